Context: an optimization exercise on an open-source flow, tuned for small area and a short achievable clock period. The choices shown serve that exercise and are no tape-out recipe.
RTL that was checked went through simulation tests only; none was proved equivalent to the original.
Order is by start time. A run may have started before the one above it ended, and the first run may already hold edits.
Some runs may be left out. An edit can pass the tests and still lose a function that they never use.
For runs 4 to 10 and 15, only the layout was checked, not whether the RTL still works.
Power and IR drop assume default switching activity.

<file path="flow/config.mk">
export PLATFORM = sky130hd
export DESIGN_NAME = cpu_core
export DESIGN_NICKNAME = cpu_core
export VERILOG_FILES = /design/flow/design.v
export SDC_FILE = /design/flow/constraint.sdc
export NUM_CORES = 4
export LEC_CHECK = 0
export CAP_MARGIN = 20
export CORE_MARGIN = 2
export CORE_UTILIZATION = 40
export SLEW_MARGIN = 20
</file>
<file path="flow/constraint.sdc">
create_clock -name core_clock -period 45.0 [get_ports {clk}]
set_input_delay 9.0000 -clock core_clock [delete_from_list [all_inputs] [get_ports {clk}]]
set_output_delay 9.0000 -clock core_clock [all_outputs]
set_load 0.01 [all_outputs]
</file>
<file path="flow/design.v">
module if_stage (
    input  wire        clk,
    input  wire        rst_n,
    input  wire        stall,
    input  wire        branch_taken,
    input  wire [18:0] branch_target,
    output reg         ibus_valid,
    output reg  [18:0] ibus_addr,
    input  wire [18:0] ibus_rdata,
    output reg  [18:0] pc,
    output reg  [18:0] instruction
);
    always @(posedge clk or negedge rst_n) begin
        if (!rst_n) begin
            pc          <= 19'd0;
            ibus_valid  <= 1'b0;
        end
        else if (!stall) begin
            pc <= branch_taken ? branch_target : pc + 19'd1;
            ibus_valid <= 1'b1;
            ibus_addr  <= pc;
        end
    end
    always @(posedge clk or negedge rst_n) begin
        if (!rst_n)
            instruction <= 19'd0;
        else if (ibus_valid)
            instruction <= ibus_rdata;
    end
endmodule
module id_stage(
    input [18:0] instruction,
    output [4:0] opcode,
    output [2:0] rd,
    output [2:0] rs1,
    output [2:0] rs2,
    output [14:0] immediate,
    output reg [1:0] prediction
);
    assign opcode = instruction[18:14];
    assign rd = instruction[13:11];
    assign rs1 = instruction[10:8];
    assign rs2 = instruction[7:5];
    assign immediate = instruction[14:0];
    always @(*) begin
        case(opcode)
            5'b01010, 5'b01011, 5'b01100: prediction = 2'b10;  
            default: prediction = 2'b00;  
        endcase
    end
endmodule
module regfile(
    input clk,
    input [2:0] rd_addr,
    input [2:0] rs1_addr,
    input [2:0] rs2_addr,
    input [18:0] wb_data,
    input reg_write,
    output [18:0] rs1_data,
    output [18:0] rs2_data
);
    reg [18:0] registers [0:7];
    always @(posedge clk) begin
        if (reg_write && rd_addr != 0)
            registers[rd_addr] <= wb_data;
    end
    assign rs1_data = (rs1_addr == 3'd0) ? 19'd0 : registers[rs1_addr];
    assign rs2_data = (rs2_addr == 3'd0) ? 19'd0 : registers[rs2_addr];
endmodule
module alu(
    input [4:0] opcode,
    input [18:0] operand_a,
    input [18:0] operand_b,
    output reg [18:0] result,
    output reg zero_flag,
    output reg div_by_zero
);
    always @(*) begin
        result = 19'd0;
        div_by_zero = 1'b0;
        case(opcode)
            5'b00000: result = operand_a + operand_b;
            5'b00001: result = operand_a - operand_b;
            5'b00010: result = operand_a * operand_b;
            5'b00011: begin
                div_by_zero = (operand_b == 0);
                result = (operand_b == 0) ? 19'h7FFFF : operand_a / operand_b;
            end
            5'b00100: result = operand_a & operand_b;
            5'b00101: result = operand_a | operand_b;
            5'b00110: result = operand_a ^ operand_b;
            5'b00111: result = ~operand_a;
            5'b01000: result = operand_a + 1;
            5'b01001: result = operand_a - 1;
        endcase
        zero_flag = (result == 0);
    end
endmodule
module cpu_core (
    input  wire        clk,
    input  wire        rst_n,
    output reg         bus_valid,
    output reg         bus_write,
    output reg  [18:0] bus_addr,
    output reg  [18:0] bus_wdata,
    input  wire [18:0] bus_rdata
);
    wire [18:0] if_pc;
    wire [18:0] if_instr;
    wire [4:0]  opcode;
    wire [2:0]  rd, rs1, rs2;
    wire [14:0] imm;
    wire [18:0] rs1_data, rs2_data;
    wire [18:0] alu_result;
    wire        zero_flag;
    wire        div_by_zero;
    wire [18:0] wb_data;
    wire        reg_write;
    wire is_load  = (opcode == 5'b01000);
    wire is_store = (opcode == 5'b01001);
    wire mem_access = is_load | is_store;
    if_stage ifs (
        .clk(clk),
        .rst_n(rst_n),
        .stall(mem_access),           
        .branch_taken(1'b0),
        .branch_target(19'd0),
        .ibus_valid(),                
        .ibus_addr(),                 
        .ibus_rdata(bus_rdata),
        .pc(if_pc),
        .instruction(if_instr)
    );
    id_stage id (
        .instruction(if_instr),
        .opcode(opcode),
        .rd(rd),
        .rs1(rs1),
        .rs2(rs2),
        .immediate(imm),
        .prediction()
    );
    regfile rf (
        .clk(clk),
        .rd_addr(rd),
        .rs1_addr(rs1),
        .rs2_addr(rs2),
        .wb_data(wb_data),
        .reg_write(reg_write),
        .rs1_data(rs1_data),
        .rs2_data(rs2_data)
    );
    alu alu_u (
        .opcode(opcode),
        .operand_a(rs1_data),
        .operand_b(rs2_data),
        .result(alu_result),
        .zero_flag(zero_flag),
        .div_by_zero(div_by_zero)
    );
always @(*) begin
    bus_valid = mem_access;
    bus_write = is_store;
    bus_addr  = alu_result;
    bus_wdata = rs2_data;
end
    assign wb_data =
        (is_load)  ? bus_rdata :
                     alu_result;
    assign reg_write = ~is_store & ~is_load;
endmodule
</file>
<file path="flow/run.sh">
#!/bin/bash
# synth_recipe.tcl (not shown) runs the flow's synth.tcl, then flattens the netlist and writes it again
# the make line also repeats each setting of config.mk as NAME=value (left out here)
make -C /OpenROAD-flow-scripts/flow DESIGN_CONFIG=/design/flow/config.mk WORK_HOME=/design/flow/orfs CLKGATE_MAP_FILE= SYNTH_SCRIPT=/design/flow/synth_recipe.tcl finish
</file>
==> impl_metrics.ini, run 1 <==
[critical_path]
arrival_ns = 34.62
required_ns = 36.00
r2r_slack_ns = 10.41
crit_top_cell = ha_1
start_kind = register
cp-end-kind = primary output
cp_slowest_cell = or4b_2
worst-path-max-fanout = 17
critical_path_class = reg -> out
cp_slowest_stage_delay_ns = 0.64

[global_routing]
grt_overflow_total = 0
grt_pass1_wl_mm = 160
grtUsageTotal_pct = 31.8
antenna_found_initial = 11
grt_max_degree = 44
grt_pass1_vias = 25337

[die]
coreArea_um2 = 64500
start_util_pct = 40.5
die_h_um = 259
num_rows = 93
io_pins = 61
die-area_um2 = 67300
die_w_um = 259

[synth]
yosys_register_bits = 158
seq_area_frac_synth_pct = 17.9
synth_top_area_share_pct = 16.5
synth_cells = 3023
ys.flop_type = edfxtp_1
synth-edff-count = 143
yosys_warnings = 5
synth_area_um2 = 26100
ys_top_cells_by_area = edfxtp_1 (16%), ha_1 (15%), fa_1 (9.5%)
ys_types = 99
avgSynthCellArea_um2 = 8.63
synth.largest_area_cell = edfxtp_1
synthArstFlopShare_pct = 9.49

[clock_network]
clockBufferDepth = 2
cts-root-buf = clkbuf_16
path_clk_slew_ns = 0.06
cts.sinks = 158
cts-buffers-inserted = 17
tritoncts = done
htree_levels = 4
clk_latency_ns = 0.42

[layout]
design_area_um2 = 30600
area_growth_pct = 17.3
antenna_cells = 0
layout-drive-gt1-share_pct = 18.1
utilization_pct = 47.5
ff_latch_area_um2 = 4680
nets = 3672
multi_input_area_um2 = 20800
fillerInstances = 6186

[outcome]
outcome = timing/DRC/antenna clean

[run]
max_cap_violations = 0

[detailed_routing]
firstDrtPassIters = 8
wl_mm = 109
via_count = 25794
drt_iter0_drc = 3159
drc = 0
vias_per_cell = 6.32
antenna_left = 0
wl_per_cell_um = 26.8

[min_path]
hp-class = reg -> reg

[timing]
finalWorstSetupSlack_ns = 1.38
worst_pin_slew_ns = 1.14
setup_viol = 0
hold_violations = 0
finClkSkew_ns = 0.0102
slew_viol_final = 0
max_slew_margin_pct = 23.1
fmaxAchievable_mhz = 22.9
timing.final.crit_share_pct = 96.9
period_needed_ns = 43.62
whs_ns = 0.667

[placed_design]
finalWeightedCongestion = 1.01
pre_cts_ws_ns = -1.75
port_buffers = 60
post_dp_cell_area_um2 = 28800
dp_hpwl_mm = 83.8

[power_and_ir_drop]
ir_worst_vdd_uv = 96.0
power_density_nw_per_um2 = 67.5
p_leak_uw = 0.0132
## sequential cells by signal (all words and copies together) (netlist names)
register         count
ifs.ibus_valid       1
ifs.instruction     14
rf.registers       143
## layer usage
metal	track usage, %	vias up	routed length [um]
met1	41.8	12634	44100
met5	0	-	34
met3	6.11	316	10700
met2	50.1	1376	48200
met4	15.3	6	6300
li1	-	11462	-
## cells in the final DEF, fill, tap and decap left out, types with 16 or more instances in the layout
master and count:
a21oi_1 156, a221oi_1 19, a22oi_1 21, mux4_2 43, fa_1 124, nor2_1 242
mux2_2 83, nand3_1 39, clkbuf_16 18, o211ai_1 38, o21ai_1 19, mux2i_1 56
o21ai_0 153, nand4_1 19, edfxtp_1 143, clkdlybuf4s50_1 59, and3_1 20, xnor2_1 91
ha_1 308, a211oi_1 17, nor3_1 74, a21oi_2 19, o21a_1 73, nor2b_1 16
or3_1 35, inv_1 254, nand2_1 294, xor2_1 44, a21o_1 56, a31oi_1 26
buf_4 221
## worst max-delay path: cells and delay by family, from the launching register on
kind                       cells  cell delay (ns)
AOI/OAI and AO/OA             73            13.51
adders and majority gates     18             5.45
buffers and inverters         15             2.48
DFF                            1             0.50
muxes                          6             1.96
and+or+nand+nor               47            10.22
## power by group
part           internal [uW]  switching (uW)  leakage [uW]  total, uW
registers                181            6.44       0.00152        188
clock network            105            57.9      0.000322        162
logic                    715             999        0.0114       1710
total                   1000            1060        0.0132       2060
## synthesized netlist by cell type (10+ instances only)
library cell / instances
o21ai_0: 177
xnor2_1: 91
a22oi_1: 23
xor2_1: 44
or2_2: 16
nor2b_1: 17
fa_1: 124
buf_2: 21
o2111ai_1: 11
o211ai_1: 38
a221o_1: 10
nand2_1: 298
o22ai_1: 16
clkbuf_1: 93
inv_1: 254
and3_1: 22
a211o_1: 11
a21oi_1: 176
nand2b_1: 15
buf_1: 12
a31oi_1: 30
a21o_1: 57
nor3_1: 85
o21ai_1: 13
mux4_2: 43
or3_1: 37
edfxtp_1: 143
nand3_1: 41
a211oi_1: 24
a221oi_1: 24
ha_1: 314
nand4_1: 19
mux2_2: 83
dfrtp_1: 15
nor2_1: 251
mux2i_1: 57
o31ai_1: 15
o21a_1: 77
and2_1: 15
nor4_1: 14
a21boi_0: 12
## kinds of logic (layout without fill, tap and decap cells)
| kind of cell | count (synthesis) | in the layout | synth area share, % |
|---|---|---|---|
| xor gates and xnor gates | 140 | 140 | 4.96 |
| and+or+nand+nor | 875 | 876 | 15.5 |
| adders and majority gates | 438 | 438 | 24.6 |
| AOI/OAI and AO/OA | 834 | 835 | 21.6 |
| other | 1 | 10 | 0.0144 |
| muxes | 185 | 185 | 9.58 |
| DFF | 158 | 158 | 17.9 |
| buffers and inverters | 392 | 584 | 5.87 |
## through the flow
stage	setup TNS, ns	instances	total power, uW
after global routing	-0.217	4081	2230
after floorplan	0	3032	1320
after detailed placement	-1.75	4011	1780
after CTS	0	4049	1970
after global placement	-0.720	4011	1750
final	0	4081	2060
## path summary, 6_finish.rpt
kind,start,end,depth (start not counted)
min in group asynchronous,rst_n,ifs.instruction[7],1
max in group asynchronous,rst_n,ifs.instruction[5],1
worst max register to register,ifs.instruction[5],rf.registers[1][0],159
worst max-delay path,ifs.instruction[5],bus_addr[0],159
worst min register to register,ifs.instruction[12],ifs.instruction[12],1
worst min-delay path,ifs.instruction[12],ifs.instruction[12],1
## final cells by class
class	instances	share of cell area, %
clock buffers	19	1.42
clock inverters	13	0.773
inverters	261	3.20
multi-input cells	2484	67.9
flip-flops and latches	158	15.3
well taps	855	3.50
repair buffers	291	7.96
## timing repair
| action | in CTS | in global routing |
|---|---|---|
| cloned | 0 | 3 |
| hold buffers | 0 | 0 |
| gates resized for setup | 46 | 137 |
| endpoints found under the setup margin | 2 | 2 |
| pin swaps | 2 | 40 |
| buffers inserted | 6 | 29 |
| hold endpoints to repair | 0 | 0 |
==> inputs of run 2 (changes only) <==
==> flow/design.v (replaced) <==
module if_stage (
    input  wire        clk,
    input  wire        rst_n,
    input  wire [18:0] ibus_rdata,
    output reg  [13:0] instruction
);
    reg fetch_en;
    always @(posedge clk or negedge rst_n) begin
        if (!rst_n) begin
            fetch_en    <= 1'b0;
            instruction <= 14'd0;
        end else begin
            fetch_en    <= 1'b1;
            instruction <= ibus_rdata[18:5] & {14{fetch_en}};
        end
    end
endmodule
module id_stage (
    input  [13:0] instruction,    
    output [4:0]  opcode,
    output [2:0]  rd,
    output [2:0]  rs1,
    output [2:0]  rs2
);
    assign opcode = instruction[13:9];
    assign rd     = instruction[8:6];
    assign rs1    = instruction[5:3];
    assign rs2    = instruction[2:0];
endmodule
module regfile (
    input         clk,
    input  [2:0]  rd_addr,
    input  [2:0]  rs1_addr,
    input  [2:0]  rs2_addr,
    input  [18:0] wb_data,
    input         reg_write,
    output [18:0] rs1_data,
    output [18:0] rs2_data
);
    reg [18:0] registers [1:7];
    always @(posedge clk) begin
        if (reg_write && rd_addr != 3'd0)
            registers[rd_addr] <= wb_data;
    end
    assign rs1_data = (rs1_addr == 3'd0) ? 19'd0 : registers[rs1_addr];
    assign rs2_data = (rs2_addr == 3'd0) ? 19'd0 : registers[rs2_addr];
endmodule
module alu (
    input  [4:0]  opcode,
    input  [18:0] operand_a,
    input  [18:0] operand_b,
    output reg [18:0] result
);
    wire [18:0] a = operand_a;
    wire [18:0] b = operand_b;
    wire [18:0] addb = opcode[3] ? {19{opcode[0]}} : (b ^ {19{opcode[0]}});
    wire [18:0] sum  = a + addb + {18'd0, opcode[0] ^ opcode[3]};
    wire [18:0] prod = a * b;
    wire [18:0] quot;
    divider div_u (.a(a), .b(b), .q(quot));
    always @(*) begin
        case (opcode)
            5'd0, 5'd1, 5'd8, 5'd9: result = sum;
            5'd2: result = prod;
            5'd3: result = quot;
            5'd4: result = a & b;
            5'd5: result = a | b;
            5'd6: result = a ^ b;
            5'd7: result = ~a;
            default: result = 19'd0;
        endcase
    end
endmodule
module divider(input [18:0] a, input [18:0] b, output [18:0] q);
    wire [20:0] b3 = {2'b0, b} + {1'b0, b, 1'b0};
    wire [18:0] rem [0:19];
    wire top_c = (b[18:1] == 0) & (a[18] >= b[0]);
    assign q[18] = top_c;
    assign rem[18] = top_c ? {a[18] ^ b[0], a[17:0]} : a;
    genvar j;
    generate
        for (j = 8; j >= 0; j = j - 1) begin : st
            localparam integer S = 2*j;
            localparam integer W = 19 - S;
            wire [W-1:0] R = rem[S+2][18:S];
            wire ok1 = (W >= 19) ? 1'b1 : ~|(b >> W);
            wire ok2 = ~|(b >> (W-1));
            wire ok3 = ~|(b3 >> W);
            wire [W:0] d1 = {1'b0, R} - {1'b0, b[W-1:0]};
            wire [W:0] d2 = {1'b0, R} - {1'b0, b[W-2:0], 1'b0};
            wire [W:0] d3 = {1'b0, R} - {1'b0, b3[W-1:0]};
            wire c1 = ok1 & ~d1[W];
            wire c2 = ok2 & ~d2[W];
            wire c3 = ok3 & ~d3[W];
            assign q[S+1] = c2;
            assign q[S]   = c3 | (c1 & ~c2);
            wire [W-1:0] nr = c3 ? d3[W-1:0] : c2 ? d2[W-1:0] : c1 ? d1[W-1:0] : R;
            if (S == 0) begin : l
                assign rem[S] = nr;
            end else begin : m
                assign rem[S] = {nr, rem[S+2][S-1:0]};
            end
        end
    endgenerate
endmodule
module cpu_core (
    input  wire        clk,
    input  wire        rst_n,
    output wire        bus_valid,
    output wire        bus_write,
    output wire [18:0] bus_addr,
    output wire [18:0] bus_wdata,
    input  wire [18:0] bus_rdata
);
    wire [13:0] instr;
    wire [4:0]  opcode;
    wire [2:0]  rd, rs1, rs2;
    wire [18:0] rs1_data, rs2_data;
    wire [18:0] alu_result;
    if_stage ifs (
        .clk(clk),
        .rst_n(rst_n),
        .ibus_rdata(bus_rdata),
        .instruction(instr)
    );
    id_stage id (
        .instruction(instr),
        .opcode(opcode),
        .rd(rd),
        .rs1(rs1),
        .rs2(rs2)
    );
    wire mem_access = (opcode == 5'd8) | (opcode == 5'd9);
    regfile rf (
        .clk(clk),
        .rd_addr(rd),
        .rs1_addr(rs1),
        .rs2_addr(rs2),
        .wb_data(alu_result),
        .reg_write(~mem_access),
        .rs1_data(rs1_data),
        .rs2_data(rs2_data)
    );
    alu alu_u (
        .opcode(opcode),
        .operand_a(rs1_data),
        .operand_b(rs2_data),
        .result(alu_result)
    );
    assign bus_valid = mem_access;
    assign bus_write = (opcode == 5'd9);
    assign bus_addr  = alu_result;
    assign bus_wdata = rs2_data;
endmodule
--- a/flow/config.mk
+++ b/flow/config.mk
@@ -5,6 +5,7 @@
 export SDC_FILE = /design/flow/constraint.sdc
 export NUM_CORES = 4
 export LEC_CHECK = 0
+export ABC_AREA = 1
 export CAP_MARGIN = 20
 export CORE_MARGIN = 2
 export CORE_UTILIZATION = 40
==> impl_metrics.ini, run 2 <==
[run]
max_cap_violations = 0

[critical_path]
crit_end = bus_addr[0]
cp-end-kind = primary output
worst-path-max-fanout = 49
cp_slowest_stage_delay_ns = 0.73
arrival_ns = 28.45
required_ns = 36.00
start_kind = register
cp_slowest_cell = nor2_1
critical_path_class = reg -> out
r2r-end = rf.registers[4][0]
crit_top_cell = nand2_1
r2r_start = ifs.instruction[2]
r2r_slack_ns = 17.21
critPathLaunch = ifs.instruction[2]
r2r_cells = 149

[synth]
synth-edff-count = 133
synth.largest_area_cell = ha_1
avgSynthCellArea_um2 = 7.19
yosys.cell_count.top_type = nand2_1
synth_cells = 3974
ys_types = 62
yosys_warnings = 4
synth_common_cells = nand2_1 (829), inv_1 (591), ha_1 (457), a21oi_1 (365), nor2_1 (310)
yosys_register_bits = 148
seq_area_frac_synth_pct = 15.3
ys.flop_type = edfxtp_1
synth_top_area_share_pct = 20.0
synth_area_um2 = 28600
ys_top_cells_by_area = ha_1 (20%), edfxtp_1 (14%), nand2_1 (11%)
synthArstFlopShare_pct = 10.1

[global_routing]
grt_pass1_wl_mm = 152
grt_overflow_total = 0
grt_pass1_vias = 26180
antenna_found_initial = 0
grt_max_degree = 80
grtUsageTotal_pct = 26.4

[die]
die_w_um = 271
coreArea_um2 = 71100
start_util_pct = 40.2
die-area_um2 = 73600
num_rows = 98
io_pins = 61
die_h_um = 271

[power_and_ir_drop]
power_density_nw_per_um2 = 52.3
clock_power_share_pct = 8.4
switchingPower_uw = 884
p_leak_uw = 0.0157
p_int_uw = 739
total_power_uw = 1620
power_frac_comb_pct = 81.1
ir_worst_vdd_uv = 28.6
p_sw_share_pct = 54.5
seqPwrFrac_pct = 10.4

[layout]
reg_top3 = rf.registers: 133 flops, ifs.instruction: 14 flops, ifs.fetch_en: 1 flops
regMostFlops = rf.registers
fillerInstances = 7327
area_growth_pct = 8.51
multi_input_area_um2 = 21500
nets = 4659
antenna_cells = 0
instances_no_fill = 4994
ff_latch_area_um2 = 4370
most-common-layout-cells = nand2_1 (827), inv_1 (589), ha_1 (457)
largest_reg_flops = 133
layout-drive-gt1-share_pct = 5.29
layout_commonest_cell = nand2_1

[timing]
setup_tns_ns = 0
setup_viol = 0
max_slew_margin_pct = 23.6
slew_viol_final = 0
hold_violations = 0
finClkSkew_ns = 0.0140
whs_ns = 0.732
period_needed_ns = 37.45
finalWorstSetupSlack_ns = 7.55
worst_pin_slew_ns = 1.15
fmaxAchievable_mhz = 26.7
rsz0062_at_grt = false
timing.final.crit_share_pct = 83.2

[detailed_routing]
drt_iter0_drc = 2258
antenna_left = 0
firstDrtPassIters = 6
wl_mm = 98.5
drc = 0
via_count = 27240
wl_per_cell_um = 19.7
vias_per_cell = 5.45

[clock_network]
hold_buffers = 0
cts-buffers-inserted = 17
clockBufferDepth = 2
clk_latency_ns = 0.43
cts.sinks = 148
path_clk_slew_ns = 0.06
cts-root-buf = clkbuf_16
htree_levels = 4
postCtsSetupBuffers = 0
ctsResizeCount = 0
tritoncts = done

[placed_design]
dp_hpwl_mm = 73.8
port_buffers = 55
dp.cells = 4961
pre_cts_ws_ns = 8.44
finalWeightedCongestion = 0.929

[min_path]
holdPathStages = 2
hp-class = reg -> reg

[outcome]
outcome = timing/DRC/antenna clean
## run 2: cell count changes after synthesis, moves of 67 or more
cell     previous run  this run
nor3_1             85        18
mux2_2             83         0
ha_1              314       457
o21a_1             77         2
nand3_1            41       174
inv_1             254       591
a21oi_1           176       365
o21ai_0           177       272
nand2_1           298       829
## run 2: cells by family (layout without fill, tap and decap cells)
family / count (synthesis) / count (layout) / share of synthesized area (%)
buf+inv: 701 / 771 / 9.44
flops: 148 / 148 / 15.3
fa+ha+maj: 607 / 607 / 30.5
other cells: 1 / 1 / 0.0131
xor+xnor: 166 / 166 / 5.09
simple gates: 1484 / 1484 / 22.2
compound gates: 867 / 867 / 17.4
## run 2: layout make-up
class                   instances  area share, %
multi-input cells            3125           69.4
flip-flops and latches        148           14.1
inverters                     625           7.57
well taps                     950           3.83
repair buffers                114           3.23
clock buffers                  21           1.59
clock inverters                11          0.274
## run 2: through the flow
step                area, um2  util, %
finish                  31000     43.6
global route            31000     43.6
CTS                     31000     43.6
detailed placement      30400     42.8
floorplan               28600        -
global placement        30400     42.8
## run 2: power groups by stage
stage / clock (uW) / combinational [uW] / sequential (uW)
2_1_floorplan: 0 / 965 / 171
3_3_place_gp: 0 / 1280 / 172
3_5_place_dp: 0 / 1290 / 172
4_1_cts: 138 / 1300 / 169
5_1_grt: 144 / 1490 / 170
6_report: 137 / 1320 / 170
## run 2: worst min path at each step
stage	start	endpoint	slack, ns
2_1_floorplan	ifs.fetch_en	ifs.instruction[0]	0.49
3_3_place_gp	ifs.fetch_en	ifs.instruction[3]	0.72
3_5_place_dp	ifs.fetch_en	ifs.instruction[4]	0.74
4_1_cts	ifs.fetch_en	ifs.instruction[4]	0.75
5_1_grt	ifs.fetch_en	ifs.instruction[8]	0.80
6_report	ifs.fetch_en	ifs.instruction[4]	0.73
## run 2: worst max-delay path: cells and delay by family (launching register included)
kind	cells	cell delay (ns)
AO/OA/AOI/OAI	57	9.20
AND/OR/NAND/NOR	61	9.15
buffers and inverters	22	5.24
adder cells (fa/ha/maj)	9	3.32
XOR/XNOR	1	0.69
flip-flops	1	0.36
## run 2: layer usage
| metal | vias up | wire [um] | track usage, % |
|---|---|---|---|
| met5 | - | 0 | 0 |
| met4 | 0 | 3290 | 8.44 |
| met3 | 177 | 6090 | 2.18 |
| met2 | 904 | 44400 | 43.6 |
| met1 | 12830 | 44700 | 36.6 |
| li1 | 13329 | - | - |
==> inputs of run 3 (changes only) <==
==> flow/design.v (replaced) <==
module if_stage (
    input  wire        clk,
    input  wire        rst_n,
    input  wire [18:0] ibus_rdata,
    output reg         fetch_en,
    output wire [18:0] next_instr,
    output reg  [4:0]  opcode,
    output reg  [2:0]  rd
);
    assign next_instr = ibus_rdata & {19{fetch_en}};
    always @(posedge clk or negedge rst_n) begin
        if (!rst_n) begin
            fetch_en <= 1'b0;
            opcode   <= 5'd0;
            rd       <= 3'd0;
        end else begin
            fetch_en <= 1'b1;
            opcode   <= next_instr[18:14];
            rd       <= next_instr[13:11];
        end
    end
endmodule
module id_stage (
    input  [18:0] instruction,
    output [2:0]  rs1,
    output [2:0]  rs2
);
    assign rs1 = instruction[10:8];
    assign rs2 = instruction[7:5];
endmodule
module regfile (
    input         clk,
    input  [2:0]  rd_addr,
    input  [2:0]  rs1_addr,
    input  [2:0]  rs2_addr,
    input  [18:0] wb_data,
    input         reg_write,
    output [18:0] rs1_data,
    output [18:0] rs2_data
);
    reg [18:0] registers [1:7];
    always @(posedge clk) begin
        if (reg_write && rd_addr != 3'd0)
            registers[rd_addr] <= wb_data;
    end
    assign rs1_data = (rs1_addr == 3'd0) ? 19'd0 : registers[rs1_addr];
    assign rs2_data = (rs2_addr == 3'd0) ? 19'd0 : registers[rs2_addr];
endmodule
module alu #(parameter integer SP = 10) (
    input             clk,
    input             rst_n,
    input      [18:0] a_next,
    input      [18:0] b_next,
    input      [4:0]  op_next,
    input      [4:0]  opcode,
    output reg [18:0] operand_a,
    output reg [18:0] operand_b,
    output reg [18:0] result
);
    localparam integer NK = SP / 2;    
    wire        div_n = op_next[0];    
    wire [18:0] y_n   = div_n ? b_next : a_next;
    wire [20:0] y3_n  = {2'b0, y_n} + {1'b0, y_n, 1'b0};
    wire [18:0] z1_n  = y_n ^ {19{div_n}};
    wire [18:0] z3_n  = y3_n[18:0] ^ {19{div_n}};
    wire [9:0]  ok3_n;
    genvar k;
    generate
        for (k = 0; k < 10; k = k + 1) begin : ok3g
            assign ok3_n[k] = ~|(y3_n >> (19 - 2*k));
        end
    endgenerate
    wire [18:0] acc_n;
    wire [19:SP] q_n;
    md_steps #(.HI(18), .LO(SP)) pre (
        .acc_in(a_next & {19{div_n}}), .z1(z1_n), .z3(z3_n), .div(div_n),
        .b(b_next), .ok3(ok3_n[9:NK]), .acc_out(acc_n), .q(q_n)
    );
    reg  [18:SP]   acc_hi;
    reg  [18:SP]   q_hi;
    reg  [18:0]    z1, z3;
    reg  [NK-1:0]  ok3;
    reg            div_r;
    always @(posedge clk or negedge rst_n) begin
        if (!rst_n) begin
            operand_a <= 19'd0;
            operand_b <= 19'd0;
        end else begin
            operand_a <= a_next;
            operand_b <= b_next;
        end
    end
    always @(posedge clk) begin
        acc_hi <= acc_n[18:SP];
        q_hi   <= q_n[18:SP];
        z1     <= z1_n;
        z3     <= z3_n;
        ok3    <= ok3_n[NK-1:0];
        div_r  <= div_n;
    end
    wire [18:0] a = operand_a;
    wire [18:0] b = operand_b;
    wire [18:0] prod;
    wire [SP-1:0] q_lo;
    md_steps #(.HI(SP-2), .LO(0)) post (
        .acc_in({acc_hi, a[SP-1:0] & {SP{div_r}}}), .z1(z1), .z3(z3), .div(div_r),
        .b(b), .ok3(ok3), .acc_out(prod), .q(q_lo)
    );
    wire [18:0] quot = {q_hi, q_lo};
    wire [18:0] addb = opcode[3] ? {19{opcode[0]}} : (b ^ {19{opcode[0]}});
    wire [18:0] sum  = a + addb + {18'd0, opcode[0] ^ opcode[3]};
    always @(*) begin
        case (opcode)
            5'd0, 5'd1, 5'd8, 5'd9: result = sum;
            5'd2: result = prod;
            5'd3: result = quot;
            5'd4: result = a & b;
            5'd5: result = a | b;
            5'd6: result = a ^ b;
            5'd7: result = ~a;
            default: result = 19'd0;
        endcase
    end
endmodule
module md_steps #(parameter integer HI = 18, parameter integer LO = 0) (
    input  [18:0]      acc_in,
    input  [18:0]      z1,
    input  [18:0]      z3,
    input              div,
    input  [18:0]      b,
    input  [HI/2:LO/2] ok3,
    output [18:0]      acc_out,
    output [HI+1:LO]   q
);
    wire [18:0] acc [LO:HI+2];
    assign acc[HI+2] = acc_in;
    assign acc_out = acc[LO];
    wire [18:0] z2 = {z1[17:0], div};
    genvar s;
    generate
        for (s = HI; s >= LO; s = s - 2) begin : st
            localparam integer W = 19 - s;
            wire [W-1:0] r = acc[s+2][18:s];
            wire [W-1:0] nr;
            if (W == 1) begin : top
                wire x = r[0] ^ z1[0] ^ div;
                wire c1 = ~|b[18:1] & (r[0] | z1[0]);
                wire e1 = div ? c1 : b[18];
                assign q[s] = c1;
                assign q[s+1] = 1'b0;
                assign nr = e1 ? x : r;
            end else begin : full
                wire [W:0] x1 = {1'b0, r} + {1'b0, z1[W-1:0]} + {{W{1'b0}}, div};
                wire [W:0] x2 = {1'b0, r} + {1'b0, z2[W-1:0]} + {{W{1'b0}}, div};
                wire [W:0] x3 = {1'b0, r} + {1'b0, z3[W-1:0]} + {{W{1'b0}}, div};
                wire ok1 = (W >= 19) ? 1'b1 : ~|(b >> W);
                wire ok2 = ~|(b >> (W-1));
                wire c1 = ok1 & x1[W];
                wire c2 = ok2 & x2[W];
                wire c3 = ok3[s/2] & x3[W];
                assign q[s+1] = c2;
                assign q[s]   = c3 | (c1 & ~c2);
                wire e3 = div ? c3 : (b[s+1] & b[s]);
                wire e2 = div ? c2 : b[s+1];
                wire e1 = div ? c1 : b[s];
                assign nr = e3 ? x3[W-1:0] : e2 ? x2[W-1:0] : e1 ? x1[W-1:0] : r;
            end
            if (s == 0) begin : l
                assign acc[s] = nr;
            end else begin : m
                assign acc[s] = {nr, acc[s+2][s-1:0]};
            end
        end
    endgenerate
endmodule
module cpu_core (
    input  wire        clk,
    input  wire        rst_n,
    output wire        bus_valid,
    output wire        bus_write,
    output wire [18:0] bus_addr,
    output wire [18:0] bus_wdata,
    input  wire [18:0] bus_rdata
);
    wire        fetch_en;
    wire [4:0]  opcode;
    wire [2:0]  rd;
    wire [18:0] next_instr;         
    if_stage ifs (
        .clk(clk),
        .rst_n(rst_n),
        .ibus_rdata(bus_rdata),
        .fetch_en(fetch_en),
        .next_instr(next_instr),
        .opcode(opcode),
        .rd(rd)
    );
    wire [2:0] rs1_n, rs2_n;
    id_stage id (
        .instruction(next_instr),
        .rs1(rs1_n),
        .rs2(rs2_n)
    );
    wire [18:0] alu_result;
    wire        mem_access = (opcode == 5'd8) | (opcode == 5'd9);
    wire        reg_write  = ~mem_access & (rd != 3'd0);
    wire [18:0] rf_a, rf_b;
    regfile rf (
        .clk(clk),
        .rd_addr(rd),
        .rs1_addr(rs1_n),
        .rs2_addr(rs2_n),
        .wb_data(alu_result),
        .reg_write(reg_write),
        .rs1_data(rf_a),
        .rs2_data(rf_b)
    );
    wire [18:0] a_n = (reg_write && rd == rs1_n) ? alu_result : rf_a;
    wire [18:0] b_n = (reg_write && rd == rs2_n) ? alu_result : rf_b;
    wire [18:0] op_a, op_b;
    wire [18:0] quot;
    alu alu_u (
        .clk(clk),
        .rst_n(rst_n),
        .a_next(a_n),
        .b_next(b_n),
        .op_next(next_instr[18:14]),
        .opcode(opcode),
        .operand_a(op_a),
        .operand_b(op_b),
        .result(alu_result)
    );
    assign bus_valid = mem_access;
    assign bus_write = (opcode == 5'd9);
    assign bus_addr  = alu_result;
    assign bus_wdata = op_b;
endmodule
==> impl_metrics.ini, run 3 <==
[outcome]
outcome = timing/DRC/antenna clean

[synth]
synth_simple_gate_area_share_pct = 29.0
synthMuxAreaShare_pct = 0.0676
avgSynthCellArea_um2 = 6.88
synth_cells = 4308
synthArstFlopShare_pct = 19.5
seq_area_frac_synth_pct = 21.6
yosys_warnings = 5
synth_top_area_share_pct = 14.9
synth_fa_ha_area_share_pct = 16.8
ys_types = 72
yosys_register_bits = 241
synth_top_family_by_area = simple AND/OR/NAND/NOR gates
synth_area_um2 = 29600
synth_compound_area_share_pct = 18.2
synth-edff-count = 133
ys_top_cells_by_area = ha_1 (15%), nand2_1 (14%), edfxtp_1 (13%)
ys.flop_type = edfxtp_1
synthXorXnorAreaFrac_pct = 6.38
synth.largest_area_cell = ha_1
yosys.cell_count.top_type = nand2_1
synth_common_cells = nand2_1 (1135), inv_1 (461), a21oi_1 (365), ha_1 (354), nand3_1 (325)

[clock_network]
htree_levels = 1
tritoncts = done
path_clk_slew_ns = 0.06
clockBufferDepth = 3
cts.sinks = 241
postCtsSetupBuffers = 0
clk_latency_ns = 0.60
cts-buffers-inserted = 28
ctsResizeCount = 0
hold_buffers = 0
cts-root-buf = clkbuf_16

[layout]
most-common-layout-cells = nand2_1 (1133), inv_1 (460), a21oi_1 (365)
fillerInstances = 7511
layout-drive-gt1-share_pct = 7.23
instances_no_fill = 5328
area_growth_pct = 8.63
largest_reg_flops = 133
regMostFlops = rf.registers
nets = 4749
layout_commonest_cell = nand2_1

[die]
die_h_um = 276
die-area_um2 = 76300
die_w_um = 276
start_util_pct = 40.5
coreArea_um2 = 73200
num_rows = 99
io_pins = 61

[placed_design]
port_buffers = 55
finalWeightedCongestion = 0.961
dp.cells = 5275
dp_hpwl_mm = 84.4

[critical_path]
r2r_cells = 145
cp_slowest_stage_delay_ns = 1.03
r2r_slack_ns = 17.36
worst-path-max-fanout = 21
critical_path_class = reg -> reg
crit_top_cell = nand2_1
cp_slowest_cell = dfxtp_1
arrival_ns = 28.00
start_kind = register
cp-end-kind = register
required_ns = 45.36
r2r-end = alu_u.acc_hi[10]
r2r_start = alu_u.z1[8]

[timing]
setup_tns_ns = 0
hold_violations = 0
finClkSkew_ns = 0.0536
timing.final.crit_share_pct = 61.4
setup_viol = 0
max_slew_margin_pct = 28.0
slew_viol_final = 0
rsz0062_at_grt = false
period_needed_ns = 27.64
worst_pin_slew_ns = 1.08
fmaxAchievable_mhz = 36.2

[global_routing]
grt_overflow_total = 0
grt_max_degree = 71
grt_pass1_vias = 27265
antenna_found_initial = 3
grtUsageTotal_pct = 27.4
grt_pass1_wl_mm = 163

[min_path]
holdPathStages = 2
hp-class = reg -> reg
hp-start = rf.registers[1][18]
hold_path_end = alu_u.operand_a[18]

[detailed_routing]
firstDrtPassIters = 6
wl_mm = 108
drt_iter0_drc = 2635
wl_per_cell_um = 20.2
drc = 0
vias_per_cell = 5.57
via_count = 29686
antenna_left = 0

[run]
max_cap_violations = 0

[power_and_ir_drop]
ir_worst_vdd_uv = 41.2
p_leak_uw = 0.0156
power_density_nw_per_um2 = 90.6
==> run 3: cell types whose count changed in the layout (fill, tap and decap cells not counted), moves of 60 or more <==
cell     delta
nand2_1   +306
inv_1     -129
fa_1      -122
ha_1      -103
dfxtp_1    +60
nor2_1     -87
nand3_1   +151
==> run 3: through the flow <==
stage          hold WS [ns]  power [uW]  area [um2]  utilization, %  setup slack, ns
2_1_floorplan         0.565        2070       29600               -            25.33
3_3_place_gp          0.650        2630       31300            42.7            17.91
3_5_place_dp          0.639        2640       31300            42.7            17.89
4_1_cts               0.707        2880       32200            44.0            17.78
5_1_grt               0.730        3210       32200            44.0            15.22
6_report              0.700        2920       32200            44.0            17.36
==> run 3: worst max-delay path, delay by kind of cell (launching register included) <==
kind	cells	cell delay, ns
AOI/OAI and AO/OA	48	9.64
and+or+nand+nor	68	9.57
adders and majority gates	10	3.45
buffers and inverters	17	2.92
DFF	1	1.03
muxes	1	0.46
xor gates and xnor gates	1	0.23
==> run 3: worst max-delay path by stage <==
stage	from	endpoint
after floorplan	bus_rdata[8]	alu_u.acc_hi[18]
after global placement	alu_u.z1[8]	alu_u.acc_hi[10]
after detailed placement	alu_u.z1[8]	alu_u.acc_hi[10]
after CTS	alu_u.z1[8]	alu_u.acc_hi[10]
after global routing	alu_u.z1[8]	alu_u.acc_hi[14]
final	alu_u.z1[8]	alu_u.acc_hi[10]
==> run 3: logic make-up (layout without fill, tap and decap cells) <==
kind of cell    Yosys count  count (layout)
simple gates           1955            1955
mux                       2               2
fa+ha+maj               382             382
other cells               1               2
xor+xnor                216             216
flops                   241             241
compound gates          919             919
buf+inv                 592             652
==> run 3: per-layer routing <==
metal | vias up | global-route usage, % | share of wire (%) | wire, um
met5 | - | 0 | 0 | 0
met2 | 1108 | 43.8 | 44 | 47300
met4 | 0 | 8.50 | 3.3 | 3590
li1 | 14684 | - | - | -
met1 | 13733 | 38.9 | 45 | 48900
met3 | 161 | 2.38 | 7.3 | 7820
==> run 3: power by group <==
part / switching [uW] / leakage (uW) / total, uW / internal (uW)
combinational: 1470 / 0.0129 / 2340 / 867
clock: 95.2 / 0.000446 / 227 / 132
sequential: 68.6 / 0.00233 / 349 / 281
==> run 3: final cells by class <==
type,count,area [um2],share of cell area (%)
Clock inverter,16,175,0.544
Tap cell,959,1200,3.73
Timing Repair Buffer,108,943,2.93
Inverter,492,1850,5.76
Clock buffer,36,731,2.27
Sequential cell,241,6390,19.9
Antenna cell,1,2.50,0.00777
Multi-Input combinational cell,3475,20900,64.9
==> inputs of run 4 (changes only) <==
--- a/flow/design.v
+++ b/flow/design.v
@@ -150,9 +150,10 @@
                 assign q[s+1] = 1'b0;
                 assign nr = e1 ? x : r;
             end else begin : full
-                wire [W:0] x1 = {1'b0, r} + {1'b0, z1[W-1:0]} + {{W{1'b0}}, div};
-                wire [W:0] x2 = {1'b0, r} + {1'b0, z2[W-1:0]} + {{W{1'b0}}, div};
-                wire [W:0] x3 = {1'b0, r} + {1'b0, z3[W-1:0]} + {{W{1'b0}}, div};
+                wire [W:0] x1, x2, x3;
+                addc #(W) u1 (.x(r), .y(z1[W-1:0]), .ci(div), .s(x1[W-1:0]), .co(x1[W]));
+                addc #(W) u2 (.x(r), .y(z2[W-1:0]), .ci(div), .s(x2[W-1:0]), .co(x2[W]));
+                addc #(W) u3 (.x(r), .y(z3[W-1:0]), .ci(div), .s(x3[W-1:0]), .co(x3[W]));
                 wire ok1 = (W >= 19) ? 1'b1 : ~|(b >> W);
                 wire ok2 = ~|(b >> (W-1));
                 wire c1 = ok1 & x1[W];
@@ -173,6 +174,34 @@
         end
     endgenerate
 endmodule
+module addc #(parameter integer W = 8) (
+    input  [W-1:0] x, input [W-1:0] y, input ci,
+    output [W-1:0] s, output co
+);
+    localparam integer L = (W <= 1) ? 1 : $clog2(W);
+    wire [W-1:0] g [0:L];
+    wire [W-1:0] p [0:L];
+    assign g[0] = {x[W-1:1] & y[W-1:1], (x[0] & y[0]) | ((x[0] | y[0]) & ci)};
+    assign p[0] = {x[W-1:1] | y[W-1:1], 1'b0};
+    genvar l, i;
+    generate
+        for (l = 0; l < L; l = l + 1) begin : lv
+            for (i = 0; i < W; i = i + 1) begin : bt
+                if ((i >> l) & 1) begin : c
+                    localparam integer J = ((i >> l) << l) - 1;
+                    assign g[l+1][i] = g[l][i] | (p[l][i] & g[l][J]);
+                    assign p[l+1][i] = p[l][i] & p[l][J];
+                end else begin : n
+                    assign g[l+1][i] = g[l][i];
+                    assign p[l+1][i] = p[l][i];
+                end
+            end
+        end
+    endgenerate
+    wire [W-1:0] c = {g[L][W-2:0], ci};
+    assign s  = x ^ (y ^ c);
+    assign co = g[L][W-1];
+endmodule
 module cpu_core (
     input  wire        clk,
     input  wire        rst_n,
==> impl_metrics.ini, run 4 <==
[outcome]
outcome = timing/DRC/antenna clean

[clock_network]
path_clk_slew_ns = 0.06
htree_levels = 1
clockBufferDepth = 3
tritoncts = done
clk_latency_ns = 0.61
cts-root-buf = clkbuf_16
ctsResizeCount = 0
postCtsSetupBuffers = 0
hold_buffers = 0
cts.sinks = 241
cts-buffers-inserted = 28

[power_and_ir_drop]
seqPwrFrac_pct = 13.2
p_leak_uw = 0.0160
total_power_uw = 2550
p_int_uw = 1070
clock_power_share_pct = 9.3
ir_worst_vdd_uv = 54.6
p_sw_share_pct = 57.9
power_density_nw_per_um2 = 81.1
power_frac_comb_pct = 77.6
switchingPower_uw = 1470

[synth]
synth_common_cells = nand2_1 (1616), inv_1 (546), nand3_1 (436), nor2_1 (310), o21ai_0 (196)
synth_simple_gate_area_share_pct = 41.4
synth_fa_ha_area_share_pct = 8.72
synthXorXnorAreaFrac_pct = 5.06
synth-edff-count = 133
seq_area_frac_synth_pct = 22.0
ys_types = 73
yosys.cell_count.top_type = nand2_1
ys_top_cells_by_area = nand2_1 (21%), edfxtp_1 (14%), nand3_1 (7.5%)
synthArstFlopShare_pct = 19.5
synth_top_family_by_area = simple AND/OR/NAND/NOR gates
yosys_register_bits = 241
ys.flop_type = edfxtp_1
synth_top_area_share_pct = 20.9
synth.largest_area_cell = nand2_1
synthMuxAreaShare_pct = 0
synth_compound_area_share_pct = 12.0
synth_cells = 4635
avgSynthCellArea_um2 = 6.27
synth_area_um2 = 29000
yosys_warnings = 14

[layout]
fillerInstances = 7648
multi_input_area_um2 = 19500
most-common-layout-cells = nand2_1 (1615), inv_1 (545), nand3_1 (436)
layout-drive-gt1-share_pct = 9.74
regMostFlops = rf.registers
largest_reg_flops = 133
instances_no_fill = 5613
area_growth_pct = 8.19
nets = 4817
ff_latch_area_um2 = 6390
layout_commonest_cell = nand2_1

[critical_path]
arrival_ns = 25.58
critical_path_class = reg -> reg
cp_slowest_stage_delay_ns = 0.50
cp-end-kind = register
critPathTopFamily = simple AND/OR/NAND/NOR gates
cp_slowest_cell = o21ai_1
crit_top_cell = nand2_1
start_kind = register
critPathBufInv = 21
worst-path-max-fanout = 37
required_ns = 45.43

[global_routing]
grt_pass1_wl_mm = 161
grt_max_degree = 66
grt_pass1_vias = 27086
grt_overflow_total = 0
grtUsageTotal_pct = 27.8
antenna_found_initial = 1

[timing]
finClkSkew_ns = 0.0713
setup_viol = 0
timing.final.crit_share_pct = 55.9
worst_pin_slew_ns = 1.11
setup_tns_ns = 0
rsz0062_at_grt = false
period_needed_ns = 25.15
slew_viol_final = 0
fmaxAchievable_mhz = 39.8
hold_violations = 0
max_slew_margin_pct = 24.7

[min_path]
hp-class = reg -> reg

[die]
coreArea_um2 = 71700
start_util_pct = 40.5
io_pins = 61
num_rows = 98
die-area_um2 = 74800
die_w_um = 273
die_h_um = 273

[detailed_routing]
drt_iter0_drc = 3200
via_count = 30117
drc = 0
antenna_left = 0
wl_met3_mm = 8.19
met2_wirelength_mm = 47.6
wl_per_cell_um = 18.9
m1WireLength_mm = 47.1
highest_layer = met4
wl_mm = 106
firstDrtPassIters = 6
vias_per_cell = 5.37

[placed_design]
port_buffers = 55
dp_hpwl_mm = 81.5
finalWeightedCongestion = 0.960
dp.cells = 5561

[run]
max_cap_violations = 0
==> run 4: changes by cell type after synthesis, sizes merged, moves of 35 or more <==
cell,previous run,this run
nand2,1209,1771
ha,354,76
a21oi,370,142
inv,481,636
nand3,354,477
nor2,232,333
o21ai,315,263
fa,28,79
xor2,146,111
==> run 4: metal layers <==
layer	vias up	track usage [%]
met1	13899	38.8
met3	173	3.39
met4	0	8.64
li1	14870	-
met2	1175	44.7
met5	-	0
==> run 4: through the flow <==
stage | hold slack (ns) | util (%) | instance area [um2] | worst slack, ns
after floorplan | 0.550 | - | 29000 | 25.68
after global placement | 0.607 | 42.5 | 30500 | 20.33
after detailed placement | 0.623 | 42.5 | 30500 | 20.16
after CTS | 0.696 | 43.8 | 31400 | 20.10
after global routing | 0.753 | 43.8 | 31400 | 17.69
final | 0.686 | 43.8 | 31400 | 19.85
==> run 4: final timing paths <==
path | startpoint | to | slack, ns | cells past startpoint
max | alu_u.div_r | alu_u.acc_hi[10] | 19.85 | 162
min | rf.registers[1][1] | alu_u.operand_a[1] | 0.69 | 2
max reg2reg | alu_u.div_r | alu_u.acc_hi[10] | 19.85 | 162
min reg2reg | rf.registers[1][1] | alu_u.operand_a[1] | 0.69 | 2
max in group asynchronous | rst_n | alu_u.operand_b[10] | 35.96 | 2
min in group asynchronous | rst_n | ifs.rd[1] | 8.53 | 2
==> run 4: kinds of logic (layout without fill, tap and decap cells) <==
kind of cell / Yosys count / count (layout)
adder cells (fa/ha/maj): 155 / 155
XOR/XNOR: 167 / 167
buffers and inverters: 784 / 811
other: 1 / 2
AND/OR/NAND/NOR: 2716 / 2716
AO/OA/AOI/OAI: 571 / 571
flip-flops: 241 / 241
==> run 4: power groups by stage <==
stage               Combinational [uW]  Sequential (uW)  Clock [uW]
floorplan                         1500              305           0
global placement                  1930              337           0
detailed placement                1950              336           0
CTS                               1960              332         237
global route                      2230              336         246
finish                            1980              335         237
==> run 4: final cells by class <==
class                   count  share of cell area (%)
diodes                      1                 0.00796
clock buffers              43                    2.57
clock inverters             8                   0.454
inverters                 656                    7.85
multi-input cells        3610                    62.1
flip-flops and latches    241                    20.3
well taps                 950                    3.78
repair buffers            104                    2.91
==> run 4: worst register-to-register path: cells and delay by family (launching register included) <==
| family | cells | cell delay [ns] |
|---|---|---|
| simple gates | 116 | 15.17 |
| buf+inv | 21 | 3.67 |
| compound gates | 17 | 3.27 |
| fa+ha+maj | 6 | 2.22 |
| xor+xnor | 2 | 0.37 |
| flops | 1 | 0.31 |
==> inputs of run 5 (changes only) <==
--- a/flow/design.v
+++ b/flow/design.v
@@ -61,8 +61,9 @@
     wire        div_n = op_next[0];    
     wire [18:0] y_n   = div_n ? b_next : a_next;
     wire [20:0] y3_n  = {2'b0, y_n} + {1'b0, y_n, 1'b0};
-    wire [18:0] z1_n  = y_n ^ {19{div_n}};
-    wire [18:0] z3_n  = y3_n[18:0] ^ {19{div_n}};
+    wire [18:0] z1_n  = div_n ? (~b_next + 19'd1) : a_next;
+    wire [18:0] z3_n  = div_n ? (~y3_n[18:0] + 19'd1) : y3_n[18:0];
+    wire        bz_n  = ~|b_next;
     wire [9:0]  ok3_n;
     genvar k;
     generate
@@ -81,6 +82,7 @@
     reg  [18:0]    z1, z3;
     reg  [NK-1:0]  ok3;
     reg            div_r;
+    reg            bz;
     always @(posedge clk or negedge rst_n) begin
         if (!rst_n) begin
             operand_a <= 19'd0;
@@ -97,6 +99,7 @@
         z3     <= z3_n;
         ok3    <= ok3_n[NK-1:0];
         div_r  <= div_n;
+        bz     <= bz_n;
     end
     wire [18:0] a = operand_a;
     wire [18:0] b = operand_b;
@@ -106,7 +109,7 @@
         .acc_in({acc_hi, a[SP-1:0] & {SP{div_r}}}), .z1(z1), .z3(z3), .div(div_r),
         .b(b), .ok3(ok3), .acc_out(prod), .q(q_lo)
     );
-    wire [18:0] quot = {q_hi, q_lo};
+    wire [18:0] quot = {q_hi, q_lo} | {19{bz}};
     wire [18:0] addb = opcode[3] ? {19{opcode[0]}} : (b ^ {19{opcode[0]}});
     wire [18:0] sum  = a + addb + {18'd0, opcode[0] ^ opcode[3]};
     always @(*) begin
@@ -135,7 +138,7 @@
     wire [18:0] acc [LO:HI+2];
     assign acc[HI+2] = acc_in;
     assign acc_out = acc[LO];
-    wire [18:0] z2 = {z1[17:0], div};
+    wire [18:0] z2 = {z1[17:0], 1'b0};
     genvar s;
     generate
         for (s = HI; s >= LO; s = s - 2) begin : st
@@ -143,17 +146,17 @@
             wire [W-1:0] r = acc[s+2][18:s];
             wire [W-1:0] nr;
             if (W == 1) begin : top
-                wire x = r[0] ^ z1[0] ^ div;
-                wire c1 = ~|b[18:1] & (r[0] | z1[0]);
+                wire x = r[0] ^ z1[0];
+                wire c1 = ~|b[18:1] & (r[0] & z1[0]);
                 wire e1 = div ? c1 : b[18];
                 assign q[s] = c1;
                 assign q[s+1] = 1'b0;
                 assign nr = e1 ? x : r;
             end else begin : full
                 wire [W:0] x1, x2, x3;
-                addc #(W) u1 (.x(r), .y(z1[W-1:0]), .ci(div), .s(x1[W-1:0]), .co(x1[W]));
-                addc #(W) u2 (.x(r), .y(z2[W-1:0]), .ci(div), .s(x2[W-1:0]), .co(x2[W]));
-                addc #(W) u3 (.x(r), .y(z3[W-1:0]), .ci(div), .s(x3[W-1:0]), .co(x3[W]));
+                addc #(W) u1 (.x(r), .y(z1[W-1:0]), .ci(1'b0), .s(x1[W-1:0]), .co(x1[W]));
+                addc #(W) u2 (.x(r), .y(z2[W-1:0]), .ci(1'b0), .s(x2[W-1:0]), .co(x2[W]));
+                addc #(W) u3 (.x(r), .y(z3[W-1:0]), .ci(1'b0), .s(x3[W-1:0]), .co(x3[W]));
                 wire ok1 = (W >= 19) ? 1'b1 : ~|(b >> W);
                 wire ok2 = ~|(b >> (W-1));
                 wire c1 = ok1 & x1[W];
==> flow/flow/run.sh (new file) <==
#!/bin/bash
# The standard layout, with timing repair asked to leave more setup
# slack than the clock period needs (SETUP_SLACK_MARGIN, in ns, from
# flow/margin.txt), so that the layout's critical path comes out shorter.
set -euo pipefail
export SETUP_SLACK_MARGIN="$(cat flow/margin.txt)"
bash standard.sh > standard.log 2>&1
==> flow/flow/margin.txt (new file) <==
20
==> flow/standard.sh (new file) <==
#!/bin/bash
# synth_recipe.tcl (not shown) runs the flow's synth.tcl, then flattens the netlist and writes it again
# the make line also repeats each setting of config.mk as NAME=value (left out here)
make -C /OpenROAD-flow-scripts/flow DESIGN_CONFIG=/design/flow/config.mk WORK_HOME=/design/flow/orfs CLKGATE_MAP_FILE= SYNTH_SCRIPT=/design/flow/synth_recipe.tcl "${@:-finish}"
--- a/flow/config.mk
+++ b/flow/config.mk
@@ -10,3 +10,4 @@
 export CORE_MARGIN = 2
 export CORE_UTILIZATION = 40
 export SLEW_MARGIN = 20
+export TNS_END_PERCENT = 5
removed: flow/run.sh
==> impl_metrics.ini, run 5 <==
[power_and_ir_drop]
power_frac_comb_pct = 77.3
p_sw_share_pct = 58.0
p_leak_uw = 0.0162
power_density_nw_per_um2 = 75.6
p_int_uw = 1020
switchingPower_uw = 1420
clock_power_share_pct = 8.8
ir_worst_vdd_uv = 33.3
total_power_uw = 2440
seqPwrFrac_pct = 13.9

[clock_network]
htree_levels = 1
tritoncts = done
clk_latency_ns = 0.56
path_clk_slew_ns = 0.07
cts-buffers-inserted = 25
cts.sinks = 242
clockBufferDepth = 3
hold_buffers = 0
cts-root-buf = clkbuf_16

[timing]
finalWorstSetupSlack_ns = 21.89
hold_violations = 0
finClkSkew_ns = 0.0248
worst_pin_slew_ns = 1.21
period_needed_ns = 23.11
setup_tns_ns = 0
fmaxAchievable_mhz = 43.3
slew_viol_final = 0
timing.final.crit_share_pct = 51.4
rsz0062_at_grt = true
max_slew_margin_pct = 18.2
setup_viol = 0

[synth]
avgSynthCellArea_um2 = 6.31
seq_area_frac_synth_pct = 21.6
yosys.cell_count.top_type = nand2_1
ys_types = 79
synth_top_area_share_pct = 19.8
synth_cells = 4709
yosys_register_bits = 242
synth_common_cells = nand2_1 (1568), inv_1 (564), nand3_1 (424), nor2_1 (337), o21ai_0 (228)
synth-edff-count = 133
synth_area_um2 = 29700
yosys_warnings = 14
ys.flop_type = edfxtp_1
synthArstFlopShare_pct = 19.4
synth.largest_area_cell = nand2_1
ys_top_cells_by_area = nand2_1 (20%), edfxtp_1 (13%), nand3_1 (7.1%)

[die]
die_h_um = 277
num_rows = 99
io_pins = 61
die-area_um2 = 76500
start_util_pct = 40.6
coreArea_um2 = 73200
die_w_um = 277

[detailed_routing]
vias_per_cell = 5.43
firstDrtPassIters = 6
drc = 0
drt_iter0_drc = 2805
via_count = 30983
antenna_left = 0
wl_per_cell_um = 19.5
wl_mm = 111

[global_routing]
grt_pass1_vias = 28478
grt_util_met3_pct = 3.32
grt_util_met2_pct = 45.4
top_usage_layer = met2
grt_max_degree = 66
grtUsageTotal_pct = 28.3
grt_overflow_total = 0
antenna_found_initial = 1
grt_pass1_wl_mm = 168
met1_usage_pct = 37.2

[critical_path]
critPathTopFamily = simple AND/OR/NAND/NOR gates
r2r_slack_ns = 21.89
start_kind = register
critPathBufInv = 20
worst-path-max-fanout = 21
cp_slowest_cell = fa_1
critical_path_class = reg -> reg
arrival_ns = 23.52
crit_top_cell = nand2_1
cp_slowest_stage_delay_ns = 0.54
cp-end-kind = register
required_ns = 45.41

[layout]
multi_input_area_um2 = 20200
layout_commonest_cell = nand2_1
largest_reg_flops = 133
most-common-layout-cells = nand2_1 (1559), inv_1 (561), nand3_1 (424)
ff_latch_area_um2 = 6410
utilization_pct = 44.1
layout-drive-gt1-share_pct = 10.7
area_growth_pct = 8.63
regMostFlops = rf.registers
fillerInstances = 7725
instances_no_fill = 5710
nets = 4925

[run]
max_cap_violations = 0

[placed_design]
finalWeightedCongestion = 0.962
dp_hpwl_mm = 84.6
dp.cells = 5655
pre_cts_ws_ns = 19.22
port_buffers = 55

[min_path]
hp-class = reg -> reg

[outcome]
outcome = timing/DRC/antenna clean
## run 5: cell types whose count changed in the layout (fill, tap and decap cells not counted), moves of 12 or more
cell       delta
nand2_1      -56
a21oi_1      +33
o21ai_0      +24
nor2_1       +23
xor2_1       -20
ha_1         +19
o2111ai_1    -18
o211ai_1     +18
inv_1        +16
nand2_2      +16
nand2_4      +15
inv_2        -13
nand3_1      -12
## run 5: layer usage
metal / vias to the layer above / share of wire [%] / wire length, um
met5: - / 0.0099 / 11
met4: 2 / 5.6 / 6190
met3: 233 / 7.8 / 8720
met2: 1305 / 45 / 49600
met1: 14220 / 42 / 46800
li1: 15223 / - / -
## run 5: worst paths after layout
kind,to,from,depth (start not counted)
max in group asynchronous,ifs.opcode[0],rst_n,2
min in group asynchronous,ifs.rd[2],rst_n,2
worst max-delay path,alu_u.acc_hi[13],alu_u.z1[2],156
worst min register to register,alu_u.operand_a[5],rf.registers[1][5],2
worst min-delay path,alu_u.operand_a[5],rf.registers[1][5],2
worst max register to register,alu_u.acc_hi[13],alu_u.z1[2],156
## run 5: tightest hold or removal path, delay by kind of cell, from the launching register on
kind	cells	cell delay, ns
AO/OA/AOI/OAI	1	0.08
AND/OR/NAND/NOR	1	0.11
flip-flops	1	0.34
## run 5: layout make-up
type | instances | area share (%)
diodes | 1 | 0.00775
clock buffers | 36 | 2.19
clock inverters | 8 | 0.422
inverters | 670 | 7.89
multi-input cells | 3677 | 62.7
flip-flops and latches | 242 | 19.9
well taps | 959 | 3.72
repair buffers | 117 | 3.24
## run 5: kinds of logic (layout without fill, tap and decap cells)
kind of cell	count (synthesis)	after routing	synth area share, %
AOI/OAI and AO/OA	647	647	13.2
xor gates and xnor gates	151	151	4.45
adders and majority gates	173	173	9.19
buffers and inverters	791	831	11.0
DFF	242	242	21.6
other	1	2	0.0126
and+or+nand+nor	2704	2705	40.6
## run 5: what timing repair did
action | in CTS | in global routing
gates cloned | 0 | 2
pin swaps | 0 | 4
resized for setup | 8 | 48
setup endpoints to repair | 9 | 23
buffers inserted | 0 | 8
## run 5: through the flow
stage | instance area [um2] | hold slack [ns]
after global routing | 32300 | 0.641
after CTS | 32000 | 0.577
after floorplan | 29700 | 0.497
after global placement | 31100 | 0.560
final | 32300 | 0.578
after detailed placement | 31100 | 0.561
## run 5: power groups by stage
| stage | Sequential [uW] | Combinational [uW] | Clock, uW |
|---|---|---|---|
| after global placement | 339 | 1820 | 0 |
| after detailed placement | 339 | 1840 | 0 |
| final | 338 | 1890 | 216 |
| after CTS | 335 | 1850 | 218 |
| after floorplan | 309 | 1400 | 0 |
| after global routing | 339 | 2120 | 226 |
==> inputs of run 6 (changes only) <==
==> flow/flow/margin.txt (replaced) <==
26
==> impl_metrics.ini, run 6 <==
[die]
die_w_um = 277
num_rows = 99
start_util_pct = 40.6
die-area_um2 = 76500
coreArea_um2 = 73200
io_pins = 61
die_h_um = 277

[timing]
setup_tns_ns = 0
hold_violations = 0
period_needed_ns = 20.07
timing.final.crit_share_pct = 44.6
worst_pin_slew_ns = 1.13
fmaxAchievable_mhz = 49.8
max_slew_margin_pct = 23.5
slew_viol_final = 0
rsz0062_at_grt = true
finClkSkew_ns = 0.0220
whs_ns = 0.568
setup_viol = 0

[clock_network]
hold_buffers = 0
htree_levels = 1
cts.sinks = 242
cts-root-buf = clkbuf_16
clk_latency_ns = 0.57
cts-buffers-inserted = 25
path_clk_slew_ns = 0.07
clockBufferDepth = 3
tritoncts = done

[synth]
synth_area_um2 = 29700
ys_top_cells_by_area = nand2_1 (20%), edfxtp_1 (13%), nand3_1 (7.1%)
avgSynthCellArea_um2 = 6.31
yosys_warnings = 14
synth.largest_area_cell = nand2_1
yosys.cell_count.top_type = nand2_1
synth_cells = 4709
seq_area_frac_synth_pct = 21.6
yosys_register_bits = 242
synthArstFlopShare_pct = 19.4
synth-edff-count = 133
ys_types = 79
synth_top_area_share_pct = 19.8
ys.flop_type = edfxtp_1
synth_common_cells = nand2_1 (1568), inv_1 (564), nand3_1 (424), nor2_1 (337), o21ai_0 (228)

[outcome]
outcome = timing/DRC/antenna clean

[detailed_routing]
vias_per_cell = 5.57
firstDrtPassIters = 8
wl_per_cell_um = 20.5
drc = 0
drt_iter0_drc = 3231
antenna_left = 0
wl_mm = 125
via_count = 34071

[layout]
fillerInstances = 6943
most-common-layout-cells = nand2_1 (1322), inv_1 (537), buf_4 (364)
layout_commonest_cell = nand2_1
largest_reg_flops = 133
ff_latch_area_um2 = 6430
utilization_pct = 53.6
layout-drive-gt1-share_pct = 27.8
multi_input_area_um2 = 23400
regMostFlops = rf.registers
area_growth_pct = 32.0
nets = 5326

[global_routing]
antenna_found_initial = 2
grtUsageTotal_pct = 31.0
grt_overflow_total = 0
grt_pass1_wl_mm = 184
grt_max_degree = 66
grt_pass1_vias = 31273

[placed_design]
dp_hpwl_mm = 84.6
finalWeightedCongestion = 0.981
port_buffers = 55

[run]
max_cap_violations = 0

[critical_path]
required_ns = 36.00
critical_path_class = reg -> out
cp_slowest_stage_delay_ns = 0.49
start_kind = register
cp-end-kind = primary output
cp_slowest_cell = fa_1
crit_top_cell = nand2_4
worst-path-max-fanout = 12
arrival_ns = 11.07

[min_path]
hp-class = reg -> reg

[power_and_ir_drop]
ir_worst_vdd_uv = 38.5
power_density_nw_per_um2 = 78.7
p_leak_uw = 0.0193
==> run 6: cell types whose count changed in the layout (fill, tap and decap cells not counted), sizes merged, moves of 2 or more <==
cell           change
clkinv             -2
nand2             +15
clkdlybuf4s15      +5
clkinvlp           +7
clkdlybuf4s50     -19
bufbuf             +7
buf              +392
==> run 6: metal layers <==
metal	part of all wire [%]	GRT usage, %	vias up	routed length, um
li1	-	-	16070	-
met1	38	38.6	15775	48100
met2	44	49.9	1765	55500
met3	9.2	4.69	461	11500
met4	8.2	20.4	0	10200
met5	0	0	-	0
==> run 6: layout make-up <==
class	count	area share [%]
clock buffers	36	2.13
repair buffers	502	11.5
diodes	2	0.0128
multi-input cells	3692	59.7
repair inverters	1	0.0287
clock inverters	10	0.348
inverters	670	6.84
well taps	959	3.06
flip-flops and latches	242	16.4
==> run 6: power by group <==
group,switching (uW),internal (uW)
Clock,94.0,143
Combinational,1570,934
Sequential,68.1,279
==> run 6: kinds of logic (layout without fill, tap and decap cells) <==
| group | Yosys count | count (layout) | synth area share (%) |
|---|---|---|---|
| simple gates | 2704 | 2720 | 40.6 |
| buf+inv | 791 | 1219 | 11.0 |
| compound gates | 647 | 647 | 13.2 |
| flops | 242 | 242 | 21.6 |
| fa+ha+maj | 173 | 173 | 9.19 |
| xor+xnor | 151 | 151 | 4.45 |
| other cells | 1 | 3 | 0.0126 |
==> run 6: path summary, 6_finish.rpt <==
| kind | startpoint | endpoint | slack, ns | depth (start not counted) |
|---|---|---|---|---|
| setup / recovery | alu_u.z1[1] | bus_addr[8] | 24.93 | 85 |
| hold / removal | rf.registers[1][5] | alu_u.operand_a[5] | 0.57 | 2 |
| setup reg to reg | alu_u.z1[1] | alu_u.acc_hi[13] | 25.42 | 153 |
| hold reg to reg | rf.registers[1][5] | alu_u.operand_a[5] | 0.57 | 2 |
| max in group asynchronous | rst_n | alu_u.operand_b[18] | 35.94 | 2 |
| min in group asynchronous | rst_n | ifs.rd[0] | 8.52 | 2 |
==> run 6: per-stage QoR <==
stage	total power [uW]	worst slack [ns]	std cells	area (um2)
3_3_place_gp	2160	19.66	5656	31100
6_report	3090	24.93	6114	39200
3_5_place_dp	2180	19.48	5656	31100
5_1_grt	3330	24.43	6112	39200
4_1_cts	2790	25.32	5981	36800
2_1_floorplan	1710	26.01	4709	29700
==> run 6: critical path: cells and delay by family (launching register included) <==
family,cells,cell delay [ns]
AO/OA/AOI/OAI,10,1.49
adder cells (fa/ha/maj),2,0.93
flip-flops,1,0.31
buffers and inverters,15,2.12
AND/OR/NAND/NOR,58,5.57
==> run 6: repair_timing <==
item                                    in CTS  in global routing
cloned                                      23                  2
pin swaps                                  200                233
endpoints found under the setup margin      34                 30
resized for setup                          703                351
setup buffers                              256                127
==> inputs of run 7 (changes only) <==
--- a/flow/design.v
+++ b/flow/design.v
@@ -152,6 +152,21 @@
                 assign q[s] = c1;
                 assign q[s+1] = 1'b0;
                 assign nr = e1 ? x : r;
+            end else if (s == 0) begin : last
+                wire [W:0] x1, x2, x3;
+                addc #(W) u1 (.x(r), .y(z1[W-1:0]), .ci(1'b0), .s(x1[W-1:0]), .co(x1[W]));
+                addc #(W) u2 (.x(r), .y(z2[W-1:0]), .ci(1'b0), .s(x2[W-1:0]), .co(x2[W]));
+                addc #(W) u3 (.x(r), .y(z3[W-1:0]), .ci(1'b0), .s(x3[W-1:0]), .co(x3[W]));
+                wire ok2 = ~|(b >> (W-1));
+                wire c1 = x1[W];
+                wire c2 = ok2 & x2[W];
+                wire c3 = ok3[s/2] & x3[W];
+                assign q[s+1] = c2;
+                assign q[s]   = c3 | (c1 & ~c2);
+                wire [W-1:0] mz = b[s+1] ? (b[s] ? z3[W-1:0] : z2[W-1:0]) :
+                                           (b[s] ? z1[W-1:0] : {W{1'b0}});
+                wire pco;
+                addc #(W) um (.x(r), .y(mz), .ci(1'b0), .s(nr), .co(pco));
             end else begin : full
                 wire [W:0] x1, x2, x3;
                 addc #(W) u1 (.x(r), .y(z1[W-1:0]), .ci(1'b0), .s(x1[W-1:0]), .co(x1[W]));
==> flow/flow/margin.txt (replaced) <==
24
==> impl_metrics.ini, run 7 <==
[outcome]
outcome = timing/DRC/antenna clean

[layout]
antenna_cells = 0
layout_commonest_cell = nand2_1
most-common-layout-cells = nand2_1 (1269), inv_1 (514), nand3_1 (375)
nets = 4755
area_growth_pct = 15.8
regMostFlops = rf.registers
largest_reg_flops = 133
layout-drive-gt1-share_pct = 15.2
instances_no_fill = 5529

[synth]
synth_top_area_share_pct = 17.2
synth_simple_gate_area_share_pct = 37.6
synth-edff-count = 133
synth_common_cells = nand2_1 (1311), inv_1 (532), nand3_1 (388), nor2_1 (329), o21ai_0 (252)
yosys_warnings = 14
synth_top_family_by_area = simple AND/OR/NAND/NOR gates
yosys_register_bits = 242
synth_compound_area_share_pct = 15.9
ys_types = 80
synth_fa_ha_area_share_pct = 9.02
synthArstFlopShare_pct = 19.4
yosys.cell_count.top_type = nand2_1
synth.largest_area_cell = nand2_1
synth_area_um2 = 28600
synthXorXnorAreaFrac_pct = 4.29
ys.flop_type = edfxtp_1
synth_cells = 4446
seq_area_frac_synth_pct = 22.4
ys_top_cells_by_area = nand2_1 (17%), edfxtp_1 (14%), inv_1 (7.0%)
synthMuxAreaShare_pct = 0
avgSynthCellArea_um2 = 6.42

[power_and_ir_drop]
switchingPower_uw = 1290
power_density_nw_per_um2 = 68.9
p_int_uw = 989
ir_worst_vdd_uv = 42.5
total_power_uw = 2280
p_leak_uw = 0.0160
clock_power_share_pct = 10.0
seqPwrFrac_pct = 14.4
p_sw_share_pct = 56.6
power_frac_comb_pct = 75.6

[clock_network]
cts-buffers-inserted = 24
clockBufferDepth = 3
cts-root-buf = clkbuf_16
cts.sinks = 242
clk_latency_ns = 0.56
path_clk_slew_ns = 0.06
hold_buffers = 0
tritoncts = done
htree_levels = 1

[timing]
finalWorstSetupSlack_ns = 24.48
period_needed_ns = 20.52
slew_viol_final = 0
max_slew_margin_pct = 24.5
hold_violations = 0
finClkSkew_ns = 0.0186
timing.final.crit_share_pct = 45.6
worst_pin_slew_ns = 1.13
setup_viol = 0
setup_tns_ns = 0
rsz0062_at_grt = true
whs_ns = 0.673
fmaxAchievable_mhz = 48.7

[critical_path]
cp-end-kind = primary output
critical_path_class = reg -> out
start_kind = register
r2r_slack_ns = 25.20
critPathLaunch = alu_u.z3[1]
worst-path-max-fanout = 11
required_ns = 36.00
r2r-end = alu_u.acc_hi[12]
arrival_ns = 11.52
cp_slowest_stage_delay_ns = 0.76
crit_top_cell = nand2_1
r2r_start = alu_u.z3[1]
cp_slowest_cell = dfxtp_1
crit_end = bus_addr[11]
r2r_cells = 138

[detailed_routing]
drt_iter0_drc = 2633
wl_mm = 110
drc = 0
via_count = 30351
vias_per_cell = 5.49
antenna_left = 0
wl_per_cell_um = 19.9
firstDrtPassIters = 6

[placed_design]
pre_cts_ws_ns = 19.42
port_buffers = 55
dp_hpwl_mm = 81.0
finalWeightedCongestion = 0.953
dp.cells = 5366

[die]
coreArea_um2 = 70400
io_pins = 61
start_util_pct = 40.6
die_w_um = 271
num_rows = 97
die-area_um2 = 73600
die_h_um = 271

[global_routing]
grtUsageTotal_pct = 28.8
grt_max_degree = 64
antenna_found_initial = 0
grt_pass1_vias = 27783
grt_overflow_total = 0
grt_pass1_wl_mm = 165

[run]
max_cap_violations = 0

[min_path]
holdPathStages = 4
hp-class = reg -> reg
-- run 7: cell types whose count changed after synthesis, sizes merged, moves of 26 or more --
cell    previous run  this run
a221oi             9        62
inv              644       597
nor3              16        46
nand3            467       437
o31ai              6        32
a21oi            176       210
o211ai            65        15
o22ai              2        31
nand2           1748      1463
-- run 7: how the worst min path moves through the flow --
stage,startpoint,endpoint,slack (ns)
after floorplan,rf.registers[1][0],alu_u.operand_a[0],0.62
after global placement,rf.registers[1][0],alu_u.operand_a[0],0.66
after detailed placement,rf.registers[1][0],alu_u.operand_a[0],0.66
after CTS,rf.registers[1][0],alu_u.operand_a[0],0.67
after global routing,rf.registers[1][0],alu_u.operand_a[0],0.72
final,rf.registers[1][0],alu_u.operand_a[0],0.67
-- run 7: worst max-delay path, delay by kind of cell (launching register included) --
family / cells / cell delay, ns
compound gates: 10 / 1.34
fa+ha+maj: 1 / 0.38
buf+inv: 8 / 1.58
flops: 1 / 0.76
simple gates: 57 / 6.86
-- run 7: layout make-up --
type / instances / area, um2
inverter: 618 / 2400
fill: 7308 / 37300
sequential: 242 / 6420
timing repair buffer: 232 / 2120
tap: 940 / 1180
clock inverter: 16 / 228
clock buffer: 28 / 668
multi-input combinational: 3451 / 20000
timing repair inverter: 2 / 13.8
-- run 7: metal layers --
metal	vias to the layer above	GRT usage, %	wire [um]
li1	14828	-	-
met1	14119	36.9	45300
met2	1121	47.5	50100
met3	283	2.75	7300
met4	0	16.6	7350
met5	-	0	0
-- run 7: logic make-up after synthesis --
group | count (synthesis)
buffers and inverters | 758
DFF | 242
and+or+nand+nor | 2390
xor gates and xnor gates | 139
other | 1
AOI/OAI and AO/OA | 751
adders and majority gates | 165
-- run 7: what timing repair did --
item | CTS | global route
gates resized for setup | 111 | 160
pin swaps | 21 | 59
cloned | 5 | 4
setup endpoints to repair | 32 | 29
setup buffers | 41 | 69
endpoints found under the hold margin | 0 | 0
-- run 7: through the flow --
stage / cell area, um2 / utilization, %
after CTS: 31900 / 45.3
after global routing: 33100 / 47.0
final: 33100 / 47.0
after global placement: 30000 / 42.7
after detailed placement: 30100 / 42.7
after floorplan: 28600 / -
-- run 7: power by group through the flow --
stage	Sequential (uW)	Combinational, uW	Clock, uW
2_1_floorplan	304	1160	0
3_3_place_gp	330	1540	0
3_5_place_dp	330	1560	0
4_1_cts	326	1620	229
5_1_grt	330	1920	237
6_report	329	1720	227
==> inputs of run 8 (changes only) <==
--- a/flow/config.mk
+++ b/flow/config.mk
@@ -8,6 +8,7 @@
 export ABC_AREA = 1
 export CAP_MARGIN = 20
 export CORE_MARGIN = 2
-export CORE_UTILIZATION = 40
+export CORE_UTILIZATION = 60
+export PLACE_DENSITY = 0.85
 export SLEW_MARGIN = 20
 export TNS_END_PERCENT = 5
==> impl_metrics.ini, run 8 <==
[layout]
layout_commonest_cell = nand2_1
most-common-layout-cells = nand2_1 (1273), inv_1 (519), nand3_1 (377)
largest_reg_flops = 133
layout-drive-gt1-share_pct = 14.0
area_growth_pct = 11.5
regMostFlops = rf.registers
utilization_pct = 68.1
nets = 4711

[detailed_routing]
wl_per_cell_um = 20.1
antenna_left = 0
drt_iter0_drc = 4517
via_count = 31818
firstDrtPassIters = 10
vias_per_cell = 6.17
drc = 0
wl_mm = 104

[synth]
synthArstFlopShare_pct = 19.4
ys.flop_type = edfxtp_1
synth_cells = 4446
avgSynthCellArea_um2 = 6.42
synth_common_cells = nand2_1 (1311), inv_1 (532), nand3_1 (388), nor2_1 (329), o21ai_0 (252)
seq_area_frac_synth_pct = 22.4
synth_area_um2 = 28600
yosys_register_bits = 242
yosys_warnings = 14
ys_top_cells_by_area = nand2_1 (17%), edfxtp_1 (14%), inv_1 (7.0%)
synth-edff-count = 133
synth_top_area_share_pct = 17.2
ys_types = 80
synth.largest_area_cell = nand2_1
yosys.cell_count.top_type = nand2_1

[die]
die_w_um = 222
io_pins = 61
coreArea_um2 = 46800
num_rows = 79
die_h_um = 222
start_util_pct = 61.1
die-area_um2 = 49400

[global_routing]
antenna_found_initial = 8
grt_pass1_vias = 28576
grtUsageTotal_pct = 40.4
grt_overflow_total = 0
grt_pass1_wl_mm = 157
grt_max_degree = 67

[timing]
worst_pin_slew_ns = 1.19
rsz0062_at_grt = true
hold_violations = 0
whs_ns = 0.690
setup_viol = 0
slew_viol_final = 0
period_needed_ns = 21.09
finClkSkew_ns = 0.0300
timing.final.crit_share_pct = 46.9
max_slew_margin_pct = 20.4
setup_tns_ns = 0
fmaxAchievable_mhz = 47.4
finalWorstSetupSlack_ns = 23.91

[power_and_ir_drop]
clock_power_share_pct = 8.7
seqPwrFrac_pct = 15.0
p_leak_uw = 0.0157
power_frac_comb_pct = 76.3
switchingPower_uw = 1290
p_int_uw = 934
p_sw_share_pct = 57.9
power_density_nw_per_um2 = 69.7
ir_worst_vdd_uv = 42.3

[placed_design]
port_buffers = 55
pre_cts_ws_ns = 19.81
finalWeightedCongestion = 1.04
dp_hpwl_mm = 73.8

[critical_path]
cp_slowest_stage_delay_ns = 0.93
required_ns = 36.00
start_kind = register
arrival_ns = 12.09
critical_path_class = reg -> out
crit_top_cell = nand2_1
worst-path-max-fanout = 11
cp-end-kind = primary output
cp_slowest_cell = o21bai_1

[clock_network]
path_clk_slew_ns = 0.07
clk_latency_ns = 0.55
cts-root-buf = clkbuf_16
htree_levels = 1
clockBufferDepth = 3
tritoncts = done
cts.sinks = 242
cts-buffers-inserted = 23

[run]
max_cap_violations = 0

[outcome]
outcome = timing/DRC/antenna clean

[min_path]
hp-class = reg -> reg
[run 8: worst paths after layout]
path / start / to / slack (ns) / cells past startpoint
worst min-delay path: rf.registers[1][0] / alu_u.operand_a[0] / 0.69 / 4
worst max register to register: alu_u.z3[5] / alu_u.acc_hi[10] / 24.63 / 141
worst max-delay path: alu_u.z3[5] / bus_addr[10] / 23.91 / 73
min in group asynchronous: rst_n / ifs.rd[0] / 8.56 / 2
max in group asynchronous: rst_n / alu_u.operand_a[8] / 35.97 / 2
worst min register to register: rf.registers[1][0] / alu_u.operand_a[0] / 0.69 / 4
[run 8: repair_timing]
action	CTS	global route
cloned	5	1
endpoints found under the hold margin	0	0
pin swaps	18	36
setup buffers	36	48
hold buffers	0	0
endpoints found under the setup margin	32	29
resized for setup	96	116
[run 8: through the flow]
step	instance area [um2]	power [uW]	std cells
floorplan	28600	1460	4446
global placement	29500	1830	5018
detailed placement	29500	1860	5018
CTS	31000	2100	5101
global route	31800	2400	5151
finish	31800	2220	5154
[run 8: final cells by class]
| class | count | area [um2] |
|---|---|---|
| Multi-Input combinational cell | 3449 | 19800 |
| Fill cell | 3942 | 14900 |
| Sequential cell | 242 | 6420 |
| Inverter | 618 | 2380 |
| Timing Repair Buffer | 191 | 1690 |
| Tap cell | 607 | 759 |
| Clock buffer | 25 | 604 |
| Clock inverter | 17 | 136 |
| Timing Repair inverter | 2 | 13.8 |
| Antenna cell | 3 | 7.51 |
[run 8: metal layers]
layer	part of all wire [%]	vias up	global-route usage, %
met4	10	4	34.9
met2	43	2263	62.0
met3	12	632	7.93
met5	0.026	-	0
met1	35	14181	48.7
li1	-	14738	-
[run 8: critical path, delay by kind of cell (launching register included)]
family                     cells  cell delay, ns
AOI/OAI and AO/OA             11            2.46
buffers and inverters         10            1.68
and+or+nand+nor               51            6.07
adders and majority gates      1            0.40
DFF                            1            0.81
[run 8: logic make-up after synthesis]
logic type	share of synthesized area (%)
other	0.0131
adder cells (fa/ha/maj)	9.02
AO/OA/AOI/OAI	15.9
buffers and inverters	10.8
AND/OR/NAND/NOR	37.6
flip-flops	22.4
XOR/XNOR	4.29
[run 8: power by group through the flow]
stage               registers [uW]  clock network (uW)  logic [uW]
floorplan                      304                   0        1160
global placement               330                   0        1500
detailed placement             332                   0        1530
CTS                            328                 192        1580
global route                   334                 200        1860
finish                         333                 193        1690
==> inputs of run 9 (changes only) <==
==> flow/flow/run.sh (replaced) <==
#!/bin/bash
# The standard layout with two changes:
#  1. after the standard synthesis, the combinational logic is mapped again
#     by ABC with the full/half adder cells dissolved (flow/resyn.tcl); every
#     register and tie cell is kept as the standard synthesis made it;
#  2. timing repair is asked to leave more setup slack than the clock period
#     needs (SETUP_SLACK_MARGIN, in ns, from flow/margin.txt).
set -euo pipefail
R=orfs/results/sky130hd/cpu_core/base
bash standard.sh synth > synth.log 2>&1
cp "$R/1_2_yosys.v" std_1_2_yosys.v
RESYN_IN=std_1_2_yosys.v RESYN_OUT="$R/1_2_yosys.v" RESYN_TMP=resyn_flat.v \
RESYN_SCRIPT=flow/abc.script RESYN_CONSTR=flow/abc.constr RESYN_STAT=resyn_stat.txt \
    yosys -c flow/resyn.tcl > resyn.log 2>&1
rm -f "$R/1_synth.odb" "$R/1_synth.sdc"
export SETUP_SLACK_MARGIN="$(cat flow/margin.txt)"
bash standard.sh > standard.log 2>&1
==> flow/flow/abc.constr (new file) <==
set_driving_cell sky130_fd_sc_hd__buf_1
set_load 5
==> flow/flow/abc.script (new file) <==
strash
dch
map -B 0.9
topo
stime -c
buffer -c
upsize -c
dnsize -c
==> flow/flow/resyn.tcl (new file) <==
# Re-map the combinational logic of the standard synthesis netlist with ABC,
# keeping every register (and tie cell) exactly as the standard synthesis
# left it: same instances, names and cell types.
yosys -import
set lib $::env(FLOW_HOME)/platforms/sky130hd/lib/sky130_fd_sc_hd__tt_025C_1v80.lib
set in  $::env(RESYN_IN)
set out $::env(RESYN_OUT)
set script $::env(RESYN_SCRIPT)
read_liberty -ignore_miss_func $lib
read_verilog $in
hierarchy -top $::env(FLOW_TOP)
setattr -mod -set blackbox 1 sky130_fd_sc_hd__df* sky130_fd_sc_hd__edf* sky130_fd_sc_hd__conb*
flatten
opt_clean -purge
write_verilog -noattr $::env(RESYN_TMP)
design -reset
read_liberty -lib $lib
read_verilog $::env(RESYN_TMP)
hierarchy -top $::env(FLOW_TOP)
techmap
opt -fast -purge
set du {}
foreach c {probe_p_8 probec_p_8 lpflow_bleeder_1 lpflow_clkbufkapwr_1 lpflow_clkbufkapwr_16 lpflow_clkbufkapwr_2 lpflow_clkbufkapwr_4 lpflow_clkbufkapwr_8 lpflow_clkinvkapwr_1 lpflow_clkinvkapwr_16 lpflow_clkinvkapwr_2 lpflow_clkinvkapwr_4 lpflow_clkinvkapwr_8 lpflow_decapkapwr_12 lpflow_decapkapwr_3 lpflow_decapkapwr_4 lpflow_decapkapwr_6 lpflow_decapkapwr_8 lpflow_inputiso0n_1 lpflow_inputiso0p_1 lpflow_inputiso1n_1 lpflow_inputiso1p_1 lpflow_inputisolatch_1 lpflow_isobufsrc_1 lpflow_isobufsrc_16 lpflow_isobufsrc_2 lpflow_isobufsrc_4 lpflow_isobufsrc_8 lpflow_isobufsrckapwr_16 lpflow_lsbuf_lh_hl_isowell_tap_1 lpflow_lsbuf_lh_hl_isowell_tap_2 lpflow_lsbuf_lh_hl_isowell_tap_4 lpflow_lsbuf_lh_isowell_4 lpflow_lsbuf_lh_isowell_tap_1 lpflow_lsbuf_lh_isowell_tap_2 lpflow_lsbuf_lh_isowell_tap_4} {
    lappend du -dont_use sky130_fd_sc_hd__$c
}
abc -liberty $lib -script $script -constr $::env(RESYN_CONSTR) -D 45000 {*}$du
# internal nets get plain generated names; ports keep theirs
yosys rename -hide w:*.*
opt_clean -purge
splitnets
opt_clean -purge
insbuf -buf sky130_fd_sc_hd__buf_4 A X
opt_clean -purge
check -assert
tee -o $::env(RESYN_STAT) stat -liberty $lib
write_verilog -noattr -nohex -nodec $out
--- a/flow/config.mk
+++ b/flow/config.mk
@@ -8,7 +8,6 @@
 export ABC_AREA = 1
 export CAP_MARGIN = 20
 export CORE_MARGIN = 2
-export CORE_UTILIZATION = 60
-export PLACE_DENSITY = 0.85
+export CORE_UTILIZATION = 40
 export SLEW_MARGIN = 20
 export TNS_END_PERCENT = 5
==> impl_metrics.ini, run 9 <==
[min_path]
holdPathStages = 2
hp-start = ifs.fetch_en
hold_path_end = ifs.opcode[2]
hp-class = reg -> reg

[timing]
setup_tns_ns = 0
period_needed_ns = 20.39
max_slew_margin_pct = 24.4
rsz0062_at_grt = false
hold_violations = 0
setup_viol = 0
finClkSkew_ns = 0.0507
timing.final.crit_share_pct = 45.3
fmaxAchievable_mhz = 49.0
worst_pin_slew_ns = 1.11
slew_viol_final = 0

[detailed_routing]
drt_iter0_drc = 3003
wl_mm = 108
via_count = 30811
drc = 0
antenna_left = 0
vias_per_cell = 5.51
wl_per_cell_um = 19.3
firstDrtPassIters = 6

[critical_path]
critPathBufInv = 4
cp_slowest_stage_delay_ns = 0.64
critical_path_class = reg -> out
worst-path-stages = 72
r2r_slack_ns = 27.96
arrival_ns = 11.39
crit_top_cell = nand2_2
required_ns = 36.00
cp-end-kind = primary output
start_kind = register
worst-path-max-fanout = 16
cp_slowest_cell = clkdlybuf4s50_1
r2r_start = alu_u.operand_b[17]
r2r_cells = 119
critPathTopFamily = simple AND/OR/NAND/NOR gates
r2r-end = alu_u.acc_hi[11]

[placed_design]
port_buffers = 55
dp.cells = 5540
post_dp_cell_area_um2 = 29500
dp_hpwl_mm = 83.0
finalWeightedCongestion = 0.968

[global_routing]
antenna_found_initial = 4
grt_overflow_total = 0
grt_pass1_wl_mm = 162
grtUsageTotal_pct = 28.1
grt_max_degree = 48
grt_pass1_vias = 27404

[power_and_ir_drop]
p_leak_uw = 0.0150
ir_worst_vdd_uv = 36.3
power_density_nw_per_um2 = 66.2

[clock_network]
tritoncts = done
cts-buffers-inserted = 24
path_clk_slew_ns = 0.07
clockBufferDepth = 3
htree_levels = 1
cts-root-buf = clkbuf_16
clk_latency_ns = 0.58
cts.sinks = 242
hold_buffers = 0

[die]
start_util_pct = 40.5
coreArea_um2 = 70300
die_h_um = 271
die-area_um2 = 73300
io_pins = 61
die_w_um = 271
num_rows = 97

[synth]
synth_area_um2 = 28500
synth_cells = 4634
avgSynthCellArea_um2 = 6.14
yosys_warnings = 14

[layout]
fillerInstances = 7514
largest_reg_flops = 133
most-common-layout-cells = nand2_1 (1497), inv_1 (435), nand3_1 (429)
area_growth_pct = 6.97
regMostFlops = rf.registers
design_area_um2 = 30500
instances_no_fill = 5590
layout_commonest_cell = nand2_1
nets = 4654
layout-drive-gt1-share_pct = 13.3

[run]
max_cap_violations = 0

[outcome]
outcome = timing/DRC/antenna clean
run 9: metrics by stage:
stage	power, uW	setup slack (ns)	util, %	hold slack [ns]
after floorplan	1420	28.89	-	0.618
after global placement	1770	24.42	42.1	0.723
after detailed placement	1780	24.41	42.1	0.711
after CTS	1980	24.15	43.2	0.717
after global routing	2190	24.01	43.3	0.798
final	2020	24.61	43.3	0.715
run 9: cell type report:
cell class / count / area (um2) / area share, %
Inverter: 560 / 2140 / 7.01
Multi-Input combinational cell: 3690 / 18900 / 62.1
Clock buffer: 31 / 669 / 2.20
Clock inverter: 11 / 114 / 0.374
Tap cell: 940 / 1180 / 3.86
Antenna cell: 1 / 2.50 / 0.00822
Sequential cell: 242 / 6420 / 21.1
Timing Repair Buffer: 115 / 1010 / 3.31
run 9: where the power goes:
part | internal (uW) | total, uW | switching [uW]
combinational | 464 | 1470 | 1010
clock | 112 | 203 | 91.2
sequential | 275 | 341 | 66.2
run 9: worst max path at each step:
stage	slack, ns	startpoint	endpoint
2_1_floorplan	28.89	alu_u.operand_b[18]	bus_addr[18]
3_3_place_gp	24.42	alu_u.div_r	bus_addr[18]
3_5_place_dp	24.41	alu_u.div_r	bus_addr[18]
4_1_cts	24.15	alu_u.z1[2]	bus_addr[18]
5_1_grt	24.01	alu_u.operand_b[18]	bus_addr[17]
6_report	24.61	alu_u.operand_b[17]	bus_addr[14]
run 9: worst register-to-register path, delay by kind of cell, from the launching register on:
family          cells  cell delay, ns
simple gates      102           13.53
buf+inv             9            1.46
flops               1            0.49
compound gates      8            1.40
run 9: routing by layer:
layer  GRT usage, %  wire length [um]
met1           37.1             45800
met2           46.0             48000
met3           2.95              8310
met4           13.0              5450
met5              0                28
run 9: timing repair:
| action | CTS | global route |
|---|---|---|
| resized for setup | 2 | 15 |
| gates cloned | 0 | 0 |
| endpoints found under the setup margin | 1 | 15 |
| pin swaps | 0 | 1 |
| setup buffers | 0 | 7 |
==> inputs of run 10 (changes only) <==
==> flow/flow/margin.txt (replaced) <==
26
==> impl_metrics.ini, run 10 <==
[timing]
period_needed_ns = 18.83
hold_violations = 0
rsz0062_at_grt = true
max_slew_margin_pct = 14.5
timing.final.crit_share_pct = 41.9
fmaxAchievable_mhz = 53.1
slew_viol_final = 0
finClkSkew_ns = 0.0407
setup_viol = 0
setup_tns_ns = 0
worst_pin_slew_ns = 1.27

[critical_path]
start_kind = register
cp_slowest_stage_delay_ns = 0.66
cp-end-kind = primary output
arrival_ns = 9.83
cp_slowest_cell = clkdlybuf4s50_1
crit_top_cell = nand2_2
required_ns = 36.00
critical_path_class = reg -> out
worst-path-max-fanout = 10

[clock_network]
htree_levels = 1
tritoncts = done
hold_buffers = 0
cts-root-buf = clkbuf_16
clk_latency_ns = 0.58
path_clk_slew_ns = 0.07
cts.sinks = 242
cts-buffers-inserted = 24
clockBufferDepth = 3

[layout]
fillerInstances = 7445
area_growth_pct = 11.4
most-common-layout-cells = nand2_1 (1472), inv_1 (432), nand3_1 (410)
regMostFlops = rf.registers
nets = 4723
largest_reg_flops = 133
layout-drive-gt1-share_pct = 16.4
design_area_um2 = 31700
layout_commonest_cell = nand2_1

[power_and_ir_drop]
total_power_uw = 2090
p_leak_uw = 0.0156
power_density_nw_per_um2 = 66.0
ir_worst_vdd_uv = 35.9

[detailed_routing]
antenna_left = 0
via_count = 31417
wl_mm = 110
drc = 0
drt_iter0_drc = 3129
wl_per_cell_um = 19.5
vias_per_cell = 5.55
firstDrtPassIters = 6

[global_routing]
grt_pass1_wl_mm = 162
grt_max_degree = 48
grtUsageTotal_pct = 28.2
grt_pass1_vias = 27571
grt_overflow_total = 0
antenna_found_initial = 5

[synth]
avgSynthCellArea_um2 = 6.14
yosys_warnings = 14
synth_area_um2 = 28500
synth_cells = 4634

[die]
num_rows = 97
io_pins = 61
coreArea_um2 = 70300
die-area_um2 = 73300
die_h_um = 271
start_util_pct = 40.5
die_w_um = 271

[placed_design]
finalWeightedCongestion = 0.968
post_dp_cell_area_um2 = 29500
port_buffers = 55
dp_hpwl_mm = 83.0

[run]
max_cap_violations = 0

[outcome]
outcome = timing/DRC/antenna clean

[min_path]
hp-class = reg -> reg
-- run 10: where the power goes --
group          leakage (uW)  internal [uW]  switching (uW)
Clock              0.000375            112            91.0
Combinational        0.0128            500            1050
Sequential          0.00235            277            64.9
Total                0.0156            889            1200
-- run 10: path summary, 6_finish.rpt --
| check | start | end | slack [ns] | cells past startpoint |
|---|---|---|---|---|
| min in group asynchronous | rst_n | ifs.opcode[1] | 8.51 | 2 |
| worst min register to register | ifs.fetch_en | ifs.opcode[2] | 0.72 | 2 |
| worst min-delay path | ifs.fetch_en | ifs.opcode[2] | 0.72 | 2 |
| worst max-delay path | alu_u.z3[1] | bus_addr[10] | 26.17 | 65 |
| worst max register to register | alu_u.z3[1] | alu_u.acc_hi[16] | 29.32 | 118 |
| max in group asynchronous | rst_n | alu_u.operand_a[9] | 35.98 | 2 |
-- run 10: critical path: cells and delay by family (launching register included) --
kind,cells,cell delay (ns)
flip-flops,1,0.38
AO/OA/AOI/OAI,9,2.10
buffers and inverters,7,1.33
AND/OR/NAND/NOR,49,5.45
-- run 10: stage by stage --
| step | hold WS, ns | setup WS (ns) | std cells | util, % |
|---|---|---|---|---|
| finish | 0.716 | 26.17 | 5660 | 45.1 |
| global route | 0.798 | 25.66 | 5658 | 45.1 |
| CTS | 0.717 | 25.87 | 5604 | 43.8 |
| detailed placement | 0.711 | 24.41 | 5540 | 42.1 |
| global placement | 0.723 | 24.42 | 5540 | 42.1 |
| floorplan | 0.618 | 28.89 | 4634 | - |
-- run 10: per-layer routing --
layer	vias to the layer above	wire length, um	part of all wire [%]	track usage, %
li1	15241	-	-	-
met1	14437	46400	42	37.0
met2	1435	49100	44	46.3
met3	300	9210	8.4	3.23
met4	4	5560	5.0	13.0
met5	-	29	0.026	0
-- run 10: timing repair --
action	in CTS	in global routing
cloned	0	6
endpoints found under the setup margin	19	26
resized for setup	57	128
buffers inserted	22	48
pin swaps	13	31
-- run 10: final cells by class --
cell class | instances | area, um2 | share of cell area, %
antenna | 2 | 5.00 | 0.0158
timing repair buffer | 178 | 1570 | 4.94
inverter | 560 | 2180 | 6.88
clock buffer | 31 | 669 | 2.11
multi-input combinational | 3696 | 19500 | 61.6
clock inverter | 11 | 114 | 0.359
tap | 940 | 1180 | 3.71
sequential | 242 | 6470 | 20.4
==> inputs of run 11 (changes only) <==
--- a/flow/design.v
+++ b/flow/design.v
@@ -196,7 +196,7 @@
     input  [W-1:0] x, input [W-1:0] y, input ci,
     output [W-1:0] s, output co
 );
-    localparam integer L = (W <= 1) ? 1 : $clog2(W);
+    localparam integer L = (W <= 2) ? 1 : (W <= 4) ? 2 : (W <= 8) ? 3 : (W <= 16) ? 4 : 5;
     wire [W-1:0] g [0:L];
     wire [W-1:0] p [0:L];
     assign g[0] = {x[W-1:1] & y[W-1:1], (x[0] & y[0]) | ((x[0] | y[0]) & ci)};
==> flow/flow/margin.txt (replaced) <==
24
==> impl_metrics.ini, run 11 <==
[synth]
avgSynthCellArea_um2 = 6.14
synth_cells = 4634
yosys_warnings = 14
synth_area_um2 = 28500

[min_path]
hp-start = ifs.fetch_en
hp-class = reg -> reg
holdPathStages = 2
hold_path_end = ifs.opcode[2]

[critical_path]
cp-end-kind = primary output
cp_slowest_stage_delay_ns = 0.64
crit_top_cell = nand2_2
r2r-end = alu_u.acc_hi[11]
required_ns = 36.00
worst-path-max-fanout = 16
arrival_ns = 11.39
start_kind = register
r2r_cells = 119
critical_path_class = reg -> out
r2r_slack_ns = 27.96
r2r_start = alu_u.operand_b[17]
cp_slowest_cell = clkdlybuf4s50_1

[layout]
layout_commonest_cell = nand2_1
most-common-layout-cells = nand2_1 (1497), inv_1 (435), nand3_1 (429)
design_area_um2 = 30500
ff_latch_area_um2 = 6420
largest_reg_flops = 133
multi_input_area_um2 = 18900
layout-drive-gt1-share_pct = 13.3
fillerInstances = 7514
regMostFlops = rf.registers
nets = 4654
instances_no_fill = 5590
area_growth_pct = 6.97

[timing]
hold_violations = 0
worst_pin_slew_ns = 1.11
whs_ns = 0.715
timing.final.crit_share_pct = 45.3
max_slew_margin_pct = 24.4
fmaxAchievable_mhz = 49.0
rsz0062_at_grt = false
slew_viol_final = 0
finalWorstSetupSlack_ns = 24.61
setup_viol = 0
setup_tns_ns = 0
period_needed_ns = 20.39
finClkSkew_ns = 0.0507

[global_routing]
antenna_found_initial = 4
grt_pass1_wl_mm = 162
met1_usage_pct = 37.1
grt_util_met3_pct = 2.95
grtUsageTotal_pct = 28.1
grt_pass1_vias = 27404
top_usage_layer = met2
grt_max_degree = 48
grt_overflow_total = 0
grt_util_met2_pct = 46.0

[die]
coreArea_um2 = 70300
io_pins = 61
die-area_um2 = 73300
die_w_um = 271
start_util_pct = 40.5
die_h_um = 271
num_rows = 97

[placed_design]
post_dp_cell_area_um2 = 29500
dp.cells = 5540
dp_hpwl_mm = 83.0
port_buffers = 55
pre_cts_ws_ns = 24.41
finalWeightedCongestion = 0.968

[detailed_routing]
firstDrtPassIters = 6
antenna_left = 0
via_count = 30811
drt_iter0_drc = 3003
drc = 0
wl_per_cell_um = 19.3
wl_mm = 108
vias_per_cell = 5.51

[clock_network]
clockBufferDepth = 3
path_clk_slew_ns = 0.07
tritoncts = done
cts.sinks = 242
htree_levels = 1
cts-buffers-inserted = 24
clk_latency_ns = 0.58
cts-root-buf = clkbuf_16

[power_and_ir_drop]
p_leak_uw = 0.0150
power_density_nw_per_um2 = 66.2
ir_worst_vdd_uv = 36.3

[outcome]
outcome = timing/DRC/antenna clean

[run]
max_cap_violations = 0
-- run 11: cell type report --
class	instances	share of cell area [%]
multi-input combinational	3690	62.1
sequential	242	21.1
antenna	1	0.00822
timing repair buffer	115	3.31
inverter	560	7.01
clock inverter	11	0.374
tap	940	3.86
clock buffer	31	2.20
-- run 11: per-stage QoR --
stage                     utilization [%]  power (uW)
after floorplan                         -        1420
after global placement               42.1        1770
after detailed placement             42.1        1780
after CTS                            43.2        1980
after global routing                 43.3        2190
final                                43.3        2020
-- run 11: power breakdown --
part	internal [uW]	switching, uW	leakage (uW)
clock	112	91.2	0.000375
combinational	464	1010	0.0123
sequential	275	66.2	0.00235
-- run 11: how the worst max path moves through the flow --
stage / startpoint / endpoint / depth (start not counted)
floorplan: alu_u.operand_b[18] / bus_addr[18] / 73
global placement: alu_u.div_r / bus_addr[18] / 72
detailed placement: alu_u.div_r / bus_addr[18] / 74
CTS: alu_u.z1[2] / bus_addr[18] / 72
global route: alu_u.operand_b[18] / bus_addr[17] / 73
finish: alu_u.operand_b[17] / bus_addr[14] / 72
-- run 11: per-layer routing --
layer / wire length, um / vias to the layer above / share of wire [%]
met2: 48000 / 1294 / 45
met4: 5450 / 4 / 5.1
met5: 28 / - / 0.026
met1: 45800 / 14151 / 43
met3: 8310 / 278 / 7.7
li1: - / 15084 / -
-- run 11: worst max-delay path: cells and delay by family (launching register included) --
family                 cells  cell delay, ns
buffers and inverters      4            1.00
AOI/OAI and AO/OA          5            0.84
and+or+nand+nor           63            8.40
DFF                        1            0.49
-- run 11: timing repair --
item / CTS / global route
hold endpoints to repair: 0 / 0
hold buffers: 0 / 0
setup endpoints to repair: 1 / 15
setup buffers: 0 / 7
pin swaps: 0 / 1
gates resized for setup: 2 / 15
==> inputs of run 12 (changes only) <==
==> flow/flow/run.sh (replaced) <==
#!/bin/bash
# The standard layout with three changes:
#  1. after the standard synthesis, the combinational logic is mapped again
#     by ABC with the full/half adder cells dissolved (flow/resyn.tcl); every
#     register and tie cell is kept as the standard synthesis made it;
#  2. timing repair is asked to leave more setup slack than the clock period
#     needs (SETUP_SLACK_MARGIN, in ns, from flow/margin.txt);
#  3. every input and output port is still given a buffer, but a plain
#     buf_4 rather than the delay cell buffer_ports picks by default.
set -euo pipefail
R=orfs/results/sky130hd/cpu_core/base
bash standard.sh synth > synth.log 2>&1
cp "$R/1_2_yosys.v" std_1_2_yosys.v
RESYN_IN=std_1_2_yosys.v RESYN_OUT="$R/1_2_yosys.v" RESYN_TMP=resyn_flat.v \
RESYN_SCRIPT=flow/abc.script RESYN_CONSTR=flow/abc.constr RESYN_STAT=resyn_stat.txt \
    yosys -c flow/resyn.tcl > resyn.log 2>&1
rm -f "$R/1_synth.odb" "$R/1_synth.sdc"
export SETUP_SLACK_MARGIN="$(cat flow/margin.txt)"
export BUFFER_PORTS_ARGS="-buffer_cell sky130_fd_sc_hd__buf_4"
bash standard.sh > standard.log 2>&1
==> flow/flow/margin.txt (replaced) <==
26
--- a/flow/config.mk
+++ b/flow/config.mk
@@ -9,5 +9,7 @@
 export CAP_MARGIN = 20
 export CORE_MARGIN = 2
 export CORE_UTILIZATION = 40
+export CTS_BUF_LIST = sky130_fd_sc_hd__clkbuf_4 sky130_fd_sc_hd__clkbuf_8
+export CTS_CLUSTER_SIZE = 24
 export SLEW_MARGIN = 20
 export TNS_END_PERCENT = 5
==> impl_metrics.ini, run 12 <==
[critical_path]
required_ns = 36.00
r2r_cells = 124
r2r_start = alu_u.operand_b[17]
cp_slowest_cell = dfrtp_2
r2r-end = alu_u.acc_hi[12]
start_kind = register
crit_top_cell = nand2_2
arrival_ns = 9.61
worst-path-max-fanout = 12
r2r_slack_ns = 29.28
critical_path_class = reg -> out
cp-end-kind = primary output
cp_slowest_stage_delay_ns = 0.46

[global_routing]
grt_overflow_total = 0
grt_max_degree = 48
grt_pass1_wl_mm = 163
antenna_found_initial = 3
grtUsageTotal_pct = 28.5
grt_pass1_vias = 27242

[power_and_ir_drop]
p_sw_share_pct = 57.8
clock_power_share_pct = 9.9
p_leak_uw = 0.0157
seqPwrFrac_pct = 16.4
total_power_uw = 2110
power_density_nw_per_um2 = 66.4
power_frac_comb_pct = 73.7
switchingPower_uw = 1220
p_int_uw = 888
ir_worst_vdd_uv = 41.5

[clock_network]
hold_buffers = 0
path_clk_slew_ns = 0.06
clk_latency_ns = 0.60
tritoncts = done
clockBufferDepth = 3
htree_levels = 2
cts.sinks = 242
cts-root-buf = clkbuf_8
cts-buffers-inserted = 41

[timing]
slew_viol_final = 0
setup_tns_ns = 0
timing.final.crit_share_pct = 41.4
finClkSkew_ns = 0.0392
max_slew_margin_pct = 23.7
setup_viol = 0
fmaxAchievable_mhz = 53.7
period_needed_ns = 18.61
hold_violations = 0
rsz0062_at_grt = true
worst_pin_slew_ns = 1.12

[run]
max_cap_violations = 0

[detailed_routing]
firstDrtPassIters = 6
drt_iter0_drc = 3290
wl_per_cell_um = 19.4
drc = 0
wl_mm = 110
via_count = 31304
antenna_left = 0
vias_per_cell = 5.50

[die]
num_rows = 97
die-area_um2 = 73300
die_w_um = 271
coreArea_um2 = 70300
io_pins = 61
die_h_um = 271
start_util_pct = 40.5

[layout]
area_growth_pct = 11.4
regMostFlops = rf.registers
largest_reg_flops = 133
nets = 4734
most-common-layout-cells = nand2_1 (1459), inv_1 (432), nand3_1 (406)
layout_commonest_cell = nand2_1
layout-drive-gt1-share_pct = 18.4

[placed_design]
dp_hpwl_mm = 83.0
port_buffers = 55
finalWeightedCongestion = 0.966

[synth]
synth_area_um2 = 28500
yosys_warnings = 14
synth_cells = 4634
avgSynthCellArea_um2 = 6.14

[min_path]
hp-class = reg -> reg
hold_path_end = ifs.opcode[3]
hp-start = ifs.fetch_en
holdPathStages = 2

[outcome]
outcome = timing/DRC/antenna clean
## run 12: how the worst max path moves through the flow
stage               cells after the start           startpoint            to
finish                                 74  alu_u.operand_b[17]  bus_addr[17]
global placement                       74          alu_u.div_r  bus_addr[14]
floorplan                              73  alu_u.operand_b[18]  bus_addr[18]
CTS                                    75  alu_u.operand_b[18]  bus_addr[17]
global route                           77  alu_u.operand_b[17]  bus_addr[17]
detailed placement                     74          alu_u.div_r  bus_addr[14]
## run 12: power groups by stage
stage               Clock, uW  Sequential [uW]  Combinational [uW]
CTS                       211              341                1450
detailed placement          0              345                1430
global placement            0              346                1420
global route              220              346                1710
finish                    209              344                1550
floorplan                   0              299                1120
## run 12: worst max-delay path, delay by kind of cell, from the launching register on
kind                   cells  cell delay (ns)
DFF                        1             0.46
and+or+nand+nor           60             6.30
AOI/OAI and AO/OA          9             1.54
buffers and inverters      5             0.66
## run 12: timing repair
action / CTS / global route
gates resized for setup: 47 / 155
cloned: 1 / 6
endpoints found under the setup margin: 18 / 26
buffers inserted: 14 / 58
pin swaps: 7 / 38
## run 12: layer usage
layer,share of wire (%),vias up,GRT usage (%)
li1,-,15283,-
met1,42,14319,37.7
met2,45,1446,47.3
met3,8.0,256,2.95
met4,4.8,0,11.7
met5,0,-,0
## run 12: layout make-up
type	count	area (um2)
diodes	3	7.51
clock buffers	53	673
clock inverters	23	193
fillers	7398	38600
inverters	560	2170
multi-input cells	3696	19600
flip-flops and latches	242	6460
well taps	940	1180
repair buffers	172	1390
## run 12: per-stage QoR
| step | hold slack (ns) | setup WS (ns) | instance area, um2 | utilization (%) | cells |
|---|---|---|---|---|---|
| 2_1_floorplan | 0.618 | 28.89 | 28500 | - | 4634 |
| 3_3_place_gp | 0.704 | 25.15 | 29300 | 41.8 | 5531 |
| 3_5_place_dp | 0.721 | 25.06 | 29300 | 41.8 | 5531 |
| 4_1_cts | 0.729 | 26.00 | 30500 | 43.5 | 5622 |
| 5_1_grt | 0.789 | 25.80 | 31700 | 45.1 | 5687 |
| 6_report | 0.718 | 26.39 | 31700 | 45.1 | 5689 |
==> inputs of run 13 (changes only) <==
--- a/flow/config.mk
+++ b/flow/config.mk
@@ -9,7 +9,5 @@
 export CAP_MARGIN = 20
 export CORE_MARGIN = 2
 export CORE_UTILIZATION = 40
-export CTS_BUF_LIST = sky130_fd_sc_hd__clkbuf_4 sky130_fd_sc_hd__clkbuf_8
-export CTS_CLUSTER_SIZE = 24
 export SLEW_MARGIN = 20
 export TNS_END_PERCENT = 5
==> impl_metrics.ini, run 13 <==
[clock_network]
path_clk_slew_ns = 0.07
tritoncts = done
cts.sinks = 242
hold_buffers = 0
clk_latency_ns = 0.58
htree_levels = 1
cts-buffers-inserted = 26
cts-root-buf = clkbuf_16
clockBufferDepth = 3

[timing]
finClkSkew_ns = 0.0391
setup_tns_ns = 0
worst_pin_slew_ns = 1.19
slew_viol_final = 0
fmaxAchievable_mhz = 54.0
hold_violations = 0
setup_viol = 0
max_slew_margin_pct = 18.5
rsz0062_at_grt = true
period_needed_ns = 18.52
timing.final.crit_share_pct = 41.2

[die]
io_pins = 61
start_util_pct = 40.5
die-area_um2 = 73300
num_rows = 97
coreArea_um2 = 70300
die_w_um = 271
die_h_um = 271

[global_routing]
grt_pass1_vias = 27108
grtUsageTotal_pct = 28.4
grt_overflow_total = 0
antenna_found_initial = 4
grt_pass1_wl_mm = 163
grt_max_degree = 48

[placed_design]
dp_hpwl_mm = 83.0
dp.cells = 5531
finalWeightedCongestion = 0.966
port_buffers = 55

[critical_path]
cp-end-kind = primary output
critPathBufInv = 12
cp_slowest_cell = dfrtp_2
critical_path_class = reg -> out
cp_slowest_stage_delay_ns = 0.46
critPathTopFamily = simple AND/OR/NAND/NOR gates
required_ns = 36.00
crit_top_cell = nand2_2
start_kind = register
arrival_ns = 9.52
worst-path-max-fanout = 13

[detailed_routing]
wl_mm = 110
antenna_left = 0
via_count = 31248
wl_per_cell_um = 19.4
drt_iter0_drc = 3343
drc = 0
firstDrtPassIters = 6
vias_per_cell = 5.51

[power_and_ir_drop]
clock_power_share_pct = 9.9
p_int_uw = 890
power_frac_comb_pct = 73.7
switchingPower_uw = 1210
p_sw_share_pct = 57.6
p_leak_uw = 0.0157
seqPwrFrac_pct = 16.4
ir_worst_vdd_uv = 39.5
power_density_nw_per_um2 = 66.2

[layout]
fillerInstances = 7403
most-common-layout-cells = nand2_1 (1462), inv_1 (433), nand3_1 (409)
layout-drive-gt1-share_pct = 18.1
regMostFlops = rf.registers
largest_reg_flops = 133
instances_no_fill = 5668
nets = 4727
area_growth_pct = 11.5
layout_commonest_cell = nand2_1

[synth]
avgSynthCellArea_um2 = 6.14
synth_area_um2 = 28500
synth_cells = 4634
yosys_warnings = 14

[min_path]
hp-class = reg -> reg

[outcome]
outcome = timing/DRC/antenna clean

[run]
max_cap_violations = 0
-- run 13: area by class of cell --
| cell class | instances | area [um2] | area share, % |
|---|---|---|---|
| clock buffers | 30 | 666 | 2.10 |
| multi-input cells | 3696 | 19600 | 61.9 |
| diodes | 3 | 7.51 | 0.0237 |
| clock inverters | 17 | 154 | 0.485 |
| flip-flops and latches | 242 | 6470 | 20.4 |
| well taps | 940 | 1180 | 3.71 |
| inverters | 560 | 2180 | 6.86 |
| repair buffers | 180 | 1440 | 4.53 |
-- run 13: path summary, 6_finish.rpt --
check / startpoint / endpoint / slack, ns / cells past startpoint
setup / recovery: alu_u.operand_b[17] / bus_addr[17] / 26.48 / 77
hold / removal: ifs.fetch_en / ifs.opcode[3] / 0.72 / 2
setup reg to reg: alu_u.operand_b[17] / alu_u.acc_hi[12] / 29.35 / 127
hold reg to reg: ifs.fetch_en / ifs.opcode[3] / 0.72 / 2
max in group asynchronous: rst_n / alu_u.operand_a[8] / 36.07 / 1
min in group asynchronous: rst_n / ifs.rd[2] / 8.41 / 1
-- run 13: routing by layer --
| layer | wire length, um | global-route usage (%) | part of all wire (%) | up-vias |
|---|---|---|---|---|
| met4 | 4850 | 11.5 | 4.4 | 0 |
| met5 | 0 | 0 | 0 | - |
| li1 | - | - | - | 15268 |
| met3 | 8810 | 2.74 | 8.0 | 239 |
| met1 | 46700 | 37.7 | 42 | 14341 |
| met2 | 49800 | 47.2 | 45 | 1400 |
-- run 13: timing repair --
item / CTS / global route
pin swaps: 7 / 41
cloned: 1 / 6
gates resized for setup: 46 / 170
endpoints found under the setup margin: 18 / 27
buffers inserted: 13 / 67
-- run 13: power groups by stage --
stage | clock network, uW | registers, uW | logic [uW]
2_1_floorplan | 0 | 299 | 1120
3_3_place_gp | 0 | 346 | 1420
3_5_place_dp | 0 | 345 | 1430
4_1_cts | 209 | 341 | 1450
5_1_grt | 217 | 346 | 1710
6_report | 208 | 345 | 1550
-- run 13: worst min-delay path: stages, from the launching register on --
cell and delay, ns:
dfrtp_1 0.54, nand2_1 0.12, inv_1 0.03
-- run 13: through the flow --
stage | hold slack (ns) | total power [uW] | setup WS (ns) | util, % | area [um2]
after global placement | 0.704 | 1760 | 25.15 | 41.8 | 29300
after global routing | 0.793 | 2270 | 25.88 | 45.2 | 31700
final | 0.722 | 2100 | 26.48 | 45.2 | 31700
after floorplan | 0.618 | 1420 | 28.89 | - | 28500
after detailed placement | 0.721 | 1770 | 25.06 | 41.8 | 29300
after CTS | 0.729 | 2000 | 26.00 | 43.4 | 30500
==> inputs of run 14 (changes only) <==
--- a/flow/config.mk
+++ b/flow/config.mk
@@ -6,8 +6,10 @@
 export NUM_CORES = 4
 export LEC_CHECK = 0
 export ABC_AREA = 1
-export CAP_MARGIN = 20
+export CAP_MARGIN = 5
 export CORE_MARGIN = 2
 export CORE_UTILIZATION = 40
-export SLEW_MARGIN = 20
+export CTS_BUF_LIST = sky130_fd_sc_hd__clkbuf_4 sky130_fd_sc_hd__clkbuf_8
+export CTS_CLUSTER_SIZE = 24
+export SLEW_MARGIN = 5
 export TNS_END_PERCENT = 5
==> impl_metrics.ini, run 14 <==
[global_routing]
grtUsageTotal_pct = 28.5
grt_pass1_vias = 27242
grt_pass1_wl_mm = 163
grt_max_degree = 48
antenna_found_initial = 3
grt_overflow_total = 0

[layout]
ff_latch_area_um2 = 6460
layout-drive-gt1-share_pct = 18.3
fillerInstances = 7403
regMostFlops = rf.registers
multi_input_area_um2 = 19600
largest_reg_flops = 133
most-common-layout-cells = nand2_1 (1462), inv_1 (432), nand3_1 (406)
area_growth_pct = 11.3
layout_commonest_cell = nand2_1
nets = 4738

[die]
num_rows = 97
start_util_pct = 40.5
coreArea_um2 = 70300
die_w_um = 271
die-area_um2 = 73300
io_pins = 61
die_h_um = 271

[timing]
period_needed_ns = 18.71
fmaxAchievable_mhz = 53.5
finClkSkew_ns = 0.0424
max_slew_margin_pct = 7.73
setup_viol = 0
rsz0062_at_grt = true
worst_pin_slew_ns = 1.37
timing.final.crit_share_pct = 41.6
setup_tns_ns = 0
slew_viol_final = 0
hold_violations = 0

[synth]
yosys_warnings = 14
synth_area_um2 = 28500
synth_cells = 4634
avgSynthCellArea_um2 = 6.14

[critical_path]
start_kind = register
cp_slowest_stage_delay_ns = 0.46
worst-path-max-fanout = 8
crit_top_cell = nand2_2
required_ns = 36.00
critical_path_class = reg -> out
arrival_ns = 9.71
cp_slowest_cell = dfrtp_2
cp-end-kind = primary output

[outcome]
outcome = timing/DRC/antenna clean

[detailed_routing]
via_count = 31229
firstDrtPassIters = 8
wl_per_cell_um = 19.4
antenna_left = 0
drt_iter0_drc = 3226
drc = 0
vias_per_cell = 5.49
wl_mm = 110

[clock_network]
tritoncts = done
path_clk_slew_ns = 0.06
htree_levels = 2
cts-buffers-inserted = 41
cts.sinks = 242
clk_latency_ns = 0.60
cts-root-buf = clkbuf_8
clockBufferDepth = 3

[power_and_ir_drop]
total_power_uw = 2100
ir_worst_vdd_uv = 41.5
p_leak_uw = 0.0157
power_density_nw_per_um2 = 66.4

[placed_design]
finalWeightedCongestion = 0.966
dp_hpwl_mm = 83.0
port_buffers = 55

[run]
max_cap_violations = 0

[min_path]
hp-class = reg -> reg
run 14: worst paths after layout:
kind                       cells past startpoint  slack, ns            endpoint           startpoint
max                                           77      26.29        bus_addr[17]  alu_u.operand_b[17]
min                                            2       0.72       ifs.opcode[3]         ifs.fetch_en
max reg2reg                                  128      29.24    alu_u.acc_hi[11]  alu_u.operand_b[17]
min reg2reg                                    2       0.72       ifs.opcode[3]         ifs.fetch_en
max in group asynchronous                      1      36.08  alu_u.operand_a[8]                rst_n
min in group asynchronous                      1       8.40           ifs.rd[2]                rst_n
run 14: per-layer routing:
| layer | GRT usage (%) | part of all wire [%] | vias to the layer above |
|---|---|---|---|
| met5 | 0 | 0 | - |
| met4 | 11.7 | 4.5 | 0 |
| met3 | 2.95 | 8.2 | 237 |
| met2 | 47.3 | 45 | 1415 |
| met1 | 37.7 | 42 | 14307 |
| li1 | - | - | 15270 |
run 14: worst max-delay path, delay by kind of cell, from the launching register on:
kind | cells | cell delay, ns
flops | 1 | 0.46
buf+inv | 11 | 1.22
simple gates | 55 | 5.67
compound gates | 11 | 1.67
run 14: where the power goes:
group | switching [uW] | leakage (uW) | internal (uW) | total (uW)
clock network | 97.4 | 0.000447 | 112 | 209
registers | 68.1 | 0.00235 | 276 | 344
logic | 1050 | 0.0129 | 499 | 1550
run 14: what timing repair did:
item,4_1_cts,5_1_grt
gates resized for setup,47,142
pin swaps,7,42
endpoints found under the setup margin,18,26
cloned,1,6
setup buffers,14,62
hold buffers,0,0
run 14: per-stage QoR:
| step | util, % | hold slack [ns] | area, um2 | cells | setup WS [ns] |
|---|---|---|---|---|---|
| 2_1_floorplan | - | 0.618 | 28500 | 4634 | 28.89 |
| 3_3_place_gp | 41.8 | 0.704 | 29300 | 5531 | 25.15 |
| 3_5_place_dp | 41.8 | 0.721 | 29300 | 5531 | 25.06 |
| 6_report | 45.1 | 0.719 | 31700 | 5692 | 26.29 |
| 5_1_grt | 45.1 | 0.789 | 31700 | 5691 | 25.78 |
| 4_1_cts | 43.5 | 0.729 | 30500 | 5622 | 26.00 |
run 14: area by class of cell:
| type | instances | share of cell area, % |
|---|---|---|
| Sequential cell | 242 | 20.4 |
| Antenna cell | 2 | 0.0158 |
| Inverter | 560 | 6.86 |
| Multi-Input combinational cell | 3696 | 61.9 |
| Clock inverter | 23 | 0.608 |
| Tap cell | 940 | 3.71 |
| Timing Repair Buffer | 176 | 4.40 |
| Clock buffer | 53 | 2.13 |
==> inputs of run 15 (changes only) <==
--- a/flow/design.v
+++ b/flow/design.v
@@ -179,10 +179,12 @@
                 wire c3 = ok3[s/2] & x3[W];
                 assign q[s+1] = c2;
                 assign q[s]   = c3 | (c1 & ~c2);
-                wire e3 = div ? c3 : (b[s+1] & b[s]);
-                wire e2 = div ? c2 : b[s+1];
-                wire e1 = div ? c1 : b[s];
-                assign nr = e3 ? x3[W-1:0] : e2 ? x2[W-1:0] : e1 ? x1[W-1:0] : r;
+                wire h3 = div ? c3 : (b[s+1] & b[s]);
+                wire h2 = div ? (c2 & ~c3) : (b[s+1] & ~b[s]);
+                wire h1 = div ? (c1 & ~c2) : (~b[s+1] & b[s]);
+                wire h0 = div ? ~c1 : ~(b[s+1] | b[s]);
+                assign nr = ({W{h3}} & x3[W-1:0]) | ({W{h2}} & x2[W-1:0]) |
+                            ({W{h1}} & x1[W-1:0]) | ({W{h0}} & r);
             end
             if (s == 0) begin : l
                 assign acc[s] = nr;
==> flow/config.mk (replaced) <==
export PLATFORM = sky130hd
export DESIGN_NAME = cpu_core
export DESIGN_NICKNAME = cpu_core
export VERILOG_FILES = /design/flow/design.v
export SDC_FILE = /design/flow/constraint.sdc
export NUM_CORES = 4
export LEC_CHECK = 0
export ABC_AREA = 1
export CAP_MARGIN = 20
export CORE_MARGIN = 2
export CORE_UTILIZATION = 40
export SLEW_MARGIN = 20
export TNS_END_PERCENT = 5
==> impl_metrics.ini, run 15 <==
[layout]
nets = 4695
area_growth_pct = 15.8
regMostFlops = rf.registers
largest_reg_flops = 133
layout-drive-gt1-share_pct = 19.6
most-common-layout-cells = nand2_1 (1321), inv_1 (450), nor2_1 (436)
layout_commonest_cell = nand2_1

[synth]
yosys_warnings = 14
synth_cells = 4555
synth_area_um2 = 27600
avgSynthCellArea_um2 = 6.07

[detailed_routing]
wl_per_cell_um = 19.8
drc = 0
wl_mm = 110
drt_iter0_drc = 3588
firstDrtPassIters = 6
vias_per_cell = 5.56
via_count = 31024
antenna_left = 0

[critical_path]
required_ns = 36.00
start_kind = register
crit_top_cell = nand2_2
r2r-end = alu_u.acc_hi[10]
cp_slowest_cell = dfrtp_2
worst-path-max-fanout = 10
critical_path_class = reg -> out
r2r_slack_ns = 29.68
cp-end-kind = primary output
r2r_cells = 119
arrival_ns = 9.68
r2r_start = alu_u.operand_a[8]
cp_slowest_stage_delay_ns = 0.43

[placed_design]
finalWeightedCongestion = 0.961
dp_hpwl_mm = 81.2
port_buffers = 55
pre_cts_ws_ns = 24.53

[outcome]
outcome = timing/DRC/antenna clean

[global_routing]
grt_max_degree = 56
grt_pass1_wl_mm = 160
grt_overflow_total = 0
grt_pass1_vias = 26795
grtUsageTotal_pct = 29.2
antenna_found_initial = 4

[die]
start_util_pct = 40.4
die_w_um = 267
coreArea_um2 = 68500
die-area_um2 = 71200
num_rows = 96
die_h_um = 267
io_pins = 61

[timing]
period_needed_ns = 18.68
max_slew_margin_pct = 28.8
fmaxAchievable_mhz = 53.5
finClkSkew_ns = 0.0626
timing.final.crit_share_pct = 41.5
slew_viol_final = 0
setup_viol = 0
finalWorstSetupSlack_ns = 26.32
worst_pin_slew_ns = 1.06
setup_tns_ns = 0
hold_violations = 0
rsz0062_at_grt = true

[clock_network]
clockBufferDepth = 3
cts-buffers-inserted = 28
cts.sinks = 242
clk_latency_ns = 0.61
tritoncts = done
hold_buffers = 0
htree_levels = 1
cts-root-buf = clkbuf_16
path_clk_slew_ns = 0.06

[power_and_ir_drop]
ir_worst_vdd_uv = 39.6
power_density_nw_per_um2 = 69.4
p_leak_uw = 0.0156

[min_path]
holdPathStages = 2
hp-start = ifs.fetch_en
hold_path_end = ifs.rd[1]
hp-class = reg -> reg

[run]
max_cap_violations = 0
## run 15: changes by cell type in the layout (fill, tap and decap cells not counted), moves of 23 or more
cell / before / now
buf_4: 167 / 211
clkbuf_16: 0 / 30
clkbuf_8: 44 / 3
inv_2: 84 / 107
nand2_1: 1462 / 1321
nand3_1: 406 / 242
nand4_1: 46 / 71
nor2_1: 371 / 436
o21ai_0: 195 / 242
xnor2_1: 54 / 79
## run 15: routing by layer
layer / up-vias / global-route usage [%] / part of all wire, %
met5: - / 0 / 0.011
met4: 2 / 9.10 / 3.6
met3: 222 / 3.98 / 8.8
met2: 1425 / 46.4 / 44
met1: 14338 / 40.8 / 43
li1: 15037 / - / -
## run 15: what timing repair did
| item | 4_1_cts | 5_1_grt |
|---|---|---|
| pin swaps | 4 | 113 |
| endpoints found under the setup margin | 19 | 15 |
| endpoints found under the hold margin | 0 | 0 |
| buffers inserted | 10 | 112 |
| resized for setup | 61 | 277 |
| cloned | 0 | 8 |
## run 15: worst max-delay path by stage
stage / from / endpoint / cells past startpoint
global placement: alu_u.div_r / bus_addr[12] / 71
floorplan: alu_u.operand_b[18] / bus_addr[17] / 71
global route: alu_u.operand_a[8] / bus_addr[17] / 78
CTS: alu_u.div_r / bus_addr[13] / 72
detailed placement: alu_u.div_r / bus_addr[12] / 71
finish: alu_u.operand_a[8] / bus_addr[18] / 72
## run 15: worst max-delay path, delay by kind of cell, from the launching register on
kind,cells,cell delay (ns)
buffers and inverters,7,1.03
flip-flops,1,0.43
AO/OA/AOI/OAI,10,1.71
AND/OR/NAND/NOR,55,5.82
## run 15: power breakdown
group | total [uW] | switching, uW | internal (uW)
Combinational | 1650 | 1090 | 558
Clock | 232 | 97.2 | 134
Sequential | 339 | 61.4 | 278
Total | 2220 | 1250 | 970
## run 15: through the flow
stage               instance area [um2]  hold WS, ns  utilization (%)  cells  total power, uW
floorplan                         27600        0.630                -   4555             1390
global placement                  28700        0.733             41.9   5396             1740
detailed placement                28700        0.726             41.9   5396             1750
CTS                               29900        0.738             43.7   5456             2000
global route                      32000        0.795             46.8   5577             2390
finish                            32000        0.730             46.8   5577             2220
## run 15: layout make-up
type / count / area, um2
Sequential cell: 242 / 6470
Multi-Input combinational cell: 3593 / 19500
Inverter: 586 / 2240
Clock buffer: 39 / 793
Antenna cell: 1 / 2.50
Clock inverter: 11 / 130
Fill cell: 7180 / 36500
Tap cell: 882 / 1100
Timing Repair Buffer: 223 / 1780
==> inputs of run 16 (changes only) <==
--- a/flow/design.v
+++ b/flow/design.v
@@ -43,8 +43,20 @@
         if (reg_write && rd_addr != 3'd0)
             registers[rd_addr] <= wb_data;
     end
-    assign rs1_data = (rs1_addr == 3'd0) ? 19'd0 : registers[rs1_addr];
-    assign rs2_data = (rs2_addr == 3'd0) ? 19'd0 : registers[rs2_addr];
+    wire [7:0] sel1 = 8'd1 << rs1_addr;
+    wire [7:0] sel2 = 8'd1 << rs2_addr;
+    reg  [18:0] rd1, rd2;
+    integer i;
+    always @(*) begin
+        rd1 = 19'd0;
+        rd2 = 19'd0;
+        for (i = 1; i < 8; i = i + 1) begin
+            rd1 = rd1 | ({19{sel1[i]}} & registers[i]);
+            rd2 = rd2 | ({19{sel2[i]}} & registers[i]);
+        end
+    end
+    assign rs1_data = rd1;
+    assign rs2_data = rd2;
 endmodule
 module alu #(parameter integer SP = 10) (
     input             clk,
==> impl_metrics.ini, run 16 <==
[outcome]
outcome = timing/DRC/antenna clean

[layout]
regMostFlops = rf.registers
nets = 4545
layout-drive-gt1-share_pct = 19.0
multi_input_area_um2 = 18600
layout_commonest_cell = nand2_1
fillerInstances = 7226
ff_latch_area_um2 = 6460
area_growth_pct = 12.2
largest_reg_flops = 133
most-common-layout-cells = nand2_1 (1307), inv_1 (475), nor2_1 (425)

[clock_network]
htree_levels = 1
cts.sinks = 242
tritoncts = done
clockBufferDepth = 3
path_clk_slew_ns = 0.06
cts-buffers-inserted = 29
cts-root-buf = clkbuf_16
clk_latency_ns = 0.60
hold_buffers = 0

[critical_path]
r2r_start = alu_u.operand_b[18]
cp-end-kind = primary output
worst-path-max-fanout = 10
arrival_ns = 9.45
crit_top_cell = nand2_1
cp_slowest_stage_delay_ns = 0.43
critical_path_class = reg -> out
r2r_cells = 109
critPathLaunch = alu_u.operand_b[18]
r2r-end = alu_u.acc_hi[11]
cp_slowest_cell = dfrtp_2
crit_end = bus_addr[14]
r2r_slack_ns = 30.18
required_ns = 36.00
start_kind = register

[timing]
worst_pin_slew_ns = 1.08
timing.final.crit_share_pct = 41.0
whs_ns = 0.730
fmaxAchievable_mhz = 54.2
period_needed_ns = 18.45
max_slew_margin_pct = 27.7
hold_violations = 0
finClkSkew_ns = 0.0327
rsz0062_at_grt = false
slew_viol_final = 0
setup_viol = 0
setup_tns_ns = 0

[die]
io_pins = 61
die-area_um2 = 70900
num_rows = 96
start_util_pct = 40.3
coreArea_um2 = 68300
die_h_um = 266
die_w_um = 266

[global_routing]
grt_max_degree = 52
grt_overflow_total = 0
antenna_found_initial = 2
grt_pass1_wl_mm = 158
grt_pass1_vias = 26417
grtUsageTotal_pct = 29.2

[synth]
synth_cells = 4452
yosys_warnings = 14
synth_area_um2 = 27500
avgSynthCellArea_um2 = 6.18

[min_path]
holdPathStages = 4
hp-class = reg -> reg
hp-start = rf.registers[5][8]

[detailed_routing]
wl_per_cell_um = 20.1
via_count = 29910
antenna_left = 0
wl_mm = 109
drc = 0
firstDrtPassIters = 7
vias_per_cell = 5.51
drt_iter0_drc = 3118

[power_and_ir_drop]
clock_power_share_pct = 11.8
power_frac_comb_pct = 71.4
p_int_uw = 888
switchingPower_uw = 1150
power_density_nw_per_um2 = 66.1
seqPwrFrac_pct = 16.8
p_sw_share_pct = 56.5
p_leak_uw = 0.0151
ir_worst_vdd_uv = 36.6

[placed_design]
port_buffers = 55
dp_hpwl_mm = 82.2
finalWeightedCongestion = 0.975

[run]
max_cap_violations = 0
## run 16: per-stage QoR
stage                     worst slack [ns]  cell area, um2  cells  util [%]  power (uW)
final                                26.55           30900   5430      45.2        2040
after global routing                 25.94           30900   5429      45.2        2200
after CTS                            25.86           29700   5365      43.5        1930
after detailed placement             24.72           28500   5304      41.7        1680
after global placement               24.79           28500   5304      41.7        1670
after floorplan                      29.15           27500   4452         -        1350
## run 16: critical path, delay by kind of cell, from the launching register on
kind / cells / cell delay (ns)
flops: 1 / 0.43
simple gates: 65 / 7.15
compound gates: 3 / 0.40
buf+inv: 10 / 0.86
## run 16: repair_timing
| item | 4_1_cts | 5_1_grt |
|---|---|---|
| resized for setup | 34 | 171 |
| pin swaps | 3 | 52 |
| setup buffers | 7 | 55 |
| gates cloned | 0 | 9 |
| setup endpoints to repair | 19 | 17 |
## run 16: power groups by stage
stage | clock network [uW] | registers (uW) | logic, uW
final | 241 | 342 | 1460
after global routing | 251 | 345 | 1600
after CTS | 241 | 338 | 1350
after detailed placement | 0 | 342 | 1340
after global placement | 0 | 341 | 1330
after floorplan | 0 | 297 | 1050
## run 16: area by class of cell
class                           instances  share of cell area (%)
Clock inverter                         16                   0.515
Sequential cell                       242                    20.9
Antenna cell                            1                 0.00810
Timing Repair Buffer                  158                    4.14
Inverter                              644                    7.92
Tap cell                              882                    3.57
Clock buffer                           38                    2.63
Multi-Input combinational cell       3449                    60.3
## run 16: worst min path at each step
| stage | to |
|---|---|
| 6_report | alu_u.operand_a[8] |
| 5_1_grt | alu_u.operand_a[6] |
| 4_1_cts | alu_u.operand_a[6] |
| 3_5_place_dp | alu_u.operand_a[6] |
| 3_3_place_gp | alu_u.operand_a[9] |
| 2_1_floorplan | alu_u.operand_a[5] |
## run 16: metal layers
metal  wire length [um]  share of wire (%)  vias up  global-route usage, %
met4               4490                4.1        0                   10.6
met1              46700                 43    13715                   40.4
li1                   -                  -    14580                      -
met5                  0                  0        -                      0
met3              10100                9.2      242                   4.02
met2              47700                 44     1373                   46.1
==> inputs of run 17 (changes only) <==
==> flow/flow/margin.txt (replaced) <==
27
==> impl_metrics.ini, run 17 <==
[outcome]
outcome = timing/DRC/antenna clean

[die]
die_w_um = 266
start_util_pct = 40.3
coreArea_um2 = 68300
num_rows = 96
die-area_um2 = 70900
io_pins = 61
die_h_um = 266

[timing]
rsz0062_at_grt = true
max_slew_margin_pct = 22.3
slew_viol_final = 0
setup_tns_ns = 0
worst_pin_slew_ns = 1.16
timing.final.crit_share_pct = 40.3
fmaxAchievable_mhz = 55.2
setup_viol = 0
finalWorstSetupSlack_ns = 26.87
period_needed_ns = 18.13
hold_violations = 0
finClkSkew_ns = 0.0259

[placed_design]
finalWeightedCongestion = 0.975
dp_hpwl_mm = 82.2
post_dp_cell_area_um2 = 28500
pre_cts_ws_ns = 24.72
port_buffers = 55

[clock_network]
clockBufferDepth = 3
hold_buffers = 0
cts-root-buf = clkbuf_16
tritoncts = done
cts-buffers-inserted = 29
path_clk_slew_ns = 0.06
htree_levels = 1
clk_latency_ns = 0.60
cts.sinks = 242

[critical_path]
r2r_cells = 113
crit_end = bus_addr[2]
cp-end-kind = primary output
r2r_slack_ns = 29.98
arrival_ns = 9.13
start_kind = register
cp_slowest_stage_delay_ns = 0.90
cp_slowest_cell = o21bai_1
worst-path-max-fanout = 10
critical_path_class = reg -> out
crit_top_cell = nand2_2
critPathLaunch = alu_u.operand_a[9]
required_ns = 36.00
r2r_start = alu_u.operand_a[9]
r2r-end = alu_u.acc_hi[11]

[detailed_routing]
wl_mm = 112
drc = 0
drt_iter0_drc = 3311
vias_per_cell = 5.53
firstDrtPassIters = 8
wl_per_cell_um = 20.3
antenna_left = 0
via_count = 30515

[min_path]
hp-start = rf.registers[5][9]
hp-class = reg -> reg

[global_routing]
grt_overflow_total = 0
grt_pass1_vias = 27436
grtUsageTotal_pct = 30.2
grt_pass1_wl_mm = 164
grt_max_degree = 52
antenna_found_initial = 4

[power_and_ir_drop]
power_density_nw_per_um2 = 66.7
ir_worst_vdd_uv = 35.6
p_leak_uw = 0.0160

[layout]
largest_reg_flops = 133
most-common-layout-cells = nand2_1 (1216), inv_1 (471), nor2_1 (393)
layout-drive-gt1-share_pct = 24.5
layout_commonest_cell = nand2_1
area_growth_pct = 19.7
design_area_um2 = 32900
regMostFlops = rf.registers
nets = 4631
antenna_cells = 0

[run]
max_cap_violations = 0

[synth]
yosys_warnings = 14
synth_cells = 4452
avgSynthCellArea_um2 = 6.18
synth_area_um2 = 27500
-- run 17: critical path, delay by kind of cell, from the launching register on --
| kind | cells | cell delay, ns |
|---|---|---|
| AO/OA/AOI/OAI | 1 | 0.90 |
| flip-flops | 1 | 0.46 |
| buffers and inverters | 13 | 1.67 |
| AND/OR/NAND/NOR | 50 | 5.45 |
-- run 17: metal layers --
layer	wire, um	vias up	track usage, %
met3	9490	271	4.45
met2	49900	1356	48.3
met5	0	-	0
met1	47900	14124	41.2
met4	4940	0	11.0
li1	-	14764	-
-- run 17: report_power, final --
part	switching, uW	internal (uW)	leakage [uW]	total [uW]
Combinational	1070	549	0.0132	1620
Clock	105	136	0.000484	241
Sequential	59.1	278	0.00235	337
-- run 17: metrics by stage --
step                cells  util, %  hold slack (ns)  power (uW)
floorplan            4452        -            0.572        1350
global placement     5304     41.7            0.684        1670
detailed placement   5304     41.7            0.690        1680
CTS                  5453     45.8            0.731        2040
global route         5515     48.2            0.763        2360
finish               5515     48.2            0.717        2200
-- run 17: area by class of cell --
type / instances / area, um2
timing repair buffer: 242 / 2070
tap: 882 / 1100
clock inverter: 16 / 159
sequential: 242 / 6490
multi-input combinational: 3451 / 19800
clock buffer: 38 / 811
fill: 7025 / 35400
inverter: 644 / 2470
-- run 17: what timing repair did --
action / 4_1_cts / 5_1_grt
gates resized for setup: 253 / 275
endpoints found under the setup margin: 19 / 18
buffers inserted: 85 / 61
pin swaps: 78 / 157
gates cloned: 10 / 1
-- run 17: how the worst min path moves through the flow --
stage	end	slack (ns)	depth (start not counted)
2_1_floorplan	alu_u.operand_a[5]	0.57	4
3_3_place_gp	alu_u.operand_a[9]	0.68	4
3_5_place_dp	alu_u.operand_a[6]	0.69	4
4_1_cts	alu_u.operand_a[6]	0.73	4
5_1_grt	alu_u.operand_a[6]	0.76	4
6_report	alu_u.operand_a[9]	0.72	4
==> inputs of run 18 (changes only) <==
==> flow/flow/margin.txt (replaced) <==
25
==> impl_metrics.ini, run 18 <==
[critical_path]
critical_path_class = reg -> out
cp_slowest_cell = dfxtp_1
cp_slowest_stage_delay_ns = 0.77
start_kind = register
worst-path-max-fanout = 17
cp-end-kind = primary output
crit_top_cell = nand2_1
arrival_ns = 10.30
required_ns = 36.00

[layout]
design_area_um2 = 29800
most-common-layout-cells = nand2_1 (1348), inv_1 (478), nor2_1 (438)
area_growth_pct = 8.24
antenna_cells = 0
largest_reg_flops = 133
ff_latch_area_um2 = 6420
layout-drive-gt1-share_pct = 16.0
layout_commonest_cell = nand2_1
fillerInstances = 7298
regMostFlops = rf.registers
nets = 4489
multi_input_area_um2 = 18000

[placed_design]
finalWeightedCongestion = 0.975
pre_cts_ws_ns = 24.72
port_buffers = 55
dp_hpwl_mm = 82.2
post_dp_cell_area_um2 = 28500

[clock_network]
path_clk_slew_ns = 0.07
cts-buffers-inserted = 29
cts.sinks = 242
clk_latency_ns = 0.60
htree_levels = 1
cts-root-buf = clkbuf_16
clockBufferDepth = 3
hold_buffers = 0
tritoncts = done

[power_and_ir_drop]
ir_worst_vdd_uv = 35.7
p_leak_uw = 0.0147
power_density_nw_per_um2 = 65.9

[detailed_routing]
wl_mm = 106
drt_iter0_drc = 3049
vias_per_cell = 5.47
firstDrtPassIters = 6
drc = 0
wl_per_cell_um = 19.8
antenna_left = 0
via_count = 29372

[timing]
slew_viol_final = 0
period_needed_ns = 19.30
timing.final.crit_share_pct = 42.9
setup_tns_ns = 0
finalWorstSetupSlack_ns = 25.70
rsz0062_at_grt = true
hold_violations = 0
fmaxAchievable_mhz = 51.8
setup_viol = 0
worst_pin_slew_ns = 1.16
finClkSkew_ns = 0.0333
max_slew_margin_pct = 22.6

[global_routing]
grt_pass1_wl_mm = 158
grt_pass1_vias = 26382
grtUsageTotal_pct = 29.1
grt_max_degree = 52
grt_overflow_total = 0
antenna_found_initial = 1

[die]
die_w_um = 266
start_util_pct = 40.3
io_pins = 61
num_rows = 96
coreArea_um2 = 68300
die-area_um2 = 70900
die_h_um = 266

[run]
max_cap_violations = 0

[synth]
synth_cells = 4452
synth_area_um2 = 27500
yosys_warnings = 14
avgSynthCellArea_um2 = 6.18

[outcome]
outcome = timing/DRC/antenna clean

[min_path]
hp-class = reg -> reg
-- run 18: changes by cell type in the layout (fill, tap and decap cells not counted), moves of 20 or more --
cell and change:
nand2_8 -22, nor2_4 -25, nand2_1 +132, nor2_1 +45, nand2_4 -51, nand2_2 -66, nor2_2 -20, buf_4 -110
nand3_1 +46, nand3_2 -22, nand3_4 -26
-- run 18: per-layer routing --
| metal | global-route usage (%) | vias to the layer above | wire length (um) |
|---|---|---|---|
| met1 | 40.3 | 13388 | 46400 |
| li1 | - | 14432 | - |
| met5 | 0 | - | 0 |
| met2 | 45.9 | 1321 | 46400 |
| met3 | 4.09 | 231 | 9260 |
| met4 | 10.7 | 0 | 4250 |
-- run 18: metrics by stage --
step | instances | power [uW] | hold slack, ns | util (%)
2_1_floorplan | 4452 | 1350 | 0.572 | -
3_3_place_gp | 5304 | 1670 | 0.684 | 41.7
3_5_place_dp | 5304 | 1680 | 0.690 | 41.7
4_1_cts | 5361 | 1930 | 0.731 | 43.3
5_1_grt | 5373 | 2120 | 0.763 | 43.6
6_report | 5373 | 1960 | 0.728 | 43.6
-- run 18: layout make-up --
cell class / count / share of cell area, %
inverters: 644 / 8.17
clock buffers: 38 / 2.72
repair buffers: 109 / 2.87
well taps: 882 / 3.70
multi-input cells: 3442 / 60.4
clock inverters: 16 / 0.533
flip-flops and latches: 242 / 21.6
-- run 18: worst max-delay path, delay by kind of cell (launching register included) --
family                 cells  cell delay [ns]
AO/OA/AOI/OAI              5             0.70
buffers and inverters      6             0.71
AND/OR/NAND/NOR           60             7.48
flip-flops                 1             0.77
-- run 18: power breakdown --
part           total, uW  leakage, uW  switching (uW)  internal [uW]
Clock                240     0.000484             105            136
Combinational       1380       0.0119             943            440
Sequential           340      0.00235            65.2            275
Total               1960       0.0147            1110            851
-- run 18: repair_timing --
item	in CTS	in global routing
pin swaps	2	4
gates resized for setup	14	32
buffers inserted	3	12
setup endpoints to repair	14	15
-- run 18: worst paths after layout --
check	startpoint	to	slack, ns	cells past startpoint
max	alu_u.z3[6]	bus_addr[17]	25.70	71
max in group asynchronous	rst_n	ifs.opcode[0]	36.00	1
min in group asynchronous	rst_n	ifs.rd[2]	8.45	1
min reg2reg	ifs.fetch_en	ifs.rd[1]	0.73	2
min	ifs.fetch_en	ifs.rd[1]	0.73	2
max reg2reg	alu_u.z3[6]	alu_u.acc_hi[11]	29.57	108
==> inputs of run 19 (changes only) <==
==> flow/flow/margin.txt (replaced) <==
26
--- a/flow/config.mk
+++ b/flow/config.mk
@@ -8,6 +8,7 @@
 export ABC_AREA = 1
 export CAP_MARGIN = 20
 export CORE_MARGIN = 2
-export CORE_UTILIZATION = 40
+export CORE_UTILIZATION = 50
+export PLACE_DENSITY = 0.7
 export SLEW_MARGIN = 20
 export TNS_END_PERCENT = 5
==> impl_metrics.ini, run 19 <==
[global_routing]
grt_max_degree = 52
grt_pass1_vias = 26583
grtUsageTotal_pct = 34.5
grt_overflow_total = 0
grt_pass1_wl_mm = 152
antenna_found_initial = 2

[die]
num_rows = 85
die-area_um2 = 56900
die_h_um = 239
coreArea_um2 = 54100
io_pins = 61
start_util_pct = 50.8
die_w_um = 239

[clock_network]
path_clk_slew_ns = 0.06
cts-root-buf = clkbuf_16
hold_buffers = 0
clk_latency_ns = 0.59
clockBufferDepth = 3
htree_levels = 1
tritoncts = done
cts.sinks = 242
cts-buffers-inserted = 27

[timing]
setup_tns_ns = 0
hold_violations = 0
setup_viol = 0
fmaxAchievable_mhz = 54.1
finClkSkew_ns = 0.0310
slew_viol_final = 0
period_needed_ns = 18.50
rsz0062_at_grt = false
timing.final.crit_share_pct = 41.1
max_slew_margin_pct = 27.5
whs_ns = 0.722
worst_pin_slew_ns = 1.08

[min_path]
hp-class = reg -> reg
holdPathStages = 4

[power_and_ir_drop]
p_leak_uw = 0.0150
ir_worst_vdd_uv = 33.7
power_density_nw_per_um2 = 66.4

[detailed_routing]
antenna_left = 0
firstDrtPassIters = 6
drc = 0
wl_per_cell_um = 19.7
vias_per_cell = 5.80
wl_mm = 103
drt_iter0_drc = 3544
via_count = 30263

[critical_path]
cp-end-kind = primary output
critical_path_class = reg -> out
r2r_cells = 112
cp_slowest_stage_delay_ns = 0.79
worst-path-max-fanout = 12
start_kind = register
arrival_ns = 9.50
cp_slowest_cell = dfxtp_1
crit_top_cell = nand2_1
required_ns = 36.00

[layout]
nets = 4519
area_growth_pct = 9.84
layout_commonest_cell = nand2_1
instances_no_fill = 5216
largest_reg_flops = 133
layout-drive-gt1-share_pct = 17.7
most-common-layout-cells = nand2_1 (1325), inv_1 (476), nor2_1 (426)
regMostFlops = rf.registers

[placed_design]
dp.cells = 5118
port_buffers = 55
dp_hpwl_mm = 78.1
finalWeightedCongestion = 1.02

[outcome]
outcome = timing/DRC/antenna clean

[synth]
avgSynthCellArea_um2 = 6.18
synth_area_um2 = 27500
yosys_warnings = 14
synth_cells = 4452

[run]
max_cap_violations = 0
## run 19: area by class of cell
cell class,count,area [um2]
inverter,644,2440
clock buffer,32,724
sequential,242,6430
clock inverter,18,229
antenna,1,2.50
tap,696,871
timing repair buffer,137,1100
multi-input combinational,3446,18400
fill,5467,23900
## run 19: path summary, 6_finish.rpt
check / slack [ns] / endpoint / startpoint
max: 26.50 / bus_addr[17] / alu_u.z3[9]
min: 0.72 / alu_u.operand_a[9] / rf.registers[6][9]
max reg2reg: 30.22 / alu_u.acc_hi[11] / alu_u.z3[9]
min reg2reg: 0.72 / alu_u.operand_a[9] / rf.registers[6][9]
max in group asynchronous: 35.97 / alu_u.operand_b[0] / rst_n
min in group asynchronous: 8.47 / ifs.opcode[3] / rst_n
## run 19: routing by layer
layer / vias to the layer above / share of wire [%] / global-route usage, %
li1: 14538 / - / -
met4: 4 / 5.5 / 17.4
met3: 333 / 11 / 6.86
met1: 13723 / 40 / 45.7
met2: 1665 / 43 / 53.6
met5: - / 0.022 / 0
## run 19: critical path, delay by kind of cell, from the launching register on
| kind | cells | cell delay [ns] |
|---|---|---|
| and+or+nand+nor | 46 | 5.54 |
| AOI/OAI and AO/OA | 10 | 1.81 |
| DFF | 1 | 0.79 |
| buffers and inverters | 8 | 0.73 |
## run 19: stage by stage
stage | total power, uW | worst slack [ns] | instance area, um2 | util [%]
final | 2010 | 26.50 | 30200 | 55.8
after global routing | 2160 | 25.93 | 30200 | 55.8
after CTS | 1910 | 26.01 | 29400 | 54.3
after detailed placement | 1660 | 25.12 | 28300 | 52.2
after global placement | 1650 | 25.19 | 28300 | 52.2
after floorplan | 1350 | 29.15 | 27500 | -
## run 19: power by group
group	total [uW]	leakage, uW	internal (uW)	switching [uW]
registers	338	0.00235	275	62.1
logic	1430	0.0121	466	964
clock network	238	0.000472	140	98.6
## run 19: repair_timing
action,CTS,global route
endpoints found under the setup margin,19,17
endpoints found under the hold margin,0,0
resized for setup,31,114
cloned,0,5
pin swaps,2,29
buffers inserted,4,38
==> inputs of run 20 (changes only) <==
--- a/flow/config.mk
+++ b/flow/config.mk
@@ -8,7 +8,7 @@
 export ABC_AREA = 1
 export CAP_MARGIN = 20
 export CORE_MARGIN = 2
-export CORE_UTILIZATION = 50
-export PLACE_DENSITY = 0.7
+export CORE_UTILIZATION = 60
+export PLACE_DENSITY = 0.8
 export SLEW_MARGIN = 20
 export TNS_END_PERCENT = 5
==> impl_metrics.ini, run 20 <==
[outcome]
outcome = timing/DRC/antenna clean

[critical_path]
critPathBufInv = 11
critical_path_class = reg -> out
crit_top_cell = nand2_1
worst-path-stages = 67
cp-end-kind = primary output
cp_slowest_stage_delay_ns = 0.72
r2r_start = alu_u.z3[7]
r2r_slack_ns = 30.07
crit_end = bus_addr[18]
cp_slowest_cell = dfxtp_1
start_kind = register
r2r_cells = 121
critPathLaunch = alu_u.z3[7]
arrival_ns = 9.55
required_ns = 36.00
worst-path-max-fanout = 9
r2r-end = alu_u.acc_hi[13]
critPathTopFamily = simple AND/OR/NAND/NOR gates

[global_routing]
antenna_found_initial = 4
grt_max_degree = 52
grtUsageTotal_pct = 40.2
grt_overflow_total = 0
grt_pass1_vias = 27200
grt_pass1_wl_mm = 149

[timing]
rsz0062_at_grt = true
whs_ns = 0.742
finClkSkew_ns = 0.0311
period_needed_ns = 18.55
setup_tns_ns = 0
worst_pin_slew_ns = 1.06
slew_viol_final = 0
max_slew_margin_pct = 29.2
hold_violations = 0
fmaxAchievable_mhz = 53.9
setup_viol = 0
timing.final.crit_share_pct = 41.2

[power_and_ir_drop]
p_sw_share_pct = 56.4
power_density_nw_per_um2 = 66.2
p_leak_uw = 0.0150
power_frac_comb_pct = 71.8
clock_power_share_pct = 11.3
seqPwrFrac_pct = 16.9
ir_worst_vdd_uv = 53.9
p_int_uw = 872
switchingPower_uw = 1130

[layout]
instances_no_fill = 5127
regMostFlops = rf.registers
area_growth_pct = 9.71
layout-drive-gt1-share_pct = 17.9
most-common-layout-cells = nand2_1 (1321), inv_1 (477), nor2_1 (423)
utilization_pct = 66.7
layout_commonest_cell = nand2_1
nets = 4526
largest_reg_flops = 133
fillerInstances = 4123

[die]
num_rows = 78
die_w_um = 218
die-area_um2 = 47600
die_h_um = 218
start_util_pct = 60.8
io_pins = 61
coreArea_um2 = 45300

[detailed_routing]
via_count = 30775
antenna_left = 0
wl_per_cell_um = 19.6
vias_per_cell = 6.00
drt_iter0_drc = 3692
drc = 0
wl_mm = 100
firstDrtPassIters = 8

[clock_network]
cts-root-buf = clkbuf_16
path_clk_slew_ns = 0.06
tritoncts = done
cts.sinks = 242
htree_levels = 1
clk_latency_ns = 0.59
cts-buffers-inserted = 26
clockBufferDepth = 3

[placed_design]
dp.cells = 5018
port_buffers = 55
finalWeightedCongestion = 1.04
dp_hpwl_mm = 75.1

[synth]
synth_area_um2 = 27500
synth_cells = 4452
avgSynthCellArea_um2 = 6.18
yosys_warnings = 14

[run]
max_cap_violations = 0

[min_path]
hp-class = reg -> reg
## run 20: how the worst min path moves through the flow
stage / start / end / slack [ns] / cells after the start
2_1_floorplan: rf.registers[3][5] / alu_u.operand_a[5] / 0.57 / 4
4_1_cts: rf.registers[6][9] / alu_u.operand_a[9] / 0.72 / 4
3_3_place_gp: rf.registers[6][9] / alu_u.operand_a[9] / 0.68 / 4
6_report: rf.registers[3][5] / alu_u.operand_a[5] / 0.74 / 4
5_1_grt: rf.registers[3][6] / alu_u.operand_a[6] / 0.79 / 4
3_5_place_dp: rf.registers[5][9] / alu_u.operand_a[9] / 0.70 / 4
## run 20: stage by stage
step	area [um2]	worst slack, ns	power [uW]
6_report	30200	26.45	2000
4_1_cts	29200	26.01	1890
3_3_place_gp	28100	25.42	1630
3_5_place_dp	28100	25.28	1650
5_1_grt	30200	25.89	2140
2_1_floorplan	27500	29.15	1350
## run 20: power groups by stage
stage	Sequential [uW]	Combinational, uW	Clock [uW]
floorplan	297	1050	0
global placement	335	1300	0
detailed placement	336	1320	0
CTS	332	1330	225
global route	339	1570	234
finish	338	1440	226
## run 20: area by class of cell
type / instances / area, um2 / share of cell area, %
repair buffers: 146 / 1190 / 3.95
flip-flops and latches: 242 / 6450 / 21.4
inverters: 644 / 2440 / 8.09
well taps: 600 / 751 / 2.49
clock inverters: 9 / 113 / 0.373
clock buffers: 39 / 793 / 2.63
diodes: 2 / 5.00 / 0.0166
multi-input cells: 3445 / 18400 / 61.1
## run 20: metal layers
metal / global-route usage [%] / wire length [um]
met5: 0 / 11
met1: 51.0 / 37200
met3: 8.82 / 13100
met4: 24.6 / 7500
met2: 62.4 / 42600
## run 20: timing repair
| item | 4_1_cts | 5_1_grt |
|---|---|---|
| pin swaps | 2 | 38 |
| setup endpoints to repair | 17 | 16 |
| cloned | 0 | 4 |
| hold buffers | 0 | 0 |
| buffers inserted | 7 | 48 |
| resized for setup | 25 | 139 |
## run 20: worst min-delay path, delay by kind of cell, from the launching register on
family	cells	cell delay [ns]
flip-flops	1	0.35
AND/OR/NAND/NOR	2	0.20
buffers and inverters	1	0.09
AO/OA/AOI/OAI	1	0.07

==> port drivers added, routing unchanged <==
No port has a modelled driver above. Below, the same layouts with a new extraction and two added sets of constraints.
Step 1 (the two cells are an assumption about what drives the block):
set clk [get_ports {clk}]
set_driving_cell -lib_cell sky130_fd_sc_hd__clkbuf_16 $clk
set_driving_cell -lib_cell sky130_fd_sc_hd__buf_2 [delete_from_list [all_inputs] $clk]
Step 2 times the ports against the registers' clock, not the clock port: input delays grow and output delays shrink by t, the midpoint of the rising clock arrivals with the driver on.
Slacks: ideal ports / drivers / drivers and shift; pairs: ideal ports / drivers.
run	shift t [ns]	setup slack, ns	clock arrival spread, ns
run 1	0.459	1.378 / 1.338 / 1.797	0.010 / 0.010
run 2	0.458	7.552 / 7.518 / 7.976	0.014 / 0.014
run 3	0.623	17.363 / 17.363 / 17.363	0.054 / 0.053
run 4	0.623	19.851 / 19.851 / 19.851	0.071 / 0.072
run 5	0.605	21.886 / 21.886 / 21.832	0.025 / 0.025
run 6	0.612	24.928 / 24.872 / 24.719	0.022 / 0.022
run 7	0.607	24.477 / 24.425 / 24.360	0.019 / 0.018
run 8	0.588	23.906 / 23.855 / 23.918	0.030 / 0.030
run 9	0.615	24.611 / 24.553 / 25.168	0.051 / 0.051
run 10	0.615	26.167 / 26.108 / 26.020	0.041 / 0.041
run 11	0.615	24.611 / 24.553 / 25.168	0.051 / 0.051
run 12	0.627	26.390 / 26.341 / 26.300	0.040 / 0.039
run 13	0.619	26.476 / 26.422 / 26.426	0.041 / 0.041
run 14	0.623	26.291 / 26.243 / 26.255	0.042 / 0.042
run 15	0.637	26.321 / 26.267 / 26.560	0.063 / 0.062
run 16	0.640	26.554 / 26.500 / 27.140	0.033 / 0.032
run 17	0.637	26.875 / 26.820 / 27.457	0.026 / 0.026
run 18	0.637	25.705 / 25.651 / 26.287	0.033 / 0.033
run 19	0.629	26.499 / 26.446 / 27.075	0.031 / 0.031
run 20	0.626	26.446 / 26.391 / 27.017	0.031 / 0.032
After both steps every run listed still meets setup and hold. The setup slack of run 6, which loses most, moves by -0.056 ns with the drivers and by -0.209 ns with both steps.
